What follows belongs to an exercise in optimizing a design on an open flow for small area and a short achievable clock period; a production flow would make more cautious choices. Where RTL was checked, it was by simulation tests only, not by an equivalence proof against the original. Runs are listed by start time; runs that overlapped did not see each other's results, and the first one shown may already differ from the original design. Some runs may be left out. An edit can pass the tests and still lose a function that they never use. For runs 3 to 5, 14, 19 and 21 to 25, only the layout was checked, not whether the RTL still works. Power and IR drop assume default switching activity.

==> design/flow/design.v <==
module SPI_SLAVE(
    input            clk,
    input            rst_n,
    input            MOSI,
    input            SS_n,
    input      [7:0] tx_data,
    input            tx_valid,
    output reg [9:0] rx_data,
    output reg       rx_valid,
    output reg       MISO
);
localparam IDLE      = 3'b000;
localparam CHK_CMD   = 3'b001;
localparam WRITE     = 3'b011;
localparam READ_ADD  = 3'b010;
localparam READ_DATA = 3'b110;
reg [2:0] cs, ns;
reg [7:0] tx_shift;
reg signed [3:0] counter;
reg       read_add_flg;
reg [9:0] P_rx_data;
always @(posedge clk or negedge rst_n) begin
    if (!rst_n)
        cs <= IDLE;
    else
        cs <= ns;
end
always @(*) begin
    case(cs)
        IDLE:      ns = (SS_n == 0) ? CHK_CMD : IDLE;
        CHK_CMD: begin
            if (SS_n == 0 && MOSI == 0)
                ns = WRITE;
            else if (SS_n == 0 && MOSI == 1 && !read_add_flg)
                ns = READ_ADD;
            else if (SS_n == 0 && MOSI == 1 && read_add_flg)
                ns = READ_DATA;
            else
                ns = IDLE;
        end
        WRITE:      ns = (SS_n == 0) ? WRITE : IDLE;
        READ_ADD:   ns = (SS_n == 0) ? READ_ADD : IDLE;
        READ_DATA:  ns = (SS_n == 0) ? READ_DATA : IDLE;
        default:    ns = IDLE;
    endcase
end
always @(posedge clk or negedge rst_n) begin
    if (!rst_n) begin
        rx_data      <= 0;
        rx_valid     <= 0;
        MISO         <= 0;
        counter      <= -1;
        read_add_flg <= 0;
        tx_shift     <= 0;
         P_rx_data <=0;
    end else begin
        rx_valid <= 0;    
        case (cs)
            IDLE: begin
                rx_data      <= 0;
                MISO         <= 0;
                counter      <= -1;
                rx_valid <= 0; 
                tx_shift     <= 0;
                 P_rx_data <=0;
            end
            WRITE: begin
                counter <= counter + 1;
                P_rx_data <= {P_rx_data[8:0], MOSI};
                if (counter == 4'd9) begin
                    rx_valid <= 1;
                    rx_data  <= P_rx_data;
                    counter  <= -1;
                end
            end
            READ_ADD: begin
                counter <= counter + 1;
                P_rx_data <= {P_rx_data[8:0], MOSI};
                if (counter == 4'd9) begin
                    rx_valid <= 1;
                    rx_data  <= P_rx_data;
                    counter  <= -1;
                    read_add_flg <= 1;
                end
            end
            READ_DATA: begin
                if (tx_valid) begin
                    rx_valid     <= 0;
                    if (counter == -1) begin
                        tx_shift <= tx_data;   
                        counter  <= 4'd7;
                    end else begin
                        MISO     <= tx_shift[0];
                        tx_shift <= tx_shift >> 1;
                        counter  <= counter - 1;
                    end
                end
                else begin 
                          counter <= counter + 1;
                P_rx_data <= {P_rx_data[8:0], MOSI};
                if (counter == 4'd9) begin
                    rx_valid     <= 1;
                    counter      <= -1;
                    read_add_flg <= 0;
                    rx_data  <= P_rx_data;
                end
            end
            end
        endcase
    end
end
endmodule
module RAM #(parameter ADDR_SIZE=8,
		    parameter MEM_DEPTH=256)(
    input            clk,
    input            rst_n,
    input      [9:0] din,
    input            rx_valid,
    output reg [7:0] dout,
    output reg       tx_valid
);
reg [ADDR_SIZE-1:0] MEM [0:MEM_DEPTH-1];
reg [ADDR_SIZE-1:0] ADDR;
always @(posedge clk or negedge rst_n)
begin 
    if (!rst_n) begin 
        dout     <= 0;
        ADDR     <= 0;
        tx_valid <= 0;
    end
    else begin 
        if(rx_valid) begin 
            if (din[9:8] == 2'b00) begin 
               ADDR <= din [7:0];
               tx_valid <= 0;
               dout <= 0;
            end
            else if (din [9:8] == 2'b01)
            begin 
            MEM[ADDR] <= din[7:0];
             tx_valid <= 0;
               dout <= 0;
            end 
            else if (din [9:8] == 2'b10)
            begin 
                ADDR <= din [7:0];
                 tx_valid <= 0;
               dout <= 0;
            end
            else if (din[9:8] == 2'b11)
           begin 
           dout <= MEM[ADDR];
           tx_valid <= 1;
          end
        end 
    end 
end
endmodule
module SPI_WRAPPER(
  input    MOSI,
  input    clk,
  input    rst_n,
  input    SS_n,
  output   MISO
);
wire        rx_valid, tx_valid;
wire [9:0]  rx_data;
wire [7:0]  tx_data;
SPI_SLAVE SPISLAVE (
    .clk(clk),
    .rst_n(rst_n),
    .MOSI(MOSI),
    .rx_data(rx_data),
    .tx_data(tx_data),
    .SS_n(SS_n),
    .rx_valid(rx_valid),
    .tx_valid(tx_valid),
    .MISO(MISO)
);
RAM #(
    .ADDR_SIZE(8),
    .MEM_DEPTH(256)
) ram_mem (
    .clk(clk),
    .rst_n(rst_n),
    .din(rx_data),
    .dout(tx_data),      
    .rx_valid(rx_valid),
    .tx_valid(tx_valid)
);
endmodule
==> design/flow/run.sh <==
#!/bin/bash
# synth_recipe.tcl (not shown) runs the flow's synth.tcl, then flattens the netlist and writes it again
# the make line also repeats each setting of config.mk as NAME=value (left out here)
make -C /OpenROAD-flow-scripts/flow DESIGN_CONFIG=/design/flow/config.mk WORK_HOME=/design/flow/orfs CLKGATE_MAP_FILE= SYNTH_SCRIPT=/design/flow/synth_recipe.tcl finish
==> design/flow/config.mk <==
export PLATFORM = sky130hd
export DESIGN_NAME = SPI_WRAPPER
export DESIGN_NICKNAME = SPI_WRAPPER
export VERILOG_FILES = /design/flow/design.v
export SDC_FILE = /design/flow/constraint.sdc
export NUM_CORES = 4
export LEC_CHECK = 0
export CAP_MARGIN = 40
export CORE_MARGIN = 2
export CORE_UTILIZATION = 40
export SLEW_MARGIN = 40
==> design/flow/constraint.sdc <==
create_clock -name core_clock -period 6.5 [get_ports {clk}]
set_input_delay 1.3000 -clock core_clock [delete_from_list [all_inputs] [get_ports {clk}]]
set_output_delay 1.3000 -clock core_clock [all_outputs]
set_load 0.01 [all_outputs]
==> reports/metrics.cfg, run 1 <==
[power]
p_int_mw=21.5
pwr-share-comb_pct=1.2
total_leakage_power_nw=28.6
powerDensity_nw_per_um2=297
power_mw=27.2
switching_share_pct=21.1
switchingPower_mw=5.75
p_seq_share_pct=54.2
clkPwrFrac_pct=44.6
peakVddDrop_uv=251

[finish]
nFillCells=16800
final_common_cell=edfxtp_1
drive_above_1_share_pct=17.3
final_nets=4902
final_cells=7725
area_growth_syn_to_layout_pct=15.5
utilization_pct=46.5
final_cell_mix=edfxtp_1 (2048), a22oi_1 (525), clkbuf_16 (218)

[run_status]
status=finished clean

[routing]
viasPerCell=6.99
drt-total-wl_microns=350000
initialDrtViolationCount=10900
final_antenna_net_count=0
wire_per_inst_microns=45.4
drcViolationCount=0
drtPass1Iterations=9
vias=54000

[placement]
gp_congestion=1.10
dp_hpwl_microns=234000
io_buffers=4
place_inst=7303

[clocking]
holdBufCountCts=0
clock-root-buffer=clkbuf_16
worstSkewPairLatency_ns=0.88
cts_tree=yes
clkTransAtPathRegs_ns=0.06
cts.sinks=2103
cts_resized=0
numCtsBuffers=211
cts-htree-levels=4
cts_setup_buffers=0
clockBufferDepth=3

[floorplan]
die_h_microns=449
rows=163
initial_utilization_pct=40.2
fp.dieW_microns=449
top_level_ports=5
coreArea_sq_um=197000
die_area_sq_um=202000

[setup_path]
crit_path_end_kind=flip-flop
crit_type=reg2reg
cp.required_ns=7.22
critPathMaxStageDelay_ns=0.87
cp-start-kind=flip-flop
worst-path-max-fanout=24
crit_buf_inv=2
cp_slowest_cell=dfrtp_1
arrival_ns=6.10
critical_path.top_delay_family=simple AND/OR/NAND/NOR gates
path_cells=buf_4, nand4bb_2, buf_4, nor2_1, a22oi_1, nand4_1, nor4_1, nand4_1, o31a_1

[sta]
finalHoldViolCount=0
hold_ws_ns=0.481
fin_crit_sh_pct=82.7
setup_tns_ns=0
fmax_mhz=186
rsz0062_at_grt=no
min_period_ns=5.38
finClkSkew_ns=0.0457
relSlewSlack_pct=24.5
slew_viol_final=0
worstMarginPinSlew_ns=1.12
setup_viol=0

[worst_hold_path]
min_path_type=reg2reg

[grt]
grt_use_total_pct=33.9
grt_pass1_wl_microns=461000
overflow=0
antenna_found_initial=35
grt_max_degree=157
first_global_vias=49000

[synth]
ys_seq_area_share_pct=79.3
ys_ff_latch=2103
yosysTopAreaCell=edfxtp_1
syn_avg_cell_area_sq_um=16.6
yosysWarnings=3
synth_top_area_share_pct=77.5
synth_cells=4773
synth_area_leaders=edfxtp_1 (78%), a22oi_1 (5.0%), a32oi_1 (1.9%)
synth_area_sq_um=79300
synth-edff-count=2048
synth_ff_type=edfxtp_1
async_flop_share_pct=2.62
yosysUniqueCellTypes=58
syn_nets=4780

[job]
maxCapViolations=0

worst register-to-register path: stages (launching register included):
cell and delay (ns):
dfrtp_1 0.87, buf_4 0.33, nand4bb_2 0.55, buf_4 0.42, nor2_1 0.27, a22oi_1 0.27, nand4_1 0.37, nor4_1 0.86
nand4_1 0.69, o31a_1 0.60
state kept, by name, indices dropped and copies added (netlist names):
register	count
SPISLAVE.MISO	1
SPISLAVE.P_rx_data	10
SPISLAVE.counter	4
SPISLAVE.cs	3
SPISLAVE.read_add_flg	1
SPISLAVE.rx_data	10
SPISLAVE.rx_valid	1
SPISLAVE.tx_shift	8
ram_mem.ADDR	8
ram_mem.MEM	2048
ram_mem.dout	8
ram_mem.tx_valid	1
synth_stat cells (55+ instances only):
| master | count |
|---|---|
| nand3_1 | 211 |
| nand4_1 | 132 |
| a22o_1 | 98 |
| buf_1 | 67 |
| o21ai_0 | 55 |
| a22oi_1 | 526 |
| nor2_1 | 322 |
| nor4_1 | 65 |
| o22ai_1 | 168 |
| a32oi_1 | 172 |
| buf_2 | 125 |
| edfxtp_1 | 2048 |
| clkbuf_1 | 156 |
| nand2_1 | 122 |
| nor3_1 | 67 |
| a21oi_1 | 71 |
kinds of logic after synthesis:
family                     count (synthesis)  share of synthesized area (%)
muxes                                     15                          0.202
adders and majority gates                  3                         0.0473
and+or+nand+nor                         1061                           6.90
buffers and inverters                    364                           1.98
DFF                                     2103                           79.3
AOI/OAI and AO/OA                       1226                           11.6
xor gates and xnor gates                   1                         0.0110
power by group through the flow:
stage | sequential, mW | clock [mW] | combinational [mW]
finish | 14.8 | 12.2 | 0.339
floorplan | 15.1 | 0 | 0.152
CTS | 14.8 | 12.1 | 0.319
detailed placement | 15.0 | 0 | 0.319
global placement | 15.0 | 0 | 0.311
global route | 14.7 | 12.7 | 0.347
metal layers:
metal | vias to the layer above | global-route usage (%) | share of wire [%]
li1 | 20200 | - | -
met1 | 27800 | 43.1 | 36
met2 | 4898 | 47.3 | 41
met3 | 1097 | 15.1 | 15
met4 | 28 | 21.1 | 7.9
met5 | - | 0 | 0.086
path summary, 6_finish.rpt:
check                                      startpoint                     to  slack, ns  depth (start not counted)
worst max-delay path                  ram_mem.ADDR[6]        ram_mem.dout[0]       1.12                          9
worst min-delay path            SPISLAVE.P_rx_data[5]  SPISLAVE.P_rx_data[5]       0.48                          2
worst max register to register        ram_mem.ADDR[6]        ram_mem.dout[0]       1.12                          9
worst min register to register  SPISLAVE.P_rx_data[5]  SPISLAVE.P_rx_data[5]       0.48                          2
max in group asynchronous                       rst_n    SPISLAVE.rx_data[5]       5.48                          2
min in group asynchronous                       rst_n   SPISLAVE.tx_shift[4]       0.55                          2
stage by stage:
stage	instance area, sq um	setup WS [ns]
3_3_place_gp	83600	1.45
2_1_floorplan	79300	2.49
4_1_cts	91200	1.51
6_report	91700	1.12
5_1_grt	91600	1.34
3_5_place_dp	84400	1.50
area by class of cell:
cell class                      instances  area (sq um)  share of cell area (%)
Antenna cell                           18          45.0                  0.0491
Clock buffer                          265          5690                    6.20
Clock inverter                        120          1120                    1.22
Inverter                                6          22.5                  0.0246
Multi-Input combinational cell       2306         16200                    17.6
Sequential cell                      2103         62900                    68.6
Tap cell                             2640          3300                    3.60
Timing Repair Buffer                  267          2420                    2.64
==> inputs of run 2 (changes only) <==
==> design/flow/design.v (replaced) <==
module SPI_SLAVE(
    input            clk,
    input            rst_n,
    input            MOSI,
    input            SS_n,
    input      [7:0] tx_data,
    input            tx_valid,
    output     [9:0] rx_data,
    output reg       rx_valid,
    output reg       MISO
);
localparam IDLE      = 3'b000;
localparam CHK_CMD   = 3'b001;
localparam WRITE     = 3'b011;
localparam READ_ADD  = 3'b010;
localparam READ_DATA = 3'b110;
reg [2:0]  cs, ns;
reg [3:0]  counter;       
reg        read_add_flg;
reg        loaded;        
reg [10:0] sr;
assign rx_data = sr[10:1];
always @(posedge clk)
    sr <= {sr[9:0], MOSI};
always @(*) begin
    case (cs)
        IDLE:      ns = SS_n ? IDLE : CHK_CMD;
        CHK_CMD:   ns = SS_n ? IDLE : (!MOSI ? WRITE : (read_add_flg ? READ_DATA : READ_ADD));
        WRITE:     ns = SS_n ? IDLE : WRITE;
        READ_ADD:  ns = SS_n ? IDLE : READ_ADD;
        READ_DATA: ns = SS_n ? IDLE : READ_DATA;
        default:   ns = IDLE;
    endcase
end
always @(posedge clk or negedge rst_n) begin
    if (!rst_n)
        cs <= IDLE;
    else
        cs <= ns;
end
wire collect = (cs == WRITE) || (cs == READ_ADD) || (cs == READ_DATA && !tx_valid);
wire shift   = (cs == READ_DATA) && tx_valid;
always @(posedge clk or negedge rst_n) begin
    if (!rst_n) begin
        rx_valid     <= 1'b0;
        MISO         <= 1'b0;
        counter      <= 4'hf;
        read_add_flg <= 1'b0;
        loaded       <= 1'b0;
    end else begin
        rx_valid <= 1'b0;
        if (cs == IDLE) begin
            MISO    <= 1'b0;
            counter <= 4'hf;
            loaded  <= 1'b0;
        end
        if (collect) begin
            counter <= counter + 4'd1;
            if (counter == 4'd9) begin
                rx_valid <= 1'b1;
                counter  <= 4'hf;
                if (cs == READ_ADD)  read_add_flg <= 1'b1;
                if (cs == READ_DATA) read_add_flg <= 1'b0;
            end
        end
        if (shift) begin
            if (counter == 4'hf) begin
                loaded  <= 1'b1;
                counter <= 4'd7;
            end else begin
                MISO    <= loaded & tx_data[~counter[2:0]];
                counter <= counter - 4'd1;
            end
        end
    end
end
endmodule
module RAM (
    input            clk,
    input            rst_n,
    input      [9:0] din,
    input            rx_valid,
    output reg [7:0] dout,
    output reg       tx_valid
);
reg [2:0] phase;
reg [7:0] ADDR;
reg       addr_rst;
reg       dirty;
wire       match  = (phase == ADDR[7:5]);
wire       wr_now = dirty & match;
wire       ld     = rx_valid & ~din[8];
wire       wev    = rx_valid & ~din[9] & din[8];
wire [7:0] tap [0:31];
genvar g;
generate
    for (g = 0; g < 32; g = g + 1) begin : ring
        reg [63:0] r;
        wire we = wr_now & (ADDR[4:0] == g);
        always @(posedge clk)
            r <= {r[55:0], we ? dout : r[63:56]};
        assign tap[g] = r[63:56];
    end
endgenerate
always @(posedge clk)
    phase <= phase + 3'd1;
always @(posedge clk) begin
    if (ld)
        ADDR <= din[7:0];
    else if (addr_rst & (~dirty | match))
        ADDR <= 8'd0;
end
always @(posedge clk or negedge rst_n) begin
    if (!rst_n)
        addr_rst <= 1'b1;
    else if (ld | ~dirty | match)
        addr_rst <= 1'b0;
end
always @(posedge clk) begin
    if (wev)
        dirty <= 1'b1;
    else if (match)
        dirty <= 1'b0;
end
always @(posedge clk) begin
    if (wev)
        dout <= din[7:0];
    else if (match & ~dirty)
        dout <= tap[ADDR[4:0]];
end
always @(posedge clk or negedge rst_n) begin
    if (!rst_n)
        tx_valid <= 1'b0;
    else if (rx_valid)
        tx_valid <= din[9] & din[8];
end
endmodule
module SPI_WRAPPER(
  input    MOSI,
  input    clk,
  input    rst_n,
  input    SS_n,
  output   MISO
);
wire        rx_valid, tx_valid;
wire [9:0]  rx_data;
wire [7:0]  tx_data;
SPI_SLAVE SPISLAVE (
    .clk(clk),
    .rst_n(rst_n),
    .MOSI(MOSI),
    .rx_data(rx_data),
    .tx_data(tx_data),
    .SS_n(SS_n),
    .rx_valid(rx_valid),
    .tx_valid(tx_valid),
    .MISO(MISO)
);
RAM ram_mem (
    .clk(clk),
    .rst_n(rst_n),
    .din(rx_data),
    .dout(tx_data),
    .rx_valid(rx_valid),
    .tx_valid(tx_valid)
);
endmodule
==> reports/metrics.cfg, run 2 <==
[run_status]
status=finished clean  ; unchanged

[placement]
dpl_cell_area_sq_um=50300  ; was 84400 sq um
dp_hpwl_microns=62400  ; was 234000 microns
gp_congestion=0.876  ; was 1.10
post-place-ws_ns=3.26  ; was 1.50 ns
io_buffers=4  ; unchanged

[synth]
synth_area_leaders=dfxtp_1 (85%), mux2_2 (5.8%), edfxtp_1 (0.99%)  ; was edfxtp_1 (78%), a22oi_1 (5.0%), a32oi_1 (1.9%)
syn_avg_cell_area_sq_um=17.0  ; was 16.6 sq um
synth_cells=2853  ; was 4773
synthSimpleGateAreaFrac_pct=3.05  ; was 6.90%
ys_ff_latch=2092  ; was 2103
synth-edff-count=16  ; was 2048
yosysTopAreaCell=dfxtp_1  ; was edfxtp_1
synth_top_family_by_area=multiplexers  ; was compound AO/OA/AOI/OAI gates
synth_xor_area_share_pct=0.0724  ; was 0.0110%
synth_area_sq_um=48400  ; was 79300 sq um
ys_seq_area_share_pct=87.0  ; was 79.3%
synth_most_common_cell=dfxtp_1  ; was edfxtp_1
synth_top_area_share_pct=85.3  ; was 77.5%
muxShareOfSynthArea_pct=6.49  ; was 0.202%
async_flop_share_pct=0.621  ; was 2.62%
synth_common_cells=dfxtp_1 (2063), mux2_2 (251), a22oi_1 (49)  ; was edfxtp_1 (2048), a22oi_1 (526), nor2_1 (322)
synth_ff_type=dfxtp_1  ; was edfxtp_1
syn_nets=2861  ; was 4780
yosysWarnings=2  ; was 3
yosysUniqueCellTypes=65  ; was 58
synthAdderAreaFrac_pct=0.103  ; was 0.0473%
synth_compound_area_share_pct=2.51  ; was 11.6%

[finish]
utilization_pct=47.5  ; was 46.5%
reg_top3=ram_mem.ring.r (2048), SPISLAVE.sr (11)  ; was ram_mem.MEM (2048), SPISLAVE.P_rx_data (10), SPISLAVE.rx_data (10)
final_common_cell=dfxtp_1  ; was edfxtp_1
largest_reg_flops=2048  ; unchanged
area_growth_syn_to_layout_pct=17.7  ; was 15.5%
final_nets=3005  ; was 4902
nFillCells=10000  ; was 16800
largest-register=ram_mem.ring.r  ; was ram_mem.MEM
multi_input_area_sq_um=5950  ; was 16200 sq um
seq_area_sq_um=42100  ; was 62900 sq um
final_cell_area_sq_um=57000  ; was 91700 sq um
final_cell_mix=dfxtp_1 (2063), mux2_2 (251), clkbuf_16 (191)  ; was edfxtp_1 (2048), a22oi_1 (525), clkbuf_16 (218)
drive_above_1_share_pct=21.0  ; was 17.3%

[worst_hold_path]
min_path_type=reg2reg  ; unchanged

[floorplan]
fp.dieW_microns=352  ; was 449 microns
die_area_sq_um=124000  ; was 202000 sq um
rows=127  ; was 163
initial_utilization_pct=40.4  ; was 40.2%
top_level_ports=5  ; unchanged
coreArea_sq_um=120000  ; was 197000 sq um
die_h_microns=352  ; was 449 microns

[grt]
antenna_found_initial=6  ; was 35
grt_max_degree=38  ; was 157
grt_use_met2_pct=22.8  ; was 47.3%
first_global_vias=20000  ; was 49000
overflow=0  ; unchanged
grt_use_met3_pct=3.48  ; was 15.1%
use_met1_pct=22.3  ; was 43.1%
grt_use_total_pct=15.6  ; was 33.9%
busiest_layer=met2  ; unchanged
grt_pass1_wl_microns=139000  ; was 461000 microns

[power]
peakVddDrop_uv=223  ; was 251 uV
powerDensity_nw_per_um2=429  ; was 297 nW/um^2
p_seq_share_pct=52.8  ; was 54.2%
clkPwrFrac_pct=46.8  ; was 44.6%
switchingPower_mw=4.79  ; was 5.75 mW
pwr-share-comb_pct=0.4  ; was 1.2%
total_leakage_power_nw=22.8  ; was 28.6 nW
p_int_mw=19.6  ; was 21.5 mW
switching_share_pct=19.6  ; was 21.1%

[setup_path]
crit_type=reg2reg  ; unchanged
critPathMaxStageDelay_ns=0.68  ; was 0.87 ns
cp_slowest_cell=nand3b_1  ; was dfrtp_1
path_cells=buf_4, nand3b_1, nor2_1, a22oi_1, nand4_1, a2111oi_0, a21oi_1  ; was buf_4, nand4bb_2, buf_4, nor2_1, a22oi_1, nand4_1, nor4_1, nand4_1, o31a_1
worst-path-max-fanout=34  ; was 24
crit_buf_inv=1  ; was 2
crit_path_end_kind=flip-flop  ; unchanged
cp.required_ns=7.01  ; was 7.22 ns
critical_path.top_delay_family=simple AND/OR/NAND/NOR gates  ; unchanged
cp-start-kind=flip-flop  ; unchanged
arrival_ns=3.87  ; was 6.10 ns

[routing]
drtPass1Iterations=5  ; was 9
viasPerCell=4.30  ; was 6.99
drt-total-wl_microns=96600  ; was 350000 microns
drcViolationCount=0  ; unchanged
initialDrtViolationCount=1353  ; was 10900
wire_per_inst_microns=20.3  ; was 45.4 microns
final_antenna_net_count=0  ; unchanged
vias=20500  ; was 54000

[sta]
fmax_mhz=297  ; was 186 MHz
relSlewSlack_pct=39.6  ; was 24.5%
min_period_ns=3.36  ; was 5.38 ns
fin_crit_sh_pct=51.7  ; was 82.7%
setup_viol=0  ; unchanged
slew_viol_final=0  ; unchanged
rsz0062_at_grt=no  ; unchanged
setup_tns_ns=0  ; unchanged
finalHoldViolCount=0  ; unchanged
worstMarginPinSlew_ns=0.907  ; was 1.12 ns
fin_ws_ns=3.14  ; was 1.12 ns
finClkSkew_ns=0.0602  ; was 0.0457 ns

[clocking]
cts_tree=yes  ; unchanged
cts-htree-levels=4  ; unchanged
worstSkewPairLatency_ns=0.79  ; was 0.88 ns
clkTransAtPathRegs_ns=0.07  ; was 0.06 ns
holdBufCountCts=0  ; unchanged
cts.sinks=2092  ; was 2103
cts_resized=0  ; unchanged
clock-root-buffer=clkbuf_16  ; unchanged
cts_setup_buffers=0  ; unchanged
clockBufferDepth=3  ; unchanged
numCtsBuffers=187  ; was 211

[job]
maxCapViolations=0  ; unchanged

run 2: cell count changes after synthesis, moves of 90 or more:
| cell | delta |
|---|---|
| nand3_1 | -185 |
| o22ai_1 | -157 |
| a32oi_1 | -155 |
| nand2_1 | -90 |
| a22oi_1 | -477 |
| dfxtp_1 | +2063 |
| buf_2 | -110 |
| clkbuf_1 | -128 |
| mux2_2 | +243 |
| edfxtp_1 | -2032 |
| nand4_1 | -114 |
| nor2_1 | -281 |
run 2: worst paths after layout:
check / to / slack [ns] / depth (start not counted) / startpoint
worst max-delay path: ram_mem.dout[1] / 3.14 / 7 / ram_mem.ADDR[2]
worst min-delay path: ram_mem.ring[13].r[27] / 0.29 / 0 / ram_mem.ring[13].r[19]
worst max register to register: ram_mem.dout[1] / 3.14 / 7 / ram_mem.ADDR[2]
worst min register to register: ram_mem.ring[13].r[27] / 0.29 / 0 / ram_mem.ring[13].r[19]
max in group asynchronous: SPISLAVE.cs[2] / 5.16 / 1 / rst_n
min in group asynchronous: ram_mem.tx_valid / 0.93 / 1 / rst_n
run 2: metrics by stage:
stage	hold WS [ns]	total power [mW]	cells
3_5_place_dp	0.312	13.3	4420
5_1_grt	0.293	25.2	4768
3_3_place_gp	0.309	13.3	4420
6_report	0.287	24.4	4770
2_1_floorplan	0.310	13.2	2853
4_1_cts	0.281	24.7	4768
run 2: worst reg2reg max path, delay by kind of cell (launching register included):
kind,cells,cell delay (ns)
AND/OR/NAND/NOR,3,1.17
AO/OA/AOI/OAI,3,0.93
flip-flops,1,0.56
buffers and inverters,1,0.45
run 2: power groups by stage:
stage / Combinational [mW] / Sequential [mW] / Clock, mW
finish: 0.105 / 12.9 / 11.4
global route: 0.114 / 12.9 / 12.2
CTS: 0.104 / 12.9 / 11.7
detailed placement: 0.104 / 13.2 / 0
global placement: 0.102 / 13.2 / 0
floorplan: 0.0732 / 13.2 / 0
run 2: area by class of cell:
| cell class | instances | area share, % |
|---|---|---|
| diodes | 2 | 0.00878 |
| clock buffers | 265 | 9.81 |
| clock inverters | 83 | 1.94 |
| inverters | 9 | 0.0593 |
| multi-input cells | 685 | 10.4 |
| flip-flops and latches | 2092 | 73.9 |
| well taps | 1612 | 3.54 |
| repair buffers | 22 | 0.307 |
run 2: kinds of logic after synthesis:
family | after synthesis
simple gates | 233
xor+xnor | 4
buf+inv | 76
mux | 276
compound gates | 168
flops | 2092
fa+ha+maj | 4
run 2: routing by layer:
metal / share of wire (%) / wire length (microns) / vias to the layer above
met1: 50 / 47900 / 10100
met5: 0 / 0 / -
met2: 43 / 41300 / 453
li1: - / - / 9818
met4: 3.0 / 2890 / 0
met3: 4.8 / 4650 / 164
==> inputs of run 3 (changes only) <==
--- a/design/flow/design.v
+++ b/design/flow/design.v
@@ -122,11 +122,17 @@
     else if (match)
         dirty <= 1'b0;
 end
+reg [7:0] mq;
+reg       fq;
+always @(posedge clk) begin
+    mq <= tap[ADDR[4:0]];
+    fq <= match & ~dirty & ~wev;
+end
 always @(posedge clk) begin
     if (wev)
         dout <= din[7:0];
-    else if (match & ~dirty)
-        dout <= tap[ADDR[4:0]];
+    else if (fq)
+        dout <= mq;
 end
 always @(posedge clk or negedge rst_n) begin
     if (!rst_n)
==> reports/metrics.cfg, run 3 <==
[run_status]
status=finished clean  ; unchanged

[floorplan]
coreArea_sq_um=121000  ; was 120000 sq um
fp.dieW_microns=353  ; was 352 microns
die_area_sq_um=125000  ; was 124000 sq um
rows=128  ; was 127
top_level_ports=5  ; unchanged
die_h_microns=353  ; was 352 microns
initial_utilization_pct=40.1  ; was 40.4%

[synth]
yosysTopAreaCell=dfxtp_1  ; unchanged
yosysUniqueCellTypes=67  ; was 65
ys_seq_area_share_pct=86.8  ; was 87.0%
synth_area_sq_um=48700  ; was 48400 sq um
synth_compound_area_share_pct=2.10  ; was 2.51%
synth_cells=2902  ; was 2853
synth_xor_area_share_pct=0.0719  ; was 0.0724%
synth_ff_type=dfxtp_1  ; unchanged
synth_top_family_by_area=multiplexers  ; unchanged
synth_area_leaders=dfxtp_1 (85%), mux2_2 (6.0%), edfxtp_1 (0.99%)  ; was dfxtp_1 (85%), mux2_2 (5.8%), edfxtp_1 (0.99%)
synth-edff-count=16  ; unchanged
muxShareOfSynthArea_pct=6.48  ; was 6.49%
synth_most_common_cell=dfxtp_1  ; unchanged
synth_common_cells=dfxtp_1 (2072), mux2_2 (261), clkbuf_1 (53)  ; was dfxtp_1 (2063), mux2_2 (251), a22oi_1 (49)
ys_ff_latch=2101  ; was 2092
synth_top_area_share_pct=85.1  ; was 85.3%
syn_nets=2910  ; was 2861
yosysWarnings=2  ; unchanged
syn_avg_cell_area_sq_um=16.8  ; was 17.0 sq um
synthAdderAreaFrac_pct=0.103  ; about the same
synthSimpleGateAreaFrac_pct=3.55  ; was 3.05%
async_flop_share_pct=0.619  ; was 0.621%

[grt]
grt_max_degree=58  ; was 38
first_global_vias=20200  ; was 20000
antenna_found_initial=0  ; was 6
use_met1_pct=19.6  ; was 22.3%
grt_use_total_pct=13.5  ; was 15.6%
grt_use_met2_pct=19.6  ; was 22.8%
grt_pass1_wl_microns=126000  ; was 139000 microns
busiest_layer=met1  ; was met2
grt_use_met3_pct=2.88  ; was 3.48%
overflow=0  ; unchanged

[placement]
dp_hpwl_microns=49800  ; was 62400 microns
io_buffers=4  ; unchanged
gp_congestion=0.786  ; was 0.876

[clocking]
cts_setup_buffers=0  ; unchanged
cts_tree=yes  ; unchanged
cts.sinks=2101  ; was 2092
clockBufferDepth=3  ; unchanged
cts_resized=0  ; unchanged
holdBufCountCts=0  ; unchanged
clock-root-buffer=clkbuf_16  ; unchanged
worstSkewPairLatency_ns=0.77  ; was 0.79 ns
clkTransAtPathRegs_ns=0.07  ; about the same
numCtsBuffers=181  ; was 187
cts-htree-levels=4  ; unchanged

[worst_hold_path]
holdCritStartpoint=ram_mem.ring[31].r[11]  ; was ram_mem.ring[13].r[19]
whs_endpoint=ram_mem.ring[31].r[19]  ; was ram_mem.ring[13].r[27]
whs_path_depth=0  ; unchanged
min_path_type=reg2reg  ; unchanged

[finish]
largest-register=ram_mem.ring.r  ; unchanged
area_growth_syn_to_layout_pct=16.6  ; was 17.7%
antenna_cells=0  ; was 2
final_cell_mix=dfxtp_1 (2072), mux2_2 (261), clkbuf_16 (181)  ; was dfxtp_1 (2063), mux2_2 (251), clkbuf_16 (191)
final_nets=3031  ; was 3005
utilization_pct=46.8  ; was 47.5%
reg_top3=ram_mem.ring.r (2048), SPISLAVE.sr (11)  ; unchanged
largest_reg_flops=2048  ; unchanged
drive_above_1_share_pct=20.0  ; was 21.0%
final_common_cell=dfxtp_1  ; unchanged

[routing]
initialDrtViolationCount=1237  ; was 1353
viasPerCell=4.26  ; was 4.30
drt-total-wl_microns=84400  ; was 96600 microns
wire_per_inst_microns=17.6  ; was 20.3 microns
vias=20400  ; was 20500
drtPass1Iterations=5  ; unchanged
drcViolationCount=0  ; unchanged
final_antenna_net_count=0  ; unchanged

[setup_path]
arrival_ns=4.07  ; was 3.87 ns
crit_type=reg2reg  ; unchanged
cp_slowest_cell=a2111oi_1  ; was nand3b_1
worst-path-max-fanout=33  ; was 34
crit_buf_inv=1  ; unchanged
path_cells=buf_4, nand2b_1, nor2_1, a2111oi_1, nand4_1, o32a_1  ; was buf_4, nand3b_1, nor2_1, a22oi_1, nand4_1, a2111oi_0, a21oi_1
reg2reg_from=ram_mem.ADDR[0]  ; was ram_mem.ADDR[2]
reg2reg_depth=6  ; was 7
path_depth=6  ; was 7
critPathMaxStageDelay_ns=0.83  ; was 0.68 ns
cp.required_ns=7.16  ; was 7.01 ns
r2r_slack_ns=3.09  ; was 3.14 ns
critical_path.top_delay_family=compound AO/OA/AOI/OAI gates  ; was simple AND/OR/NAND/NOR gates
cp-start-kind=flip-flop  ; unchanged
r2r_end=ram_mem.mq[1]  ; was ram_mem.dout[1]
crit_path_end_kind=flip-flop  ; unchanged

[power]
peakVddDrop_uv=213  ; was 223 uV
total_leakage_power_nw=22.8  ; about the same
power_mw=23.8  ; was 24.4 mW
powerDensity_nw_per_um2=419  ; was 429 nW/um^2

[job]
maxCapViolations=0  ; unchanged

[sta]
min_period_ns=3.41  ; was 3.36 ns
relSlewSlack_pct=41.3  ; was 39.6%
worstMarginPinSlew_ns=0.858  ; was 0.907 ns
rsz0062_at_grt=no  ; unchanged
fin_crit_sh_pct=52.5  ; was 51.7%
finalHoldViolCount=0  ; unchanged
setup_tns_ns=0  ; unchanged
finClkSkew_ns=0.0248  ; was 0.0602 ns
fmax_mhz=293  ; was 297 MHz
setup_viol=0  ; unchanged
slew_viol_final=0  ; unchanged

[run 3: worst max-delay path by stage]
stage                                from                   end  slack, ns
after detailed placement  ram_mem.ADDR[1]         ram_mem.mq[7]       3.11
after floorplan           ram_mem.ADDR[2]  ram_mem.ring[1].r[0]       4.44
final                     ram_mem.ADDR[0]         ram_mem.mq[1]       3.09
after global placement    ram_mem.ADDR[1]         ram_mem.mq[1]       2.81
after global routing      ram_mem.ADDR[0]         ram_mem.mq[2]       3.10
after CTS                 ram_mem.ADDR[1]         ram_mem.mq[7]       3.11
[run 3: report_power, final]
part,switching (mW),leakage (nW),internal (mW)
combinational,0.0601,2.81,0.0399
clock,4.57,3.02,6.17
sequential,0.0283,17.0,12.9
total,4.65,22.8,19.1
[run 3: logic make-up (layout without fill, tap and decap cells)]
family	after synthesis	count (layout)
AO/OA/AOI/OAI	140	140
XOR/XNOR	4	4
adder cells (fa/ha/maj)	4	4
buffers and inverters	97	366
flip-flops	2101	2101
multiplexers	279	279
AND/OR/NAND/NOR	277	277
[run 3: per-stage QoR]
step	worst slack (ns)	cells	hold WS [ns]	cell area, sq um
finish	3.09	4796	0.305	56800
global route	3.10	4796	0.312	56800
CTS	3.11	4796	0.303	56800
detailed placement	3.11	4465	0.312	50600
global placement	2.81	4465	0.310	50600
floorplan	4.44	2902	0.310	48700
[run 3: per-layer routing]
layer | wire length, microns | up-vias
met2 | 35300 | 420
li1 | - | 9900
met5 | 0 | -
met1 | 43300 | 9963
met4 | 2350 | 0
met3 | 3510 | 165
[run 3: cell type report]
cell class / count / area (sq um)
Clock buffer: 257 / 5270
Clock inverter: 74 / 880
Fill cell: 10400 / 64600
Inverter: 11 / 41.3
Multi-Input combinational cell: 704 / 6080
Sequential cell: 2101 / 42300
Tap cell: 1625 / 2030
Timing Repair Buffer: 24 / 194
[run 3: worst reg2reg max path: stages (launching register included)]
cell and delay, ns:
edfxtp_1 0.32, buf_4 0.43, nand2b_1 0.56, nor2_1 0.29, a2111oi_1 0.83, nand4_1 0.43, o32a_1 0.45
==> inputs of run 4 (changes only) <==
--- a/design/flow/config.mk
+++ b/design/flow/config.mk
@@ -7,5 +7,6 @@
 export LEC_CHECK = 0
 export CAP_MARGIN = 40
 export CORE_MARGIN = 2
-export CORE_UTILIZATION = 40
+export CORE_UTILIZATION = 65
+export SETUP_SLACK_MARGIN = 4
 export SLEW_MARGIN = 40
==> reports/metrics.cfg, run 4 <==
[routing]
drtPass1Iterations=7  ; was 5
drcViolationCount=0  ; unchanged
drt-total-wl_microns=89100  ; was 84400 microns
initialDrtViolationCount=1413  ; was 1237
wire_per_inst_microns=21.4  ; was 17.6 microns
final_antenna_net_count=0  ; unchanged
viasPerCell=5.03  ; was 4.26
vias=21000  ; was 20400

[placement]
dpl_cell_area_sq_um=49800  ; was 50600 sq um
io_buffers=4  ; unchanged
dp_hpwl_microns=51000  ; was 49800 microns
gp_congestion=0.879  ; was 0.786

[floorplan]
die_area_sq_um=77200  ; was 125000 sq um
fp.dieW_microns=278  ; was 353 microns
initial_utilization_pct=65.6  ; was 40.1%
top_level_ports=5  ; unchanged
coreArea_sq_um=74300  ; was 121000 sq um
die_h_microns=278  ; was 353 microns
rows=100  ; was 128

[finish]
largest_reg_flops=2048  ; unchanged
nFillCells=4337  ; was 10400
final_nets=3064  ; was 3031
drive_above_1_share_pct=21.4  ; was 20.0%
final_common_cell=dfxtp_1  ; unchanged
largest-register=ram_mem.ring.r  ; unchanged
area_growth_syn_to_layout_pct=16.7  ; was 16.6%
final_cell_mix=dfxtp_1 (2072), mux2_2 (261), clkbuf_16 (183)  ; was dfxtp_1 (2072), mux2_2 (261), clkbuf_16 (181)
reg_top3=ram_mem.ring.r (2048), SPISLAVE.sr (11)  ; unchanged
final_cell_area_sq_um=56900  ; was 56800 sq um

[sta]
finClkSkew_ns=0.0322  ; was 0.0248 ns
rsz0062_at_grt=yes  ; was no
min_period_ns=2.58  ; was 3.41 ns
finalHoldViolCount=0  ; unchanged
fin_crit_sh_pct=39.7  ; was 52.5%
setup_tns_ns=0  ; unchanged
hold_ws_ns=0.306  ; was 0.305 ns
setup_viol=0  ; unchanged
worstMarginPinSlew_ns=0.806  ; was 0.858 ns
relSlewSlack_pct=46.0  ; was 41.3%
fmax_mhz=387  ; was 293 MHz
slew_viol_final=0  ; unchanged

[grt]
antenna_found_initial=1  ; was 0
overflow=0  ; unchanged
busiest_layer=met2  ; was met1
grt_max_degree=39  ; was 58
first_global_vias=21500  ; was 20200
grt_use_met2_pct=35.1  ; was 19.6%
grt_use_met3_pct=4.61  ; was 2.88%
grt_pass1_wl_microns=132000  ; was 126000 microns
use_met1_pct=33.1  ; was 19.6%
grt_use_total_pct=23.2  ; was 13.5%

[synth]
synth_common_cells=dfxtp_1 (2072), mux2_2 (261), clkbuf_1 (53)  ; unchanged
yosysTopAreaCell=dfxtp_1  ; unchanged
syn_nets=2910  ; unchanged
yosysWarnings=2  ; unchanged
synth_xor_area_share_pct=0.0719  ; unchanged
synth_cells=2902  ; unchanged
syn_avg_cell_area_sq_um=16.8  ; unchanged
yosysUniqueCellTypes=67  ; unchanged
muxShareOfSynthArea_pct=6.48  ; unchanged
ys_seq_area_share_pct=86.8  ; unchanged
ys_ff_latch=2101  ; unchanged
synth_most_common_cell=dfxtp_1  ; unchanged
synth_top_area_share_pct=85.1  ; unchanged
synth_compound_area_share_pct=2.10  ; unchanged
synth-edff-count=16  ; unchanged
async_flop_share_pct=0.619  ; unchanged
synth_ff_type=dfxtp_1  ; unchanged
synthSimpleGateAreaFrac_pct=3.55  ; unchanged
synth_area_sq_um=48700  ; unchanged
synth_area_leaders=dfxtp_1 (85%), mux2_2 (6.0%), edfxtp_1 (0.99%)  ; unchanged
synthAdderAreaFrac_pct=0.103  ; unchanged
synth_top_family_by_area=multiplexers  ; unchanged

[setup_path]
reg2reg_depth=7  ; was 6
cp.required_ns=5.20  ; was 7.16 ns
worst-path-max-fanout=2  ; was 33
reg2reg_from=ram_mem.ADDR[1]  ; was ram_mem.ADDR[0]
crit_buf_inv=1  ; unchanged
path_cells=buf_6  ; was buf_4, nand2b_1, nor2_1, a2111oi_1, nand4_1, o32a_1
crit_path_end_kind=output pin  ; was flip-flop
crit_type=reg2out  ; was reg2reg
critPathMaxStageDelay_ns=0.40  ; was 0.83 ns
cp-start-kind=flip-flop  ; unchanged
cp_slowest_cell=dfrtp_1  ; was a2111oi_1
critical_path.top_delay_family=flip-flops  ; was compound AO/OA/AOI/OAI gates
arrival_ns=1.28  ; was 4.07 ns
r2r_end=ram_mem.mq[2]  ; was ram_mem.mq[1]
r2r_slack_ns=3.98  ; was 3.09 ns

[clocking]
clock-root-buffer=clkbuf_16  ; unchanged
cts-htree-levels=4  ; unchanged
numCtsBuffers=178  ; was 181
worstSkewPairLatency_ns=0.75  ; was 0.77 ns
cts_tree=yes  ; unchanged
clockBufferDepth=3  ; unchanged
clkTransAtPathRegs_ns=0.07  ; about the same
cts.sinks=2101  ; unchanged

[power]
power_mw=24.0  ; was 23.8 mW
total_leakage_power_nw=23.3  ; was 22.8 nW
peakVddDrop_uv=272  ; was 213 uV
powerDensity_nw_per_um2=423  ; was 419 nW/um^2

[run_status]
status=finished clean  ; unchanged

[job]
maxCapViolations=0  ; unchanged

[worst_hold_path]
min_path_type=reg2reg  ; unchanged
whs_endpoint=ram_mem.ring[0].r[61]  ; was ram_mem.ring[31].r[19]
whs_path_depth=0  ; unchanged
holdCritStartpoint=ram_mem.ring[0].r[53]  ; was ram_mem.ring[31].r[11]

run 4: cell count changes in the layout (fill, tap and decap cells not counted), moves of 4 or more:
cell and change:
buf_12 +10, buf_4 +14, clkinvlp_4 -9, a221oi_1 -6, nor2_4 +9, a21oi_1 -4
a221oi_4 +6, a2111oi_0 -4, bufinv_16 +8, a21oi_2 +4, nor2_2 -9, buf_6 +4
clkbuf_1 +7
run 4: cells by family after synthesis:
logic type / after synthesis
flip-flops: 2101
multiplexers: 279
AND/OR/NAND/NOR: 277
AO/OA/AOI/OAI: 140
buffers and inverters: 97
XOR/XNOR: 4
adder cells (fa/ha/maj): 4
run 4: worst reg2reg max path, stage by stage, from the launching register on:
cell and delay, ns:
edfxtp_1 0.42, buf_4 0.18, buf_8 0.29, mux2i_1 0.28, nor2_1 0.08, a21oi_1 0.33, nand4_1 0.37, o32a_1 0.45
run 4: area by class of cell:
class | instances | area (sq um) | area share (%)
Sequential cell | 2101 | 42300 | 74.4
Multi-Input combinational cell | 706 | 6390 | 11.2
Clock buffer | 261 | 5240 | 9.21
Tap cell | 969 | 1210 | 2.13
Clock inverter | 66 | 1030 | 1.80
Timing Repair Buffer | 58 | 659 | 1.16
Inverter | 11 | 41.3 | 0.0726
Antenna cell | 1 | 2.50 | 0.00440
run 4: worst max-delay path by stage:
stage	startpoint	to	slack (ns)	depth (start not counted)
2_1_floorplan	ram_mem.ADDR[2]	ram_mem.ring[1].r[0]	4.44	7
3_3_place_gp	ram_mem.ADDR[1]	ram_mem.mq[2]	3.12	6
3_5_place_dp	ram_mem.ADDR[1]	ram_mem.mq[5]	3.12	6
4_1_cts	SPISLAVE.MISO	MISO	3.86	1
5_1_grt	SPISLAVE.MISO	MISO	3.87	1
6_report	SPISLAVE.MISO	MISO	3.92	1
run 4: stage by stage:
step                setup WS, ns  util (%)  cells
finish                      3.92      76.5   4173
CTS                         3.86      76.0   4158
global route                3.87      76.5   4172
detailed placement          3.12      67.1   3810
floorplan                   4.44         -   2902
global placement            3.12      66.9   3809
run 4: where the power goes:
group	switching, mW	leakage [nW]	internal [mW]
clock	4.52	3.09	6.44
combinational	0.0698	3.18	0.0489
sequential	0.0303	17.0	12.9
total	4.62	23.3	19.4
run 4: timing repair:
item / 4_1_cts / 5_1_grt
pin swaps: 13 / 17
gates cloned: 2 / 4
setup buffers: 19 / 10
gates resized for setup: 52 / 37
hold buffers: 0 / 0
setup endpoints to repair: 265 / 84
run 4: layer usage:
metal	vias to the layer above	part of all wire, %
li1	9957	-
met1	10300	48
met2	551	44
met3	182	4.9
met4	0	3.4
met5	-	0
==> inputs of run 5 (changes only) <==
--- a/design/flow/config.mk
+++ b/design/flow/config.mk
@@ -8,5 +8,7 @@
 export CAP_MARGIN = 40
 export CORE_MARGIN = 2
 export CORE_UTILIZATION = 65
+export CTS_CLUSTER_DIAMETER = 60
+export CTS_CLUSTER_SIZE = 25
 export SETUP_SLACK_MARGIN = 4
 export SLEW_MARGIN = 40
==> reports/metrics.cfg, run 5 <==
[finish]
antenna_cells=0  ; was 1
final_cells=3977  ; was 4173
utilization_pct=71.8  ; was 76.5%
largest-register=ram_mem.ring.r  ; unchanged
final_cell_mix=dfxtp_1 (2072), mux2_2 (261), clkbuf_16 (102)  ; was dfxtp_1 (2072), mux2_2 (261), clkbuf_16 (183)
reg_top3=ram_mem.ring.r (2048), SPISLAVE.sr (11)  ; unchanged
final_common_cell=dfxtp_1  ; unchanged
final_nets=2981  ; was 3064
area_growth_syn_to_layout_pct=9.59  ; was 16.7%
final_cell_area_sq_um=53400  ; was 56900 sq um
drive_above_1_share_pct=17.3  ; was 21.4%
largest_reg_flops=2048  ; unchanged

[floorplan]
coreArea_sq_um=74300  ; unchanged
top_level_ports=5  ; unchanged
die_h_microns=278  ; unchanged
initial_utilization_pct=65.6  ; unchanged
rows=100  ; unchanged
die_area_sq_um=77200  ; unchanged
fp.dieW_microns=278  ; unchanged

[placement]
dp_hpwl_microns=51000  ; unchanged
io_buffers=4  ; unchanged
gp_congestion=0.879  ; unchanged
dpl_cell_area_sq_um=49800  ; unchanged
post-place-ws_ns=3.12  ; unchanged
place_inst=3810  ; unchanged

[routing]
viasPerCell=5.06  ; was 5.03
wire_per_inst_microns=21.0  ; was 21.4 microns
vias=20100  ; was 21000
drcViolationCount=0  ; unchanged
final_antenna_net_count=0  ; unchanged
drtPass1Iterations=5  ; was 7
drt-total-wl_microns=83500  ; was 89100 microns
initialDrtViolationCount=1399  ; was 1413

[setup_path]
critical_path.top_delay_family=compound AO/OA/AOI/OAI gates  ; was flip-flops
arrival_ns=3.13  ; was 1.28 ns
crit_type=reg2reg  ; was reg2out
path_cells=buf_12, and3_1, buf_8, a22o_4, a221oi_4, nand4_1, o32a_1  ; was buf_6
reg2reg_depth=7  ; unchanged
path_depth=7  ; was 1
cp_slowest_cell=edfxtp_1  ; was dfrtp_1
startpoint=ram_mem.ADDR[3]  ; was SPISLAVE.MISO
critPathMaxStageDelay_ns=0.48  ; was 0.40 ns
cp.required_ns=7.07  ; was 5.20 ns
worst-path-max-fanout=19  ; was 2
reg2reg_from=ram_mem.ADDR[3]  ; was ram_mem.ADDR[1]
crit_buf_inv=2  ; was 1
cp-start-kind=flip-flop  ; unchanged
crit_path_end_kind=flip-flop  ; was output pin

[power]
total_leakage_power_nw=21.6  ; was 23.3 nW
switchingPower_mw=3.83  ; was 4.62 mW
p_seq_share_pct=65.6  ; was 53.9%
pwr-share-comb_pct=0.6  ; was 0.5%
clkPwrFrac_pct=33.8  ; was 45.6%
switching_share_pct=19.4  ; was 19.2%
power_mw=19.7  ; was 24.0 mW
powerDensity_nw_per_um2=369  ; was 423 nW/um^2
p_int_mw=15.9  ; was 19.4 mW
peakVddDrop_uv=334  ; was 272 uV

[synth]
synth_common_cells=dfxtp_1 (2072), mux2_2 (261), clkbuf_1 (53)  ; unchanged
synth_cells=2902  ; unchanged
synth_top_area_share_pct=85.1  ; unchanged
yosysTopAreaCell=dfxtp_1  ; unchanged
yosysWarnings=2  ; unchanged
async_flop_share_pct=0.619  ; unchanged
synth_most_common_cell=dfxtp_1  ; unchanged
synth-edff-count=16  ; unchanged
ys_ff_latch=2101  ; unchanged
yosysUniqueCellTypes=67  ; unchanged
synth_ff_type=dfxtp_1  ; unchanged
syn_avg_cell_area_sq_um=16.8  ; unchanged
ys_seq_area_share_pct=86.8  ; unchanged
synth_area_leaders=dfxtp_1 (85%), mux2_2 (6.0%), edfxtp_1 (0.99%)  ; unchanged
syn_nets=2910  ; unchanged
synth_area_sq_um=48700  ; unchanged

[sta]
worstMarginPinSlew_ns=0.861  ; was 0.806 ns
finalHoldViolCount=0  ; unchanged
relSlewSlack_pct=42.4  ; was 46.0%
setup_viol=0  ; unchanged
fin_ws_ns=3.93  ; was 3.92 ns
fin_crit_sh_pct=39.5  ; was 39.7%
slew_viol_final=0  ; unchanged
hold_ws_ns=0.316  ; was 0.306 ns
setup_tns_ns=0  ; unchanged
rsz0062_at_grt=yes  ; unchanged
min_period_ns=2.57  ; was 2.58 ns
fmax_mhz=389  ; was 387 MHz
finClkSkew_ns=0.0194  ; was 0.0322 ns

[grt]
first_global_vias=20200  ; was 21500
grt_max_degree=39  ; unchanged
overflow=0  ; unchanged
antenna_found_initial=2  ; was 1
grt_use_total_pct=21.7  ; was 23.2%
grt_pass1_wl_microns=125000  ; was 132000 microns

[clocking]
cts-htree-levels=3  ; was 4
cts_tree=yes  ; unchanged
clkTransAtPathRegs_ns=0.10  ; was 0.07 ns
clockBufferDepth=3  ; unchanged
cts.sinks=2101  ; unchanged
clock-root-buffer=clkbuf_16  ; unchanged
holdBufCountCts=0  ; unchanged
numCtsBuffers=99  ; was 178
worstSkewPairLatency_ns=0.67  ; was 0.75 ns

[job]
maxCapViolations=0  ; unchanged

[run_status]
status=finished clean  ; unchanged

[worst_hold_path]
whs_path_depth=0  ; unchanged
min_path_type=reg2reg  ; unchanged
holdCritStartpoint=ram_mem.ring[30].r[23]  ; was ram_mem.ring[0].r[53]

[run 5: metal layers]
metal  global-route usage [%]  share of wire (%)  routed length [microns]
met1                     32.7                 50                    41700
met2                     32.7                 43                    36000
met3                     3.36                3.9                     3280
met4                     6.89                3.0                     2540
met5                        0                  0                        0
[run 5: path summary, 6_finish.rpt]
kind | endpoint | slack [ns]
worst min-delay path | ram_mem.ring[30].r[31] | 0.32
worst max register to register | ram_mem.mq[2] | 3.93
max in group asynchronous | ram_mem.tx_valid | 5.11
min in group asynchronous | SPISLAVE.MISO | 1.00
worst max-delay path | ram_mem.mq[2] | 3.93
worst min register to register | ram_mem.ring[30].r[31] | 0.32
[run 5: kinds of logic (layout without fill, tap and decap cells)]
| family | Yosys count | in the layout | share of synthesized area (%) |
|---|---|---|---|
| flops | 2101 | 2101 | 86.8 |
| mux | 279 | 279 | 6.48 |
| simple gates | 277 | 279 | 3.55 |
| compound gates | 140 | 140 | 2.10 |
| buf+inv | 97 | 201 | 0.889 |
| fa+ha+maj | 4 | 4 | 0.103 |
| xor+xnor | 4 | 4 | 0.0719 |
[run 5: final cells by class]
| cell class | count | area [sq um] |
|---|---|---|
| Fill cell | 4774 | 20900 |
| Sequential cell | 2101 | 42300 |
| Clock buffer | 112 | 2590 |
| Inverter | 11 | 41.3 |
| Clock inverter | 24 | 267 |
| Tap cell | 969 | 1210 |
| Timing Repair Buffer | 54 | 596 |
| Multi-Input combinational cell | 706 | 6400 |
[run 5: repair_timing]
item / CTS / global route
setup buffers: 17 / 10
endpoints found under the setup margin: 265 / 92
cloned: 2 / 2
gates resized for setup: 54 / 24
pin swaps: 19 / 11
[run 5: power by group through the flow]
stage | logic, mW | clock network [mW] | registers, mW
floorplan | 0.0763 | 0 | 13.2
global placement | 0.0907 | 0 | 13.2
detailed placement | 0.101 | 0 | 13.2
CTS | 0.108 | 6.81 | 12.9
global route | 0.120 | 7.26 | 12.9
finish | 0.114 | 6.67 | 12.9
==> inputs of run 6 (changes only) <==
--- a/design/flow/design.v
+++ b/design/flow/design.v
@@ -84,31 +84,48 @@
     output reg       tx_valid
 );
 reg [2:0] phase;
-reg [7:0] ADDR;
+reg [2:0] slot;
+reg [3:0] sel_lo;
+reg [7:0] sel_hi;
 reg       addr_rst;
 reg       dirty;
-wire       match  = (phase == ADDR[7:5]);
-wire       wr_now = dirty & match;
-wire       ld     = rx_valid & ~din[8];
-wire       wev    = rx_valid & ~din[9] & din[8];
-wire [7:0] tap [0:31];
-genvar g;
+wire match = (phase == slot);
+wire wr    = dirty & match;
+wire ld    = rx_valid & ~din[8];
+wire wev   = rx_valid & ~din[9] & din[8];
+wire clr   = addr_rst & (~dirty | match);
+wire [7:0] grp [0:7];
+genvar g, h;
 generate
-    for (g = 0; g < 32; g = g + 1) begin : ring
-        reg [63:0] r;
-        wire we = wr_now & (ADDR[4:0] == g);
-        always @(posedge clk)
-            r <= {r[55:0], we ? dout : r[63:56]};
-        assign tap[g] = r[63:56];
+    for (h = 0; h < 8; h = h + 1) begin : bank
+        wire [7:0] tap [0:3];
+        for (g = 0; g < 4; g = g + 1) begin : ring
+            reg [63:0] r;
+            wire we = wr & sel_hi[h] & sel_lo[g];
+            always @(posedge clk)
+                r <= {r[55:0], we ? dout : r[63:56]};
+            assign tap[g] = r[63:56];
+        end
+        assign grp[h] = ({8{sel_lo[0]}} & tap[0]) | ({8{sel_lo[1]}} & tap[1])
+                      | ({8{sel_lo[2]}} & tap[2]) | ({8{sel_lo[3]}} & tap[3]);
     end
 endgenerate
+wire [7:0] rd = ({8{sel_hi[0]}} & grp[0]) | ({8{sel_hi[1]}} & grp[1])
+              | ({8{sel_hi[2]}} & grp[2]) | ({8{sel_hi[3]}} & grp[3])
+              | ({8{sel_hi[4]}} & grp[4]) | ({8{sel_hi[5]}} & grp[5])
+              | ({8{sel_hi[6]}} & grp[6]) | ({8{sel_hi[7]}} & grp[7]);
 always @(posedge clk)
     phase <= phase + 3'd1;
 always @(posedge clk) begin
-    if (ld)
-        ADDR <= din[7:0];
-    else if (addr_rst & (~dirty | match))
-        ADDR <= 8'd0;
+    if (ld) begin
+        slot   <= din[7:5];
+        sel_hi <= 8'd1 << din[4:2];
+        sel_lo <= 4'd1 << din[1:0];
+    end else if (clr) begin
+        slot   <= 3'd0;
+        sel_hi <= 8'd1;
+        sel_lo <= 4'd1;
+    end
 end
 always @(posedge clk or negedge rst_n) begin
     if (!rst_n)
@@ -125,7 +142,7 @@
 reg [7:0] mq;
 reg       fq;
 always @(posedge clk) begin
-    mq <= tap[ADDR[4:0]];
+    mq <= rd;
     fq <= match & ~dirty & ~wev;
 end
 always @(posedge clk) begin
--- a/design/flow/config.mk
+++ b/design/flow/config.mk
@@ -10,5 +10,5 @@
 export CORE_UTILIZATION = 65
 export CTS_CLUSTER_DIAMETER = 60
 export CTS_CLUSTER_SIZE = 25
-export SETUP_SLACK_MARGIN = 4
+export SETUP_SLACK_MARGIN = 5
 export SLEW_MARGIN = 40
==> reports/metrics.cfg, run 6 <==
[grt]
use_met1_pct=32.7  ; about the same
overflow=0  ; unchanged
grt_pass1_wl_microns=124000  ; was 125000 microns
antenna_found_initial=0  ; was 2
grt_use_met2_pct=32.0  ; was 32.7%
grt_max_degree=39  ; unchanged
grt_use_met3_pct=2.83  ; was 3.36%
first_global_vias=19800  ; was 20200
grt_use_total_pct=21.5  ; was 21.7%
busiest_layer=met1  ; unchanged

[finish]
final_cells=3942  ; was 3977
area_growth_syn_to_layout_pct=11.1  ; was 9.59%
antenna_cells=0  ; unchanged
final_common_cell=dfxtp_1  ; unchanged
final_nets=2931  ; was 2981
final_cell_mix=dfxtp_1 (2072), mux2_4 (257), clkbuf_16 (106)  ; was dfxtp_1 (2072), mux2_2 (261), clkbuf_16 (102)
largest_reg_flops=2048  ; unchanged
nFillCells=4765  ; was 4774
utilization_pct=72.8  ; was 71.8%
drive_above_1_share_pct=22.5  ; was 17.3%
reg_top3=ram_mem.bank.ring.r (2048), SPISLAVE.sr (11)  ; was ram_mem.ring.r (2048), SPISLAVE.sr (11)
final_cell_area_sq_um=55200  ; was 53400 sq um
largest-register=ram_mem.bank.ring.r  ; was ram_mem.ring.r

[power]
peakVddDrop_uv=307  ; was 334 uV
power_mw=20.4  ; was 19.7 mW
powerDensity_nw_per_um2=369  ; about the same
total_leakage_power_nw=22.0  ; was 21.6 nW

[floorplan]
die_h_microns=280  ; was 278 microns
fp.dieW_microns=280  ; was 278 microns
die_area_sq_um=78600  ; was 77200 sq um
top_level_ports=5  ; unchanged
rows=101  ; was 100
initial_utilization_pct=65.5  ; was 65.6%
coreArea_sq_um=75800  ; was 74300 sq um

[worst_hold_path]
min_path_type=reg2reg  ; unchanged
holdCritStartpoint=ram_mem.bank[6].ring[1].r[26]  ; was ram_mem.ring[30].r[23]

[placement]
gp_congestion=0.813  ; was 0.879
io_buffers=4  ; unchanged
post-place-ws_ns=3.82  ; was 3.12 ns
dp_hpwl_microns=45400  ; was 51000 microns
place_inst=3738  ; was 3810
dpl_cell_area_sq_um=50200  ; was 49800 sq um

[routing]
vias=19500  ; was 20100
drt-total-wl_microns=84700  ; was 83500 microns
viasPerCell=4.96  ; was 5.06
final_antenna_net_count=0  ; unchanged
initialDrtViolationCount=1146  ; was 1399
drtPass1Iterations=5  ; unchanged
drcViolationCount=0  ; unchanged
wire_per_inst_microns=21.5  ; was 21.0 microns

[clocking]
holdBufCountCts=0  ; unchanged
cts_tree=yes  ; unchanged
clockBufferDepth=3  ; unchanged
cts.sinks=2108  ; was 2101
worstSkewPairLatency_ns=0.67  ; about the same
clock-root-buffer=clkbuf_16  ; unchanged
clkTransAtPathRegs_ns=0.09  ; was 0.10 ns
cts-htree-levels=3  ; unchanged
numCtsBuffers=102  ; was 99

[synth]
synth_ff_type=dfxtp_1  ; unchanged
synth_most_common_cell=dfxtp_1  ; unchanged
synth_area_leaders=dfxtp_1 (84%), mux2_4 (6.8%), a22oi_1 (2.4%)  ; was dfxtp_1 (85%), mux2_2 (6.0%), edfxtp_1 (0.99%)
yosysUniqueCellTypes=44  ; was 67
synth_cells=2837  ; was 2902
syn_avg_cell_area_sq_um=17.5  ; was 16.8 sq um
ys_seq_area_share_pct=85.6  ; was 86.8%
synth_area_sq_um=49700  ; was 48700 sq um
async_flop_share_pct=0.617  ; was 0.619%
yosysWarnings=2  ; unchanged
ys_ff_latch=2108  ; was 2101
synth_common_cells=dfxtp_1 (2072), mux2_4 (224), a22oi_1 (160)  ; was dfxtp_1 (2072), mux2_2 (261), clkbuf_1 (53)
syn_nets=2845  ; was 2910
yosysTopAreaCell=dfxtp_1  ; unchanged
synth-edff-count=23  ; was 16
synth_top_area_share_pct=83.5  ; was 85.1%

[sta]
rsz0062_at_grt=yes  ; unchanged
fin_ws_ns=3.97  ; was 3.93 ns
finalHoldViolCount=0  ; unchanged
relSlewSlack_pct=43.8  ; was 42.4%
setup_viol=0  ; unchanged
fmax_mhz=395  ; was 389 MHz
min_period_ns=2.53  ; was 2.57 ns
fin_crit_sh_pct=38.9  ; was 39.5%
finClkSkew_ns=0.0197  ; was 0.0194 ns
setup_tns_ns=0  ; unchanged
slew_viol_final=0  ; unchanged
hold_ws_ns=0.321  ; was 0.316 ns
worstMarginPinSlew_ns=0.843  ; was 0.861 ns

[setup_path]
critical_path.top_delay_family=flip-flops  ; was compound AO/OA/AOI/OAI gates
startpoint=SPISLAVE.MISO  ; was ram_mem.ADDR[3]
crit_type=reg2out  ; was reg2reg
critPathMaxStageDelay_ns=0.41  ; was 0.48 ns
cp-start-kind=flip-flop  ; unchanged
arrival_ns=1.23  ; was 3.13 ns
cp_slowest_cell=dfrtp_1  ; was edfxtp_1
crit_path_end_kind=output pin  ; was flip-flop
worst-path-max-fanout=2  ; was 19
cp.required_ns=5.20  ; was 7.07 ns
path_cells=buf_2  ; was buf_12, and3_1, buf_8, a22o_4, a221oi_4, nand4_1, o32a_1
reg2reg_from=ram_mem.slot[2]  ; was ram_mem.ADDR[3]
crit_buf_inv=1  ; was 2

[run_status]
status=finished clean  ; unchanged

[job]
maxCapViolations=0  ; unchanged

## run 6: cell type report
class                           instances  area (sq um)  share of cell area [%]
Sequential cell                      2108         42500                    77.0
Multi-Input combinational cell        627          7130                    12.9
Clock buffer                          113          2670                    4.83
Tap cell                              978          1220                    2.22
Timing Repair Buffer                   80          1140                    2.07
Clock inverter                         32           495                   0.898
Inverter                                4          15.0                  0.0272
## run 6: repair_timing
item / in CTS / in global routing
resized for setup: 202 / 64
buffers inserted: 35 / 9
cloned: 11 / 3
pin swaps: 60 / 47
hold endpoints to repair: 0 / 0
setup endpoints to repair: 308 / 298
## run 6: path summary, 6_finish.rpt
check,depth (start not counted),slack (ns),end
worst max-delay path,1,3.97,MISO
worst min-delay path,0,0.32,ram_mem.bank[6].ring[1].r[34]
worst max register to register,7,4.50,ram_mem.bank[5].ring[0].r[4]
worst min register to register,0,0.32,ram_mem.bank[6].ring[1].r[34]
max in group asynchronous,1,5.35,SPISLAVE.cs[0]
min in group asynchronous,1,0.66,SPISLAVE.cs[1]
## run 6: cells by family after synthesis
family,synth area share (%)
adders and majority gates,0.101
DFF,85.6
AOI/OAI and AO/OA,2.66
muxes,7.79
buffers and inverters,1.75
xor gates and xnor gates,0.0882
and+or+nand+nor,2.01
## run 6: power breakdown
part	leakage (nW)	internal, mW	switching (mW)
Clock	1.55	3.35	3.83
Combinational	3.45	0.0912	0.108
Sequential	17.0	13.0	0.0384
Total	22.0	16.4	3.98
## run 6: routing by layer
layer	part of all wire (%)	vias to the layer above
met4	3.0	0
met2	43	288
met3	2.8	146
met1	51	9692
li1	-	9420
met5	0	-
==> inputs of run 7 (changes only) <==
--- a/design/flow/config.mk
+++ b/design/flow/config.mk
@@ -5,10 +5,11 @@
 export SDC_FILE = /design/flow/constraint.sdc
 export NUM_CORES = 4
 export LEC_CHECK = 0
+export ABC_AREA = 1
 export CAP_MARGIN = 40
 export CORE_MARGIN = 2
 export CORE_UTILIZATION = 65
 export CTS_CLUSTER_DIAMETER = 60
 export CTS_CLUSTER_SIZE = 25
-export SETUP_SLACK_MARGIN = 5
+export SETUP_SLACK_MARGIN = 4
 export SLEW_MARGIN = 40
==> reports/metrics.cfg, run 7 <==
[setup_path]
cp.required_ns=5.20  ; about the same
critPathMaxStageDelay_ns=0.44  ; was 0.41 ns
r2r_end=ram_mem.bank[1].ring[3].r[5]  ; was ram_mem.bank[5].ring[0].r[4]
path_depth=1  ; unchanged
critical_path.top_delay_family=flip-flops  ; unchanged
cp-start-kind=flip-flop  ; unchanged
cp_slowest_cell=dfrtp_1  ; unchanged
reg2reg_from=ram_mem.slot[0]  ; was ram_mem.slot[2]
reg2reg_depth=8  ; was 7
worst-path-max-fanout=2  ; unchanged
crit_type=reg2out  ; unchanged
path_cells=buf_2  ; unchanged
crit_buf_inv=1  ; unchanged
crit_path_end_kind=output pin  ; unchanged
r2r_slack_ns=4.13  ; was 4.50 ns
arrival_ns=1.26  ; was 1.23 ns

[placement]
dpl_cell_area_sq_um=50500  ; was 50200 sq um
dp_hpwl_microns=50600  ; was 45400 microns
gp_congestion=0.788  ; was 0.813
post-place-ws_ns=4.12  ; was 3.82 ns
io_buffers=4  ; unchanged

[power]
total_leakage_power_nw=22.0  ; about the same
clkPwrFrac_pct=34.7  ; was 35.3%
powerDensity_nw_per_um2=375  ; was 369 nW/um^2
switching_share_pct=19.7  ; was 19.5%
switchingPower_mw=3.97  ; was 3.98 mW
p_int_mw=16.2  ; was 16.4 mW
p_seq_share_pct=64.4  ; was 63.8%
pwr-share-comb_pct=0.9  ; was 1.0%
peakVddDrop_uv=298  ; was 307 uV

[synth]
synth_area_leaders=dfxtp_1 (83%), nand2_1 (6.8%), nand4_1 (4.0%)  ; was dfxtp_1 (84%), mux2_4 (6.8%), a22oi_1 (2.4%)
synth_common_cells=dfxtp_1 (2072), nand2_1 (899), nand4_1 (321)  ; was dfxtp_1 (2072), mux2_4 (224), a22oi_1 (160)
synth_area_sq_um=49800  ; was 49700 sq um
yosysUniqueCellTypes=30  ; was 44
syn_nets=3663  ; was 2845
synth-edff-count=23  ; unchanged
ys_seq_area_share_pct=85.4  ; was 85.6%
synth_cells=3655  ; was 2837
yosysWarnings=2  ; unchanged
synth_top_area_share_pct=83.3  ; was 83.5%
ys_ff_latch=2108  ; unchanged
synth_most_common_cell=dfxtp_1  ; unchanged
async_flop_share_pct=0.617  ; unchanged
yosysTopAreaCell=dfxtp_1  ; unchanged
synth_ff_type=dfxtp_1  ; unchanged
syn_avg_cell_area_sq_um=13.6  ; was 17.5 sq um

[floorplan]
top_level_ports=5  ; unchanged
coreArea_sq_um=75800  ; unchanged
rows=101  ; unchanged
fp.dieW_microns=281  ; was 280 microns
die_h_microns=281  ; was 280 microns
die_area_sq_um=78800  ; was 78600 sq um
initial_utilization_pct=65.6  ; was 65.5%

[sta]
fin_crit_sh_pct=39.5  ; was 38.9%
worstMarginPinSlew_ns=0.866  ; was 0.843 ns
relSlewSlack_pct=42.3  ; was 43.8%
fin_ws_ns=3.94  ; was 3.97 ns
slew_viol_final=0  ; unchanged
hold_ws_ns=0.321  ; about the same
fmax_mhz=390  ; was 395 MHz
finalHoldViolCount=0  ; unchanged
setup_viol=0  ; unchanged
min_period_ns=2.56  ; was 2.53 ns
setup_tns_ns=0  ; unchanged
rsz0062_at_grt=yes  ; unchanged
finClkSkew_ns=0.0189  ; was 0.0197 ns

[clocking]
cts.sinks=2108  ; unchanged
cts_tree=yes  ; unchanged
clkTransAtPathRegs_ns=0.09  ; about the same
cts-htree-levels=3  ; unchanged
numCtsBuffers=101  ; was 102
worstSkewPairLatency_ns=0.68  ; was 0.67 ns
clock-root-buffer=clkbuf_16  ; unchanged
clockBufferDepth=3  ; unchanged

[worst_hold_path]
min_path_type=reg2reg  ; unchanged
whs_endpoint=ram_mem.bank[5].ring[0].r[9]  ; was ram_mem.bank[6].ring[1].r[34]
holdCritStartpoint=ram_mem.bank[5].ring[0].r[1]  ; was ram_mem.bank[6].ring[1].r[26]
whs_path_depth=0  ; unchanged

[routing]
drcViolationCount=0  ; unchanged
final_antenna_net_count=0  ; unchanged
drt-total-wl_microns=86800  ; was 84700 microns
vias=23800  ; was 19500
wire_per_inst_microns=18.6  ; was 21.5 microns
initialDrtViolationCount=1878  ; was 1146
viasPerCell=5.10  ; was 4.96
drtPass1Iterations=6  ; was 5

[finish]
final_nets=3640  ; was 2931
final_cell_mix=dfxtp_1 (2072), nand2_1 (899), nand4_1 (321)  ; was dfxtp_1 (2072), mux2_4 (257), clkbuf_16 (106)
largest_reg_flops=2048  ; unchanged
final_cell_area_sq_um=53700  ; was 55200 sq um
final_common_cell=dfxtp_1  ; unchanged
largest-register=ram_mem.bank.ring.r  ; unchanged
utilization_pct=70.8  ; was 72.8%
drive_above_1_share_pct=5.90  ; was 22.5%
reg_top3=ram_mem.bank.ring.r (2048), SPISLAVE.sr (11)  ; unchanged
area_growth_syn_to_layout_pct=7.88  ; was 11.1%
nFillCells=5182  ; was 4765

[grt]
grt_max_degree=151  ; was 39
antenna_found_initial=1  ; was 0
overflow=0  ; unchanged
first_global_vias=22900  ; was 19800
grt_use_total_pct=21.9  ; was 21.5%
grt_pass1_wl_microns=132000  ; was 124000 microns

[run_status]
status=finished clean  ; unchanged

[job]
maxCapViolations=0  ; unchanged

## run 7: cell types whose count changed after synthesis, sizes merged, moves of 11 or more
cell / before / now
nand2: 76 / 899
nand4: 9 / 321
mux2: 266 / 0
a22oi: 160 / 0
clkbuf: 49 / 104
nand3: 8 / 50
and3: 33 / 0
nor2: 8 / 32
inv: 4 / 27
buf: 50 / 61
## run 7: how the worst max path moves through the flow
stage	end	start
floorplan	SPISLAVE.cs[2]	MOSI
global placement	ram_mem.bank[7].ring[1].r[3]	ram_mem.sel_lo[1]
detailed placement	ram_mem.bank[7].ring[1].r[1]	ram_mem.sel_lo[1]
CTS	MISO	SPISLAVE.MISO
global route	MISO	SPISLAVE.MISO
finish	MISO	SPISLAVE.MISO
## run 7: per-stage QoR
stage	cells	total power, mW
2_1_floorplan	3655	13.4
3_3_place_gp	4503	13.4
3_5_place_dp	4505	13.5
4_1_cts	4656	20.3
5_1_grt	4658	20.8
6_report	4659	20.2
## run 7: timing repair
action                     4_1_cts  5_1_grt
cloned                           0        1
gates resized for setup          4        2
hold buffers                     0        0
setup buffers                    0        0
setup endpoints to repair        1       15
## run 7: kinds of logic (layout without fill, tap and decap cells)
| logic type | Yosys count | count (layout) | synth area share, % |
|---|---|---|---|
| buffers and inverters | 192 | 217 | 1.74 |
| and+or+nand+nor | 1319 | 1319 | 12.4 |
| DFF | 2108 | 2108 | 85.4 |
| other | 0 | 1 | 0 |
| AOI/OAI and AO/OA | 26 | 26 | 0.277 |
| adders and majority gates | 4 | 4 | 0.101 |
| xor gates and xnor gates | 6 | 6 | 0.106 |
## run 7: final cells by class
class | instances | area, sq um | share of cell area, %
multi-input cells | 1355 | 6400 | 11.9
well taps | 978 | 1220 | 2.28
repair buffers | 39 | 370 | 0.690
clock inverters | 34 | 382 | 0.711
diodes | 1 | 2.50 | 0.00466
clock buffers | 117 | 2710 | 5.05
inverters | 27 | 101 | 0.189
flip-flops and latches | 2108 | 42500 | 79.2
## run 7: per-layer routing
| metal | global-route usage [%] | wire (microns) |
|---|---|---|
| met3 | 2.98 | 3780 |
| met4 | 7.95 | 2950 |
| met1 | 32.9 | 42600 |
| met5 | 0 | 0 |
| met2 | 32.7 | 37400 |
## run 7: power by group through the flow
stage	clock network [mW]	logic, mW	registers, mW
after detailed placement	0	0.177	13.3
final	6.99	0.185	13.0
after global routing	7.62	0.198	13.0
after global placement	0	0.163	13.3
after CTS	7.16	0.177	13.0
after floorplan	0	0.135	13.3
==> inputs of run 8 (changes only) <==
--- a/design/flow/config.mk
+++ b/design/flow/config.mk
@@ -5,7 +5,6 @@
 export SDC_FILE = /design/flow/constraint.sdc
 export NUM_CORES = 4
 export LEC_CHECK = 0
-export ABC_AREA = 1
 export CAP_MARGIN = 40
 export CORE_MARGIN = 2
 export CORE_UTILIZATION = 65
==> reports/metrics.cfg, run 8 <==
[finish]
reg_top3=ram_mem.bank.ring.r (2048), SPISLAVE.sr (11)  ; unchanged
largest_reg_flops=2048  ; unchanged
area_growth_syn_to_layout_pct=7.23  ; was 7.88%
largest-register=ram_mem.bank.ring.r  ; unchanged
final_common_cell=dfxtp_1  ; unchanged
final_cell_mix=dfxtp_1 (2072), mux2_4 (224), a22oi_1 (160)  ; was dfxtp_1 (2072), nand2_1 (899), nand4_1 (321)
antenna_cells=0  ; was 1
final_nets=2875  ; was 3640
drive_above_1_share_pct=16.0  ; was 5.90%

[floorplan]
rows=101  ; unchanged
fp.dieW_microns=280  ; was 281 microns
top_level_ports=5  ; unchanged
initial_utilization_pct=65.5  ; was 65.6%
coreArea_sq_um=75800  ; unchanged
die_area_sq_um=78600  ; was 78800 sq um
die_h_microns=280  ; was 281 microns

[clocking]
holdBufCountCts=0  ; unchanged
cts.sinks=2108  ; unchanged
clockBufferDepth=3  ; unchanged
cts-htree-levels=3  ; unchanged
clkTransAtPathRegs_ns=0.09  ; about the same
numCtsBuffers=101  ; unchanged
cts_tree=yes  ; unchanged
clock-root-buffer=clkbuf_16  ; unchanged
worstSkewPairLatency_ns=0.68  ; about the same

[setup_path]
r2r_slack_ns=4.13  ; about the same
reg2reg_from=ram_mem.slot[0]  ; unchanged
arrival_ns=1.23  ; was 1.26 ns
r2r_end=ram_mem.bank[7].ring[1].r[5]  ; was ram_mem.bank[1].ring[3].r[5]
cp.required_ns=5.20  ; about the same
path_cells=buf_6  ; was buf_2
path_depth=1  ; unchanged
crit_buf_inv=1  ; unchanged
critPathMaxStageDelay_ns=0.42  ; was 0.44 ns
cp-start-kind=flip-flop  ; unchanged
cp_slowest_cell=dfrtp_1  ; unchanged
worst-path-max-fanout=2  ; unchanged
crit_type=reg2out  ; unchanged
reg2reg_depth=5  ; was 8
crit_path_end_kind=output pin  ; unchanged
critical_path.top_delay_family=flip-flops  ; unchanged

[synth]
syn_avg_cell_area_sq_um=17.5  ; was 13.6 sq um
synth_most_common_cell=dfxtp_1  ; unchanged
yosysUniqueCellTypes=44  ; was 30
yosysTopAreaCell=dfxtp_1  ; unchanged
synth_area_sq_um=49700  ; was 49800 sq um
synth_compound_area_share_pct=2.66  ; was 0.277%
yosysWarnings=2  ; unchanged
muxShareOfSynthArea_pct=7.79  ; was 0%
syn_nets=2845  ; was 3663
synth_xor_area_share_pct=0.0882  ; was 0.106%
synth_top_family_by_area=multiplexers  ; was simple AND/OR/NAND/NOR gates
synth_area_leaders=dfxtp_1 (84%), mux2_4 (6.8%), a22oi_1 (2.4%)  ; was dfxtp_1 (83%), nand2_1 (6.8%), nand4_1 (4.0%)
synth_ff_type=dfxtp_1  ; unchanged
synth_common_cells=dfxtp_1 (2072), mux2_4 (224), a22oi_1 (160)  ; was dfxtp_1 (2072), nand2_1 (899), nand4_1 (321)
synthAdderAreaFrac_pct=0.101  ; about the same
synth_cells=2837  ; was 3655
ys_ff_latch=2108  ; unchanged
synth-edff-count=23  ; unchanged
synthSimpleGateAreaFrac_pct=2.01  ; was 12.4%
async_flop_share_pct=0.617  ; unchanged
ys_seq_area_share_pct=85.6  ; was 85.4%
synth_top_area_share_pct=83.5  ; was 83.3%

[sta]
fin_crit_sh_pct=38.8  ; was 39.5%
relSlewSlack_pct=46.5  ; was 42.3%
setup_viol=0  ; unchanged
slew_viol_final=0  ; unchanged
finalHoldViolCount=0  ; unchanged
finClkSkew_ns=0.0224  ; was 0.0189 ns
worstMarginPinSlew_ns=0.802  ; was 0.866 ns
fmax_mhz=396  ; was 390 MHz
min_period_ns=2.53  ; was 2.56 ns
rsz0062_at_grt=yes  ; unchanged
setup_tns_ns=0  ; unchanged

[grt]
first_global_vias=19700  ; was 22900
antenna_found_initial=0  ; was 1
grt_pass1_wl_microns=120000  ; was 132000 microns
grt_use_total_pct=20.6  ; was 21.9%
grt_max_degree=41  ; was 151
overflow=0  ; unchanged

[job]
maxCapViolations=0  ; unchanged

[power]
powerDensity_nw_per_um2=376  ; was 375 nW/um^2
power_mw=20.0  ; was 20.2 mW
peakVddDrop_uv=302  ; was 298 uV
total_leakage_power_nw=21.3  ; was 22.0 nW

[worst_hold_path]
whs_path_depth=0  ; unchanged
whs_endpoint=ram_mem.bank[0].ring[3].r[59]  ; was ram_mem.bank[5].ring[0].r[9]
holdCritStartpoint=ram_mem.bank[0].ring[3].r[51]  ; was ram_mem.bank[5].ring[0].r[1]
min_path_type=reg2reg  ; unchanged

[routing]
drcViolationCount=0  ; unchanged
drt-total-wl_microns=79500  ; was 86800 microns
wire_per_inst_microns=20.5  ; was 18.6 microns
viasPerCell=4.94  ; was 5.10
initialDrtViolationCount=1264  ; was 1878
vias=19200  ; was 23800
drtPass1Iterations=7  ; was 6
final_antenna_net_count=0  ; unchanged

[placement]
io_buffers=4  ; unchanged
gp_congestion=0.795  ; was 0.788
dp_hpwl_microns=45500  ; was 50600 microns

[run_status]
status=finished clean  ; unchanged

[run 8: changes by cell type in the layout (fill, tap and decap cells not counted), sizes merged, moves of 8 or more]
cell	before	now
a22oi	0	160
and2	1	9
and3	0	33
buf	35	23
inv	40	15
mux2	0	266
nand2	899	76
nand3	50	8
nand4	321	9
nor2	32	8
o21ai	15	7
[run 8: logic make-up after synthesis]
logic type,Yosys count
adders and majority gates,4
buffers and inverters,103
AOI/OAI and AO/OA,179
xor gates and xnor gates,5
and+or+nand+nor,170
DFF,2108
muxes,268
[run 8: layer usage]
| metal | wire, microns | share of wire (%) | global-route usage (%) |
|---|---|---|---|
| met4 | 1830 | 2.3 | 5.57 |
| met3 | 2490 | 3.1 | 3.13 |
| met2 | 33500 | 42 | 30.0 |
| met5 | 0 | 0 | 0 |
| met1 | 41700 | 52 | 32.0 |
[run 8: worst max-delay path by stage]
stage | startpoint | end | slack, ns
detailed placement | ram_mem.sel_lo[1] | ram_mem.bank[7].ring[1].r[5] | 3.64
finish | SPISLAVE.MISO | MISO | 3.97
CTS | SPISLAVE.MISO | MISO | 3.93
global placement | ram_mem.sel_lo[1] | ram_mem.bank[7].ring[1].r[4] | 3.69
global route | SPISLAVE.MISO | MISO | 3.93
floorplan | ram_mem.slot[0] | ram_mem.sel_hi[0] | 4.60
[run 8: repair_timing]
action                                  CTS  global route
endpoints found under the setup margin  144            45
resized for setup                        13             2
buffers inserted                          0             4
[run 8: final cells by class]
class	count	area, sq um
sequential	2108	42500
fill	4965	22600
multi-input combinational	626	6290
clock buffer	111	2660
tap	978	1220
clock inverter	27	334
timing repair buffer	26	218
inverter	4	15.0
[run 8: where the power goes]
part	leakage (nW)	total, mW	internal, mW	switching (mW)
sequential	17.0	13.0	13.0	0.0378
combinational	2.84	0.104	0.0365	0.0676
clock	1.47	6.93	3.14	3.79
[run 8: through the flow]
step / std cells / utilization (%) / hold WS (ns) / instance area [sq um] / setup WS (ns)
finish: 3880 / 70.2 / 0.317 / 53200 / 3.97
global route: 3880 / 70.2 / 0.320 / 53200 / 3.93
CTS: 3876 / 70.2 / 0.314 / 53200 / 3.93
detailed placement: 3738 / 66.2 / 0.312 / 50200 / 3.64
global placement: 3738 / 66.2 / 0.310 / 50200 / 3.69
floorplan: 2837 / - / 0.310 / 49700 / 4.60
==> inputs of run 9 (changes only) <==
==> design/flow/flow/run.sh (new file) <==
#!/bin/bash
# Standard layout with custom clock-tree-synthesis arguments.
set -euo pipefail
export CTS_ARGS="-sink_clustering_enable -repair_clock_nets -dont_use_dummy_load -sink_clustering_size 25 -sink_clustering_max_diameter 60"
bash standard.sh > standard.log 2>&1
==> design/flow/standard.sh (new file) <==
#!/bin/bash
# synth_recipe.tcl (not shown) runs the flow's synth.tcl, then flattens the netlist and writes it again
# the make line also repeats each setting of config.mk as NAME=value (left out here)
make -C /OpenROAD-flow-scripts/flow DESIGN_CONFIG=/design/flow/config.mk WORK_HOME=/design/flow/orfs CLKGATE_MAP_FILE= SYNTH_SCRIPT=/design/flow/synth_recipe.tcl "${@:-finish}"
--- a/design/flow/config.mk
+++ b/design/flow/config.mk
@@ -8,7 +8,5 @@
 export CAP_MARGIN = 40
 export CORE_MARGIN = 2
 export CORE_UTILIZATION = 65
-export CTS_CLUSTER_DIAMETER = 60
-export CTS_CLUSTER_SIZE = 25
 export SETUP_SLACK_MARGIN = 4
 export SLEW_MARGIN = 40
removed: design/flow/run.sh
==> reports/metrics.cfg, run 9 <==
[setup_path]
worst-path-max-fanout=2  ; unchanged
cp.required_ns=5.20  ; about the same
reg2reg_from=ram_mem.sel_lo[2]  ; was ram_mem.slot[0]
crit_path_end_kind=output pin  ; unchanged
critical_path.top_delay_family=flip-flops  ; unchanged
crit_buf_inv=1  ; unchanged
path_cells=clkbuf_2  ; was buf_6
startpoint=SPISLAVE.MISO  ; unchanged
cp_slowest_cell=dfrtp_1  ; unchanged
critPathMaxStageDelay_ns=0.41  ; was 0.42 ns
cp-start-kind=flip-flop  ; unchanged
crit_type=reg2out  ; unchanged
arrival_ns=1.22  ; was 1.23 ns

[grt]
overflow=0  ; unchanged
antenna_found_initial=0  ; unchanged
use_met1_pct=31.9  ; was 32.0%
busiest_layer=met1  ; unchanged
grt_use_total_pct=20.5  ; was 20.6%
grt_max_degree=41  ; unchanged
grt_pass1_wl_microns=120000  ; about the same
first_global_vias=19600  ; was 19700
grt_use_met3_pct=3.14  ; was 3.13%
grt_use_met2_pct=30.2  ; was 30.0%

[floorplan]
die_area_sq_um=78600  ; unchanged
top_level_ports=5  ; unchanged
initial_utilization_pct=65.5  ; unchanged
die_h_microns=280  ; unchanged
coreArea_sq_um=75800  ; unchanged
rows=101  ; unchanged
fp.dieW_microns=280  ; unchanged

[synth]
synth_top_area_share_pct=83.5  ; unchanged
yosysWarnings=2  ; unchanged
synth-edff-count=23  ; unchanged
syn_nets=2845  ; unchanged
synth_cells=2837  ; unchanged
async_flop_share_pct=0.617  ; unchanged
synth_ff_type=dfxtp_1  ; unchanged
synth_common_cells=dfxtp_1 (2072), mux2_4 (224), a22oi_1 (160)  ; unchanged
yosysUniqueCellTypes=44  ; unchanged
synth_area_sq_um=49700  ; unchanged
synth_most_common_cell=dfxtp_1  ; unchanged
ys_ff_latch=2108  ; unchanged
syn_avg_cell_area_sq_um=17.5  ; unchanged
yosysTopAreaCell=dfxtp_1  ; unchanged
synth_area_leaders=dfxtp_1 (84%), mux2_4 (6.8%), a22oi_1 (2.4%)  ; unchanged
ys_seq_area_share_pct=85.6  ; unchanged

[finish]
antenna_cells=0  ; unchanged
final_nets=2875  ; unchanged
largest_reg_flops=2048  ; unchanged
drive_above_1_share_pct=15.0  ; was 16.0%
final_cell_mix=dfxtp_1 (2072), mux2_4 (224), a22oi_1 (160)  ; unchanged
final_cells=3843  ; was 3880
final_common_cell=dfxtp_1  ; unchanged
reg_top3=ram_mem.bank.ring.r (2048), SPISLAVE.sr (11)  ; unchanged
area_growth_syn_to_layout_pct=6.27  ; was 7.23%
largest-register=ram_mem.bank.ring.r  ; unchanged

[sta]
setup_viol=0  ; unchanged
finClkSkew_ns=0.0416  ; was 0.0224 ns
rsz0062_at_grt=yes  ; unchanged
relSlewSlack_pct=44.3  ; was 46.5%
fmax_mhz=397  ; was 396 MHz
finalHoldViolCount=0  ; unchanged
slew_viol_final=0  ; unchanged
worstMarginPinSlew_ns=0.835  ; was 0.802 ns
fin_crit_sh_pct=38.8  ; about the same
setup_tns_ns=0  ; unchanged
min_period_ns=2.52  ; was 2.53 ns

[placement]
gp_congestion=0.795  ; unchanged
io_buffers=4  ; unchanged
dp_hpwl_microns=45500  ; unchanged
place_inst=3738  ; unchanged

[power]
powerDensity_nw_per_um2=368  ; was 376 nW/um^2
peakVddDrop_uv=284  ; was 302 uV
total_leakage_power_nw=21.1  ; was 21.3 nW

[worst_hold_path]
holdCritStartpoint=ram_mem.bank[5].ring[3].r[54]  ; was ram_mem.bank[0].ring[3].r[51]
min_path_type=reg2reg  ; unchanged

[clocking]
numCtsBuffers=101  ; unchanged
cts.sinks=2108  ; unchanged
clockBufferDepth=3  ; unchanged
worstSkewPairLatency_ns=0.67  ; was 0.68 ns
cts-htree-levels=3  ; unchanged
cts_tree=yes  ; unchanged
holdBufCountCts=0  ; unchanged
clkTransAtPathRegs_ns=0.09  ; about the same
clock-root-buffer=clkbuf_16  ; unchanged

[routing]
initialDrtViolationCount=1181  ; was 1264
drcViolationCount=0  ; unchanged
wire_per_inst_microns=20.6  ; was 20.5 microns
drt-total-wl_microns=79200  ; was 79500 microns
viasPerCell=4.94  ; about the same
vias=19000  ; was 19200
final_antenna_net_count=0  ; unchanged
drtPass1Iterations=5  ; was 7

[job]
maxCapViolations=0  ; unchanged

[run_status]
status=finished clean  ; unchanged

==> run 9: cell counts after synthesis <==
Identical to the previous run, type by type.
==> run 9: layout make-up <==
cell class | instances | area, sq um
clock buffer | 101 | 2530
timing repair buffer | 26 | 211
tap | 978 | 1220
multi-input combinational | 626 | 6280
fill | 4996 | 23100
sequential | 2108 | 42500
inverter | 4 | 15.0
==> run 9: kinds of logic after synthesis <==
family	share of synthesized area (%)
multiplexers	7.79
adder cells (fa/ha/maj)	0.101
AO/OA/AOI/OAI	2.66
buffers and inverters	1.75
XOR/XNOR	0.0882
AND/OR/NAND/NOR	2.01
flip-flops	85.6
==> run 9: path summary, 6_finish.rpt <==
path | slack, ns | depth (start not counted) | to
max | 3.98 | 1 | MISO
max in group asynchronous | 5.05 | 1 | SPISLAVE.cs[2]
min in group asynchronous | 1.02 | 1 | SPISLAVE.MISO
max reg2reg | 4.03 | 4 | ram_mem.bank[7].ring[2].r[2]
min reg2reg | 0.29 | 0 | ram_mem.bank[5].ring[3].r[62]
min | 0.29 | 0 | ram_mem.bank[5].ring[3].r[62]
==> run 9: through the flow <==
| stage | worst slack (ns) | utilization [%] | hold slack (ns) | area (sq um) | power (mW) |
|---|---|---|---|---|---|
| 2_1_floorplan | 4.60 | - | 0.310 | 49700 | 13.3 |
| 3_3_place_gp | 3.69 | 66.2 | 0.310 | 50200 | 13.4 |
| 3_5_place_dp | 3.64 | 66.2 | 0.312 | 50200 | 13.4 |
| 4_1_cts | 3.83 | 69.6 | 0.284 | 52700 | 19.6 |
| 5_1_grt | 3.94 | 69.6 | 0.292 | 52800 | 20.1 |
| 6_report | 3.98 | 69.6 | 0.287 | 52800 | 19.4 |
==> run 9: routing by layer <==
layer / part of all wire (%) / vias up
met5: 0 / -
met4: 2.1 / 0
met3: 3.1 / 106
met2: 42 / 252
met1: 53 / 9361
li1: - / 9261
==> run 9: report_power, final <==
group / switching, mW / leakage (nW) / internal (mW)
combinational: 0.0677 / 2.84 / 0.0363
sequential: 0.0376 / 17.0 / 13.0
clock: 3.58 / 1.24 / 2.77
total: 3.69 / 21.1 / 15.8
==> run 9: repair_timing <==
action | in CTS | in global routing
endpoints found under the setup margin | 144 | 39
pin swaps | 0 | 0
resized for setup | 9 | 2
setup buffers | 0 | 4
==> inputs of run 10 (changes only) <==
--- a/design/flow/config.mk
+++ b/design/flow/config.mk
@@ -7,6 +7,6 @@
 export LEC_CHECK = 0
 export CAP_MARGIN = 40
 export CORE_MARGIN = 2
-export CORE_UTILIZATION = 65
+export CORE_UTILIZATION = 80
 export SETUP_SLACK_MARGIN = 4
 export SLEW_MARGIN = 40
==> reports/metrics.cfg, run 10 <==
[clocking]
worstSkewPairLatency_ns=0.67  ; about the same
cts_tree=yes  ; unchanged
clkTransAtPathRegs_ns=0.09  ; about the same
clock-root-buffer=clkbuf_16  ; unchanged
cts.sinks=2108  ; unchanged
cts-htree-levels=3  ; unchanged
numCtsBuffers=94  ; was 101
clockBufferDepth=3  ; unchanged

[power]
pwr-share-comb_pct=0.6  ; was 0.5%
total_leakage_power_nw=21.0  ; was 21.1 nW
powerDensity_nw_per_um2=370  ; was 368 nW/um^2
switching_share_pct=19.6  ; was 19.0%
peakVddDrop_uv=364  ; was 284 uV
p_int_mw=15.6  ; was 15.8 mW
switchingPower_mw=3.81  ; was 3.69 mW
p_seq_share_pct=67.1  ; was 66.8%
clkPwrFrac_pct=32.3  ; was 32.7%
power_mw=19.4  ; about the same

[synth]
synth_area_sq_um=49700  ; unchanged
synth_ff_type=dfxtp_1  ; unchanged
synth_common_cells=dfxtp_1 (2072), mux2_4 (224), a22oi_1 (160)  ; unchanged
yosysUniqueCellTypes=44  ; unchanged
synth-edff-count=23  ; unchanged
synth_top_area_share_pct=83.5  ; unchanged
syn_avg_cell_area_sq_um=17.5  ; unchanged
yosysWarnings=2  ; unchanged
synth_cells=2837  ; unchanged
syn_nets=2845  ; unchanged
synth_area_leaders=dfxtp_1 (84%), mux2_4 (6.8%), a22oi_1 (2.4%)  ; unchanged
ys_ff_latch=2108  ; unchanged
ys_seq_area_share_pct=85.6  ; unchanged
async_flop_share_pct=0.617  ; unchanged
synth_most_common_cell=dfxtp_1  ; unchanged
yosysTopAreaCell=dfxtp_1  ; unchanged

[setup_path]
arrival_ns=3.03  ; was 1.22 ns
startpoint=ram_mem.sel_lo[0]  ; was SPISLAVE.MISO
cp_slowest_cell=and2_1  ; was dfrtp_1
cp.required_ns=7.04  ; was 5.20 ns
path_cells=and2_1, and3_1, mux2_2  ; was clkbuf_2
critPathMaxStageDelay_ns=0.79  ; was 0.41 ns
crit_type=reg2reg  ; was reg2out
cp-start-kind=flip-flop  ; unchanged
worst-path-max-fanout=11  ; was 2
crit_path_end_kind=flip-flop  ; was output pin
reg2reg_from=ram_mem.sel_lo[0]  ; was ram_mem.sel_lo[2]
reg2reg_depth=3  ; was 4

[sta]
relSlewSlack_pct=41.7  ; was 44.3%
setup_viol=0  ; unchanged
fin_ws_ns=4.01  ; was 3.98 ns
rsz0062_at_grt=no  ; was yes
fin_crit_sh_pct=38.3  ; was 38.8%
setup_tns_ns=0  ; unchanged
worstMarginPinSlew_ns=0.874  ; was 0.835 ns
finalHoldViolCount=0  ; unchanged
min_period_ns=2.49  ; was 2.52 ns
fmax_mhz=401  ; was 397 MHz
hold_ws_ns=0.300  ; was 0.287 ns
finClkSkew_ns=0.0387  ; was 0.0416 ns
slew_viol_final=0  ; unchanged

[routing]
viasPerCell=5.58  ; was 4.94
wire_per_inst_microns=26.3  ; was 20.6 microns
drtPass1Iterations=7  ; was 5
drt-total-wl_microns=96000  ; was 79200 microns
vias=20400  ; was 19000
initialDrtViolationCount=1600  ; was 1181
drcViolationCount=0  ; unchanged
final_antenna_net_count=0  ; unchanged

[floorplan]
top_level_ports=5  ; unchanged
rows=91  ; was 101
initial_utilization_pct=80.8  ; was 65.5%
fp.dieW_microns=253  ; was 280 microns
die_h_microns=253  ; was 280 microns
die_area_sq_um=64100  ; was 78600 sq um
coreArea_sq_um=61500  ; was 75800 sq um

[finish]
final_nets=2868  ; was 2875
final_common_cell=dfxtp_1  ; unchanged
reg_top3=ram_mem.bank.ring.r (2048), SPISLAVE.sr (11)  ; unchanged
final_cell_area_sq_um=52400  ; was 52800 sq um
area_growth_syn_to_layout_pct=5.46  ; was 6.27%
drive_above_1_share_pct=14.7  ; was 15.0%
final_cell_mix=dfxtp_1 (2072), mux2_4 (224), a22oi_1 (160)  ; unchanged
antenna_cells=0  ; unchanged
largest-register=ram_mem.bank.ring.r  ; unchanged
largest_reg_flops=2048  ; unchanged

[grt]
grt_pass1_wl_microns=142000  ; was 120000 microns
antenna_found_initial=3  ; was 0
grt_use_total_pct=30.6  ; was 20.5%
overflow=0  ; unchanged
grt_max_degree=47  ; was 41
first_global_vias=22100  ; was 19600

[job]
maxCapViolations=0  ; unchanged

[run_status]
status=finished clean  ; unchanged

[worst_hold_path]
min_path_type=reg2reg  ; unchanged
whs_path_depth=0  ; unchanged
holdCritStartpoint=ram_mem.bank[6].ring[1].r[54]  ; was ram_mem.bank[5].ring[3].r[54]

[placement]
post-place-ws_ns=3.91  ; was 3.64 ns
gp_congestion=0.818  ; was 0.795
dp_hpwl_microns=49800  ; was 45500 microns
io_buffers=4  ; unchanged
dpl_cell_area_sq_um=50000  ; was 50200 sq um

run 10: cell counts after synthesis:
No cell type changed its count.
run 10: power groups by stage:
stage               logic, mW  clock network, mW  registers [mW]
floorplan              0.0745                  0            13.3
global placement       0.0838                  0            13.3
detailed placement      0.101                  0            13.3
CTS                     0.113               6.32            13.0
global route            0.121               6.73            13.0
finish                  0.118               6.27            13.0
run 10: cell type report:
type	count	area [sq um]
timing repair buffer	26	223
tap	790	988
clock buffer	94	2350
sequential	2108	42500
inverter	4	15.0
multi-input combinational	626	6280
fill	2458	9120
run 10: worst max-delay path, delay by kind of cell (launching register included):
family / cells / cell delay, ns
muxes: 1 / 0.39
and+or+nand+nor: 2 / 1.28
DFF: 1 / 0.71
run 10: kinds of logic after synthesis:
family                     after synthesis  share of synthesized area, %
buffers and inverters                  103                          1.75
adders and majority gates                4                         0.101
DFF                                   2108                          85.6
muxes                                  268                          7.79
xor gates and xnor gates                 5                        0.0882
and+or+nand+nor                        170                          2.01
AOI/OAI and AO/OA                      179                          2.66
run 10: routing by layer:
metal / routed length (microns) / global-route usage, % / up-vias
met2: 46700 / 51.0 / 600
met3: 4160 / 3.65 / 205
met5: 13 / 0 / -
li1: - / - / 9239
met4: 3150 / 11.0 / 2
met1: 42000 / 42.0 / 10300
run 10: final timing paths:
| path | to | slack, ns |
|---|---|---|
| hold reg to reg | ram_mem.bank[6].ring[1].r[62] | 0.30 |
| max in group asynchronous | SPISLAVE.cs[0] | 4.97 |
| setup / recovery | ram_mem.bank[7].ring[0].r[7] | 4.01 |
| hold / removal | ram_mem.bank[6].ring[1].r[62] | 0.30 |
| setup reg to reg | ram_mem.bank[7].ring[0].r[7] | 4.01 |
| min in group asynchronous | SPISLAVE.loaded | 1.07 |
run 10: what timing repair did:
action | in CTS | in global routing
endpoints found under the setup margin | 37 | 1
hold buffers | 0 | 0
buffers inserted | 0 | 0
resized for setup | 5 | 1
run 10: metrics by stage:
stage	util, %	cells
after floorplan	-	2837
after global placement	81.2	3549
after detailed placement	81.3	3553
after CTS	85.2	3647
after global routing	85.2	3648
final	85.2	3648
==> inputs of run 11 (changes only) <==
==> design/flow/flow/run.sh (replaced) <==
#!/bin/bash
# Standard layout with custom clock-tree-synthesis arguments.
set -euo pipefail
export CTS_ARGS="-sink_clustering_enable -repair_clock_nets -dont_use_dummy_load -sink_clustering_size 30 -sink_clustering_max_diameter 50"
bash standard.sh > standard.log 2>&1
--- a/design/flow/config.mk
+++ b/design/flow/config.mk
@@ -7,6 +7,6 @@
 export LEC_CHECK = 0
 export CAP_MARGIN = 40
 export CORE_MARGIN = 2
-export CORE_UTILIZATION = 80
+export CORE_UTILIZATION = 65
 export SETUP_SLACK_MARGIN = 4
 export SLEW_MARGIN = 40
==> reports/metrics.cfg, run 11 <==
[placement]
dpl_cell_area_sq_um=50200  ; was 50000 sq um
post-place-ws_ns=3.64  ; was 3.91 ns
io_buffers=4  ; unchanged
gp_congestion=0.795  ; was 0.818
dp_hpwl_microns=45500  ; was 49800 microns

[sta]
finalHoldViolCount=0  ; unchanged
finClkSkew_ns=0.0627  ; was 0.0387 ns
relSlewSlack_pct=48.1  ; was 41.7%
min_period_ns=2.53  ; was 2.49 ns
slew_viol_final=0  ; unchanged
setup_tns_ns=0  ; unchanged
rsz0062_at_grt=yes  ; was no
fin_ws_ns=3.97  ; was 4.01 ns
worstMarginPinSlew_ns=0.778  ; was 0.874 ns
fin_crit_sh_pct=39.0  ; was 38.3%
setup_viol=0  ; unchanged
fmax_mhz=395  ; was 401 MHz

[setup_path]
critPathMaxStageDelay_ns=0.41  ; was 0.79 ns
critical_path.top_delay_family=flip-flops  ; was simple AND/OR/NAND/NOR gates
path_cells=buf_6  ; was and2_1, and3_1, mux2_2
cp-start-kind=flip-flop  ; unchanged
cp_slowest_cell=dfrtp_1  ; was and2_1
crit_path_end_kind=output pin  ; was flip-flop
arrival_ns=1.23  ; was 3.03 ns
worst-path-max-fanout=2  ; was 11
crit_type=reg2out  ; was reg2reg
cp.required_ns=5.20  ; was 7.04 ns
crit_buf_inv=1  ; was 0

[clocking]
numCtsBuffers=138  ; was 94
clock-root-buffer=clkbuf_16  ; unchanged
cts-htree-levels=4  ; was 3
clkTransAtPathRegs_ns=0.08  ; was 0.09 ns
holdBufCountCts=0  ; unchanged
clockBufferDepth=3  ; unchanged
cts_tree=yes  ; unchanged
cts.sinks=2108  ; unchanged
worstSkewPairLatency_ns=0.73  ; was 0.67 ns

[finish]
final_nets=2912  ; was 2868
final_cell_mix=dfxtp_1 (2072), mux2_4 (224), a22oi_1 (160)  ; unchanged
final_cell_area_sq_um=53700  ; was 52400 sq um
area_growth_syn_to_layout_pct=8.15  ; was 5.46%
antenna_cells=0  ; unchanged
largest-register=ram_mem.bank.ring.r  ; unchanged
multi_input_area_sq_um=6290  ; was 6280 sq um
nFillCells=4894  ; was 2458
largest_reg_flops=2048  ; unchanged
drive_above_1_share_pct=16.1  ; was 14.7%
seq_area_sq_um=42500  ; unchanged
reg_top3=ram_mem.bank.ring.r (2048), SPISLAVE.sr (11)  ; unchanged
final_common_cell=dfxtp_1  ; unchanged

[run_status]
status=finished clean  ; unchanged

[synth]
syn_nets=2845  ; unchanged
ys_seq_area_share_pct=85.6  ; unchanged
syn_avg_cell_area_sq_um=17.5  ; unchanged
synth_area_leaders=dfxtp_1 (84%), mux2_4 (6.8%), a22oi_1 (2.4%)  ; unchanged
synth_cells=2837  ; unchanged
async_flop_share_pct=0.617  ; unchanged
yosysUniqueCellTypes=44  ; unchanged
yosysWarnings=2  ; unchanged
synth-edff-count=23  ; unchanged
ys_ff_latch=2108  ; unchanged
yosysTopAreaCell=dfxtp_1  ; unchanged
synth_area_sq_um=49700  ; unchanged
synth_common_cells=dfxtp_1 (2072), mux2_4 (224), a22oi_1 (160)  ; unchanged
synth_top_area_share_pct=83.5  ; unchanged
synth_most_common_cell=dfxtp_1  ; unchanged
synth_ff_type=dfxtp_1  ; unchanged

[grt]
grt_pass1_wl_microns=122000  ; was 142000 microns
antenna_found_initial=0  ; was 3
overflow=0  ; unchanged
grt_max_degree=41  ; was 47
grt_use_total_pct=20.9  ; was 30.6%
first_global_vias=20000  ; was 22100

[floorplan]
coreArea_sq_um=75800  ; was 61500 sq um
initial_utilization_pct=65.5  ; was 80.8%
top_level_ports=5  ; unchanged
rows=101  ; was 91
die_area_sq_um=78600  ; was 64100 sq um
fp.dieW_microns=280  ; was 253 microns
die_h_microns=280  ; was 253 microns

[routing]
final_antenna_net_count=0  ; unchanged
drcViolationCount=0  ; unchanged
initialDrtViolationCount=1178  ; was 1600
vias=19300  ; was 20400
viasPerCell=4.97  ; was 5.58
drtPass1Iterations=5  ; was 7
drt-total-wl_microns=79900  ; was 96000 microns
wire_per_inst_microns=20.6  ; was 26.3 microns

[power]
power_mw=20.6  ; was 19.4 mW
pwr-share-comb_pct=0.5  ; was 0.6%
clkPwrFrac_pct=36.5  ; was 32.3%
p_seq_share_pct=63.0  ; was 67.1%
p_int_mw=16.7  ; was 15.6 mW
peakVddDrop_uv=284  ; was 364 uV
switching_share_pct=18.8  ; was 19.6%
powerDensity_nw_per_um2=384  ; was 370 nW/um^2
switchingPower_mw=3.87  ; was 3.81 mW
total_leakage_power_nw=21.6  ; was 21.0 nW

[job]
maxCapViolations=0  ; unchanged

[worst_hold_path]
min_path_type=reg2reg  ; unchanged

[run 11: cell counts after synthesis]
No cell type changed its count.
[run 11: layer usage]
| layer | vias to the layer above | track usage, % | share of wire (%) |
|---|---|---|---|
| met5 | - | 0 | 0 |
| met4 | 0 | 5.99 | 2.0 |
| met3 | 121 | 3.91 | 3.3 |
| met2 | 290 | 30.7 | 43 |
| met1 | 9531 | 31.8 | 52 |
| li1 | 9330 | - | - |
[run 11: logic make-up after synthesis]
kind of cell | after synthesis | synth area share (%)
flip-flops | 2108 | 85.6
adder cells (fa/ha/maj) | 4 | 0.101
buffers and inverters | 103 | 1.75
XOR/XNOR | 5 | 0.0882
AND/OR/NAND/NOR | 170 | 2.01
multiplexers | 268 | 7.79
AO/OA/AOI/OAI | 179 | 2.66
[run 11: final timing paths]
check / start / endpoint / slack (ns) / cells past startpoint
max in group asynchronous: rst_n / ram_mem.tx_valid / 5.04 / 1
min in group asynchronous: rst_n / SPISLAVE.cs[2] / 0.99 / 1
worst min-delay path: ram_mem.bank[6].ring[3].r[19] / ram_mem.bank[6].ring[3].r[27] / 0.26 / 0
worst min register to register: ram_mem.bank[6].ring[3].r[19] / ram_mem.bank[6].ring[3].r[27] / 0.26 / 0
worst max register to register: ram_mem.sel_lo[3] / ram_mem.bank[7].ring[3].r[7] / 4.10 / 4
worst max-delay path: SPISLAVE.MISO / MISO / 3.97 / 1
[run 11: power groups by stage]
stage / Combinational (mW) / Clock (mW) / Sequential [mW]
3_3_place_gp: 0.0890 / 0 / 13.3
2_1_floorplan: 0.0745 / 0 / 13.3
4_1_cts: 0.0991 / 7.69 / 13.0
5_1_grt: 0.110 / 8.17 / 13.0
3_5_place_dp: 0.0980 / 0 / 13.3
6_report: 0.103 / 7.52 / 13.0
[run 11: per-stage QoR]
stage,util (%),hold slack (ns),instances
2_1_floorplan,-,0.310,2837
3_3_place_gp,66.2,0.310,3738
3_5_place_dp,66.2,0.312,3738
4_1_cts,70.8,0.258,3876
5_1_grt,70.8,0.257,3880
6_report,70.8,0.263,3880
[run 11: cell type report]
class,instances,share of cell area [%]
flip-flops and latches,2108,79.2
multi-input cells,626,11.7
clock buffers,138,6.43
well taps,978,2.28
repair buffers,26,0.405
inverters,4,0.0280
[run 11: repair_timing]
action                     CTS  global route
cloned                       0             0
hold endpoints to repair     0             0
resized for setup           12             2
setup endpoints to repair  144            41
buffers inserted             0             4
==> inputs of run 12 (changes only) <==
==> design/flow/flow/run.sh (replaced) <==
#!/bin/bash
# Standard layout with custom clock-tree-synthesis arguments, and every combinational cell
# set to its smallest size after floorplan (timing repair upsizes what it needs).
set -euo pipefail
export CTS_ARGS="-sink_clustering_enable -repair_clock_nets -dont_use_dummy_load -sink_clustering_size 25 -sink_clustering_max_diameter 60"
export POST_FLOORPLAN_TCL=$PWD/flow/downsize.tcl
bash standard.sh > standard.log 2>&1
==> design/flow/flow/downsize.tcl (new file) <==
# Replace each combinational cell by the smallest cell of the same function family
# (same name without the drive-strength suffix); timing repair later upsizes where needed.
set n 0
foreach inst [get_cells *] {
  set lc [get_lib_cell -of_objects $inst]
  if {[regexp {^sky130_fd_sc_hd__(df|edf|sdf|dl|sdl|bufbuf|lpflow)} [get_name $lc]]} { continue }
  set name [get_name $lc]
  if {![regexp {^(sky130_fd_sc_hd__[a-z0-9]+)_([0-9]+)$} $name -> base drv]} { continue }
  if {[regexp {^sky130_fd_sc_hd__(clk|dly|conb|tap|fill|decap|diode)} $name]} { continue }
  set best ""; set best_area 1e9
  foreach cand [get_lib_cells ${base}_*] {
    set cn [get_name $cand]
    if {![regexp "^${base}_\[0-9\]+\$" $cn]} { continue }
    if {[lsearch -exact $::env(DONT_USE_CELLS) $cn] >= 0} { continue }
    set a [get_property $cand area]
    if {$a < $best_area} { set best_area $a; set best $cn }
  }
  if {$best ne "" && $best ne $name} {
    replace_cell $inst [lindex [get_lib_cells $best] 0]
    incr n
  }
}
puts "downsize: replaced $n cells"
--- a/design/flow/config.mk
+++ b/design/flow/config.mk
@@ -7,6 +7,6 @@
 export LEC_CHECK = 0
 export CAP_MARGIN = 40
 export CORE_MARGIN = 2
-export CORE_UTILIZATION = 65
+export CORE_UTILIZATION = 80
 export SETUP_SLACK_MARGIN = 4
 export SLEW_MARGIN = 40
==> reports/metrics.cfg, run 12 <==
[setup_path]
crit_path_end_kind=output pin  ; unchanged
cp.required_ns=5.20  ; about the same
cp_slowest_cell=dfrtp_1  ; unchanged
crit_buf_inv=1  ; unchanged
crit_type=reg2out  ; unchanged
r2r_slack_ns=4.06  ; was 4.10 ns
path_cells=buf_2  ; was buf_6
critPathMaxStageDelay_ns=0.39  ; was 0.41 ns
worst-path-max-fanout=2  ; unchanged
arrival_ns=1.16  ; was 1.23 ns
cp-start-kind=flip-flop  ; unchanged
critical_path.top_delay_family=flip-flops  ; unchanged

[floorplan]
top_level_ports=5  ; unchanged
coreArea_sq_um=61500  ; was 75800 sq um
fp.dieW_microns=253  ; was 280 microns
die_h_microns=253  ; was 280 microns
die_area_sq_um=64100  ; was 78600 sq um
rows=91  ; was 101
initial_utilization_pct=80.8  ; was 65.5%

[clocking]
clockBufferDepth=3  ; unchanged
numCtsBuffers=94  ; was 138
clock-root-buffer=clkbuf_16  ; unchanged
worstSkewPairLatency_ns=0.67  ; was 0.73 ns
clkTransAtPathRegs_ns=0.09  ; was 0.08 ns
cts-htree-levels=3  ; was 4
cts.sinks=2108  ; unchanged
holdBufCountCts=0  ; unchanged
cts_tree=yes  ; unchanged

[synth]
synth_top_area_share_pct=83.5  ; unchanged
synth-edff-count=23  ; unchanged
synth_most_common_cell=dfxtp_1  ; unchanged
syn_nets=2845  ; unchanged
syn_avg_cell_area_sq_um=17.5  ; unchanged
yosysUniqueCellTypes=44  ; unchanged
synth_area_sq_um=49700  ; unchanged
yosysTopAreaCell=dfxtp_1  ; unchanged
ys_ff_latch=2108  ; unchanged
synth_area_leaders=dfxtp_1 (84%), mux2_4 (6.8%), a22oi_1 (2.4%)  ; unchanged
synth_cells=2837  ; unchanged
ys_seq_area_share_pct=85.6  ; unchanged
synth_ff_type=dfxtp_1  ; unchanged
synth_common_cells=dfxtp_1 (2072), mux2_4 (224), a22oi_1 (160)  ; unchanged
yosysWarnings=2  ; unchanged
async_flop_share_pct=0.617  ; unchanged

[power]
switching_share_pct=19.2  ; was 18.8%
clkPwrFrac_pct=32.1  ; was 36.5%
total_leakage_power_nw=21.2  ; was 21.6 nW
peakVddDrop_uv=313  ; was 284 uV
p_int_mw=15.6  ; was 16.7 mW
switchingPower_mw=3.69  ; was 3.87 mW
powerDensity_nw_per_um2=375  ; was 384 nW/um^2
p_seq_share_pct=67.4  ; was 63.0%
pwr-share-comb_pct=0.5  ; about the same

[run_status]
status=finished clean  ; unchanged

[worst_hold_path]
min_path_type=reg2reg  ; unchanged

[sta]
fmax_mhz=407  ; was 395 MHz
relSlewSlack_pct=45.6  ; was 48.1%
slew_viol_final=0  ; unchanged
min_period_ns=2.46  ; was 2.53 ns
setup_viol=0  ; unchanged
setup_tns_ns=0  ; unchanged
finClkSkew_ns=0.0432  ; was 0.0627 ns
fin_ws_ns=4.04  ; was 3.97 ns
hold_ws_ns=0.311  ; was 0.263 ns
finalHoldViolCount=0  ; unchanged
worstMarginPinSlew_ns=0.816  ; was 0.778 ns
rsz0062_at_grt=yes  ; unchanged
fin_crit_sh_pct=37.8  ; was 39.0%

[placement]
dp_hpwl_microns=46100  ; was 45500 microns
io_buffers=4  ; unchanged
place_inst=3549  ; was 3738
post-place-ws_ns=3.98  ; was 3.64 ns
gp_congestion=0.794  ; was 0.795

[finish]
largest-register=ram_mem.bank.ring.r  ; unchanged
area_growth_syn_to_layout_pct=3.40  ; was 8.15%
largest_reg_flops=2048  ; unchanged
drive_above_1_share_pct=4.27  ; was 16.1%
final_nets=2864  ; was 2912
final_cell_mix=dfxtp_1 (2072), mux2_1 (266), a22oi_1 (159)  ; was dfxtp_1 (2072), mux2_4 (224), a22oi_1 (160)
reg_top3=ram_mem.bank.ring.r (2048), SPISLAVE.sr (11)  ; unchanged
final_cells=3647  ; was 3880
final_common_cell=dfxtp_1  ; unchanged
utilization_pct=83.5  ; was 70.8%

[grt]
first_global_vias=20700  ; was 20000
antenna_found_initial=4  ; was 0
grt_max_degree=39  ; was 41
grt_pass1_wl_microns=126000  ; was 122000 microns
grt_use_total_pct=26.7  ; was 20.9%
overflow=0  ; unchanged

[routing]
initialDrtViolationCount=1278  ; was 1178
drcViolationCount=0  ; unchanged
wire_per_inst_microns=22.9  ; was 20.6 microns
drtPass1Iterations=5  ; unchanged
drt-total-wl_microns=83700  ; was 79900 microns
vias=19600  ; was 19300
final_antenna_net_count=0  ; unchanged
viasPerCell=5.39  ; was 4.97

[job]
maxCapViolations=0  ; unchanged

## run 12: layout make-up
class | count | area (sq um)
Antenna cell | 3 | 7.51
Clock buffer | 94 | 2350
Fill cell | 2770 | 10100
Inverter | 4 | 15.0
Multi-Input combinational cell | 626 | 5300
Sequential cell | 2108 | 42500
Tap cell | 790 | 988
Timing Repair Buffer | 22 | 178
## run 12: kinds of logic after synthesis
family	count (synthesis)	share of synthesized area, %
compound gates	179	2.66
buf+inv	103	1.75
simple gates	170	2.01
fa+ha+maj	4	0.101
mux	268	7.79
flops	2108	85.6
xor+xnor	5	0.0882
## run 12: power by group through the flow
| stage | sequential [mW] | combinational [mW] | clock, mW |
|---|---|---|---|
| 2_1_floorplan | 13.3 | 0.0745 | 0 |
| 3_3_place_gp | 13.3 | 0.0839 | 0 |
| 3_5_place_dp | 13.3 | 0.0909 | 0 |
| 4_1_cts | 13.0 | 0.0997 | 6.26 |
| 5_1_grt | 13.0 | 0.106 | 6.68 |
| 6_report | 13.0 | 0.102 | 6.18 |
## run 12: repair_timing
item | CTS | global route
endpoints found under the setup margin | 60 | 7
resized for setup | 5 | 4
cloned | 0 | 0
setup buffers | 1 | 0
## run 12: stage by stage
step | instance area [sq um] | power (mW)
finish | 51300 | 19.3
floorplan | 49700 | 13.3
global route | 51300 | 19.8
detailed placement | 49000 | 13.4
CTS | 51300 | 19.3
global placement | 49000 | 13.4
## run 12: worst reg2reg max path, cell delays in order, from the launching register on
cell      delay [ns]
edfxtp_1        0.34
buf_4           0.42
and2_1          0.61
and3_1          0.56
mux2_1          0.38
## run 12: layer usage
layer  vias to the layer above  part of all wire, %  global-route usage, %
met2                       456                   46                   42.6
met4                         0                  2.9                   8.27
met3                       145                  4.6                   3.90
met1                      9785                   47                   38.5
li1                       9257                    -                      -
met5                         -                    0                      0
## run 12: path summary, 6_finish.rpt
| path | start | to | cells past startpoint |
|---|---|---|---|
| hold / removal | ram_mem.bank[6].ring[0].r[0] | ram_mem.bank[6].ring[0].r[8] | 0 |
| min in group asynchronous | rst_n | SPISLAVE.cs[0] | 1 |
| setup reg to reg | ram_mem.sel_lo[0] | ram_mem.bank[2].ring[0].r[5] | 4 |
| hold reg to reg | ram_mem.bank[6].ring[0].r[0] | ram_mem.bank[6].ring[0].r[8] | 0 |
| max in group asynchronous | rst_n | SPISLAVE.loaded | 1 |
| setup / recovery | SPISLAVE.MISO | MISO | 1 |
==> inputs of run 13 (changes only) <==
==> design/flow/flow/run.sh (replaced) <==
#!/bin/bash
# Standard layout with custom clock-tree-synthesis arguments, and every combinational cell
# set to its smallest size after floorplan (timing repair upsizes what it needs).
set -euo pipefail
export CTS_ARGS="-sink_clustering_enable -repair_clock_nets -dont_use_dummy_load -sink_clustering_size 16 -sink_clustering_max_diameter 45 -buf_list sky130_fd_sc_hd__clkbuf_8 -root_buf sky130_fd_sc_hd__clkbuf_16"
export POST_FLOORPLAN_TCL=$PWD/flow/downsize.tcl
bash standard.sh > standard.log 2>&1
==> reports/metrics.cfg, run 13 <==
[run_status]
status=finished clean  ; unchanged

[worst_hold_path]
min_path_type=reg2reg  ; unchanged
whs_path_depth=0  ; unchanged

[clocking]
cts_tree=yes  ; unchanged
clock-root-buffer=clkbuf_16  ; unchanged
numCtsBuffers=151  ; was 94
clkTransAtPathRegs_ns=0.09  ; about the same
worstSkewPairLatency_ns=0.69  ; was 0.67 ns
clockBufferDepth=3  ; unchanged
cts.sinks=2108  ; unchanged
cts-htree-levels=4  ; was 3

[floorplan]
die_h_microns=253  ; unchanged
fp.dieW_microns=253  ; unchanged
rows=91  ; unchanged
top_level_ports=5  ; unchanged
die_area_sq_um=64100  ; unchanged
coreArea_sq_um=61500  ; unchanged
initial_utilization_pct=80.8  ; unchanged

[sta]
finalHoldViolCount=0  ; unchanged
relSlewSlack_pct=43.6  ; was 45.6%
slew_viol_final=0  ; unchanged
min_period_ns=2.48  ; was 2.46 ns
setup_viol=0  ; unchanged
setup_tns_ns=0  ; unchanged
fmax_mhz=403  ; was 407 MHz
rsz0062_at_grt=yes  ; unchanged
finClkSkew_ns=0.0590  ; was 0.0432 ns
worstMarginPinSlew_ns=0.847  ; was 0.816 ns
fin_crit_sh_pct=38.2  ; was 37.8%
fin_ws_ns=4.02  ; was 4.04 ns

[grt]
grt_use_met3_pct=5.01  ; was 3.90%
grt_use_total_pct=25.3  ; was 26.7%
grt_pass1_wl_microns=118000  ; was 126000 microns
grt_max_degree=39  ; unchanged
grt_use_met2_pct=38.1  ; was 42.6%
first_global_vias=20200  ; was 20700
busiest_layer=met2  ; unchanged
antenna_found_initial=3  ; was 4
use_met1_pct=37.0  ; was 38.5%
overflow=0  ; unchanged

[synth]
synth-edff-count=23  ; unchanged
async_flop_share_pct=0.617  ; unchanged
ys_ff_latch=2108  ; unchanged
syn_nets=2845  ; unchanged
synth_common_cells=dfxtp_1 (2072), mux2_4 (224), a22oi_1 (160)  ; unchanged
synth_area_leaders=dfxtp_1 (84%), mux2_4 (6.8%), a22oi_1 (2.4%)  ; unchanged
yosysTopAreaCell=dfxtp_1  ; unchanged
synth_cells=2837  ; unchanged
ys_seq_area_share_pct=85.6  ; unchanged
synth_area_sq_um=49700  ; unchanged
synth_ff_type=dfxtp_1  ; unchanged
synth_most_common_cell=dfxtp_1  ; unchanged
yosysUniqueCellTypes=44  ; unchanged
synth_top_area_share_pct=83.5  ; unchanged
syn_avg_cell_area_sq_um=17.5  ; unchanged
yosysWarnings=2  ; unchanged

[setup_path]
worst-path-max-fanout=2  ; unchanged
crit_path_end_kind=output pin  ; unchanged
reg2reg_depth=6  ; was 4
critPathMaxStageDelay_ns=0.40  ; was 0.39 ns
crit_type=reg2out  ; unchanged
cp_slowest_cell=dfrtp_1  ; unchanged
path_cells=buf_6  ; was buf_2
cp.required_ns=5.20  ; about the same
cp-start-kind=flip-flop  ; unchanged
crit_buf_inv=1  ; unchanged
arrival_ns=1.18  ; was 1.16 ns
critical_path.top_delay_family=flip-flops  ; unchanged
path_depth=1  ; unchanged

[finish]
final_common_cell=dfxtp_1  ; unchanged
area_growth_syn_to_layout_pct=2.88  ; was 3.40%
final_nets=2921  ; was 2864
drive_above_1_share_pct=6.22  ; was 4.27%
largest_reg_flops=2048  ; unchanged
largest-register=ram_mem.bank.ring.r  ; unchanged
reg_top3=ram_mem.bank.ring.r (2048), SPISLAVE.sr (11)  ; unchanged
final_cell_mix=dfxtp_1 (2072), mux2_1 (266), a22oi_1 (158)  ; was dfxtp_1 (2072), mux2_1 (266), a22oi_1 (159)
final_cell_area_sq_um=51100  ; was 51300 sq um

[job]
maxCapViolations=0  ; unchanged

[placement]
gp_congestion=0.794  ; unchanged
dp_hpwl_microns=46100  ; unchanged
io_buffers=4  ; unchanged
dpl_cell_area_sq_um=49000  ; unchanged
post-place-ws_ns=3.98  ; unchanged

[routing]
initialDrtViolationCount=1170  ; was 1278
drtPass1Iterations=5  ; unchanged
viasPerCell=5.28  ; was 5.39
final_antenna_net_count=0  ; unchanged
drcViolationCount=0  ; unchanged
wire_per_inst_microns=21.3  ; was 22.9 microns
vias=19600  ; about the same
drt-total-wl_microns=78700  ; was 83700 microns

[power]
powerDensity_nw_per_um2=367  ; was 375 nW/um^2
peakVddDrop_uv=364  ; was 313 uV
total_leakage_power_nw=21.1  ; was 21.2 nW

## run 13: logic make-up (layout without fill, tap and decap cells)
group / Yosys count / count (layout) / share of synthesized area (%)
AOI/OAI and AO/OA: 179 / 179 / 2.66
xor gates and xnor gates: 5 / 5 / 0.0882
adders and majority gates: 4 / 4 / 0.101
buffers and inverters: 103 / 177 / 1.75
DFF: 2108 / 2108 / 85.6
muxes: 268 / 268 / 7.79
other: 0 / 2 / 0
and+or+nand+nor: 170 / 170 / 2.01
## run 13: power breakdown
part           switching (mW)  leakage (nW)  internal (mW)
clock                    3.54          1.09           2.11
combinational          0.0591          2.99         0.0345
sequential             0.0379          17.0           13.0
## run 13: final timing paths
kind	start	endpoint	slack [ns]
setup / recovery	SPISLAVE.MISO	MISO	4.02
max in group asynchronous	rst_n	ram_mem.tx_valid	5.04
setup reg to reg	ram_mem.sel_lo[2]	ram_mem.mq[0]	4.07
hold / removal	ram_mem.bank[2].ring[3].r[26]	ram_mem.bank[2].ring[3].r[34]	0.30
hold reg to reg	ram_mem.bank[2].ring[3].r[26]	ram_mem.bank[2].ring[3].r[34]	0.30
min in group asynchronous	rst_n	SPISLAVE.cs[1]	1.03
## run 13: timing repair
item                       in CTS  in global routing
hold buffers                    0                  0
setup endpoints to repair      15                 63
buffers inserted                1                  0
gates resized for setup         5                  5
## run 13: routing by layer
| metal | vias up | share of wire, % |
|---|---|---|
| met5 | - | 0 |
| met4 | 0 | 2.7 |
| met3 | 147 | 5.4 |
| met2 | 465 | 44 |
| met1 | 9606 | 48 |
| li1 | 9349 | - |
## run 13: stage by stage
stage	hold slack (ns)	cells	total power [mW]	util (%)
after floorplan	0.310	2837	13.3	-
after global placement	0.310	3549	13.4	79.6
after detailed placement	0.312	3549	13.4	79.6
after CTS	0.294	3701	18.8	83.0
after global routing	0.303	3701	19.3	83.1
final	0.300	3703	18.7	83.1
## run 13: cell type report
class / count / area, sq um
antenna: 2 / 5.00
fill: 2891 / 10400
multi-input combinational: 626 / 5300
tap: 790 / 988
timing repair buffer: 22 / 176
clock buffer: 151 / 2090
sequential: 2108 / 42500
inverter: 4 / 15.0
==> inputs of run 14 (changes only) <==
--- a/design/flow/design.v
+++ b/design/flow/design.v
@@ -139,17 +139,11 @@
     else if (match)
         dirty <= 1'b0;
 end
-reg [7:0] mq;
-reg       fq;
-always @(posedge clk) begin
-    mq <= rd;
-    fq <= match & ~dirty & ~wev;
-end
 always @(posedge clk) begin
     if (wev)
         dout <= din[7:0];
-    else if (fq)
-        dout <= mq;
+    else if (match & ~dirty)
+        dout <= rd;
 end
 always @(posedge clk or negedge rst_n) begin
     if (!rst_n)
==> reports/metrics.cfg, run 14 <==
[run_status]
status=finished clean  ; unchanged

[floorplan]
fp.dieW_microns=249  ; was 253 microns
die_area_sq_um=61900  ; was 64100 sq um
top_level_ports=5  ; unchanged
initial_utilization_pct=81.1  ; was 80.8%
die_h_microns=249  ; was 253 microns
coreArea_sq_um=59100  ; was 61500 sq um
rows=89  ; was 91

[clocking]
holdBufCountCts=0  ; unchanged
clockBufferDepth=3  ; unchanged
cts.sinks=2099  ; was 2108
cts_tree=yes  ; unchanged
clock-root-buffer=clkbuf_16  ; unchanged
clkTransAtPathRegs_ns=0.09  ; about the same
worstSkewPairLatency_ns=0.71  ; was 0.69 ns
cts-htree-levels=4  ; unchanged
numCtsBuffers=153  ; was 151

[routing]
viasPerCell=5.39  ; was 5.28
wire_per_inst_microns=22.5  ; was 21.3 microns
vias=19900  ; was 19600
drcViolationCount=0  ; unchanged
drtPass1Iterations=7  ; was 5
initialDrtViolationCount=1188  ; was 1170
final_antenna_net_count=0  ; unchanged
drt-total-wl_microns=83100  ; was 78700 microns

[job]
maxCapViolations=0  ; unchanged

[setup_path]
crit_buf_inv=1  ; unchanged
critPathMaxStageDelay_ns=0.44  ; was 0.40 ns
crit_path_end_kind=output pin  ; unchanged
reg2reg_depth=6  ; unchanged
worst-path-max-fanout=2  ; unchanged
path_cells=buf_2  ; was buf_6
path_depth=1  ; unchanged
cp_slowest_cell=dfrtp_1  ; unchanged
crit_type=reg2out  ; unchanged
critical_path.top_delay_family=flip-flops  ; unchanged
cp.required_ns=5.20  ; about the same
cp-start-kind=flip-flop  ; unchanged
arrival_ns=1.25  ; was 1.18 ns

[synth]
synth_most_common_cell=dfxtp_1  ; unchanged
synth_ff_type=dfxtp_1  ; unchanged
synth-edff-count=23  ; unchanged
yosysTopAreaCell=dfxtp_1  ; unchanged
yosysWarnings=2  ; unchanged
ys_ff_latch=2099  ; was 2108
syn_avg_cell_area_sq_um=17.2  ; was 17.5 sq um
synth_top_area_share_pct=86.1  ; was 83.5%
synth_area_sq_um=47900  ; was 49700 sq um
synth_area_leaders=dfxtp_1 (86%), mux2_2 (5.6%), a22oi_1 (2.0%)  ; was dfxtp_1 (84%), mux2_4 (6.8%), a22oi_1 (2.4%)
async_flop_share_pct=0.619  ; was 0.617%
synth_cells=2788  ; was 2837
synth_common_cells=dfxtp_1 (2063), mux2_2 (237), a22oi_1 (128)  ; was dfxtp_1 (2072), mux2_4 (224), a22oi_1 (160)
ys_seq_area_share_pct=88.3  ; was 85.6%
syn_nets=2796  ; was 2845
yosysUniqueCellTypes=48  ; was 44

[worst_hold_path]
min_path_type=reg2reg  ; unchanged
whs_path_depth=0  ; unchanged

[sta]
relSlewSlack_pct=44.8  ; was 43.6%
setup_viol=0  ; unchanged
rsz0062_at_grt=yes  ; unchanged
fmax_mhz=391  ; was 403 MHz
finalHoldViolCount=0  ; unchanged
worstMarginPinSlew_ns=0.821  ; was 0.847 ns
min_period_ns=2.55  ; was 2.48 ns
fin_crit_sh_pct=39.3  ; was 38.2%
slew_viol_final=0  ; unchanged
hold_ws_ns=0.274  ; was 0.300 ns
finClkSkew_ns=0.0691  ; was 0.0590 ns
setup_tns_ns=0  ; unchanged

[finish]
final_common_cell=dfxtp_1  ; unchanged
utilization_pct=86.3  ; was 83.1%
final_cells=3689  ; was 3703
drive_above_1_share_pct=6.97  ; was 6.22%
area_growth_syn_to_layout_pct=6.46  ; was 2.88%
final_cell_mix=dfxtp_1 (2063), mux2_1 (258), clkbuf_8 (153)  ; was dfxtp_1 (2072), mux2_1 (266), a22oi_1 (158)
largest-register=ram_mem.bank.ring.r  ; unchanged
final_nets=2921  ; unchanged
nFillCells=2326  ; was 2891
largest_reg_flops=2048  ; unchanged
reg_top3=ram_mem.bank.ring.r (2048), SPISLAVE.sr (11)  ; unchanged

[placement]
io_buffers=4  ; unchanged
gp_congestion=0.811  ; was 0.794
place_inst=3520  ; was 3549
dp_hpwl_microns=47300  ; was 46100 microns

[power]
powerDensity_nw_per_um2=367  ; about the same
total_leakage_power_nw=20.9  ; was 21.1 nW
peakVddDrop_uv=369  ; was 364 uV
power_mw=18.7  ; about the same

[grt]
grt_pass1_wl_microns=126000  ; was 118000 microns
grt_max_degree=57  ; was 39
overflow=0  ; unchanged
grt_use_total_pct=27.4  ; was 25.3%
antenna_found_initial=6  ; was 3
first_global_vias=21000  ; was 20200

## run 14: logic make-up (layout without fill, tap and decap cells)
group                    after synthesis  after routing  synth area share [%]
flip-flops                          2099           2099                  88.3
AND/OR/NAND/NOR                      146            146                  1.70
adder cells (fa/ha/maj)                4              4                 0.104
AO/OA/AOI/OAI                        204            204                  3.14
XOR/XNOR                               4              4                0.0731
buffers and inverters                 70            193                 0.548
other                                  0              5                     0
multiplexers                         261            261                  6.17
## run 14: layout make-up
cell class | count | area [sq um] | share of cell area [%]
inverters | 5 | 18.8 | 0.0368
flip-flops and latches | 2099 | 42300 | 82.9
multi-input cells | 619 | 5310 | 10.4
diodes | 5 | 12.5 | 0.0245
well taps | 773 | 967 | 1.89
clock buffers | 153 | 2120 | 4.15
repair buffers | 35 | 304 | 0.596
## run 14: routing by layer
metal,wire length [microns],up-vias,track usage (%),share of wire [%]
met5,21,-,0,0.025
met4,2870,4,11.7,3.5
met3,4420,178,5.68,5.3
met2,38100,573,42.9,46
met1,37600,9810,37.9,45
li1,-,9331,-,-
## run 14: power breakdown
group / internal [mW] / switching [mW] / total [mW]
Clock: 2.13 / 3.59 / 5.72
Sequential: 12.9 / 0.0356 / 12.9
Combinational: 0.0343 / 0.0566 / 0.0909
Total: 15.1 / 3.68 / 18.7
## run 14: stage by stage
| step | cell area [sq um] | worst slack (ns) |
|---|---|---|
| after floorplan | 47900 | 4.34 |
| after global placement | 48700 | 3.67 |
| after detailed placement | 48800 | 3.73 |
| after CTS | 51000 | 3.91 |
| after global routing | 51000 | 3.91 |
| final | 51000 | 3.95 |
## run 14: final timing paths
check / slack (ns) / endpoint / start
setup / recovery: 3.95 / MISO / SPISLAVE.MISO
hold / removal: 0.27 / ram_mem.bank[0].ring[2].r[13] / ram_mem.bank[0].ring[2].r[5]
setup reg to reg: 3.99 / ram_mem.bank[4].ring[2].r[0] / ram_mem.sel_lo[2]
hold reg to reg: 0.27 / ram_mem.bank[0].ring[2].r[13] / ram_mem.bank[0].ring[2].r[5]
max in group asynchronous: 5.10 / SPISLAVE.loaded / rst_n
min in group asynchronous: 0.96 / SPISLAVE.cs[1] / rst_n
## run 14: timing repair
item / in CTS / in global routing
buffers inserted: 6 / 5
gates cloned: 0 / 0
endpoints found under the setup margin: 141 / 22
pin swaps: 4 / 2
resized for setup: 14 / 4
==> inputs of run 15 (changes only) <==
--- a/design/flow/design.v
+++ b/design/flow/design.v
@@ -139,11 +139,17 @@
     else if (match)
         dirty <= 1'b0;
 end
+reg [7:0] mq;
+reg       fq;
+always @(posedge clk) begin
+    mq <= rd;
+    fq <= match & ~dirty & ~wev;
+end
 always @(posedge clk) begin
     if (wev)
         dout <= din[7:0];
-    else if (match & ~dirty)
-        dout <= rd;
+    else if (fq)
+        dout <= mq;
 end
 always @(posedge clk or negedge rst_n) begin
     if (!rst_n)
--- a/design/flow/config.mk
+++ b/design/flow/config.mk
@@ -7,6 +7,6 @@
 export LEC_CHECK = 0
 export CAP_MARGIN = 40
 export CORE_MARGIN = 2
-export CORE_UTILIZATION = 80
+export CORE_UTILIZATION = 88
 export SETUP_SLACK_MARGIN = 4
 export SLEW_MARGIN = 40
==> reports/metrics.cfg, run 15 <==
[run_status]
status=finished clean  ; unchanged

[synth]
ys_ff_latch=2108  ; was 2099
synth_area_leaders=dfxtp_1 (84%), mux2_4 (6.8%), a22oi_1 (2.4%)  ; was dfxtp_1 (86%), mux2_2 (5.6%), a22oi_1 (2.0%)
synth_ff_type=dfxtp_1  ; unchanged
synth_compound_area_share_pct=2.66  ; was 3.14%
synth_xor_area_share_pct=0.0882  ; was 0.0731%
synth_top_family_by_area=multiplexers  ; unchanged
muxShareOfSynthArea_pct=7.79  ; was 6.17%
synthSimpleGateAreaFrac_pct=2.01  ; was 1.70%
synth_common_cells=dfxtp_1 (2072), mux2_4 (224), a22oi_1 (160)  ; was dfxtp_1 (2063), mux2_2 (237), a22oi_1 (128)
ys_seq_area_share_pct=85.6  ; was 88.3%
synth_cells=2837  ; was 2788
synth_most_common_cell=dfxtp_1  ; unchanged
yosysUniqueCellTypes=44  ; was 48
synth-edff-count=23  ; unchanged
syn_nets=2845  ; was 2796
synth_top_area_share_pct=83.5  ; was 86.1%
syn_avg_cell_area_sq_um=17.5  ; was 17.2 sq um
synth_area_sq_um=49700  ; was 47900 sq um
yosysWarnings=2  ; unchanged
async_flop_share_pct=0.617  ; was 0.619%
synthAdderAreaFrac_pct=0.101  ; was 0.104%
yosysTopAreaCell=dfxtp_1  ; unchanged

[setup_path]
arrival_ns=3.03  ; was 1.25 ns
critPathMaxStageDelay_ns=0.44  ; about the same
cp_slowest_cell=edfxtp_1  ; was dfrtp_1
cp.required_ns=7.02  ; was 5.20 ns
path_cells=buf_4, buf_6, a22oi_1, nand2_1, a22oi_1, nand4_1  ; was buf_2
crit_buf_inv=2  ; was 1
worst-path-max-fanout=36  ; was 2
critical_path.top_delay_family=compound AO/OA/AOI/OAI gates  ; was flip-flops
cp-start-kind=flip-flop  ; unchanged
crit_path_end_kind=flip-flop  ; was output pin
crit_type=reg2reg  ; was reg2out
cp_common_cell=a22oi_1

[clocking]
clockBufferDepth=3  ; unchanged
numCtsBuffers=151  ; was 153
clkTransAtPathRegs_ns=0.10  ; was 0.09 ns
cts-htree-levels=4  ; unchanged
worstSkewPairLatency_ns=0.70  ; was 0.71 ns
clock-root-buffer=clkbuf_16  ; unchanged
cts_tree=yes  ; unchanged
holdBufCountCts=0  ; unchanged
cts.sinks=2108  ; was 2099

[sta]
finClkSkew_ns=0.0580  ; was 0.0691 ns
setup_viol=0  ; unchanged
rsz0062_at_grt=yes  ; unchanged
setup_tns_ns=0  ; unchanged
worstMarginPinSlew_ns=0.965  ; was 0.821 ns
fin_crit_sh_pct=38.6  ; was 39.3%
min_period_ns=2.51  ; was 2.55 ns
fmax_mhz=398  ; was 391 MHz
finalHoldViolCount=0  ; unchanged
slew_viol_final=0  ; unchanged
relSlewSlack_pct=35.7  ; was 44.8%

[finish]
final_cells=3665  ; was 3689
multi_input_area_sq_um=5310  ; about the same
reg_top3=ram_mem.bank.ring.r (2048), SPISLAVE.sr (11)  ; unchanged
largest_reg_flops=2048  ; unchanged
nFillCells=1479  ; was 2326
largest-register=ram_mem.bank.ring.r  ; unchanged
final_cell_mix=dfxtp_1 (2072), mux2_1 (266), a22oi_1 (157)  ; was dfxtp_1 (2063), mux2_1 (258), clkbuf_8 (153)
antenna_cells=0  ; was 5
drive_above_1_share_pct=6.26  ; was 6.97%
final_common_cell=dfxtp_1  ; unchanged
area_growth_syn_to_layout_pct=2.77  ; was 6.46%
final_nets=2919  ; was 2921
seq_area_sq_um=42500  ; was 42300 sq um

[worst_hold_path]
min_path_type=reg2reg  ; unchanged

[routing]
final_antenna_net_count=0  ; unchanged
wire_per_inst_microns=27.1  ; was 22.5 microns
drcViolationCount=0  ; unchanged
vias=21100  ; was 19900
drt-total-wl_microns=99200  ; was 83100 microns
viasPerCell=5.75  ; was 5.39
initialDrtViolationCount=1585  ; was 1188
drtPass1Iterations=5  ; was 7

[floorplan]
die_area_sq_um=58300  ; was 61900 sq um
fp.dieW_microns=242  ; was 249 microns
coreArea_sq_um=56100  ; was 59100 sq um
die_h_microns=242  ; was 249 microns
rows=87  ; was 89
initial_utilization_pct=88.6  ; was 81.1%
top_level_ports=5  ; unchanged

[grt]
antenna_found_initial=4  ; was 6
grt_use_total_pct=34.9  ; was 27.4%
grt_max_degree=52  ; was 57
first_global_vias=23100  ; was 21000
grt_pass1_wl_microns=148000  ; was 126000 microns
overflow=0  ; unchanged

[power]
total_leakage_power_nw=21.1  ; was 20.9 nW
powerDensity_nw_per_um2=372  ; was 367 nW/um^2
peakVddDrop_uv=296  ; was 369 uV

[placement]
io_buffers=4  ; unchanged
dp_hpwl_microns=52500  ; was 47300 microns
gp_congestion=0.800  ; was 0.811
place_inst=3513  ; was 3520

[job]
maxCapViolations=0  ; unchanged

-- run 15: what timing repair did --
item,4_1_cts,5_1_grt
resized for setup,5,8
pin swaps,0,0
setup endpoints to repair,74,85
gates cloned,0,0
setup buffers,1,0
-- run 15: kinds of logic after synthesis --
| logic type | Yosys count |
|---|---|
| multiplexers | 268 |
| AND/OR/NAND/NOR | 170 |
| AO/OA/AOI/OAI | 179 |
| XOR/XNOR | 5 |
| flip-flops | 2108 |
| adder cells (fa/ha/maj) | 4 |
| buffers and inverters | 103 |
-- run 15: metal layers --
metal / wire length (microns) / GRT usage, %
met1: 39400 / 44.3
met5: 0 / 0
met4: 4540 / 17.8
met2: 48800 / 57.2
met3: 6490 / 7.77
-- run 15: stage by stage --
step / setup slack (ns) / hold WS, ns / utilization, % / total power, mW / area, sq um
global route: 3.96 / 0.271 / 91.0 / 19.4 / 51000
CTS: 3.87 / 0.281 / 91.0 / 19.0 / 51000
detailed placement: 3.89 / 0.312 / 87.2 / 13.4 / 48900
global placement: 4.02 / 0.310 / 87.2 / 13.4 / 48900
finish: 3.99 / 0.275 / 91.0 / 19.0 / 51000
floorplan: 4.60 / 0.310 / - / 13.3 / 49700
-- run 15: layout make-up --
| type | instances | share of cell area, % |
|---|---|---|
| tap | 756 | 1.85 |
| clock buffer | 151 | 4.09 |
| timing repair buffer | 20 | 0.319 |
| sequential | 2108 | 83.3 |
| inverter | 4 | 0.0294 |
| multi-input combinational | 626 | 10.4 |
-- run 15: path summary, 6_finish.rpt --
path / startpoint / end / slack [ns] / cells past startpoint
max in group asynchronous: rst_n / SPISLAVE.cs[1] / 5.00 / 1
setup reg to reg: ram_mem.sel_lo[2] / ram_mem.mq[1] / 3.99 / 6
min in group asynchronous: rst_n / SPISLAVE.MISO / 1.05 / 1
hold reg to reg: ram_mem.bank[7].ring[2].r[21] / ram_mem.bank[7].ring[2].r[29] / 0.28 / 0
setup / recovery: ram_mem.sel_lo[2] / ram_mem.mq[1] / 3.99 / 6
hold / removal: ram_mem.bank[7].ring[2].r[21] / ram_mem.bank[7].ring[2].r[29] / 0.28 / 0
-- run 15: power by group --
group | switching [mW] | internal, mW | leakage (nW)
clock | 3.75 | 2.11 | 1.09
combinational | 0.0761 | 0.0344 | 2.98
sequential | 0.0472 | 13.0 | 17.0
total | 3.87 | 15.1 | 21.1
==> inputs of run 16 (changes only) <==
--- a/design/flow/design.v
+++ b/design/flow/design.v
@@ -40,6 +40,7 @@
 end
 wire collect = (cs == WRITE) || (cs == READ_ADD) || (cs == READ_DATA && !tx_valid);
 wire shift   = (cs == READ_DATA) && tx_valid;
+wire miso_next = shift & loaded & tx_data[(counter == 4'hf) ? 3'd7 : ~counter[2:0]];
 always @(posedge clk or negedge rst_n) begin
     if (!rst_n) begin
         rx_valid     <= 1'b0;
@@ -49,8 +50,8 @@
         loaded       <= 1'b0;
     end else begin
         rx_valid <= 1'b0;
+        MISO <= miso_next;
         if (cs == IDLE) begin
-            MISO    <= 1'b0;
             counter <= 4'hf;
             loaded  <= 1'b0;
         end
@@ -68,7 +69,6 @@
                 loaded  <= 1'b1;
                 counter <= 4'd7;
             end else begin
-                MISO    <= loaded & tx_data[~counter[2:0]];
                 counter <= counter - 4'd1;
             end
         end
--- a/design/flow/config.mk
+++ b/design/flow/config.mk
@@ -7,6 +7,6 @@
 export LEC_CHECK = 0
 export CAP_MARGIN = 40
 export CORE_MARGIN = 2
-export CORE_UTILIZATION = 88
+export CORE_UTILIZATION = 80
 export SETUP_SLACK_MARGIN = 4
 export SLEW_MARGIN = 40
==> reports/metrics.cfg, run 16 <==
[run_status]
status=finished clean  ; unchanged

[clocking]
clkTransAtPathRegs_ns=0.10  ; about the same
cts-htree-levels=4  ; unchanged
numCtsBuffers=153  ; was 151
clock-root-buffer=clkbuf_16  ; unchanged
holdBufCountCts=0  ; unchanged
clockBufferDepth=3  ; unchanged
cts_tree=yes  ; unchanged
worstSkewPairLatency_ns=0.67  ; was 0.70 ns
cts.sinks=2108  ; unchanged

[setup_path]
cp-start-kind=flip-flop  ; unchanged
worst-path-max-fanout=40  ; was 36
path_cells=buf_4, buf_4, a22oi_1, nand2_1, a22oi_1, nand4_1  ; was buf_4, buf_6, a22oi_1, nand2_1, a22oi_1, nand4_1
crit_type=reg2reg  ; unchanged
critical_path.top_delay_family=compound AO/OA/AOI/OAI gates  ; unchanged
cp_slowest_cell=a22oi_1  ; was edfxtp_1
path_depth=6  ; unchanged
arrival_ns=3.00  ; was 3.03 ns
r2r_slack_ns=4.03  ; was 3.99 ns
crit_buf_inv=2  ; unchanged
cp.required_ns=7.03  ; was 7.02 ns
critPathMaxStageDelay_ns=0.46  ; was 0.44 ns
crit_path_end_kind=flip-flop  ; unchanged
reg2reg_depth=6  ; unchanged

[finish]
reg_top3=ram_mem.bank.ring.r (2048), SPISLAVE.sr (11)  ; unchanged
final_cell_mix=dfxtp_1 (2072), mux2_1 (265), a22oi_1 (160)  ; was dfxtp_1 (2072), mux2_1 (266), a22oi_1 (157)
largest_reg_flops=2048  ; unchanged
final_nets=2931  ; was 2919
utilization_pct=84.7  ; was 91.0%
final_cell_area_sq_um=51100  ; was 51000 sq um
antenna_cells=0  ; unchanged
final_common_cell=dfxtp_1  ; unchanged
largest-register=ram_mem.bank.ring.r  ; unchanged
area_growth_syn_to_layout_pct=4.64  ; was 2.77%
drive_above_1_share_pct=6.26  ; about the same

[sta]
slew_viol_final=0  ; unchanged
relSlewSlack_pct=35.1  ; was 35.7%
min_period_ns=2.47  ; was 2.51 ns
finClkSkew_ns=0.0370  ; was 0.0580 ns
setup_viol=0  ; unchanged
fmax_mhz=404  ; was 398 MHz
worstMarginPinSlew_ns=0.974  ; was 0.965 ns
fin_crit_sh_pct=38.0  ; was 38.6%
finalHoldViolCount=0  ; unchanged
setup_tns_ns=0  ; unchanged
rsz0062_at_grt=yes  ; unchanged

[synth]
async_flop_share_pct=0.617  ; unchanged
syn_nets=2850  ; was 2845
syn_avg_cell_area_sq_um=17.2  ; was 17.5 sq um
synth_compound_area_share_pct=2.79  ; was 2.66%
synth_top_area_share_pct=84.9  ; was 83.5%
ys_ff_latch=2108  ; unchanged
synth_cells=2842  ; was 2837
synth-edff-count=23  ; unchanged
synth_area_leaders=dfxtp_1 (85%), mux2_2 (3.7%), mux2_4 (2.7%)  ; was dfxtp_1 (84%), mux2_4 (6.8%), a22oi_1 (2.4%)
synth_common_cells=dfxtp_1 (2072), a22oi_1 (160), mux2_2 (160)  ; was dfxtp_1 (2072), mux2_4 (224), a22oi_1 (160)
muxShareOfSynthArea_pct=6.89  ; was 7.79%
ys_seq_area_share_pct=87.0  ; was 85.6%
synth_ff_type=dfxtp_1  ; unchanged
synth_area_sq_um=48900  ; was 49700 sq um
synth_top_family_by_area=multiplexers  ; unchanged
synth_xor_area_share_pct=0.0717  ; was 0.0882%
yosysUniqueCellTypes=48  ; was 44
yosysTopAreaCell=dfxtp_1  ; unchanged
synthAdderAreaFrac_pct=0.102  ; was 0.101%
synthSimpleGateAreaFrac_pct=1.77  ; was 2.01%
yosysWarnings=2  ; unchanged
synth_most_common_cell=dfxtp_1  ; unchanged

[routing]
drt-total-wl_microns=83500  ; was 99200 microns
wire_per_inst_microns=22.5  ; was 27.1 microns
viasPerCell=5.37  ; was 5.75
drcViolationCount=0  ; unchanged
final_antenna_net_count=0  ; unchanged
initialDrtViolationCount=1297  ; was 1585
vias=19900  ; was 21100
drtPass1Iterations=5  ; unchanged

[power]
total_leakage_power_nw=21.1  ; about the same
powerDensity_nw_per_um2=368  ; was 372 nW/um^2
power_mw=18.8  ; was 19.0 mW
peakVddDrop_uv=292  ; was 296 uV

[worst_hold_path]
min_path_type=reg2reg  ; unchanged
whs_path_depth=0  ; unchanged

[job]
maxCapViolations=0  ; unchanged

[grt]
grt_max_degree=65  ; was 52
overflow=0  ; unchanged
first_global_vias=21300  ; was 23100
grt_pass1_wl_microns=127000  ; was 148000 microns
antenna_found_initial=6  ; was 4
grt_use_total_pct=27.3  ; was 34.9%

[placement]
io_buffers=4  ; unchanged
gp_congestion=0.804  ; was 0.800
dp_hpwl_microns=46500  ; was 52500 microns
dpl_cell_area_sq_um=49000  ; was 48900 sq um

[floorplan]
rows=90  ; was 87
coreArea_sq_um=60400  ; was 56100 sq um
die_h_microns=251  ; was 242 microns
fp.dieW_microns=251  ; was 242 microns
top_level_ports=5  ; unchanged
die_area_sq_um=63100  ; was 58300 sq um
initial_utilization_pct=81.0  ; was 88.6%

run 16: what timing repair did:
action,CTS,global route
buffers inserted,1,0
gates resized for setup,1,5
endpoints found under the setup margin,144,1
pin swaps,1,0
hold endpoints to repair,0,0
run 16: per-layer routing:
layer	track usage (%)	up-vias	part of all wire (%)
met4	10.7	2	3.0
met3	4.65	176	4.2
met2	44.0	457	47
met5	0	-	0.012
met1	37.5	9883	46
li1	-	9361	-
run 16: area by class of cell:
cell class | count | area, sq um
Sequential cell | 2108 | 42500
Fill cell | 2622 | 9210
Multi-Input combinational cell | 627 | 5300
Clock buffer | 153 | 2120
Tap cell | 782 | 978
Timing Repair Buffer | 25 | 214
Inverter | 8 | 30.0
run 16: cell families (layout without fill, tap and decap cells):
group / Yosys count / count (layout)
fa+ha+maj: 4 / 4
mux: 268 / 268
simple gates: 165 / 165
compound gates: 186 / 186
xor+xnor: 4 / 4
flops: 2108 / 2108
buf+inv: 107 / 186
run 16: power breakdown:
part	internal [mW]	switching, mW	leakage, nW
logic	0.0362	0.0725	2.92
clock network	2.13	3.62	1.11
registers	12.9	0.0353	17.1
run 16: per-stage QoR:
step	setup slack [ns]	hold WS (ns)	instances
2_1_floorplan	4.59	0.310	2842
3_3_place_gp	3.52	0.310	3547
3_5_place_dp	3.72	0.312	3548
4_1_cts	3.82	0.301	3702
5_1_grt	4.00	0.296	3703
6_report	4.03	0.301	3703
run 16: worst paths after layout:
kind / from / end
setup / recovery: ram_mem.sel_lo[2] / ram_mem.mq[4]
hold / removal: ram_mem.bank[2].ring[3].r[11] / ram_mem.bank[2].ring[3].r[19]
setup reg to reg: ram_mem.sel_lo[2] / ram_mem.mq[4]
hold reg to reg: ram_mem.bank[2].ring[3].r[11] / ram_mem.bank[2].ring[3].r[19]
max in group asynchronous: rst_n / SPISLAVE.read_add_flg
min in group asynchronous: rst_n / ram_mem.tx_valid
==> inputs of run 17 (changes only) <==
--- a/design/flow/config.mk
+++ b/design/flow/config.mk
@@ -8,5 +8,5 @@
 export CAP_MARGIN = 40
 export CORE_MARGIN = 2
 export CORE_UTILIZATION = 80
-export SETUP_SLACK_MARGIN = 4
+export SETUP_SLACK_MARGIN = 4.12
 export SLEW_MARGIN = 40
==> reports/metrics.cfg, run 17 <==
[run_status]
status=finished clean  ; unchanged

[finish]
nFillCells=2618  ; was 2622
area_growth_syn_to_layout_pct=4.67  ; was 4.64%
seq_area_sq_um=42500  ; unchanged
multi_input_area_sq_um=5310  ; was 5300 sq um
antenna_cells=0  ; unchanged
largest_reg_flops=2048  ; unchanged
reg_top3=ram_mem.bank.ring.r (2048), SPISLAVE.sr (11)  ; unchanged
final_nets=2931  ; unchanged
final_common_cell=dfxtp_1  ; unchanged
drive_above_1_share_pct=6.30  ; was 6.26%
largest-register=ram_mem.bank.ring.r  ; unchanged
final_cell_area_sq_um=51200  ; was 51100 sq um
final_cell_mix=dfxtp_1 (2072), mux2_1 (265), a22oi_1 (159)  ; was dfxtp_1 (2072), mux2_1 (265), a22oi_1 (160)

[floorplan]
fp.dieW_microns=251  ; unchanged
die_area_sq_um=63100  ; unchanged
rows=90  ; unchanged
die_h_microns=251  ; unchanged
initial_utilization_pct=81.0  ; unchanged
top_level_ports=5  ; unchanged
coreArea_sq_um=60400  ; unchanged

[power]
pwr-share-comb_pct=0.6  ; about the same
switchingPower_mw=3.73  ; was 3.72 mW
peakVddDrop_uv=292  ; about the same
total_leakage_power_nw=21.1  ; about the same
clkPwrFrac_pct=30.5  ; about the same
p_seq_share_pct=68.9  ; about the same
p_int_mw=15.1  ; about the same
powerDensity_nw_per_um2=368  ; about the same
switching_share_pct=19.8  ; about the same

[setup_path]
crit_type=reg2out  ; was reg2reg
crit_path_end_kind=output pin  ; was flip-flop
arrival_ns=1.16  ; was 3.00 ns
cp-start-kind=flip-flop  ; unchanged
worst-path-max-fanout=1  ; was 40
path_cells=buf_6  ; was buf_4, buf_4, a22oi_1, nand2_1, a22oi_1, nand4_1
crit_buf_inv=1  ; was 2
critical_path.top_delay_family=flip-flops  ; was compound AO/OA/AOI/OAI gates
critPathMaxStageDelay_ns=0.38  ; was 0.46 ns
cp.required_ns=5.20  ; was 7.03 ns
reg2reg_from=ram_mem.dirty  ; was ram_mem.sel_lo[2]
startpoint=SPISLAVE.MISO  ; was ram_mem.sel_lo[2]
cp_slowest_cell=dfrtp_1  ; was a22oi_1

[job]
maxCapViolations=0  ; unchanged

[clocking]
cts-htree-levels=4  ; unchanged
clkTransAtPathRegs_ns=0.09  ; was 0.10 ns
clock-root-buffer=clkbuf_16  ; unchanged
cts_tree=yes  ; unchanged
clockBufferDepth=3  ; unchanged
cts.sinks=2108  ; unchanged
numCtsBuffers=153  ; unchanged
worstSkewPairLatency_ns=0.67  ; about the same
holdBufCountCts=0  ; unchanged

[synth]
synth_most_common_cell=dfxtp_1  ; unchanged
synth_top_family_by_area=multiplexers  ; unchanged
synth_compound_area_share_pct=2.79  ; unchanged
synthAdderAreaFrac_pct=0.102  ; unchanged
synth_top_area_share_pct=84.9  ; unchanged
synth-edff-count=23  ; unchanged
yosysWarnings=2  ; unchanged
yosysTopAreaCell=dfxtp_1  ; unchanged
ys_seq_area_share_pct=87.0  ; unchanged
synth_area_sq_um=48900  ; unchanged
yosysUniqueCellTypes=48  ; unchanged
synth_area_leaders=dfxtp_1 (85%), mux2_2 (3.7%), mux2_4 (2.7%)  ; unchanged
synth_ff_type=dfxtp_1  ; unchanged
synth_common_cells=dfxtp_1 (2072), a22oi_1 (160), mux2_2 (160)  ; unchanged
synthSimpleGateAreaFrac_pct=1.77  ; unchanged
ys_ff_latch=2108  ; unchanged
syn_nets=2850  ; unchanged
muxShareOfSynthArea_pct=6.89  ; unchanged
syn_avg_cell_area_sq_um=17.2  ; unchanged
synth_cells=2842  ; unchanged
async_flop_share_pct=0.617  ; unchanged
synth_xor_area_share_pct=0.0717  ; unchanged

[grt]
overflow=0  ; unchanged
first_global_vias=21300  ; about the same
grt_max_degree=65  ; unchanged
antenna_found_initial=6  ; unchanged
grt_use_total_pct=27.3  ; about the same
grt_pass1_wl_microns=127000  ; unchanged

[worst_hold_path]
min_path_type=reg2reg  ; unchanged
holdCritStartpoint=ram_mem.bank[2].ring[0].r[18]  ; was ram_mem.bank[2].ring[3].r[11]

[routing]
final_antenna_net_count=0  ; unchanged
viasPerCell=5.37  ; about the same
drt-total-wl_microns=83700  ; was 83500 microns
initialDrtViolationCount=1314  ; was 1297
drtPass1Iterations=5  ; unchanged
wire_per_inst_microns=22.6  ; was 22.5 microns
drcViolationCount=0  ; unchanged
vias=19900  ; about the same

[sta]
setup_viol=0  ; unchanged
finClkSkew_ns=0.0385  ; was 0.0370 ns
finalHoldViolCount=0  ; unchanged
slew_viol_final=0  ; unchanged
setup_tns_ns=0  ; unchanged
worstMarginPinSlew_ns=0.968  ; was 0.974 ns
min_period_ns=2.46  ; was 2.47 ns
fmax_mhz=406  ; was 404 MHz
rsz0062_at_grt=yes  ; unchanged
fin_crit_sh_pct=37.9  ; was 38.0%
relSlewSlack_pct=35.5  ; was 35.1%

[placement]
io_buffers=4  ; unchanged
dp_hpwl_microns=46500  ; unchanged
dpl_cell_area_sq_um=49000  ; unchanged
gp_congestion=0.804  ; unchanged

-- run 17: routing by layer --
| layer | up-vias | routed length [microns] | track usage (%) |
|---|---|---|---|
| met5 | - | 10 | 0 |
| met4 | 2 | 2590 | 10.8 |
| met3 | 173 | 3500 | 4.65 |
| met2 | 483 | 39400 | 44.0 |
| met1 | 9867 | 38200 | 37.5 |
| li1 | 9357 | - | - |
-- run 17: timing repair --
action	in CTS	in global routing
setup buffers	1	0
pin swaps	1	0
endpoints found under the setup margin	206	1
resized for setup	4	5
-- run 17: power by group through the flow --
| stage | clock network (mW) | registers (mW) | logic (mW) |
|---|---|---|---|
| after floorplan | 0 | 13.3 | 0.0758 |
| after global placement | 0 | 13.3 | 0.0898 |
| after detailed placement | 0 | 13.3 | 0.102 |
| after CTS | 5.85 | 13.0 | 0.103 |
| after global routing | 6.30 | 13.0 | 0.116 |
| final | 5.75 | 13.0 | 0.108 |
-- run 17: through the flow --
stage	hold slack, ns	std cells	power [mW]	worst slack [ns]	utilization [%]
2_1_floorplan	0.310	2842	13.3	4.59	-
3_3_place_gp	0.310	3547	13.4	3.52	81.2
3_5_place_dp	0.312	3548	13.4	3.72	81.2
4_1_cts	0.301	3702	18.9	3.82	84.7
5_1_grt	0.296	3703	19.4	4.00	84.8
6_report	0.292	3703	18.8	4.04	84.8
-- run 17: worst paths after layout --
check / end / slack (ns) / cells past startpoint
max: MISO / 4.04 / 1
min: ram_mem.bank[2].ring[0].r[26] / 0.29 / 0
max reg2reg: ram_mem.bank[7].ring[0].r[5] / 4.17 / 4
min reg2reg: ram_mem.bank[2].ring[0].r[26] / 0.29 / 0
max in group asynchronous: SPISLAVE.read_add_flg / 4.98 / 1
min in group asynchronous: ram_mem.tx_valid / 1.05 / 1
-- run 17: cells by family (layout without fill, tap and decap cells) --
family	after synthesis	after routing
AO/OA/AOI/OAI	186	186
XOR/XNOR	4	4
adder cells (fa/ha/maj)	4	4
buffers and inverters	107	186
flip-flops	2108	2108
multiplexers	268	268
AND/OR/NAND/NOR	165	165
-- run 17: layout make-up --
| class | count | area share [%] |
|---|---|---|
| multi-input combinational | 627 | 10.4 |
| timing repair buffer | 25 | 0.433 |
| clock buffer | 153 | 4.14 |
| tap | 782 | 1.91 |
| sequential | 2108 | 83.1 |
| inverter | 8 | 0.0587 |
-- run 17: worst register-to-register path, stage by stage, from the launching register on --
cell,delay [ns]
dfxtp_1,0.41
and2_0,0.56
buf_4,0.29
and3_1,0.54
mux2_1,0.41
==> inputs of run 18 (changes only) <==
--- a/design/flow/config.mk
+++ b/design/flow/config.mk
@@ -8,5 +8,5 @@
 export CAP_MARGIN = 40
 export CORE_MARGIN = 2
 export CORE_UTILIZATION = 80
-export SETUP_SLACK_MARGIN = 4.12
+export SETUP_SLACK_MARGIN = 4.06
 export SLEW_MARGIN = 40
==> reports/metrics.cfg, run 18 <==
[setup_path]
crit_end=MISO  ; unchanged
path_depth=1  ; unchanged
worst-path-max-fanout=1  ; unchanged
reg2reg_depth=4  ; unchanged
reg2reg_from=ram_mem.dirty  ; unchanged
crit_type=reg2out  ; unchanged
arrival_ns=1.16  ; about the same
cp.required_ns=5.20  ; about the same
path_cells=buf_6  ; unchanged
cp-start-kind=flip-flop  ; unchanged
cp_slowest_cell=dfrtp_1  ; unchanged
crit_buf_inv=1  ; unchanged
r2r_end=ram_mem.bank[7].ring[0].r[5]  ; unchanged
startpoint=SPISLAVE.MISO  ; unchanged
r2r_slack_ns=4.15  ; was 4.17 ns
crit_path_end_kind=output pin  ; unchanged
critPathMaxStageDelay_ns=0.38  ; about the same
critical_path.top_delay_family=flip-flops  ; unchanged

[floorplan]
coreArea_sq_um=60400  ; unchanged
fp.dieW_microns=251  ; unchanged
rows=90  ; unchanged
initial_utilization_pct=81.0  ; unchanged
die_area_sq_um=63100  ; unchanged
die_h_microns=251  ; unchanged
top_level_ports=5  ; unchanged

[routing]
initialDrtViolationCount=1281  ; was 1314
drtPass1Iterations=5  ; unchanged
wire_per_inst_microns=22.5  ; was 22.6 microns
viasPerCell=5.36  ; was 5.37
drcViolationCount=0  ; unchanged
drt-total-wl_microns=83500  ; was 83700 microns
final_antenna_net_count=0  ; unchanged
vias=19900  ; about the same

[finish]
area_growth_syn_to_layout_pct=4.68  ; was 4.67%
drive_above_1_share_pct=6.30  ; unchanged
nFillCells=2616  ; was 2618
final_cell_mix=dfxtp_1 (2072), mux2_1 (265), a22oi_1 (159)  ; unchanged
final_common_cell=dfxtp_1  ; unchanged
largest-register=ram_mem.bank.ring.r  ; unchanged
final_nets=2931  ; unchanged
reg_top3=ram_mem.bank.ring.r (2048), SPISLAVE.sr (11)  ; unchanged
largest_reg_flops=2048  ; unchanged
final_cell_area_sq_um=51200  ; about the same

[job]
maxCapViolations=0  ; unchanged

[sta]
setup_viol=0  ; unchanged
relSlewSlack_pct=34.3  ; was 35.5%
fin_crit_sh_pct=37.9  ; about the same
rsz0062_at_grt=yes  ; unchanged
finalHoldViolCount=0  ; unchanged
finClkSkew_ns=0.0403  ; was 0.0385 ns
worstMarginPinSlew_ns=0.985  ; was 0.968 ns
hold_ws_ns=0.292  ; about the same
slew_viol_final=0  ; unchanged
min_period_ns=2.46  ; about the same
fmax_mhz=406  ; about the same
setup_tns_ns=0  ; unchanged

[clocking]
cts_tree=yes  ; unchanged
clockBufferDepth=3  ; unchanged
worstSkewPairLatency_ns=0.67  ; about the same
clkTransAtPathRegs_ns=0.09  ; about the same
numCtsBuffers=153  ; unchanged
clock-root-buffer=clkbuf_16  ; unchanged
cts.sinks=2108  ; unchanged
cts-htree-levels=4  ; unchanged

[grt]
grt_use_total_pct=27.3  ; about the same
antenna_found_initial=6  ; unchanged
first_global_vias=21300  ; about the same
grt_max_degree=65  ; unchanged
grt_pass1_wl_microns=127000  ; unchanged
overflow=0  ; unchanged

[synth]
syn_nets=2850  ; unchanged
synth_top_area_share_pct=84.9  ; unchanged
synth_most_common_cell=dfxtp_1  ; unchanged
synth_area_leaders=dfxtp_1 (85%), mux2_2 (3.7%), mux2_4 (2.7%)  ; unchanged
synth-edff-count=23  ; unchanged
synth_area_sq_um=48900  ; unchanged
ys_ff_latch=2108  ; unchanged
yosysUniqueCellTypes=48  ; unchanged
syn_avg_cell_area_sq_um=17.2  ; unchanged
ys_seq_area_share_pct=87.0  ; unchanged
yosysWarnings=2  ; unchanged
synth_ff_type=dfxtp_1  ; unchanged
yosysTopAreaCell=dfxtp_1  ; unchanged
async_flop_share_pct=0.617  ; unchanged
synth_common_cells=dfxtp_1 (2072), a22oi_1 (160), mux2_2 (160)  ; unchanged
synth_cells=2842  ; unchanged

[placement]
dp_hpwl_microns=46500  ; unchanged
dpl_cell_area_sq_um=49000  ; unchanged
gp_congestion=0.804  ; unchanged
io_buffers=4  ; unchanged

[worst_hold_path]
min_path_type=reg2reg  ; unchanged
holdCritStartpoint=ram_mem.bank[2].ring[0].r[18]  ; unchanged

[run_status]
status=finished clean  ; unchanged

[power]
powerDensity_nw_per_um2=368  ; about the same
peakVddDrop_uv=292  ; about the same
total_leakage_power_nw=21.1  ; unchanged

[run 18: cell counts after synthesis]
No cell type changed its count.
[run 18: where the power goes]
part | internal, mW | switching (mW)
Combinational | 0.0363 | 0.0722
Sequential | 12.9 | 0.0351
Clock | 2.13 | 3.62
[run 18: kinds of logic after synthesis]
group / after synthesis / synth area share [%]
mux: 268 / 6.89
xor+xnor: 4 / 0.0717
compound gates: 186 / 2.79
flops: 2108 / 87.0
simple gates: 165 / 1.77
buf+inv: 107 / 1.42
fa+ha+maj: 4 / 0.102
[run 18: through the flow]
| stage | utilization [%] | setup WS (ns) | total power [mW] | instances |
|---|---|---|---|---|
| 6_report | 84.8 | 4.04 | 18.8 | 3705 |
| 3_5_place_dp | 81.2 | 3.72 | 13.4 | 3548 |
| 3_3_place_gp | 81.2 | 3.52 | 13.4 | 3547 |
| 4_1_cts | 84.7 | 3.82 | 18.9 | 3702 |
| 2_1_floorplan | - | 4.59 | 13.3 | 2842 |
| 5_1_grt | 84.8 | 4.00 | 19.4 | 3703 |
[run 18: worst min-delay path by stage]
stage | endpoint | cells after the start
3_3_place_gp | ram_mem.bank[6].ring[3].r[40] | 0
4_1_cts | ram_mem.bank[2].ring[3].r[19] | 0
5_1_grt | ram_mem.bank[2].ring[3].r[19] | 0
6_report | ram_mem.bank[2].ring[0].r[26] | 0
3_5_place_dp | ram_mem.bank[1].ring[1].r[56] | 0
2_1_floorplan | SPISLAVE.sr[1] | 0
[run 18: area by class of cell]
type | count | area [sq um] | share of cell area [%]
inverter | 8 | 30.0 | 0.0587
clock buffer | 153 | 2120 | 4.14
sequential | 2108 | 42500 | 83.1
timing repair buffer | 25 | 221 | 0.433
tap | 782 | 978 | 1.91
antenna | 2 | 5.00 | 0.00978
multi-input combinational | 627 | 5310 | 10.4
[run 18: what timing repair did]
item / in CTS / in global routing
resized for setup: 1 / 8
setup endpoints to repair: 153 / 14
setup buffers: 1 / 0
hold buffers: 0 / 0
pin swaps: 1 / 0
[run 18: metal layers]
| layer | wire [microns] | GRT usage (%) | vias to the layer above |
|---|---|---|---|
| li1 | - | - | 9364 |
| met1 | 37800 | 37.5 | 9831 |
| met2 | 39200 | 44.0 | 483 |
| met3 | 3940 | 4.65 | 177 |
| met4 | 2500 | 10.7 | 2 |
| met5 | 10 | 0 | - |
==> inputs of run 19 (changes only) <==
--- a/design/flow/design.v
+++ b/design/flow/design.v
@@ -83,7 +83,9 @@
     output reg [7:0] dout,
     output reg       tx_valid
 );
-reg [2:0] phase;
+reg [3:0] ph;
+wire [2:0] phase = ph[2:0];
+wire       pol   = ph[3];
 reg [2:0] slot;
 reg [3:0] sel_lo;
 reg [7:0] sel_hi;
@@ -94,6 +96,7 @@
 wire ld    = rx_valid & ~din[8];
 wire wev   = rx_valid & ~din[9] & din[8];
 wire clr   = addr_rst & (~dirty | match);
+wire [7:0] wdat = dout ^ {8{pol}};
 wire [7:0] grp [0:7];
 genvar g, h;
 generate
@@ -103,7 +106,7 @@
             reg [63:0] r;
             wire we = wr & sel_hi[h] & sel_lo[g];
             always @(posedge clk)
-                r <= {r[55:0], we ? dout : r[63:56]};
+                r <= {r[55:0], ~(we ? wdat : r[63:56])};
             assign tap[g] = r[63:56];
         end
         assign grp[h] = ({8{sel_lo[0]}} & tap[0]) | ({8{sel_lo[1]}} & tap[1])
@@ -115,7 +118,7 @@
               | ({8{sel_hi[4]}} & grp[4]) | ({8{sel_hi[5]}} & grp[5])
               | ({8{sel_hi[6]}} & grp[6]) | ({8{sel_hi[7]}} & grp[7]);
 always @(posedge clk)
-    phase <= phase + 3'd1;
+    ph <= ph + 4'd1;
 always @(posedge clk) begin
     if (ld) begin
         slot   <= din[7:5];
@@ -142,7 +145,7 @@
 reg [7:0] mq;
 reg       fq;
 always @(posedge clk) begin
-    mq <= rd;
+    mq <= rd ^ {8{pol}};
     fq <= match & ~dirty & ~wev;
 end
 always @(posedge clk) begin
==> reports/metrics.cfg, run 19 <==
[finish]
drive_above_1_share_pct=6.44  ; was 6.30%
final_common_cell=dfxtp_1  ; unchanged
largest_reg_flops=2048  ; unchanged
antenna_cells=0  ; was 2
final_cell_mix=dfxtp_1 (2072), mux2i_1 (260), a22oi_1 (161)  ; was dfxtp_1 (2072), mux2_1 (265), a22oi_1 (159)
reg_top3=ram_mem.bank.ring.r (2048), SPISLAVE.sr (11)  ; unchanged
final_nets=2943  ; was 2931
largest-register=ram_mem.bank.ring.r  ; unchanged
area_growth_syn_to_layout_pct=6.28  ; was 4.68%

[synth]
yosysTopAreaCell=dfxtp_1  ; unchanged
synth_common_cells=dfxtp_1 (2073), mux2i_1 (260), a22oi_1 (161)  ; was dfxtp_1 (2072), a22oi_1 (160), mux2_2 (160)
async_flop_share_pct=0.616  ; was 0.617%
synth_ff_type=dfxtp_1  ; unchanged
ys_ff_latch=2109  ; was 2108
synth_most_common_cell=dfxtp_1  ; unchanged
syn_nets=2843  ; was 2850
synth_cells=2835  ; was 2842
synth-edff-count=23  ; unchanged
yosysUniqueCellTypes=41  ; was 48
syn_avg_cell_area_sq_um=16.9  ; was 17.2 sq um
yosysWarnings=2  ; unchanged
synth_area_leaders=dfxtp_1 (87%), mux2i_1 (5.4%), a22oi_1 (2.5%)  ; was dfxtp_1 (85%), mux2_2 (3.7%), mux2_4 (2.7%)
ys_seq_area_share_pct=88.6  ; was 87.0%
synth_area_sq_um=48000  ; was 48900 sq um
synth_top_area_share_pct=86.5  ; was 84.9%

[setup_path]
critPathMaxStageDelay_ns=0.40  ; was 0.38 ns
cp-start-kind=flip-flop  ; unchanged
arrival_ns=1.19  ; was 1.16 ns
cp_slowest_cell=dfrtp_1  ; unchanged
worst-path-max-fanout=1  ; unchanged
crit_path_end_kind=output pin  ; unchanged
critical_path.top_delay_family=flip-flops  ; unchanged
path_cells=buf_6  ; unchanged
r2r_end=ram_mem.bank[7].ring[0].r[6]  ; was ram_mem.bank[7].ring[0].r[5]
startpoint=SPISLAVE.MISO  ; unchanged
cp.required_ns=5.20  ; about the same
reg2reg_from=ram_mem.slot[0]  ; was ram_mem.dirty
crit_type=reg2out  ; unchanged
crit_buf_inv=1  ; unchanged
r2r_slack_ns=4.11  ; was 4.15 ns
reg2reg_depth=5  ; was 4

[placement]
post-place-ws_ns=3.71  ; was 3.72 ns
dp_hpwl_microns=49100  ; was 46500 microns
io_buffers=4  ; unchanged
gp_congestion=0.833  ; was 0.804

[run_status]
status=finished clean  ; unchanged

[sta]
rsz0062_at_grt=yes  ; unchanged
fin_ws_ns=4.01  ; was 4.04 ns
finalHoldViolCount=0  ; unchanged
relSlewSlack_pct=42.2  ; was 34.3%
fin_crit_sh_pct=38.3  ; was 37.9%
setup_tns_ns=0  ; unchanged
finClkSkew_ns=0.0511  ; was 0.0403 ns
min_period_ns=2.49  ; was 2.46 ns
worstMarginPinSlew_ns=0.866  ; was 0.985 ns
fmax_mhz=402  ; was 406 MHz
setup_viol=0  ; unchanged
slew_viol_final=0  ; unchanged

[clocking]
cts.sinks=2109  ; was 2108
worstSkewPairLatency_ns=0.70  ; was 0.67 ns
numCtsBuffers=152  ; was 153
clock-root-buffer=clkbuf_16  ; unchanged
holdBufCountCts=0  ; unchanged
clkTransAtPathRegs_ns=0.09  ; about the same
cts_tree=yes  ; unchanged
cts_setup_buffers=0  ; was 1
cts-htree-levels=4  ; unchanged
clockBufferDepth=3  ; unchanged

[floorplan]
die_area_sq_um=61900  ; was 63100 sq um
initial_utilization_pct=81.1  ; was 81.0%
die_h_microns=249  ; was 251 microns
fp.dieW_microns=249  ; was 251 microns
top_level_ports=5  ; unchanged
coreArea_sq_um=59100  ; was 60400 sq um
rows=89  ; was 90

[grt]
grt_max_degree=67  ; was 65
grt_pass1_wl_microns=128000  ; was 127000 microns
grt_use_total_pct=28.0  ; was 27.3%
overflow=0  ; unchanged
first_global_vias=21200  ; was 21300
antenna_found_initial=0  ; was 6

[routing]
drtPass1Iterations=8  ; was 5
initialDrtViolationCount=1494  ; was 1281
drcViolationCount=0  ; unchanged
drt-total-wl_microns=84800  ; was 83500 microns
vias=20100  ; was 19900
final_antenna_net_count=0  ; unchanged
viasPerCell=5.41  ; was 5.36
wire_per_inst_microns=22.9  ; was 22.5 microns

[power]
total_leakage_power_nw=22.0  ; was 21.1 nW
p_seq_share_pct=68.8  ; was 68.9%
clkPwrFrac_pct=30.4  ; was 30.5%
peakVddDrop_uv=313  ; was 292 uV
p_int_mw=15.1  ; about the same
switching_share_pct=20.0  ; was 19.8%
pwr-share-comb_pct=0.8  ; was 0.6%
switchingPower_mw=3.77  ; was 3.72 mW
powerDensity_nw_per_um2=371  ; was 368 nW/um^2

[worst_hold_path]
holdCritStartpoint=ram_mem.bank[7].ring[2].r[39]  ; was ram_mem.bank[2].ring[0].r[18]
min_path_type=reg2reg  ; unchanged
whs_path_depth=0  ; unchanged
whs_endpoint=ram_mem.bank[7].ring[2].r[47]  ; was ram_mem.bank[2].ring[0].r[26]

[job]
maxCapViolations=0  ; unchanged

[run 19: kinds of logic after synthesis]
logic type / after synthesis / share of synthesized area (%)
buffers and inverters: 77 / 0.683
DFF: 2109 / 88.6
xor gates and xnor gates: 22 / 0.402
and+or+nand+nor: 169 / 1.71
adders and majority gates: 4 / 0.104
AOI/OAI and AO/OA: 185 / 2.83
muxes: 269 / 5.64
[run 19: what timing repair did]
action | 4_1_cts | 5_1_grt
cloned | 0 | 0
resized for setup | 12 | 7
setup endpoints to repair | 225 | 21
[run 19: metrics by stage]
step                util (%)  instances  hold slack [ns]  power (mW)  instance area [sq um]
floorplan                  -       2835            0.310        13.4                  48000
global placement        82.6       3554            0.309        13.4                  48800
detailed placement      82.6       3554            0.312        13.5                  48800
CTS                     86.2       3706            0.282        19.0                  51000
global route            86.2       3706            0.285        19.4                  51000
finish                  86.2       3706            0.284        18.9                  51000
[run 19: power groups by stage]
stage	Combinational, mW	Sequential (mW)	Clock (mW)
6_report	0.155	13.0	5.74
5_1_grt	0.162	13.0	6.25
4_1_cts	0.150	13.0	5.81
3_5_place_dp	0.145	13.3	0
3_3_place_gp	0.132	13.3	0
2_1_floorplan	0.107	13.3	0
[run 19: worst max path at each step]
stage / endpoint / slack, ns / cells after the start
6_report: MISO / 4.01 / 1
2_1_floorplan: ram_mem.sel_hi[0] / 4.77 / 5
3_5_place_dp: ram_mem.bank[2].ring[2].r[2] / 3.71 / 5
4_1_cts: MISO / 3.97 / 1
3_3_place_gp: ram_mem.bank[5].ring[2].r[3] / 3.82 / 4
5_1_grt: MISO / 3.98 / 1
[run 19: cell type report]
class | count | area, sq um
Fill cell | 2441 | 8140
Sequential cell | 2109 | 42500
Inverter | 6 | 22.5
Multi-Input combinational cell | 649 | 5220
Clock buffer | 152 | 2100
Timing Repair Buffer | 17 | 146
Tap cell | 773 | 967
[run 19: metal layers]
metal,vias to the layer above,track usage (%),wire (microns)
li1,9355,-,-
met1,9947,39.6,38800
met2,568,43.8,39100
met3,191,5.15,4200
met4,0,11.3,2710
met5,-,0,0
[run 19: worst reg2reg max path, stage by stage, from the launching register on]
cell      delay [ns]
edfxtp_1        0.40
xor2_1          0.21
nor3_2          0.47
and3_2          0.54
nand2_1         0.39
mux2i_1         0.24
==> inputs of run 20 (changes only) <==
--- a/design/flow/design.v
+++ b/design/flow/design.v
@@ -83,9 +83,7 @@
     output reg [7:0] dout,
     output reg       tx_valid
 );
-reg [3:0] ph;
-wire [2:0] phase = ph[2:0];
-wire       pol   = ph[3];
+reg [2:0] phase;
 reg [2:0] slot;
 reg [3:0] sel_lo;
 reg [7:0] sel_hi;
@@ -96,7 +94,6 @@
 wire ld    = rx_valid & ~din[8];
 wire wev   = rx_valid & ~din[9] & din[8];
 wire clr   = addr_rst & (~dirty | match);
-wire [7:0] wdat = dout ^ {8{pol}};
 wire [7:0] grp [0:7];
 genvar g, h;
 generate
@@ -106,7 +103,7 @@
             reg [63:0] r;
             wire we = wr & sel_hi[h] & sel_lo[g];
             always @(posedge clk)
-                r <= {r[55:0], ~(we ? wdat : r[63:56])};
+                r <= {r[55:0], we ? dout : r[63:56]};
             assign tap[g] = r[63:56];
         end
         assign grp[h] = ({8{sel_lo[0]}} & tap[0]) | ({8{sel_lo[1]}} & tap[1])
@@ -118,7 +115,7 @@
               | ({8{sel_hi[4]}} & grp[4]) | ({8{sel_hi[5]}} & grp[5])
               | ({8{sel_hi[6]}} & grp[6]) | ({8{sel_hi[7]}} & grp[7]);
 always @(posedge clk)
-    ph <= ph + 4'd1;
+    phase <= phase + 3'd1;
 always @(posedge clk) begin
     if (ld) begin
         slot   <= din[7:5];
@@ -145,7 +142,7 @@
 reg [7:0] mq;
 reg       fq;
 always @(posedge clk) begin
-    mq <= rd ^ {8{pol}};
+    mq <= rd;
     fq <= match & ~dirty & ~wev;
 end
 always @(posedge clk) begin
==> design/flow/flow/run.sh (replaced) <==
#!/bin/bash
# Standard layout with custom clock-tree-synthesis arguments; every combinational cell set to
# its smallest size after floorplan (timing repair upsizes what it needs); and the register
# that drives the output port moved next to its port buffer after global placement.
set -euo pipefail
export CTS_ARGS="-sink_clustering_enable -repair_clock_nets -dont_use_dummy_load -sink_clustering_size 16 -sink_clustering_max_diameter 45 -buf_list sky130_fd_sc_hd__clkbuf_8 -root_buf sky130_fd_sc_hd__clkbuf_16"
export POST_FLOORPLAN_TCL=$PWD/flow/downsize.tcl
export POST_GLOBAL_PLACE_TCL=$PWD/flow/pull_out.tcl
bash standard.sh > standard.log 2>&1
==> design/flow/flow/pull_out.tcl (new file) <==
# Move each flip-flop that drives an output-port buffer next to that buffer, so the
# register-to-output path has a short wire; detailed placement legalizes afterwards.
set block [ord::get_db_block]
foreach bterm [$block getBTerms] {
  if {[$bterm getIoType] ne "OUTPUT"} { continue }
  set net [$bterm getNet]
  foreach it [$net getITerms] {
    if {![$it isOutputSignal]} { continue }
    set buf [$it getInst]
    set innet ""
    foreach it2 [$buf getITerms] {
      if {[$it2 isInputSignal] && [$it2 getNet] ne "NULL"} { set innet [$it2 getNet] }
    }
    if {$innet eq ""} { continue }
    foreach it3 [$innet getITerms] {
      if {![$it3 isOutputSignal]} { continue }
      set drv [$it3 getInst]
      set m [[$drv getMaster] getName]
      if {![regexp {__(df|edf)} $m]} { continue }
      set loc [$buf getLocation]
      set bw [[$buf getMaster] getWidth]
      $drv setLocation [expr {[lindex $loc 0] + $bw}] [lindex $loc 1]
      puts "pull_out: moved [$drv getName] next to [$buf getName]"
    }
  }
}
==> reports/metrics.cfg, run 20 <==
[routing]
vias=19800  ; was 20100
wire_per_inst_microns=21.7  ; was 22.9 microns
wl_met1_microns=37800  ; was 38800 microns
drtPass1Iterations=5  ; was 8
initialDrtViolationCount=1169  ; was 1494
top_layer=met4  ; unchanged
dr_wl_met2_microns=36900  ; was 39100 microns
viasPerCell=5.34  ; was 5.41
final_antenna_net_count=0  ; unchanged
wl_met3_microns=3180  ; was 4200 microns
drt-total-wl_microns=80500  ; was 84800 microns
drcViolationCount=0  ; unchanged

[power]
p_seq_share_pct=69.2  ; was 68.8%
switching_share_pct=19.5  ; was 20.0%
pwr-share-comb_pct=0.6  ; was 0.8%
peakVddDrop_uv=265  ; was 313 uV
switchingPower_mw=3.66  ; was 3.77 mW
power_mw=18.8  ; was 18.9 mW
total_leakage_power_nw=21.1  ; was 22.0 nW
powerDensity_nw_per_um2=367  ; was 371 nW/um^2
p_int_mw=15.1  ; about the same
clkPwrFrac_pct=30.3  ; was 30.4%

[clocking]
numCtsBuffers=153  ; was 152
cts_tree=yes  ; unchanged
cts-htree-levels=4  ; unchanged
clkTransAtPathRegs_ns=0.09  ; about the same
clock-root-buffer=clkbuf_16  ; unchanged
clockBufferDepth=3  ; unchanged
cts.sinks=2108  ; was 2109
worstSkewPairLatency_ns=0.68  ; was 0.70 ns

[synth]
synth_top_area_share_pct=84.9  ; was 86.5%
syn_nets=2850  ; was 2843
yosysTopAreaCell=dfxtp_1  ; unchanged
synth_most_common_cell=dfxtp_1  ; unchanged
synth_area_leaders=dfxtp_1 (85%), mux2_2 (3.7%), mux2_4 (2.7%)  ; was dfxtp_1 (87%), mux2i_1 (5.4%), a22oi_1 (2.5%)
synth_area_sq_um=48900  ; was 48000 sq um
synth_common_cells=dfxtp_1 (2072), a22oi_1 (160), mux2_2 (160)  ; was dfxtp_1 (2073), mux2i_1 (260), a22oi_1 (161)
yosysWarnings=2  ; unchanged
synth_ff_type=dfxtp_1  ; unchanged
syn_avg_cell_area_sq_um=17.2  ; was 16.9 sq um
yosysUniqueCellTypes=48  ; was 41
ys_seq_area_share_pct=87.0  ; was 88.6%
synth_cells=2842  ; was 2835
async_flop_share_pct=0.617  ; was 0.616%
ys_ff_latch=2108  ; was 2109
synth-edff-count=23  ; unchanged

[placement]
io_buffers=4  ; unchanged
dpl_cell_area_sq_um=49000  ; was 48800 sq um
dp_hpwl_microns=46400  ; was 49100 microns
post-place-ws_ns=3.79  ; was 3.71 ns

[finish]
reg_top3=ram_mem.bank.ring.r (2048), SPISLAVE.sr (11)  ; unchanged
final_nets=2932  ; was 2943
largest-register=ram_mem.bank.ring.r  ; unchanged
final_common_cell=dfxtp_1  ; unchanged
drive_above_1_share_pct=6.30  ; was 6.44%
antenna_cells=0  ; unchanged
largest_reg_flops=2048  ; unchanged
final_cell_area_sq_um=51200  ; was 51000 sq um
nFillCells=2676  ; was 2441
area_growth_syn_to_layout_pct=4.66  ; was 6.28%
final_cell_mix=dfxtp_1 (2072), mux2_1 (265), a22oi_1 (160)  ; was dfxtp_1 (2072), mux2i_1 (260), a22oi_1 (161)

[setup_path]
cp.required_ns=5.20  ; about the same
crit_buf_inv=1  ; unchanged
crit_type=reg2out  ; unchanged
arrival_ns=1.20  ; was 1.19 ns
cp_slowest_cell=dfrtp_1  ; unchanged
crit_path_end_kind=output pin  ; unchanged
r2r_slack_ns=4.05  ; was 4.11 ns
cp-start-kind=flip-flop  ; unchanged
worst-path-max-fanout=1  ; unchanged
critical_path.top_delay_family=flip-flops  ; unchanged
path_cells=buf_6  ; unchanged
critPathMaxStageDelay_ns=0.41  ; was 0.40 ns

[grt]
first_global_vias=20700  ; was 21200
antenna_found_initial=5  ; was 0
grt_max_degree=65  ; was 67
grt_use_total_pct=26.2  ; was 28.0%
grt_pass1_wl_microns=122000  ; was 128000 microns
overflow=0  ; unchanged

[sta]
fin_crit_sh_pct=38.4  ; was 38.3%
hold_ws_ns=0.292  ; was 0.284 ns
relSlewSlack_pct=40.5  ; was 42.2%
setup_viol=0  ; unchanged
finClkSkew_ns=0.0448  ; was 0.0511 ns
worstMarginPinSlew_ns=0.893  ; was 0.866 ns
fmax_mhz=400  ; was 402 MHz
fin_ws_ns=4.00  ; was 4.01 ns
setup_tns_ns=0  ; unchanged
finalHoldViolCount=0  ; unchanged
min_period_ns=2.50  ; was 2.49 ns
rsz0062_at_grt=yes  ; unchanged
slew_viol_final=0  ; unchanged

[floorplan]
fp.dieW_microns=251  ; was 249 microns
die_h_microns=251  ; was 249 microns
coreArea_sq_um=60400  ; was 59100 sq um
top_level_ports=5  ; unchanged
initial_utilization_pct=81.0  ; was 81.1%
die_area_sq_um=63100  ; was 61900 sq um
rows=90  ; was 89

[job]
maxCapViolations=0  ; unchanged

[run_status]
status=finished clean  ; unchanged

[worst_hold_path]
min_path_type=reg2reg  ; unchanged

run 20: changes by cell type after synthesis, sizes merged, moves of 3 or more:
cell    change
nor2        -3
mux2i     -259
and3       +25
clkbuf      +7
o21ai       -3
mux2      +256
buf        +21
and2        +4
nand3       -5
a21oi       +3
nand2      -31
xor2       -17
run 20: metal layers:
| layer | vias to the layer above | track usage [%] |
|---|---|---|
| met5 | - | 0 |
| met4 | 0 | 11.6 |
| met3 | 171 | 4.08 |
| met2 | 452 | 41.1 |
| met1 | 9777 | 36.9 |
| li1 | 9365 | - |
run 20: layout make-up:
type,instances,area (sq um),share of cell area [%]
Clock buffer,153,2120,4.14
Inverter,8,30.0,0.0587
Multi-Input combinational cell,627,5300,10.4
Sequential cell,2108,42500,83.1
Tap cell,782,978,1.91
Timing Repair Buffer,26,225,0.440
run 20: cell families (layout without fill, tap and decap cells):
| group | Yosys count | count (layout) | share of synthesized area [%] |
|---|---|---|---|
| AOI/OAI and AO/OA | 186 | 186 | 2.79 |
| xor gates and xnor gates | 4 | 4 | 0.0717 |
| adders and majority gates | 4 | 4 | 0.102 |
| buffers and inverters | 107 | 187 | 1.42 |
| DFF | 2108 | 2108 | 87.0 |
| muxes | 268 | 268 | 6.89 |
| and+or+nand+nor | 165 | 165 | 1.77 |
run 20: final timing paths:
path                       depth (start not counted)                             to                           from
min reg2reg                                        0  ram_mem.bank[6].ring[0].r[57]  ram_mem.bank[6].ring[0].r[49]
max in group asynchronous                          1              SPISLAVE.rx_valid                          rst_n
max                                                1                           MISO                  SPISLAVE.MISO
min in group asynchronous                          1                 SPISLAVE.cs[0]                          rst_n
min                                                0  ram_mem.bank[6].ring[0].r[57]  ram_mem.bank[6].ring[0].r[49]
max reg2reg                                        6                  ram_mem.mq[4]              ram_mem.sel_lo[2]
run 20: through the flow:
step	cells	util (%)
global route	3704	84.8
finish	3704	84.8
floorplan	2842	-
global placement	3547	81.2
CTS	3702	84.7
detailed placement	3548	81.2
run 20: power groups by stage:
| stage | combinational (mW) | sequential [mW] | clock, mW |
|---|---|---|---|
| 2_1_floorplan | 0.0758 | 13.3 | 0 |
| 3_3_place_gp | 0.0898 | 13.3 | 0 |
| 3_5_place_dp | 0.102 | 13.3 | 0 |
| 4_1_cts | 0.103 | 13.0 | 5.79 |
| 5_1_grt | 0.115 | 13.0 | 6.24 |
| 6_report | 0.108 | 13.0 | 5.68 |
run 20: repair_timing:
| item | in CTS | in global routing |
|---|---|---|
| pin swaps | 1 | 0 |
| hold buffers | 0 | 0 |
| buffers inserted | 1 | 0 |
| gates resized for setup | 1 | 5 |
| endpoints found under the setup margin | 183 | 1 |
| gates cloned | 0 | 0 |
==> inputs of run 21 (changes only) <==
--- a/design/flow/design.v
+++ b/design/flow/design.v
@@ -83,7 +83,9 @@
     output reg [7:0] dout,
     output reg       tx_valid
 );
-reg [2:0] phase;
+reg [3:0] ph;
+wire [2:0] phase = ph[2:0];
+wire       pol   = ph[3];
 reg [2:0] slot;
 reg [3:0] sel_lo;
 reg [7:0] sel_hi;
@@ -94,6 +96,7 @@
 wire ld    = rx_valid & ~din[8];
 wire wev   = rx_valid & ~din[9] & din[8];
 wire clr   = addr_rst & (~dirty | match);
+wire [7:0] wdat = dout ^ {8{pol}};
 wire [7:0] grp [0:7];
 genvar g, h;
 generate
@@ -103,7 +106,7 @@
             reg [63:0] r;
             wire we = wr & sel_hi[h] & sel_lo[g];
             always @(posedge clk)
-                r <= {r[55:0], we ? dout : r[63:56]};
+                r <= {r[55:0], ~(we ? wdat : r[63:56])};
             assign tap[g] = r[63:56];
         end
         assign grp[h] = ({8{sel_lo[0]}} & tap[0]) | ({8{sel_lo[1]}} & tap[1])
@@ -115,7 +118,7 @@
               | ({8{sel_hi[4]}} & grp[4]) | ({8{sel_hi[5]}} & grp[5])
               | ({8{sel_hi[6]}} & grp[6]) | ({8{sel_hi[7]}} & grp[7]);
 always @(posedge clk)
-    phase <= phase + 3'd1;
+    ph <= ph + 4'd1;
 always @(posedge clk) begin
     if (ld) begin
         slot   <= din[7:5];
@@ -142,7 +145,7 @@
 reg [7:0] mq;
 reg       fq;
 always @(posedge clk) begin
-    mq <= rd;
+    mq <= rd ^ {8{pol}};
     fq <= match & ~dirty & ~wev;
 end
 always @(posedge clk) begin
==> reports/metrics.cfg, run 21 <==
[setup_path]
cp.required_ns=5.20  ; about the same
crit_buf_inv=1  ; unchanged
cp-start-kind=flip-flop  ; unchanged
arrival_ns=1.17  ; was 1.20 ns
r2r_end=ram_mem.bank[6].ring[1].r[3]  ; was ram_mem.mq[4]
critPathMaxStageDelay_ns=0.39  ; was 0.41 ns
cp_slowest_cell=dfrtp_1  ; unchanged
worst-path-max-fanout=1  ; unchanged
path_cells=clkbuf_2  ; was buf_6
reg2reg_depth=5  ; was 6
reg2reg_from=ram_mem.slot[0]  ; was ram_mem.sel_lo[2]
critical_path.top_delay_family=flip-flops  ; unchanged
crit_path_end_kind=output pin  ; unchanged
crit_type=reg2out  ; unchanged
r2r_slack_ns=4.17  ; was 4.05 ns

[power]
powerDensity_nw_per_um2=370  ; was 367 nW/um^2
total_leakage_power_nw=22.0  ; was 21.1 nW
peakVddDrop_uv=361  ; was 265 uV

[routing]
initialDrtViolationCount=1505  ; was 1169
drcViolationCount=0  ; unchanged
wire_per_inst_microns=22.5  ; was 21.7 microns
drtPass1Iterations=6  ; was 5
viasPerCell=5.37  ; was 5.34
final_antenna_net_count=0  ; unchanged
vias=19900  ; was 19800
drt-total-wl_microns=83500  ; was 80500 microns

[clocking]
cts_setup_buffers=0  ; was 1
cts_tree=yes  ; unchanged
clockBufferDepth=3  ; unchanged
cts-htree-levels=4  ; unchanged
numCtsBuffers=151  ; was 153
holdBufCountCts=0  ; unchanged
worstSkewPairLatency_ns=0.70  ; was 0.68 ns
cts.sinks=2109  ; was 2108
cts_resized=6  ; was 1
clkTransAtPathRegs_ns=0.09  ; about the same
clock-root-buffer=clkbuf_16  ; unchanged

[floorplan]
die_area_sq_um=61900  ; was 63100 sq um
top_level_ports=5  ; unchanged
initial_utilization_pct=81.1  ; was 81.0%
die_h_microns=249  ; was 251 microns
fp.dieW_microns=249  ; was 251 microns
coreArea_sq_um=59100  ; was 60400 sq um
rows=89  ; was 90

[job]
maxCapViolations=0  ; unchanged

[grt]
grt_max_degree=67  ; was 65
grt_pass1_wl_microns=126000  ; was 122000 microns
first_global_vias=20900  ; was 20700
antenna_found_initial=1  ; was 5
grt_use_total_pct=27.6  ; was 26.2%
overflow=0  ; unchanged

[synth]
syn_nets=2843  ; was 2850
synth-edff-count=23  ; unchanged
yosysTopAreaCell=dfxtp_1  ; unchanged
yosysUniqueCellTypes=41  ; was 48
synth_common_cells=dfxtp_1 (2073), mux2i_1 (260), a22oi_1 (161)  ; was dfxtp_1 (2072), a22oi_1 (160), mux2_2 (160)
ys_seq_area_share_pct=88.6  ; was 87.0%
synth_most_common_cell=dfxtp_1  ; unchanged
synth_top_area_share_pct=86.5  ; was 84.9%
synth_ff_type=dfxtp_1  ; unchanged
yosysWarnings=2  ; unchanged
ys_ff_latch=2109  ; was 2108
syn_avg_cell_area_sq_um=16.9  ; was 17.2 sq um
synth_cells=2835  ; was 2842
synth_area_sq_um=48000  ; was 48900 sq um
synth_area_leaders=dfxtp_1 (87%), mux2i_1 (5.4%), a22oi_1 (2.5%)  ; was dfxtp_1 (85%), mux2_2 (3.7%), mux2_4 (2.7%)
async_flop_share_pct=0.616  ; was 0.617%

[finish]
multi_input_area_sq_um=5210  ; was 5300 sq um
reg_top3=ram_mem.bank.ring.r (2048), SPISLAVE.sr (11)  ; unchanged
final_common_cell=dfxtp_1  ; unchanged
seq_area_sq_um=42500  ; about the same
final_cell_mix=dfxtp_1 (2072), mux2i_1 (260), a22oi_1 (161)  ; was dfxtp_1 (2072), mux2_1 (265), a22oi_1 (160)
nFillCells=2462  ; was 2676
final_cell_area_sq_um=51000  ; was 51200 sq um
largest-register=ram_mem.bank.ring.r  ; unchanged
area_growth_syn_to_layout_pct=6.22  ; was 4.66%
drive_above_1_share_pct=6.28  ; was 6.30%
antenna_cells=0  ; unchanged
final_nets=2942  ; was 2932
largest_reg_flops=2048  ; unchanged

[sta]
fmax_mhz=404  ; was 400 MHz
relSlewSlack_pct=45.2  ; was 40.5%
slew_viol_final=0  ; unchanged
setup_tns_ns=0  ; unchanged
hold_ws_ns=0.279  ; was 0.292 ns
fin_crit_sh_pct=38.1  ; was 38.4%
setup_viol=0  ; unchanged
finalHoldViolCount=0  ; unchanged
rsz0062_at_grt=yes  ; unchanged
worstMarginPinSlew_ns=0.823  ; was 0.893 ns
min_period_ns=2.47  ; was 2.50 ns
finClkSkew_ns=0.0633  ; was 0.0448 ns

[placement]
dpl_cell_area_sq_um=48800  ; was 49000 sq um
io_buffers=4  ; unchanged
dp_hpwl_microns=49300  ; was 46400 microns

[worst_hold_path]
whs_path_depth=0  ; unchanged
min_path_type=reg2reg  ; unchanged
whs_endpoint=ram_mem.bank[7].ring[2].r[26]  ; was ram_mem.bank[6].ring[0].r[57]
holdCritStartpoint=ram_mem.bank[7].ring[2].r[18]  ; was ram_mem.bank[6].ring[0].r[49]

[run_status]
status=finished clean  ; unchanged

==> run 21: cell type report <==
cell class                      count  share of cell area (%)
Tap cell                          773                    1.90
Clock buffer                      151                    4.10
Timing Repair Buffer               17                   0.282
Multi-Input combinational cell    649                    10.2
Sequential cell                  2109                    83.4
Inverter                            6                  0.0442
==> run 21: through the flow <==
| stage | util [%] | worst slack, ns | power (mW) | std cells |
|---|---|---|---|---|
| 2_1_floorplan | - | 4.77 | 13.4 | 2835 |
| 3_3_place_gp | 82.6 | 3.82 | 13.4 | 3554 |
| 3_5_place_dp | 82.6 | 3.69 | 13.5 | 3554 |
| 4_1_cts | 86.2 | 3.82 | 18.9 | 3705 |
| 5_1_grt | 86.2 | 3.99 | 19.4 | 3705 |
| 6_report | 86.2 | 4.03 | 18.9 | 3705 |
==> run 21: how the worst max path moves through the flow <==
stage / start / end / cells past startpoint
2_1_floorplan: ram_mem.slot[0] / ram_mem.sel_hi[0] / 5
5_1_grt: SPISLAVE.MISO / MISO / 1
4_1_cts: SPISLAVE.MISO / MISO / 1
3_3_place_gp: ram_mem.sel_lo[2] / ram_mem.bank[5].ring[2].r[3] / 4
6_report: SPISLAVE.MISO / MISO / 1
3_5_place_dp: ram_mem.slot[0] / ram_mem.bank[2].ring[2].r[2] / 5
==> run 21: cells by family (layout without fill, tap and decap cells) <==
logic type | count (synthesis) | after routing | synth area share [%]
AOI/OAI and AO/OA | 185 | 185 | 2.83
buffers and inverters | 77 | 174 | 0.683
DFF | 2109 | 2109 | 88.6
xor gates and xnor gates | 22 | 22 | 0.402
and+or+nand+nor | 169 | 169 | 1.71
adders and majority gates | 4 | 4 | 0.104
muxes | 269 | 269 | 5.64
==> run 21: power breakdown <==
| group | switching, mW | total [mW] | internal (mW) |
|---|---|---|---|
| logic | 0.106 | 0.154 | 0.0483 |
| clock network | 3.59 | 5.69 | 2.11 |
| registers | 0.0461 | 13.0 | 13.0 |
==> run 21: per-layer routing <==
metal	global-route usage, %	vias to the layer above	part of all wire [%]
li1	-	9369	-
met4	11.1	0	3.3
met1	39.2	9818	46
met3	5.04	183	4.7
met5	0	-	0
met2	43.0	520	46
==> inputs of run 22 (changes only) <==
==> design/flow/flow/run.sh (replaced) <==
#!/bin/bash
# Standard layout with custom clock-tree-synthesis arguments, and every combinational cell
# set to its smallest size after floorplan (timing repair upsizes what it needs).
set -euo pipefail
export CTS_ARGS="-sink_clustering_enable -repair_clock_nets -dont_use_dummy_load -sink_clustering_size 20 -sink_clustering_max_diameter 45 -buf_list sky130_fd_sc_hd__clkbuf_8 -root_buf sky130_fd_sc_hd__clkbuf_16"
export POST_FLOORPLAN_TCL=$PWD/flow/downsize.tcl
bash standard.sh > standard.log 2>&1
removed: design/flow/flow/pull_out.tcl
==> reports/metrics.cfg, run 22 <==
[run_status]
status=finished clean  ; unchanged

[clocking]
cts_setup_buffers=0  ; unchanged
clockBufferDepth=3  ; unchanged
numCtsBuffers=140  ; was 151
cts.sinks=2109  ; unchanged
worstSkewPairLatency_ns=0.70  ; about the same
cts_tree=yes  ; unchanged
cts-htree-levels=4  ; unchanged
cts_resized=10  ; was 6
holdBufCountCts=0  ; unchanged
clock-root-buffer=clkbuf_16  ; unchanged
clkTransAtPathRegs_ns=0.11  ; was 0.09 ns

[synth]
syn_avg_cell_area_sq_um=16.9  ; unchanged
synth_ff_type=dfxtp_1  ; unchanged
ys_ff_latch=2109  ; unchanged
yosysUniqueCellTypes=41  ; unchanged
synth_most_common_cell=dfxtp_1  ; unchanged
yosysTopAreaCell=dfxtp_1  ; unchanged
synth-edff-count=23  ; unchanged
synth_top_area_share_pct=86.5  ; unchanged
yosysWarnings=2  ; unchanged
ys_seq_area_share_pct=88.6  ; unchanged
synth_cells=2835  ; unchanged
syn_nets=2843  ; unchanged
async_flop_share_pct=0.616  ; unchanged
synth_area_sq_um=48000  ; unchanged
synth_common_cells=dfxtp_1 (2073), mux2i_1 (260), a22oi_1 (161)  ; unchanged
synth_area_leaders=dfxtp_1 (87%), mux2i_1 (5.4%), a22oi_1 (2.5%)  ; unchanged

[sta]
min_period_ns=2.48  ; was 2.47 ns
slew_viol_final=0  ; unchanged
setup_viol=0  ; unchanged
setup_tns_ns=0  ; unchanged
fin_ws_ns=4.02  ; was 4.03 ns
finalHoldViolCount=0  ; unchanged
fin_crit_sh_pct=38.1  ; about the same
worstMarginPinSlew_ns=0.869  ; was 0.823 ns
rsz0062_at_grt=yes  ; unchanged
finClkSkew_ns=0.0631  ; was 0.0633 ns
relSlewSlack_pct=42.0  ; was 45.2%
fmax_mhz=404  ; about the same

[setup_path]
crit_buf_inv=1  ; unchanged
path_cells=clkbuf_2  ; unchanged
crit_path_end_kind=output pin  ; unchanged
cp_slowest_cell=dfrtp_1  ; unchanged
arrival_ns=1.18  ; was 1.17 ns
crit_type=reg2out  ; unchanged
critical_path.top_delay_family=flip-flops  ; unchanged
cp-start-kind=flip-flop  ; unchanged
worst-path-max-fanout=1  ; unchanged
critPathMaxStageDelay_ns=0.39  ; about the same
cp.required_ns=5.20  ; about the same

[floorplan]
die_h_microns=249  ; unchanged
top_level_ports=5  ; unchanged
initial_utilization_pct=81.1  ; unchanged
die_area_sq_um=61900  ; unchanged
fp.dieW_microns=249  ; unchanged
rows=89  ; unchanged
coreArea_sq_um=59100  ; unchanged

[grt]
grt_use_total_pct=26.8  ; was 27.6%
first_global_vias=20700  ; was 20900
overflow=0  ; unchanged
antenna_found_initial=0  ; was 1
grt_pass1_wl_microns=123000  ; was 126000 microns
grt_max_degree=67  ; unchanged

[finish]
antenna_cells=0  ; unchanged
largest_reg_flops=2048  ; unchanged
final_common_cell=dfxtp_1  ; unchanged
reg_top3=ram_mem.bank.ring.r (2048), SPISLAVE.sr (11)  ; unchanged
largest-register=ram_mem.bank.ring.r  ; unchanged
drive_above_1_share_pct=5.96  ; was 6.28%
area_growth_syn_to_layout_pct=5.90  ; was 6.22%
final_nets=2931  ; was 2942
final_cell_mix=dfxtp_1 (2072), mux2i_1 (260), a22oi_1 (161)  ; unchanged
final_cell_area_sq_um=50800  ; was 51000 sq um
final_cells=3694  ; was 3705

[placement]
place_inst=3554  ; unchanged
post-place-ws_ns=3.71  ; was 3.69 ns
dpl_cell_area_sq_um=48800  ; unchanged
io_buffers=4  ; unchanged
dp_hpwl_microns=49100  ; was 49300 microns
gp_congestion=0.833

[routing]
wire_per_inst_microns=22.2  ; was 22.5 microns
vias=19900  ; about the same
drtPass1Iterations=6  ; unchanged
viasPerCell=5.38  ; was 5.37
final_antenna_net_count=0  ; unchanged
initialDrtViolationCount=1723  ; was 1505
drcViolationCount=0  ; unchanged
drt-total-wl_microns=81900  ; was 83500 microns

[worst_hold_path]
min_path_type=reg2reg  ; unchanged

[job]
maxCapViolations=0  ; unchanged

[power]
total_leakage_power_nw=22.0  ; about the same
powerDensity_nw_per_um2=367  ; was 370 nW/um^2
power_mw=18.6  ; was 18.9 mW
peakVddDrop_uv=264  ; was 361 uV

run 22: cell type report:
class / count / area (sq um)
clock buffers: 140 / 1940
fillers: 2519 / 8320
inverters: 6 / 22.5
multi-input cells: 649 / 5220
flip-flops and latches: 2109 / 42500
well taps: 773 / 967
repair buffers: 17 / 140
run 22: path summary, 6_finish.rpt:
path	slack, ns	endpoint	startpoint	cells after the start
min reg2reg	0.29	ram_mem.bank[7].ring[2].r[38]	ram_mem.bank[7].ring[2].r[30]	0
min in group asynchronous	0.99	ram_mem.tx_valid	rst_n	1
max	4.02	MISO	SPISLAVE.MISO	1
max reg2reg	4.11	ram_mem.bank[4].ring[3].r[3]	ram_mem.ph[3]	3
min	0.29	ram_mem.bank[7].ring[2].r[38]	ram_mem.bank[7].ring[2].r[30]	0
max in group asynchronous	5.08	ram_mem.addr_rst	rst_n	1
run 22: through the flow:
stage	hold WS [ns]	utilization (%)
6_report	0.286	85.9
5_1_grt	0.288	85.9
4_1_cts	0.285	85.9
3_5_place_dp	0.312	82.6
3_3_place_gp	0.309	82.6
2_1_floorplan	0.310	-
run 22: logic make-up after synthesis:
| group | count (synthesis) | share of synthesized area [%] |
|---|---|---|
| adders and majority gates | 4 | 0.104 |
| buffers and inverters | 77 | 0.683 |
| and+or+nand+nor | 169 | 1.71 |
| xor gates and xnor gates | 22 | 0.402 |
| muxes | 269 | 5.64 |
| DFF | 2109 | 88.6 |
| AOI/OAI and AO/OA | 185 | 2.83 |
run 22: routing by layer:
| metal | global-route usage, % | up-vias | wire [microns] |
|---|---|---|---|
| met5 | 0 | - | 0 |
| met4 | 11.3 | 0 | 2980 |
| met3 | 5.03 | 201 | 4310 |
| met2 | 41.1 | 594 | 36600 |
| met1 | 38.4 | 9763 | 38000 |
| li1 | - | 9327 | - |
run 22: power breakdown:
group	internal, mW	switching (mW)	total [mW]
Clock	1.96	3.52	5.48
Combinational	0.0483	0.105	0.153
Sequential	13.0	0.0463	13.0
Total	15.0	3.67	18.6
==> inputs of run 23 (changes only) <==
==> design/flow/flow/run.sh (replaced) <==
#!/bin/bash
# Standard layout with custom clock-tree-synthesis arguments, and every combinational cell
# set to its smallest size after floorplan (timing repair upsizes what it needs).
set -euo pipefail
export CTS_ARGS="-sink_clustering_enable -repair_clock_nets -dont_use_dummy_load -sink_clustering_size 18 -sink_clustering_max_diameter 40 -buf_list sky130_fd_sc_hd__clkbuf_8 -root_buf sky130_fd_sc_hd__clkbuf_16"
export POST_FLOORPLAN_TCL=$PWD/flow/downsize.tcl
bash standard.sh > standard.log 2>&1
==> reports/metrics.cfg, run 23 <==
[synth]
muxShareOfSynthArea_pct=5.64  ; unchanged
synth_cells=2835  ; unchanged
synth_compound_area_share_pct=2.83  ; unchanged
synth_most_common_cell=dfxtp_1  ; unchanged
synth_xor_area_share_pct=0.402  ; unchanged
ys_seq_area_share_pct=88.6  ; unchanged
synth_area_leaders=dfxtp_1 (87%), mux2i_1 (5.4%), a22oi_1 (2.5%)  ; unchanged
ys_ff_latch=2109  ; unchanged
syn_nets=2843  ; unchanged
synthSimpleGateAreaFrac_pct=1.71  ; unchanged
synth_area_sq_um=48000  ; unchanged
synthAdderAreaFrac_pct=0.104  ; unchanged
synth_top_family_by_area=multiplexers  ; unchanged
synth-edff-count=23  ; unchanged
synth_top_area_share_pct=86.5  ; unchanged
synth_common_cells=dfxtp_1 (2073), mux2i_1 (260), a22oi_1 (161)  ; unchanged
yosysUniqueCellTypes=41  ; unchanged
yosysWarnings=2  ; unchanged
syn_avg_cell_area_sq_um=16.9  ; unchanged
async_flop_share_pct=0.616  ; unchanged
yosysTopAreaCell=dfxtp_1  ; unchanged
synth_ff_type=dfxtp_1  ; unchanged

[routing]
vias=19900  ; about the same
drt-total-wl_microns=85200  ; was 81900 microns
wire_per_inst_microns=23.0  ; was 22.2 microns
viasPerCell=5.38  ; about the same
drtPass1Iterations=6  ; unchanged
final_antenna_net_count=0  ; unchanged
drcViolationCount=0  ; unchanged
initialDrtViolationCount=1531  ; was 1723

[grt]
overflow=0  ; unchanged
grt_max_degree=67  ; unchanged
antenna_found_initial=0  ; unchanged
grt_use_met2_pct=43.9  ; was 41.1%
grt_use_total_pct=28.1  ; was 26.8%
grt_pass1_wl_microns=128000  ; was 123000 microns
grt_use_met3_pct=5.45  ; was 5.03%
busiest_layer=met2  ; unchanged
first_global_vias=21200  ; was 20700
use_met1_pct=39.3  ; was 38.4%

[setup_path]
crit_path_end_kind=output pin  ; unchanged
reg2reg_from=ram_mem.slot[0]  ; was ram_mem.ph[3]
worst-path-max-fanout=1  ; unchanged
critPathMaxStageDelay_ns=0.39  ; about the same
cp.required_ns=5.20  ; about the same
critical_path.top_delay_family=flip-flops  ; unchanged
crit_buf_inv=1  ; unchanged
cp_slowest_cell=dfrtp_1  ; unchanged
arrival_ns=1.20  ; was 1.18 ns
crit_type=reg2out  ; unchanged
path_cells=clkbuf_2  ; unchanged
startpoint=SPISLAVE.MISO  ; unchanged
cp-start-kind=flip-flop  ; unchanged

[finish]
final_cell_area_sq_um=50900  ; was 50800 sq um
largest-register=ram_mem.bank.ring.r  ; unchanged
reg_top3=ram_mem.bank.ring.r (2048), SPISLAVE.sr (11)  ; unchanged
area_growth_syn_to_layout_pct=6.13  ; was 5.90%
final_nets=2939  ; was 2931
final_cell_mix=dfxtp_1 (2072), mux2i_1 (260), a22oi_1 (161)  ; unchanged
drive_above_1_share_pct=6.18  ; was 5.96%
final_common_cell=dfxtp_1  ; unchanged
largest_reg_flops=2048  ; unchanged
antenna_cells=0  ; unchanged

[clocking]
cts-htree-levels=4  ; unchanged
cts_tree=yes  ; unchanged
worstSkewPairLatency_ns=0.71  ; was 0.70 ns
numCtsBuffers=148  ; was 140
holdBufCountCts=0  ; unchanged
clockBufferDepth=3  ; unchanged
clkTransAtPathRegs_ns=0.09  ; was 0.11 ns
cts.sinks=2109  ; unchanged
clock-root-buffer=clkbuf_16  ; unchanged

[sta]
min_period_ns=2.50  ; was 2.48 ns
fmax_mhz=400  ; was 404 MHz
setup_viol=0  ; unchanged
relSlewSlack_pct=41.9  ; was 42.0%
worstMarginPinSlew_ns=0.870  ; was 0.869 ns
fin_crit_sh_pct=38.4  ; was 38.1%
setup_tns_ns=0  ; unchanged
finClkSkew_ns=0.0692  ; was 0.0631 ns
finalHoldViolCount=0  ; unchanged
slew_viol_final=0  ; unchanged
rsz0062_at_grt=yes  ; unchanged

[worst_hold_path]
holdCritStartpoint=ram_mem.bank[7].ring[2].r[32]  ; was ram_mem.bank[7].ring[2].r[30]
min_path_type=reg2reg  ; unchanged

[power]
powerDensity_nw_per_um2=370  ; was 367 nW/um^2
total_leakage_power_nw=22.0  ; about the same
peakVddDrop_uv=320  ; was 264 uV

[job]
maxCapViolations=0  ; unchanged

[run_status]
status=finished clean  ; unchanged

[floorplan]
coreArea_sq_um=59100  ; unchanged
fp.dieW_microns=249  ; unchanged
rows=89  ; unchanged
die_area_sq_um=61900  ; unchanged
initial_utilization_pct=81.1  ; unchanged
top_level_ports=5  ; unchanged
die_h_microns=249  ; unchanged

[placement]
gp_congestion=0.833  ; unchanged
dpl_cell_area_sq_um=48800  ; unchanged
io_buffers=4  ; unchanged
dp_hpwl_microns=49100  ; unchanged

==> run 23: cell families after synthesis <==
logic type / after synthesis
and+or+nand+nor: 169
muxes: 269
DFF: 2109
buffers and inverters: 77
xor gates and xnor gates: 22
AOI/OAI and AO/OA: 185
adders and majority gates: 4
==> run 23: worst paths after layout <==
kind                                                  to  slack (ns)  cells after the start
min                        ram_mem.bank[7].ring[2].r[40]        0.26                      0
min reg2reg                ram_mem.bank[7].ring[2].r[40]        0.26                      0
max                                                 MISO        4.00                      1
max in group asynchronous                 SPISLAVE.cs[0]        5.07                      1
min in group asynchronous          SPISLAVE.read_add_flg        1.02                      1
max reg2reg                 ram_mem.bank[3].ring[3].r[0]        4.11                      5
==> run 23: where the power goes <==
group	switching (mW)	total, mW	internal, mW
sequential	0.0465	13.0	13.0
clock	3.60	5.67	2.07
combinational	0.107	0.155	0.0485
==> run 23: repair_timing <==
| action | in CTS | in global routing |
|---|---|---|
| gates resized for setup | 6 | 7 |
| buffers inserted | 0 | 0 |
| setup endpoints to repair | 225 | 242 |
| endpoints found under the hold margin | 0 | 0 |
==> run 23: stage by stage <==
step                hold slack (ns)  total power, mW  setup slack, ns  utilization [%]  cells
floorplan                     0.310             13.4             4.77                -   2835
global placement              0.309             13.4             3.82             82.6   3554
detailed placement            0.312             13.5             3.71             82.6   3554
CTS                           0.265             18.9             3.80             86.1   3702
global route                  0.268             19.4             3.97             86.1   3702
finish                        0.263             18.8             4.00             86.1   3702
==> run 23: metal layers <==
metal / vias up / share of wire [%]
met4: 0 / 3.6
li1: 9350 / -
met2: 550 / 46
met5: - / 0
met3: 206 / 4.8
met1: 9816 / 46
==> run 23: layout make-up <==
type,count,area [sq um]
multi-input combinational,649,5210
tap,773,967
clock buffer,148,2050
timing repair buffer,17,144
fill,2462,8210
sequential,2109,42500
inverter,6,22.5
==> inputs of run 24 (changes only) <==
==> design/flow/flow/run.sh (replaced) <==
#!/bin/bash
# Standard layout with custom clock-tree-synthesis arguments, and every combinational cell
# set to its smallest size after floorplan (timing repair upsizes what it needs).
set -euo pipefail
export CTS_ARGS="-sink_clustering_enable -repair_clock_nets -dont_use_dummy_load -sink_clustering_size 20 -sink_clustering_max_diameter 45 -buf_list sky130_fd_sc_hd__clkbuf_8 -root_buf sky130_fd_sc_hd__clkbuf_16"
export POST_FLOORPLAN_TCL=$PWD/flow/downsize.tcl
bash standard.sh > standard.log 2>&1
--- a/design/flow/config.mk
+++ b/design/flow/config.mk
@@ -7,6 +7,7 @@
 export LEC_CHECK = 0
 export CAP_MARGIN = 40
 export CORE_MARGIN = 2
-export CORE_UTILIZATION = 80
+export CORE_UTILIZATION = 86
+export PLACE_DENSITY = 0.92
 export SETUP_SLACK_MARGIN = 4.06
 export SLEW_MARGIN = 40
==> reports/metrics.cfg, run 24 <==
[run_status]
status=aborted with a tool error  ; was finished clean
lastStage=detailed placement (3_5_place_dp)
error=[ERROR DPL-0033] detailed placement checks failed during check placement.

[placement]
io_buffers=4  ; unchanged
gp_congestion=0.825  ; was 0.833
dp_hpwl_microns=63900  ; was 49100 microns

[synth]
synth-edff-count=23  ; unchanged
ys_ff_latch=2109  ; unchanged
synth_compound_area_share_pct=2.83  ; unchanged
yosysWarnings=2  ; unchanged
synth_xor_area_share_pct=0.402  ; unchanged
syn_avg_cell_area_sq_um=16.9  ; unchanged
async_flop_share_pct=0.616  ; unchanged
synth_cells=2835  ; unchanged
synth_most_common_cell=dfxtp_1  ; unchanged
yosysTopAreaCell=dfxtp_1  ; unchanged
synth_common_cells=dfxtp_1 (2073), mux2i_1 (260), a22oi_1 (161)  ; unchanged
synth_area_sq_um=48000  ; unchanged
synth_top_family_by_area=multiplexers  ; unchanged
synthAdderAreaFrac_pct=0.104  ; unchanged
yosysUniqueCellTypes=41  ; unchanged
synthSimpleGateAreaFrac_pct=1.71  ; unchanged
synth_area_leaders=dfxtp_1 (87%), mux2i_1 (5.4%), a22oi_1 (2.5%)  ; unchanged
synth_top_area_share_pct=86.5  ; unchanged
muxShareOfSynthArea_pct=5.64  ; unchanged
synth_ff_type=dfxtp_1  ; unchanged
ys_seq_area_share_pct=88.6  ; unchanged
syn_nets=2843  ; unchanged

[floorplan]
die_h_microns=240  ; was 249 microns
initial_utilization_pct=87.1  ; was 81.1%
top_level_ports=5  ; unchanged
rows=86  ; was 89
fp.dieW_microns=240  ; was 249 microns

-- run 24: logic make-up after synthesis --
family / after synthesis
AO/OA/AOI/OAI: 185
XOR/XNOR: 22
adder cells (fa/ha/maj): 4
buffers and inverters: 77
flip-flops: 2109
multiplexers: 269
AND/OR/NAND/NOR: 169
-- run 24: how the worst max path moves through the flow --
| stage | to | slack [ns] | cells after the start |
|---|---|---|---|
| after floorplan | ram_mem.sel_hi[0] | 4.77 | 5 |
| after global placement | ram_mem.bank[5].ring[0].r[4] | 3.65 | 4 |
-- run 24: per-stage QoR --
| stage | total power, mW | cells | area [sq um] |
|---|---|---|---|
| 2_1_floorplan | 13.4 | 2835 | 48000 |
| 3_3_place_gp | 13.4 | 3528 | 48800 |
-- run 24: power by group through the flow --
stage             clock network, mW  registers, mW  logic [mW]
floorplan                         0           13.3       0.107
global placement                  0           13.3       0.127
==> inputs of run 25 (changes only) <==
--- a/design/flow/config.mk
+++ b/design/flow/config.mk
@@ -7,7 +7,7 @@
 export LEC_CHECK = 0
 export CAP_MARGIN = 40
 export CORE_MARGIN = 2
-export CORE_UTILIZATION = 86
-export PLACE_DENSITY = 0.92
+export CORE_UTILIZATION = 80
+export PLACE_DENSITY = 0.9
 export SETUP_SLACK_MARGIN = 4.06
 export SLEW_MARGIN = 40
==> reports/metrics.cfg, run 25 <==
[placement]
gp_congestion=0.825  ; about the same
dp_hpwl_microns=54000  ; was 63900 microns
io_buffers=4  ; unchanged

[setup_path]
r2r_slack_ns=3.88
arrival_ns=3.22
path_cells=xor2_1, nor3_4, and3_2, nand2_1, mux2i_1
cp.required_ns=7.10
r2r_end=ram_mem.bank[6].ring[1].r[4]
worst-path-max-fanout=8
reg2reg_depth=5
crit_path_end_kind=flip-flop
crit_type=reg2reg
reg2reg_from=ram_mem.slot[2]
critPathMaxStageDelay_ns=0.55
cp-start-kind=flip-flop
cp_slowest_cell=and3_2

[floorplan]
initial_utilization_pct=81.1  ; was 87.1%
top_level_ports=5  ; unchanged
rows=89  ; was 86
coreArea_sq_um=59100
die_area_sq_um=61900
die_h_microns=249  ; was 240 microns
fp.dieW_microns=249  ; was 240 microns

[run_status]
status=finished clean  ; was aborted with a tool error

[power]
peakVddDrop_uv=277
power_mw=18.7
total_leakage_power_nw=21.9
p_seq_share_pct=69.6
clkPwrFrac_pct=29.5
switching_share_pct=20.3
p_int_mw=14.9
pwr-share-comb_pct=0.9
powerDensity_nw_per_um2=368
switchingPower_mw=3.80

[synth]
yosysWarnings=2  ; unchanged
synth_ff_type=dfxtp_1  ; unchanged
ys_seq_area_share_pct=88.6  ; unchanged
synth_area_sq_um=48000  ; unchanged
async_flop_share_pct=0.616  ; unchanged
synth-edff-count=23  ; unchanged
syn_nets=2843  ; unchanged
yosysUniqueCellTypes=41  ; unchanged
synth_common_cells=dfxtp_1 (2073), mux2i_1 (260), a22oi_1 (161)  ; unchanged
ys_ff_latch=2109  ; unchanged
syn_avg_cell_area_sq_um=16.9  ; unchanged
synth_most_common_cell=dfxtp_1  ; unchanged
synth_top_area_share_pct=86.5  ; unchanged
synth_cells=2835  ; unchanged
yosysTopAreaCell=dfxtp_1  ; unchanged
synth_area_leaders=dfxtp_1 (87%), mux2i_1 (5.4%), a22oi_1 (2.5%)  ; unchanged

[sta]
finalHoldViolCount=0
min_period_ns=2.62
slew_viol_final=0
setup_viol=0
fmax_mhz=381
finClkSkew_ns=0.0836
setup_tns_ns=0
rsz0062_at_grt=yes
relSlewSlack_pct=42.9
worstMarginPinSlew_ns=0.857
fin_crit_sh_pct=40.4
hold_ws_ns=0.288

[grt]
antenna_found_initial=2
overflow=0
grt_use_total_pct=32.1
grt_max_degree=67
first_global_vias=22700
grt_pass1_wl_microns=145000

[clocking]
cts_tree=yes
worstSkewPairLatency_ns=0.72
clkTransAtPathRegs_ns=0.11
numCtsBuffers=134
cts.sinks=2109
clock-root-buffer=clkbuf_16
cts-htree-levels=4
holdBufCountCts=0
clockBufferDepth=3

[finish]
final_common_cell=dfxtp_1
area_growth_syn_to_layout_pct=5.99
drive_above_1_share_pct=6.58
nFillCells=2113
largest_reg_flops=2048
largest-register=ram_mem.bank.ring.r
seq_area_sq_um=42500
final_nets=2927
final_cell_mix=dfxtp_1 (2072), mux2i_1 (260), a22oi_1 (153)
multi_input_area_sq_um=5290
reg_top3=ram_mem.bank.ring.r (2048), SPISLAVE.sr (11)

[routing]
viasPerCell=5.73
final_antenna_net_count=0
initialDrtViolationCount=2012
drtPass1Iterations=7
drt-total-wl_microns=97000
drcViolationCount=0
wire_per_inst_microns=26.3
vias=21100

[worst_hold_path]
min_path_type=reg2reg
whs_path_depth=0
holdCritStartpoint=ram_mem.bank[3].ring[1].r[53]
whs_endpoint=ram_mem.bank[3].ring[1].r[61]

[job]
maxCapViolations=0

-- run 25: power by group through the flow --
stage	sequential, mW	combinational, mW	clock, mW
floorplan	13.3	0.107	0
global placement	13.3	0.127	0
detailed placement	13.3	0.149	0
CTS	13.0	0.156	5.54
finish	13.0	0.164	5.52
global route	13.0	0.165	5.97
-- run 25: metrics by stage --
stage	setup slack, ns	util, %	area (sq um)	instances
final	3.88	86.0	50800	3691
after global routing	3.92	86.0	50800	3691
after CTS	3.95	85.9	50800	3689
after detailed placement	3.47	82.6	48900	3555
after global placement	3.76	82.6	48800	3555
after floorplan	4.77	-	48000	2835
-- run 25: logic make-up after synthesis --
kind of cell	after synthesis	synth area share (%)
xor gates and xnor gates	22	0.402
AOI/OAI and AO/OA	185	2.83
buffers and inverters	77	0.683
and+or+nand+nor	169	1.71
muxes	269	5.64
DFF	2109	88.6
adders and majority gates	4	0.104
-- run 25: worst max path at each step --
stage | start | endpoint | slack (ns) | cells past startpoint
floorplan | ram_mem.slot[0] | ram_mem.sel_hi[0] | 4.77 | 5
global placement | ram_mem.sel_lo[0] | ram_mem.bank[6].ring[0].r[1] | 3.76 | 4
detailed placement | ram_mem.slot[0] | ram_mem.bank[1].ring[2].r[3] | 3.47 | 5
CTS | SPISLAVE.MISO | MISO | 3.95 | 1
global route | ram_mem.slot[2] | ram_mem.bank[3].ring[1].r[1] | 3.92 | 5
finish | ram_mem.slot[2] | ram_mem.bank[6].ring[1].r[4] | 3.88 | 5
-- run 25: metal layers --
metal | global-route usage (%) | share of wire (%) | vias to the layer above
met3 | 6.83 | 6.7 | 362
met4 | 17.2 | 5.6 | 2
met1 | 41.8 | 41 | 10400
li1 | - | - | 9325
met2 | 51.0 | 47 | 998
met5 | 0 | 0.014 | -
-- run 25: area by class of cell --
type | count | area share, %
sequential | 2109 | 83.6
multi-input combinational | 649 | 10.4
clock buffer | 134 | 3.65
tap | 773 | 1.90
timing repair buffer | 19 | 0.357
inverter | 6 | 0.0443
antenna | 1 | 0.00492
-- run 25: timing repair --
item                       4_1_cts  5_1_grt
setup endpoints to repair      280       89
gates resized for setup         33       10
setup buffers                    0        1
pin swaps                        0        3
gates cloned                     0        0
-- run 25: worst max-delay path, delay by kind of cell (launching register included) --
kind	cells	cell delay, ns
and+or+nand+nor	3	1.50
muxes	1	0.34
xor gates and xnor gates	1	0.24
DFF	1	0.42

-- what the ideal ports hide --
No port has a modelled driver above. Below, the same layouts with a new extraction and two added sets of constraints.
Step 1: set_driving_cell puts a clkbuf_16 on clk and a buf_2 on each other input, an assumption about the parent block.
Step 2 times the ports against the registers' clock, not the clock port: input delays grow and output delays shrink by t, the midpoint of the rising clock arrivals with the driver on.
Three values: ideal ports, drivers, drivers and shift; two values: the first two.
run | t, ns | setup WS [ns] | worst setup path after step 2 | cell pins on the clock port's net
run 1 | 0.970 | 1.124 / 1.124 / 1.124 | register to register | 1
run 2 | 0.828 | 3.137 / 3.137 / 3.137 | register to register | 1
run 3 | 0.825 | 3.087 / 3.087 / 3.087 | register to register | 1
run 4 | 0.804 | 3.919 / 3.853 / 3.976 | register to register | 1
run 5 | 0.726 | 3.931 / 3.914 / 3.931 | register to register | 1
run 6 | 0.726 | 3.971 / 3.904 / 4.315 | input to register | 1
run 7 | 0.734 | 3.935 / 3.870 / 4.130 | register to register | 1
run 8 | 0.732 | 3.975 / 3.907 / 4.131 | register to register | 1
run 9 | 0.714 | 3.980 / 3.912 / 4.033 | register to register | 1
run 10 | 0.712 | 4.009 / 3.954 / 3.939 | input to register | 1
run 11 | 0.772 | 3.968 / 3.901 / 4.104 | register to register | 1
run 12 | 0.708 | 4.042 / 3.981 / 4.058 | register to register | 1
run 13 | 0.721 | 4.018 / 3.956 / 4.067 | register to register | 1
run 14 | 0.738 | 3.946 / 3.881 / 3.988 | register to register | 1
run 15 | 0.732 | 3.989 / 3.936 / 3.989 | register to register | 1
run 16 | 0.722 | 4.027 / 3.975 / 4.027 | register to register | 1
run 17 | 0.722 | 4.039 / 3.975 / 4.168 | register to register | 1
run 18 | 0.722 | 4.039 / 3.974 / 4.151 | register to register | 1
run 19 | 0.739 | 4.012 / 3.947 / 4.030 | input to register | 1
run 20 | 0.734 | 4.002 / 3.936 / 4.053 | register to register | 1
run 21 | 0.736 | 4.027 / 3.963 / 3.984 | input to register | 1
run 22 | 0.725 | 4.023 / 3.963 / 4.041 | input to register | 1
run 23 | 0.736 | 4.003 / 3.937 / 4.005 | input to register | 1
run 25 | 0.740 | 3.877 / 3.877 / 3.877 | register to register | 1
After both steps every run listed still meets setup and hold. For run 10, which loses most, drivers alone change the setup slack by -0.055 ns; drivers and shift together by -0.070 ns.
